From an optimization exercise on the open Yosys and OpenROAD flow, aimed at small area; shortcuts taken in it are not production practice.
Where RTL was checked, it was by simulation tests only, not by an equivalence proof against the original.
Runs are listed by start time; runs that overlapped did not see each other's results, and the first one shown may already differ from the original design.
Some runs may be left out. An edit can pass the tests and still lose a function that they never use.
For runs 5 and 6, only the layout was checked, not whether the RTL still works.
Power is estimated from default activity; no workload was simulated. The flow treats the clock pin as an ideal source, which a real chip does not have.

### flow/design.v
package trdb_pkg;
    localparam FORMATLEN = 2;
    localparam BRANCHLEN = 5;
    localparam ILEN = 32;
    localparam XLEN = 32;
    localparam PRIVLEN = 3;
    localparam CAUSELEN = 5;
    localparam CONTEXTLEN = 32;  
    localparam PACKET_LEN = 72;
    localparam BUS_ADDR_WIDTH = XLEN;
    localparam BUS_DATA_WIDTH = 32;
    localparam PACKET_BYTE_HEADER_LEN = 4;
    localparam PACKET_TOTAL = PACKET_LEN + PACKET_BYTE_HEADER_LEN;
    localparam PACKET_BUFFER_STAGES = 4;
    localparam SOFTWARE_BUFFER_STAGES = 2;
    localparam TIMER_WIDTH = 40;
typedef enum logic[1:0] {
   F_BRANCH_FULL = 2'h0,
   F_BRANCH_DIFF = 2'h1,
   F_ADDR_ONLY   = 2'h2,
   F_SYNC        = 2'h3
} trdb_format_e;
typedef enum logic[1:0] {
    SF_START     = 2'h0,
    SF_EXCEPTION = 2'h1,
    SF_CONTEXT   = 2'h2,
    SF_UNDEF     = 2'h3
} trdb_subformat_e;
typedef enum logic [1:0] {
    W_EMPTY    = 2'h0,
    W_TIME     = 2'h1,
    W_TRACE    = 2'h2,
    W_SOFTWARE = 2'h3
} trdb_marker_e;
parameter REG_TRDB_CTRL           = 8'h0;  
parameter REG_TRDB_STATUS         = 8'h4;  
parameter REG_TRDB_FILTER         = 8'h8;  
parameter REG_TRDB_DUMP           = 8'hc;  
parameter REG_TRDB_DUMP_WITH_TIME = 8'h10; 
parameter REG_TRDB_LOWER_ADDR     = 8'h20; 
parameter REG_TRDB_HIGHER_ADDR    = 8'h24; 
typedef struct packed {
    logic      implicit_ret;
    logic      full_addr;
    logic      flush_stream;
    logic      clear_fifo;
    logic      activated;
    logic      enable;
} trdb_ctrl_t;
typedef struct packed {
    logic      ext_fifo_overflow;
    logic      fifo_overflow;
    logic      range_match;
    logic      priv_match;
    logic      qualified;
} trdb_status_t;
typedef struct packed {
    logic [1:0] stop_event;
    logic [1:0] range_event;
    logic [1:0] which_priv;
    logic       trace_priv;
    logic       apply_filters;
} trdb_filterconf_t;
parameter TRDB_CTRL_SIZE = 6;
parameter TRDB_ENABLE = 0;
parameter TRDB_TRACE_ACTIVATED = 1;
parameter TRDB_CLEAR_FIFO = 2;
parameter TRDB_FLUSH_STREAM = 3;
parameter TRDB_FULL_ADDR = 4;
parameter TRDB_IMPLICIT_RET = 5;
parameter TRDB_STATUS_SIZE = 5;
parameter TRDB_QUALIFIED = 0;
parameter TRDB_PRIV_MATCH = 1;
parameter TRDB_RANGE_MATCH = 2;
parameter TRDB_FIFO_OVERFLOW = 3;
parameter TRDB_EXTERNAL_FIFO_OVERFLOW = 4;
parameter TRDB_FILTER_SIZE = 7;  
parameter TRDB_APPLY_FILTERS = 0;
parameter TRDB_TRACE_PRIV = 1;
parameter TRDB_WHICH_PRIV = 3;
parameter TRDB_RANGE_EVENT = 4;
parameter TRDB_STOP_EVENT = 6;
parameter OP_MASK_RD = 32'h1f;
parameter OP_SH_RD = 32'd7;
parameter MASK_RD = 32'hf80;
parameter OP_MASK_RS1 = 32'h1f;
parameter OP_SH_RS1 = 32'd15;
parameter MASK_RS1 = 32'hf8000;
parameter MASK_IMM = 32'hfff00000;
parameter X_RA = 32'h1;
parameter MATCH_BEQ = 32'h63;
parameter MASK_BEQ = 32'h707f;
parameter MATCH_BNE = 32'h1063;
parameter MASK_BNE = 32'h707f;
parameter MATCH_BLT = 32'h4063;
parameter MASK_BLT = 32'h707f;
parameter MATCH_BGE = 32'h5063;
parameter MASK_BGE = 32'h707f;
parameter MATCH_BLTU = 32'h6063;
parameter MASK_BLTU = 32'h707f;
parameter MATCH_BGEU = 32'h7063;
parameter MASK_BGEU = 32'h707f;
parameter MATCH_JALR = 32'h67;
parameter MASK_JALR = 32'h707f;
parameter MATCH_JAL = 32'h6f;
parameter MASK_JAL = 32'h7f;
parameter MATCH_LUI = 32'h37;
parameter MASK_LUI = 32'h7f;
parameter MATCH_AUIPC = 32'h17;
parameter MASK_AUIPC = 32'h7f;
parameter MATCH_ADDI = 32'h13;
parameter MASK_ADDI = 32'h707f;
parameter MATCH_SLLI = 32'h1013;
parameter MASK_SLLI = 32'hfc00707f;
parameter MATCH_SLTI = 32'h2013;
parameter MASK_SLTI = 32'h707f;
parameter MATCH_SLTIU = 32'h3013;
parameter MASK_SLTIU = 32'h707f;
parameter MATCH_XORI = 32'h4013;
parameter MASK_XORI = 32'h707f;
parameter MATCH_SRLI = 32'h5013;
parameter MASK_SRLI = 32'hfc00707f;
parameter MATCH_SRAI = 32'h40005013;
parameter MASK_SRAI = 32'hfc00707f;
parameter MATCH_ORI = 32'h6013;
parameter MASK_ORI = 32'h707f;
parameter MATCH_ANDI = 32'h7013;
parameter MASK_ANDI = 32'h707f;
parameter MATCH_ADD = 32'h33;
parameter MASK_ADD = 32'hfe00707f;
parameter MATCH_SUB = 32'h40000033;
parameter MASK_SUB = 32'hfe00707f;
parameter MATCH_SLL = 32'h1033;
parameter MASK_SLL = 32'hfe00707f;
parameter MATCH_SLT = 32'h2033;
parameter MASK_SLT = 32'hfe00707f;
parameter MATCH_SLTU = 32'h3033;
parameter MASK_SLTU = 32'hfe00707f;
parameter MATCH_XOR = 32'h4033;
parameter MASK_XOR = 32'hfe00707f;
parameter MATCH_SRL = 32'h5033;
parameter MASK_SRL = 32'hfe00707f;
parameter MATCH_SRA = 32'h40005033;
parameter MASK_SRA = 32'hfe00707f;
parameter MATCH_OR = 32'h6033;
parameter MASK_OR = 32'hfe00707f;
parameter MATCH_AND = 32'h7033;
parameter MASK_AND = 32'hfe00707f;
parameter MATCH_ADDIW = 32'h1b;
parameter MASK_ADDIW = 32'h707f;
parameter MATCH_SLLIW = 32'h101b;
parameter MASK_SLLIW = 32'hfe00707f;
parameter MATCH_SRLIW = 32'h501b;
parameter MASK_SRLIW = 32'hfe00707f;
parameter MATCH_SRAIW = 32'h4000501b;
parameter MASK_SRAIW = 32'hfe00707f;
parameter MATCH_ADDW = 32'h3b;
parameter MASK_ADDW = 32'hfe00707f;
parameter MATCH_SUBW = 32'h4000003b;
parameter MASK_SUBW = 32'hfe00707f;
parameter MATCH_SLLW = 32'h103b;
parameter MASK_SLLW = 32'hfe00707f;
parameter MATCH_SRLW = 32'h503b;
parameter MASK_SRLW = 32'hfe00707f;
parameter MATCH_SRAW = 32'h4000503b;
parameter MASK_SRAW = 32'hfe00707f;
parameter MATCH_LB = 32'h3;
parameter MASK_LB = 32'h707f;
parameter MATCH_LH = 32'h1003;
parameter MASK_LH = 32'h707f;
parameter MATCH_LW = 32'h2003;
parameter MASK_LW = 32'h707f;
parameter MATCH_LD = 32'h3003;
parameter MASK_LD = 32'h707f;
parameter MATCH_LBU = 32'h4003;
parameter MASK_LBU = 32'h707f;
parameter MATCH_LHU = 32'h5003;
parameter MASK_LHU = 32'h707f;
parameter MATCH_LWU = 32'h6003;
parameter MASK_LWU = 32'h707f;
parameter MATCH_SB = 32'h23;
parameter MASK_SB = 32'h707f;
parameter MATCH_SH = 32'h1023;
parameter MASK_SH = 32'h707f;
parameter MATCH_SW = 32'h2023;
parameter MASK_SW = 32'h707f;
parameter MATCH_SD = 32'h3023;
parameter MASK_SD = 32'h707f;
parameter MATCH_FENCE = 32'hf;
parameter MASK_FENCE = 32'h707f;
parameter MATCH_FENCE_I = 32'h100f;
parameter MASK_FENCE_I = 32'h707f;
parameter MATCH_MUL = 32'h2000033;
parameter MASK_MUL = 32'hfe00707f;
parameter MATCH_MULH = 32'h2001033;
parameter MASK_MULH = 32'hfe00707f;
parameter MATCH_MULHSU = 32'h2002033;
parameter MASK_MULHSU = 32'hfe00707f;
parameter MATCH_MULHU = 32'h2003033;
parameter MASK_MULHU = 32'hfe00707f;
parameter MATCH_DIV = 32'h2004033;
parameter MASK_DIV = 32'hfe00707f;
parameter MATCH_DIVU = 32'h2005033;
parameter MASK_DIVU = 32'hfe00707f;
parameter MATCH_REM = 32'h2006033;
parameter MASK_REM = 32'hfe00707f;
parameter MATCH_REMU = 32'h2007033;
parameter MASK_REMU = 32'hfe00707f;
parameter MATCH_MULW = 32'h200003b;
parameter MASK_MULW = 32'hfe00707f;
parameter MATCH_DIVW = 32'h200403b;
parameter MASK_DIVW = 32'hfe00707f;
parameter MATCH_DIVUW = 32'h200503b;
parameter MASK_DIVUW = 32'hfe00707f;
parameter MATCH_REMW = 32'h200603b;
parameter MASK_REMW = 32'hfe00707f;
parameter MATCH_REMUW = 32'h200703b;
parameter MASK_REMUW = 32'hfe00707f;
parameter MATCH_AMOADD_W = 32'h202f;
parameter MASK_AMOADD_W = 32'hf800707f;
parameter MATCH_AMOXOR_W = 32'h2000202f;
parameter MASK_AMOXOR_W = 32'hf800707f;
parameter MATCH_AMOOR_W = 32'h4000202f;
parameter MASK_AMOOR_W = 32'hf800707f;
parameter MATCH_AMOAND_W = 32'h6000202f;
parameter MASK_AMOAND_W = 32'hf800707f;
parameter MATCH_AMOMIN_W = 32'h8000202f;
parameter MASK_AMOMIN_W = 32'hf800707f;
parameter MATCH_AMOMAX_W = 32'ha000202f;
parameter MASK_AMOMAX_W = 32'hf800707f;
parameter MATCH_AMOMINU_W = 32'hc000202f;
parameter MASK_AMOMINU_W = 32'hf800707f;
parameter MATCH_AMOMAXU_W = 32'he000202f;
parameter MASK_AMOMAXU_W = 32'hf800707f;
parameter MATCH_AMOSWAP_W = 32'h800202f;
parameter MASK_AMOSWAP_W = 32'hf800707f;
parameter MATCH_LR_W = 32'h1000202f;
parameter MASK_LR_W = 32'hf9f0707f;
parameter MATCH_SC_W = 32'h1800202f;
parameter MASK_SC_W = 32'hf800707f;
parameter MATCH_AMOADD_D = 32'h302f;
parameter MASK_AMOADD_D = 32'hf800707f;
parameter MATCH_AMOXOR_D = 32'h2000302f;
parameter MASK_AMOXOR_D = 32'hf800707f;
parameter MATCH_AMOOR_D = 32'h4000302f;
parameter MASK_AMOOR_D = 32'hf800707f;
parameter MATCH_AMOAND_D = 32'h6000302f;
parameter MASK_AMOAND_D = 32'hf800707f;
parameter MATCH_AMOMIN_D = 32'h8000302f;
parameter MASK_AMOMIN_D = 32'hf800707f;
parameter MATCH_AMOMAX_D = 32'ha000302f;
parameter MASK_AMOMAX_D = 32'hf800707f;
parameter MATCH_AMOMINU_D = 32'hc000302f;
parameter MASK_AMOMINU_D = 32'hf800707f;
parameter MATCH_AMOMAXU_D = 32'he000302f;
parameter MASK_AMOMAXU_D = 32'hf800707f;
parameter MATCH_AMOSWAP_D = 32'h800302f;
parameter MASK_AMOSWAP_D = 32'hf800707f;
parameter MATCH_LR_D = 32'h1000302f;
parameter MASK_LR_D = 32'hf9f0707f;
parameter MATCH_SC_D = 32'h1800302f;
parameter MASK_SC_D = 32'hf800707f;
parameter MATCH_ECALL = 32'h73;
parameter MASK_ECALL = 32'hffffffff;
parameter MATCH_EBREAK = 32'h100073;
parameter MASK_EBREAK = 32'hffffffff;
parameter MATCH_URET = 32'h200073;
parameter MASK_URET = 32'hffffffff;
parameter MATCH_SRET = 32'h10200073;
parameter MASK_SRET = 32'hffffffff;
parameter MATCH_MRET = 32'h30200073;
parameter MASK_MRET = 32'hffffffff;
parameter MATCH_DRET = 32'h7b200073;
parameter MASK_DRET = 32'hffffffff;
parameter MATCH_SFENCE_VMA = 32'h12000073;
parameter MASK_SFENCE_VMA = 32'hfe007fff;
parameter MATCH_WFI = 32'h10500073;
parameter MASK_WFI = 32'hffffffff;
parameter MATCH_CSRRW = 32'h1073;
parameter MASK_CSRRW = 32'h707f;
parameter MATCH_CSRRS = 32'h2073;
parameter MASK_CSRRS = 32'h707f;
parameter MATCH_CSRRC = 32'h3073;
parameter MASK_CSRRC = 32'h707f;
parameter MATCH_CSRRWI = 32'h5073;
parameter MASK_CSRRWI = 32'h707f;
parameter MATCH_CSRRSI = 32'h6073;
parameter MASK_CSRRSI = 32'h707f;
parameter MATCH_CSRRCI = 32'h7073;
parameter MASK_CSRRCI = 32'h707f;
parameter MATCH_FADD_S = 32'h53;
parameter MASK_FADD_S = 32'hfe00007f;
parameter MATCH_FSUB_S = 32'h8000053;
parameter MASK_FSUB_S = 32'hfe00007f;
parameter MATCH_FMUL_S = 32'h10000053;
parameter MASK_FMUL_S = 32'hfe00007f;
parameter MATCH_FDIV_S = 32'h18000053;
parameter MASK_FDIV_S = 32'hfe00007f;
parameter MATCH_FSGNJ_S = 32'h20000053;
parameter MASK_FSGNJ_S = 32'hfe00707f;
parameter MATCH_FSGNJN_S = 32'h20001053;
parameter MASK_FSGNJN_S = 32'hfe00707f;
parameter MATCH_FSGNJX_S = 32'h20002053;
parameter MASK_FSGNJX_S = 32'hfe00707f;
parameter MATCH_FMIN_S = 32'h28000053;
parameter MASK_FMIN_S = 32'hfe00707f;
parameter MATCH_FMAX_S = 32'h28001053;
parameter MASK_FMAX_S = 32'hfe00707f;
parameter MATCH_FSQRT_S = 32'h58000053;
parameter MASK_FSQRT_S = 32'hfff0007f;
parameter MATCH_FADD_D = 32'h2000053;
parameter MASK_FADD_D = 32'hfe00007f;
parameter MATCH_FSUB_D = 32'ha000053;
parameter MASK_FSUB_D = 32'hfe00007f;
parameter MATCH_FMUL_D = 32'h12000053;
parameter MASK_FMUL_D = 32'hfe00007f;
parameter MATCH_FDIV_D = 32'h1a000053;
parameter MASK_FDIV_D = 32'hfe00007f;
parameter MATCH_FSGNJ_D = 32'h22000053;
parameter MASK_FSGNJ_D = 32'hfe00707f;
parameter MATCH_FSGNJN_D = 32'h22001053;
parameter MASK_FSGNJN_D = 32'hfe00707f;
parameter MATCH_FSGNJX_D = 32'h22002053;
parameter MASK_FSGNJX_D = 32'hfe00707f;
parameter MATCH_FMIN_D = 32'h2a000053;
parameter MASK_FMIN_D = 32'hfe00707f;
parameter MATCH_FMAX_D = 32'h2a001053;
parameter MASK_FMAX_D = 32'hfe00707f;
parameter MATCH_FCVT_S_D = 32'h40100053;
parameter MASK_FCVT_S_D = 32'hfff0007f;
parameter MATCH_FCVT_D_S = 32'h42000053;
parameter MASK_FCVT_D_S = 32'hfff0007f;
parameter MATCH_FSQRT_D = 32'h5a000053;
parameter MASK_FSQRT_D = 32'hfff0007f;
parameter MATCH_FADD_Q = 32'h6000053;
parameter MASK_FADD_Q = 32'hfe00007f;
parameter MATCH_FSUB_Q = 32'he000053;
parameter MASK_FSUB_Q = 32'hfe00007f;
parameter MATCH_FMUL_Q = 32'h16000053;
parameter MASK_FMUL_Q = 32'hfe00007f;
parameter MATCH_FDIV_Q = 32'h1e000053;
parameter MASK_FDIV_Q = 32'hfe00007f;
parameter MATCH_FSGNJ_Q = 32'h26000053;
parameter MASK_FSGNJ_Q = 32'hfe00707f;
parameter MATCH_FSGNJN_Q = 32'h26001053;
parameter MASK_FSGNJN_Q = 32'hfe00707f;
parameter MATCH_FSGNJX_Q = 32'h26002053;
parameter MASK_FSGNJX_Q = 32'hfe00707f;
parameter MATCH_FMIN_Q = 32'h2e000053;
parameter MASK_FMIN_Q = 32'hfe00707f;
parameter MATCH_FMAX_Q = 32'h2e001053;
parameter MASK_FMAX_Q = 32'hfe00707f;
parameter MATCH_FCVT_S_Q = 32'h40300053;
parameter MASK_FCVT_S_Q = 32'hfff0007f;
parameter MATCH_FCVT_Q_S = 32'h46000053;
parameter MASK_FCVT_Q_S = 32'hfff0007f;
parameter MATCH_FCVT_D_Q = 32'h42300053;
parameter MASK_FCVT_D_Q = 32'hfff0007f;
parameter MATCH_FCVT_Q_D = 32'h46100053;
parameter MASK_FCVT_Q_D = 32'hfff0007f;
parameter MATCH_FSQRT_Q = 32'h5e000053;
parameter MASK_FSQRT_Q = 32'hfff0007f;
parameter MATCH_FLE_S = 32'ha0000053;
parameter MASK_FLE_S = 32'hfe00707f;
parameter MATCH_FLT_S = 32'ha0001053;
parameter MASK_FLT_S = 32'hfe00707f;
parameter MATCH_FEQ_S = 32'ha0002053;
parameter MASK_FEQ_S = 32'hfe00707f;
parameter MATCH_FLE_D = 32'ha2000053;
parameter MASK_FLE_D = 32'hfe00707f;
parameter MATCH_FLT_D = 32'ha2001053;
parameter MASK_FLT_D = 32'hfe00707f;
parameter MATCH_FEQ_D = 32'ha2002053;
parameter MASK_FEQ_D = 32'hfe00707f;
parameter MATCH_FLE_Q = 32'ha6000053;
parameter MASK_FLE_Q = 32'hfe00707f;
parameter MATCH_FLT_Q = 32'ha6001053;
parameter MASK_FLT_Q = 32'hfe00707f;
parameter MATCH_FEQ_Q = 32'ha6002053;
parameter MASK_FEQ_Q = 32'hfe00707f;
parameter MATCH_FCVT_W_S = 32'hc0000053;
parameter MASK_FCVT_W_S = 32'hfff0007f;
parameter MATCH_FCVT_WU_S = 32'hc0100053;
parameter MASK_FCVT_WU_S = 32'hfff0007f;
parameter MATCH_FCVT_L_S = 32'hc0200053;
parameter MASK_FCVT_L_S = 32'hfff0007f;
parameter MATCH_FCVT_LU_S = 32'hc0300053;
parameter MASK_FCVT_LU_S = 32'hfff0007f;
parameter MATCH_FMV_X_W = 32'he0000053;
parameter MASK_FMV_X_W = 32'hfff0707f;
parameter MATCH_FCLASS_S = 32'he0001053;
parameter MASK_FCLASS_S = 32'hfff0707f;
parameter MATCH_FCVT_W_D = 32'hc2000053;
parameter MASK_FCVT_W_D = 32'hfff0007f;
parameter MATCH_FCVT_WU_D = 32'hc2100053;
parameter MASK_FCVT_WU_D = 32'hfff0007f;
parameter MATCH_FCVT_L_D = 32'hc2200053;
parameter MASK_FCVT_L_D = 32'hfff0007f;
parameter MATCH_FCVT_LU_D = 32'hc2300053;
parameter MASK_FCVT_LU_D = 32'hfff0007f;
parameter MATCH_FMV_X_D = 32'he2000053;
parameter MASK_FMV_X_D = 32'hfff0707f;
parameter MATCH_FCLASS_D = 32'he2001053;
parameter MASK_FCLASS_D = 32'hfff0707f;
parameter MATCH_FCVT_W_Q = 32'hc6000053;
parameter MASK_FCVT_W_Q = 32'hfff0007f;
parameter MATCH_FCVT_WU_Q = 32'hc6100053;
parameter MASK_FCVT_WU_Q = 32'hfff0007f;
parameter MATCH_FCVT_L_Q = 32'hc6200053;
parameter MASK_FCVT_L_Q = 32'hfff0007f;
parameter MATCH_FCVT_LU_Q = 32'hc6300053;
parameter MASK_FCVT_LU_Q = 32'hfff0007f;
parameter MATCH_FMV_X_Q = 32'he6000053;
parameter MASK_FMV_X_Q = 32'hfff0707f;
parameter MATCH_FCLASS_Q = 32'he6001053;
parameter MASK_FCLASS_Q = 32'hfff0707f;
parameter MATCH_FCVT_S_W = 32'hd0000053;
parameter MASK_FCVT_S_W = 32'hfff0007f;
parameter MATCH_FCVT_S_WU = 32'hd0100053;
parameter MASK_FCVT_S_WU = 32'hfff0007f;
parameter MATCH_FCVT_S_L = 32'hd0200053;
parameter MASK_FCVT_S_L = 32'hfff0007f;
parameter MATCH_FCVT_S_LU = 32'hd0300053;
parameter MASK_FCVT_S_LU = 32'hfff0007f;
parameter MATCH_FMV_W_X = 32'hf0000053;
parameter MASK_FMV_W_X = 32'hfff0707f;
parameter MATCH_FCVT_D_W = 32'hd2000053;
parameter MASK_FCVT_D_W = 32'hfff0007f;
parameter MATCH_FCVT_D_WU = 32'hd2100053;
parameter MASK_FCVT_D_WU = 32'hfff0007f;
parameter MATCH_FCVT_D_L = 32'hd2200053;
parameter MASK_FCVT_D_L = 32'hfff0007f;
parameter MATCH_FCVT_D_LU = 32'hd2300053;
parameter MASK_FCVT_D_LU = 32'hfff0007f;
parameter MATCH_FMV_D_X = 32'hf2000053;
parameter MASK_FMV_D_X = 32'hfff0707f;
parameter MATCH_FCVT_Q_W = 32'hd6000053;
parameter MASK_FCVT_Q_W = 32'hfff0007f;
parameter MATCH_FCVT_Q_WU = 32'hd6100053;
parameter MASK_FCVT_Q_WU = 32'hfff0007f;
parameter MATCH_FCVT_Q_L = 32'hd6200053;
parameter MASK_FCVT_Q_L = 32'hfff0007f;
parameter MATCH_FCVT_Q_LU = 32'hd6300053;
parameter MASK_FCVT_Q_LU = 32'hfff0007f;
parameter MATCH_FMV_Q_X = 32'hf6000053;
parameter MASK_FMV_Q_X = 32'hfff0707f;
parameter MATCH_FLW = 32'h2007;
parameter MASK_FLW = 32'h707f;
parameter MATCH_FLD = 32'h3007;
parameter MASK_FLD = 32'h707f;
parameter MATCH_FLQ = 32'h4007;
parameter MASK_FLQ = 32'h707f;
parameter MATCH_FSW = 32'h2027;
parameter MASK_FSW = 32'h707f;
parameter MATCH_FSD = 32'h3027;
parameter MASK_FSD = 32'h707f;
parameter MATCH_FSQ = 32'h4027;
parameter MASK_FSQ = 32'h707f;
parameter MATCH_FMADD_S = 32'h43;
parameter MASK_FMADD_S = 32'h600007f;
parameter MATCH_FMSUB_S = 32'h47;
parameter MASK_FMSUB_S = 32'h600007f;
parameter MATCH_FNMSUB_S = 32'h4b;
parameter MASK_FNMSUB_S = 32'h600007f;
parameter MATCH_FNMADD_S = 32'h4f;
parameter MASK_FNMADD_S = 32'h600007f;
parameter MATCH_FMADD_D = 32'h2000043;
parameter MASK_FMADD_D = 32'h600007f;
parameter MATCH_FMSUB_D = 32'h2000047;
parameter MASK_FMSUB_D = 32'h600007f;
parameter MATCH_FNMSUB_D = 32'h200004b;
parameter MASK_FNMSUB_D = 32'h600007f;
parameter MATCH_FNMADD_D = 32'h200004f;
parameter MASK_FNMADD_D = 32'h600007f;
parameter MATCH_FMADD_Q = 32'h6000043;
parameter MASK_FMADD_Q = 32'h600007f;
parameter MATCH_FMSUB_Q = 32'h6000047;
parameter MASK_FMSUB_Q = 32'h600007f;
parameter MATCH_FNMSUB_Q = 32'h600004b;
parameter MASK_FNMSUB_Q = 32'h600007f;
parameter MATCH_FNMADD_Q = 32'h600004f;
parameter MASK_FNMADD_Q = 32'h600007f;
parameter MATCH_SLLI_RV32 = 32'h1013;
parameter MASK_SLLI_RV32 = 32'hfe00707f;
parameter MATCH_SRLI_RV32 = 32'h5013;
parameter MASK_SRLI_RV32 = 32'hfe00707f;
parameter MATCH_SRAI_RV32 = 32'h40005013;
parameter MASK_SRAI_RV32 = 32'hfe00707f;
parameter MATCH_FRFLAGS = 32'h102073;
parameter MASK_FRFLAGS = 32'hfffff07f;
parameter MATCH_FSFLAGS = 32'h101073;
parameter MASK_FSFLAGS = 32'hfff0707f;
parameter MATCH_FSFLAGSI = 32'h105073;
parameter MASK_FSFLAGSI = 32'hfff0707f;
parameter MATCH_FRRM = 32'h202073;
parameter MASK_FRRM = 32'hfffff07f;
parameter MATCH_FSRM = 32'h201073;
parameter MASK_FSRM = 32'hfff0707f;
parameter MATCH_FSRMI = 32'h205073;
parameter MASK_FSRMI = 32'hfff0707f;
parameter MATCH_FSCSR = 32'h301073;
parameter MASK_FSCSR = 32'hfff0707f;
parameter MATCH_FRCSR = 32'h302073;
parameter MASK_FRCSR = 32'hfffff07f;
parameter MATCH_RDCYCLE = 32'hc0002073;
parameter MASK_RDCYCLE = 32'hfffff07f;
parameter MATCH_RDTIME = 32'hc0102073;
parameter MASK_RDTIME = 32'hfffff07f;
parameter MATCH_RDINSTRET = 32'hc0202073;
parameter MASK_RDINSTRET = 32'hfffff07f;
parameter MATCH_RDCYCLEH = 32'hc8002073;
parameter MASK_RDCYCLEH = 32'hfffff07f;
parameter MATCH_RDTIMEH = 32'hc8102073;
parameter MASK_RDTIMEH = 32'hfffff07f;
parameter MATCH_RDINSTRETH = 32'hc8202073;
parameter MASK_RDINSTRETH = 32'hfffff07f;
parameter MATCH_SCALL = 32'h73;
parameter MASK_SCALL = 32'hffffffff;
parameter MATCH_SBREAK = 32'h100073;
parameter MASK_SBREAK = 32'hffffffff;
parameter MATCH_FMV_X_S = 32'he0000053;
parameter MASK_FMV_X_S = 32'hfff0707f;
parameter MATCH_FMV_S_X = 32'hf0000053;
parameter MASK_FMV_S_X = 32'hfff0707f;
parameter MATCH_FENCE_TSO = 32'h8330000f;
parameter MASK_FENCE_TSO = 32'hfff0707f;
parameter MATCH_C_ADDI4SPN = 32'h0;
parameter MASK_C_ADDI4SPN = 32'he003;
parameter MATCH_C_FLD = 32'h2000;
parameter MASK_C_FLD = 32'he003;
parameter MATCH_C_LW = 32'h4000;
parameter MASK_C_LW = 32'he003;
parameter MATCH_C_FLW = 32'h6000;
parameter MASK_C_FLW = 32'he003;
parameter MATCH_C_FSD = 32'ha000;
parameter MASK_C_FSD = 32'he003;
parameter MATCH_C_SW = 32'hc000;
parameter MASK_C_SW = 32'he003;
parameter MATCH_C_FSW = 32'he000;
parameter MASK_C_FSW = 32'he003;
parameter MATCH_C_ADDI = 32'h1;
parameter MASK_C_ADDI = 32'he003;
parameter MATCH_C_JAL = 32'h2001;
parameter MASK_C_JAL = 32'he003;
parameter MATCH_C_LI = 32'h4001;
parameter MASK_C_LI = 32'he003;
parameter MATCH_C_LUI = 32'h6001;
parameter MASK_C_LUI = 32'he003;
parameter MATCH_C_SRLI = 32'h8001;
parameter MASK_C_SRLI = 32'hec03;
parameter MATCH_C_SRAI = 32'h8401;
parameter MASK_C_SRAI = 32'hec03;
parameter MATCH_C_ANDI = 32'h8801;
parameter MASK_C_ANDI = 32'hec03;
parameter MATCH_C_SUB = 32'h8c01;
parameter MASK_C_SUB = 32'hfc63;
parameter MATCH_C_XOR = 32'h8c21;
parameter MASK_C_XOR = 32'hfc63;
parameter MATCH_C_OR = 32'h8c41;
parameter MASK_C_OR = 32'hfc63;
parameter MATCH_C_AND = 32'h8c61;
parameter MASK_C_AND = 32'hfc63;
parameter MATCH_C_SUBW = 32'h9c01;
parameter MASK_C_SUBW = 32'hfc63;
parameter MATCH_C_ADDW = 32'h9c21;
parameter MASK_C_ADDW = 32'hfc63;
parameter MATCH_C_J = 32'ha001;
parameter MASK_C_J = 32'he003;
parameter MATCH_C_BEQZ = 32'hc001;
parameter MASK_C_BEQZ = 32'he003;
parameter MATCH_C_BNEZ = 32'he001;
parameter MASK_C_BNEZ = 32'he003;
parameter MATCH_C_SLLI = 32'h2;
parameter MASK_C_SLLI = 32'he003;
parameter MATCH_C_FLDSP = 32'h2002;
parameter MASK_C_FLDSP = 32'he003;
parameter MATCH_C_LWSP = 32'h4002;
parameter MASK_C_LWSP = 32'he003;
parameter MATCH_C_FLWSP = 32'h6002;
parameter MASK_C_FLWSP = 32'he003;
parameter MATCH_C_MV = 32'h8002;
parameter MASK_C_MV = 32'hf003;
parameter MATCH_C_ADD = 32'h9002;
parameter MASK_C_ADD = 32'hf003;
parameter MATCH_C_FSDSP = 32'ha002;
parameter MASK_C_FSDSP = 32'he003;
parameter MATCH_C_SWSP = 32'hc002;
parameter MASK_C_SWSP = 32'he003;
parameter MATCH_C_FSWSP = 32'he002;
parameter MASK_C_FSWSP = 32'he003;
parameter MATCH_C_NOP = 32'h1;
parameter MASK_C_NOP = 32'hffff;
parameter MATCH_C_ADDI16SP = 32'h6101;
parameter MASK_C_ADDI16SP = 32'hef83;
parameter MATCH_C_JR = 32'h8002;
parameter MASK_C_JR = 32'hf07f;
parameter MATCH_C_JALR = 32'h9002;
parameter MASK_C_JALR = 32'hf07f;
parameter MATCH_C_EBREAK = 32'h9002;
parameter MASK_C_EBREAK = 32'hffff;
parameter MATCH_C_LD = 32'h6000;
parameter MASK_C_LD = 32'he003;
parameter MATCH_C_SD = 32'he000;
parameter MASK_C_SD = 32'he003;
parameter MATCH_C_ADDIW = 32'h2001;
parameter MASK_C_ADDIW = 32'he003;
parameter MATCH_C_LDSP = 32'h6002;
parameter MASK_C_LDSP = 32'he003;
parameter MATCH_C_SDSP = 32'he002;
parameter MASK_C_SDSP = 32'he003;
parameter MATCH_LP_STARTI = 32'h7b;
parameter MASK_LP_STARTI = 32'hfff7f;
parameter MATCH_LP_ENDI = 32'h107b;
parameter MASK_LP_ENDI = 32'hfff7f;
parameter MATCH_LP_COUNT = 32'h207b;
parameter MASK_LP_COUNT = 32'hfff07f7f;
parameter MATCH_LP_COUNTI = 32'h307b;
parameter MASK_LP_COUNTI = 32'hfff7f;
parameter MATCH_LP_SETUP = 32'h407b;
parameter MASK_LP_SETUP = 32'h7f7f;
parameter MATCH_LP_SETUPI = 32'h507b;
parameter MASK_LP_SETUPI = 32'h7f7f;
parameter MATCH_P_BEQIMM = 32'h2063;
parameter MASK_P_BEQIMM = 32'h707f;
parameter MATCH_P_BNEIMM = 32'h3063;
parameter MASK_P_BNEIMM = 32'h707f;
parameter CSR_FFLAGS = 32'h1;
parameter CSR_FRM = 32'h2;
parameter CSR_FCSR = 32'h3;
parameter CSR_CYCLE = 32'hc00;
parameter CSR_TIME = 32'hc01;
parameter CSR_INSTRET = 32'hc02;
parameter CSR_HPMCOUNTER3 = 32'hc03;
parameter CSR_HPMCOUNTER4 = 32'hc04;
parameter CSR_HPMCOUNTER5 = 32'hc05;
parameter CSR_HPMCOUNTER6 = 32'hc06;
parameter CSR_HPMCOUNTER7 = 32'hc07;
parameter CSR_HPMCOUNTER8 = 32'hc08;
parameter CSR_HPMCOUNTER9 = 32'hc09;
parameter CSR_HPMCOUNTER10 = 32'hc0a;
parameter CSR_HPMCOUNTER11 = 32'hc0b;
parameter CSR_HPMCOUNTER12 = 32'hc0c;
parameter CSR_HPMCOUNTER13 = 32'hc0d;
parameter CSR_HPMCOUNTER14 = 32'hc0e;
parameter CSR_HPMCOUNTER15 = 32'hc0f;
parameter CSR_HPMCOUNTER16 = 32'hc10;
parameter CSR_HPMCOUNTER17 = 32'hc11;
parameter CSR_HPMCOUNTER18 = 32'hc12;
parameter CSR_HPMCOUNTER19 = 32'hc13;
parameter CSR_HPMCOUNTER20 = 32'hc14;
parameter CSR_HPMCOUNTER21 = 32'hc15;
parameter CSR_HPMCOUNTER22 = 32'hc16;
parameter CSR_HPMCOUNTER23 = 32'hc17;
parameter CSR_HPMCOUNTER24 = 32'hc18;
parameter CSR_HPMCOUNTER25 = 32'hc19;
parameter CSR_HPMCOUNTER26 = 32'hc1a;
parameter CSR_HPMCOUNTER27 = 32'hc1b;
parameter CSR_HPMCOUNTER28 = 32'hc1c;
parameter CSR_HPMCOUNTER29 = 32'hc1d;
parameter CSR_HPMCOUNTER30 = 32'hc1e;
parameter CSR_HPMCOUNTER31 = 32'hc1f;
parameter CSR_SSTATUS = 32'h100;
parameter CSR_SIE = 32'h104;
parameter CSR_STVEC = 32'h105;
parameter CSR_SCOUNTEREN = 32'h106;
parameter CSR_SSCRATCH = 32'h140;
parameter CSR_SEPC = 32'h141;
parameter CSR_SCAUSE = 32'h142;
parameter CSR_STVAL = 32'h143;
parameter CSR_SIP = 32'h144;
parameter CSR_SATP = 32'h180;
parameter CSR_MSTATUS = 32'h300;
parameter CSR_MISA = 32'h301;
parameter CSR_MEDELEG = 32'h302;
parameter CSR_MIDELEG = 32'h303;
parameter CSR_MIE = 32'h304;
parameter CSR_MTVEC = 32'h305;
parameter CSR_MCOUNTEREN = 32'h306;
parameter CSR_MSCRATCH = 32'h340;
parameter CSR_MEPC = 32'h341;
parameter CSR_MCAUSE = 32'h342;
parameter CSR_MTVAL = 32'h343;
parameter CSR_MIP = 32'h344;
parameter CSR_PMPCFG0 = 32'h3a0;
parameter CSR_PMPCFG1 = 32'h3a1;
parameter CSR_PMPCFG2 = 32'h3a2;
parameter CSR_PMPCFG3 = 32'h3a3;
parameter CSR_PMPADDR0 = 32'h3b0;
parameter CSR_PMPADDR1 = 32'h3b1;
parameter CSR_PMPADDR2 = 32'h3b2;
parameter CSR_PMPADDR3 = 32'h3b3;
parameter CSR_PMPADDR4 = 32'h3b4;
parameter CSR_PMPADDR5 = 32'h3b5;
parameter CSR_PMPADDR6 = 32'h3b6;
parameter CSR_PMPADDR7 = 32'h3b7;
parameter CSR_PMPADDR8 = 32'h3b8;
parameter CSR_PMPADDR9 = 32'h3b9;
parameter CSR_PMPADDR10 = 32'h3ba;
parameter CSR_PMPADDR11 = 32'h3bb;
parameter CSR_PMPADDR12 = 32'h3bc;
parameter CSR_PMPADDR13 = 32'h3bd;
parameter CSR_PMPADDR14 = 32'h3be;
parameter CSR_PMPADDR15 = 32'h3bf;
parameter CSR_TSELECT = 32'h7a0;
parameter CSR_TDATA1 = 32'h7a1;
parameter CSR_TDATA2 = 32'h7a2;
parameter CSR_TDATA3 = 32'h7a3;
parameter CSR_DCSR = 32'h7b0;
parameter CSR_DPC = 32'h7b1;
parameter CSR_DSCRATCH = 32'h7b2;
parameter CSR_MCYCLE = 32'hb00;
parameter CSR_MINSTRET = 32'hb02;
parameter CSR_MHPMCOUNTER3 = 32'hb03;
parameter CSR_MHPMCOUNTER4 = 32'hb04;
parameter CSR_MHPMCOUNTER5 = 32'hb05;
parameter CSR_MHPMCOUNTER6 = 32'hb06;
parameter CSR_MHPMCOUNTER7 = 32'hb07;
parameter CSR_MHPMCOUNTER8 = 32'hb08;
parameter CSR_MHPMCOUNTER9 = 32'hb09;
parameter CSR_MHPMCOUNTER10 = 32'hb0a;
parameter CSR_MHPMCOUNTER11 = 32'hb0b;
parameter CSR_MHPMCOUNTER12 = 32'hb0c;
parameter CSR_MHPMCOUNTER13 = 32'hb0d;
parameter CSR_MHPMCOUNTER14 = 32'hb0e;
parameter CSR_MHPMCOUNTER15 = 32'hb0f;
parameter CSR_MHPMCOUNTER16 = 32'hb10;
parameter CSR_MHPMCOUNTER17 = 32'hb11;
parameter CSR_MHPMCOUNTER18 = 32'hb12;
parameter CSR_MHPMCOUNTER19 = 32'hb13;
parameter CSR_MHPMCOUNTER20 = 32'hb14;
parameter CSR_MHPMCOUNTER21 = 32'hb15;
parameter CSR_MHPMCOUNTER22 = 32'hb16;
parameter CSR_MHPMCOUNTER23 = 32'hb17;
parameter CSR_MHPMCOUNTER24 = 32'hb18;
parameter CSR_MHPMCOUNTER25 = 32'hb19;
parameter CSR_MHPMCOUNTER26 = 32'hb1a;
parameter CSR_MHPMCOUNTER27 = 32'hb1b;
parameter CSR_MHPMCOUNTER28 = 32'hb1c;
parameter CSR_MHPMCOUNTER29 = 32'hb1d;
parameter CSR_MHPMCOUNTER30 = 32'hb1e;
parameter CSR_MHPMCOUNTER31 = 32'hb1f;
parameter CSR_MHPMEVENT3 = 32'h323;
parameter CSR_MHPMEVENT4 = 32'h324;
parameter CSR_MHPMEVENT5 = 32'h325;
parameter CSR_MHPMEVENT6 = 32'h326;
parameter CSR_MHPMEVENT7 = 32'h327;
parameter CSR_MHPMEVENT8 = 32'h328;
parameter CSR_MHPMEVENT9 = 32'h329;
parameter CSR_MHPMEVENT10 = 32'h32a;
parameter CSR_MHPMEVENT11 = 32'h32b;
parameter CSR_MHPMEVENT12 = 32'h32c;
parameter CSR_MHPMEVENT13 = 32'h32d;
parameter CSR_MHPMEVENT14 = 32'h32e;
parameter CSR_MHPMEVENT15 = 32'h32f;
parameter CSR_MHPMEVENT16 = 32'h330;
parameter CSR_MHPMEVENT17 = 32'h331;
parameter CSR_MHPMEVENT18 = 32'h332;
parameter CSR_MHPMEVENT19 = 32'h333;
parameter CSR_MHPMEVENT20 = 32'h334;
parameter CSR_MHPMEVENT21 = 32'h335;
parameter CSR_MHPMEVENT22 = 32'h336;
parameter CSR_MHPMEVENT23 = 32'h337;
parameter CSR_MHPMEVENT24 = 32'h338;
parameter CSR_MHPMEVENT25 = 32'h339;
parameter CSR_MHPMEVENT26 = 32'h33a;
parameter CSR_MHPMEVENT27 = 32'h33b;
parameter CSR_MHPMEVENT28 = 32'h33c;
parameter CSR_MHPMEVENT29 = 32'h33d;
parameter CSR_MHPMEVENT30 = 32'h33e;
parameter CSR_MHPMEVENT31 = 32'h33f;
parameter CSR_MVENDORID = 32'hf11;
parameter CSR_MARCHID = 32'hf12;
parameter CSR_MIMPID = 32'hf13;
parameter CSR_MHARTID = 32'hf14;
parameter CSR_CYCLEH = 32'hc80;
parameter CSR_TIMEH = 32'hc81;
parameter CSR_INSTRETH = 32'hc82;
parameter CSR_HPMCOUNTER3H = 32'hc83;
parameter CSR_HPMCOUNTER4H = 32'hc84;
parameter CSR_HPMCOUNTER5H = 32'hc85;
parameter CSR_HPMCOUNTER6H = 32'hc86;
parameter CSR_HPMCOUNTER7H = 32'hc87;
parameter CSR_HPMCOUNTER8H = 32'hc88;
parameter CSR_HPMCOUNTER9H = 32'hc89;
parameter CSR_HPMCOUNTER10H = 32'hc8a;
parameter CSR_HPMCOUNTER11H = 32'hc8b;
parameter CSR_HPMCOUNTER12H = 32'hc8c;
parameter CSR_HPMCOUNTER13H = 32'hc8d;
parameter CSR_HPMCOUNTER14H = 32'hc8e;
parameter CSR_HPMCOUNTER15H = 32'hc8f;
parameter CSR_HPMCOUNTER16H = 32'hc90;
parameter CSR_HPMCOUNTER17H = 32'hc91;
parameter CSR_HPMCOUNTER18H = 32'hc92;
parameter CSR_HPMCOUNTER19H = 32'hc93;
parameter CSR_HPMCOUNTER20H = 32'hc94;
parameter CSR_HPMCOUNTER21H = 32'hc95;
parameter CSR_HPMCOUNTER22H = 32'hc96;
parameter CSR_HPMCOUNTER23H = 32'hc97;
parameter CSR_HPMCOUNTER24H = 32'hc98;
parameter CSR_HPMCOUNTER25H = 32'hc99;
parameter CSR_HPMCOUNTER26H = 32'hc9a;
parameter CSR_HPMCOUNTER27H = 32'hc9b;
parameter CSR_HPMCOUNTER28H = 32'hc9c;
parameter CSR_HPMCOUNTER29H = 32'hc9d;
parameter CSR_HPMCOUNTER30H = 32'hc9e;
parameter CSR_HPMCOUNTER31H = 32'hc9f;
parameter CSR_MCYCLEH = 32'hb80;
parameter CSR_MINSTRETH = 32'hb82;
parameter CSR_MHPMCOUNTER3H = 32'hb83;
parameter CSR_MHPMCOUNTER4H = 32'hb84;
parameter CSR_MHPMCOUNTER5H = 32'hb85;
parameter CSR_MHPMCOUNTER6H = 32'hb86;
parameter CSR_MHPMCOUNTER7H = 32'hb87;
parameter CSR_MHPMCOUNTER8H = 32'hb88;
parameter CSR_MHPMCOUNTER9H = 32'hb89;
parameter CSR_MHPMCOUNTER10H = 32'hb8a;
parameter CSR_MHPMCOUNTER11H = 32'hb8b;
parameter CSR_MHPMCOUNTER12H = 32'hb8c;
parameter CSR_MHPMCOUNTER13H = 32'hb8d;
parameter CSR_MHPMCOUNTER14H = 32'hb8e;
parameter CSR_MHPMCOUNTER15H = 32'hb8f;
parameter CSR_MHPMCOUNTER16H = 32'hb90;
parameter CSR_MHPMCOUNTER17H = 32'hb91;
parameter CSR_MHPMCOUNTER18H = 32'hb92;
parameter CSR_MHPMCOUNTER19H = 32'hb93;
parameter CSR_MHPMCOUNTER20H = 32'hb94;
parameter CSR_MHPMCOUNTER21H = 32'hb95;
parameter CSR_MHPMCOUNTER22H = 32'hb96;
parameter CSR_MHPMCOUNTER23H = 32'hb97;
parameter CSR_MHPMCOUNTER24H = 32'hb98;
parameter CSR_MHPMCOUNTER25H = 32'hb99;
parameter CSR_MHPMCOUNTER26H = 32'hb9a;
parameter CSR_MHPMCOUNTER27H = 32'hb9b;
parameter CSR_MHPMCOUNTER28H = 32'hb9c;
parameter CSR_MHPMCOUNTER29H = 32'hb9d;
parameter CSR_MHPMCOUNTER30H = 32'hb9e;
parameter CSR_MHPMCOUNTER31H = 32'hb9f;
parameter CAUSE_MISALIGNED_FETCH = 5'h0;
parameter CAUSE_FETCH_ACCESS = 5'h1;
parameter CAUSE_ILLEGAL_INSTRUCTION = 5'h2;
parameter CAUSE_BREAKPOINT = 5'h3;
parameter CAUSE_MISALIGNED_LOAD = 5'h4;
parameter CAUSE_LOAD_ACCESS = 5'h5;
parameter CAUSE_MISALIGNED_STORE = 5'h6;
parameter CAUSE_STORE_ACCESS = 5'h7;
parameter CAUSE_USER_ECALL = 5'h8;
parameter CAUSE_SUPERVISOR_ECALL = 5'h9;
parameter CAUSE_HYPERVISOR_ECALL = 5'ha;
parameter CAUSE_MACHINE_ECALL = 5'hb;
parameter CAUSE_FETCH_PAGE_FAULT = 5'hc;
parameter CAUSE_LOAD_PAGE_FAULT = 5'hd;
parameter CAUSE_STORE_PAGE_FAULT = 5'hf;
endpackage
module generic_fifo_adv
#(
    parameter int unsigned DATA_WIDTH = 32,
    parameter int unsigned DATA_DEPTH = 8
)
(
    input  logic                  clk,
    input  logic                  rst_n,
    input  logic                  clear_i,
    input  logic [DATA_WIDTH-1:0] data_i,
    input  logic                  valid_i,
    output logic                  grant_o,
    output logic [DATA_WIDTH-1:0] data_o,
    output logic                  valid_o,
    input  logic                  grant_i,
    input  logic                  test_mode_i
);
    localparam int unsigned ADDR_DEPTH = $clog2(DATA_DEPTH);
    typedef enum logic [1:0] {EMPTY, FULL, MIDDLE} fifo_state_e;
    fifo_state_e cs, ns;
    logic [ADDR_DEPTH-1:0] pop_ptr_q, pop_ptr_d;
    logic [ADDR_DEPTH-1:0] push_ptr_q, push_ptr_d;
    logic [ADDR_DEPTH-1:0] push_ptr_inc, pop_ptr_inc;
    logic [DATA_DEPTH-1:0][DATA_WIDTH-1:0] regs_q;
    assign push_ptr_inc = (push_ptr_q == ADDR_DEPTH'(DATA_DEPTH-1)) ?
                          '0 : push_ptr_q + 1'b1;
    assign pop_ptr_inc  = (pop_ptr_q == ADDR_DEPTH'(DATA_DEPTH-1)) ?
                          '0 : pop_ptr_q + 1'b1;
    assign grant_o = (cs == EMPTY) || (cs == MIDDLE);
    assign valid_o = (cs == MIDDLE) || (cs == FULL);
    always_comb begin
        ns         = cs;
        push_ptr_d = push_ptr_q;
        pop_ptr_d  = pop_ptr_q;
        case (cs)
        EMPTY: begin
            if (valid_i) begin
                ns         = MIDDLE;
                push_ptr_d = push_ptr_inc;
            end
        end
        MIDDLE: begin
            case ({valid_i, grant_i})
            2'b01: begin
                if (pop_ptr_inc == push_ptr_q)
                    ns = EMPTY;
                pop_ptr_d = pop_ptr_inc;
            end
            2'b11: begin
                push_ptr_d = push_ptr_inc;
                pop_ptr_d  = pop_ptr_inc;
            end
            2'b10: begin
                if (push_ptr_inc == pop_ptr_q)
                    ns = FULL;
                push_ptr_d = push_ptr_inc;
            end
            default: ;
            endcase
        end
        FULL: begin
            if (grant_i) begin
                ns        = MIDDLE;
                pop_ptr_d = pop_ptr_inc;
            end
        end
        default: begin
            ns         = EMPTY;
            push_ptr_d = '0;
            pop_ptr_d  = '0;
        end
        endcase
    end
    always_ff @(posedge clk, negedge rst_n) begin
        if (~rst_n) begin
            cs         <= EMPTY;
            pop_ptr_q  <= '0;
            push_ptr_q <= '0;
        end else if (clear_i) begin
            cs         <= EMPTY;
            pop_ptr_q  <= '0;
            push_ptr_q <= '0;
        end else begin
            cs         <= ns;
            pop_ptr_q  <= pop_ptr_d;
            push_ptr_q <= push_ptr_d;
        end
    end
    for (genvar i = 0; i < DATA_DEPTH; i++) begin : gen_regs
        always_ff @(posedge clk, negedge rst_n) begin
            if (~rst_n)
                regs_q[i] <= '0;
            else if (grant_o && valid_i && push_ptr_q == ADDR_DEPTH'(i))
                regs_q[i] <= data_i;
        end
    end
    assign data_o = regs_q[pop_ptr_q];
endmodule
module trdb_lzc #(
    parameter int WIDTH = 32,
    parameter int MODE  = 0
)(
    input  logic [WIDTH-1:0]         in_i,
    output logic [$clog2(WIDTH)-1:0] cnt_o,
    output logic                     empty_o  
);
    localparam int NUM_LEVELS = $clog2(WIDTH);
    logic [WIDTH-1:0][NUM_LEVELS-1:0]          index_lut;
    logic [2**NUM_LEVELS-1:0]                  sel_nodes;
    logic [2**NUM_LEVELS-1:0][NUM_LEVELS-1:0]  index_nodes;
    logic [WIDTH-1:0] in_tmp;
    for (genvar i = 0; i < WIDTH; i++) begin
        assign in_tmp[i] = MODE ? in_i[WIDTH-1-i] : in_i[i];
    end
    for (genvar j = 0; j < WIDTH; j++) begin
        assign index_lut[j] = j;
    end
    for (genvar level = 0; level < NUM_LEVELS; level++) begin
        if (level < NUM_LEVELS-1) begin
            for (genvar l = 0; l < 2**level; l++) begin
                assign sel_nodes[2**level-1+l]   = sel_nodes[2**(level+1)-1+l*2] | sel_nodes[2**(level+1)-1+l*2+1];
                assign index_nodes[2**level-1+l] = (sel_nodes[2**(level+1)-1+l*2] == 1'b1) ?
                    index_nodes[2**(level+1)-1+l*2] : index_nodes[2**(level+1)-1+l*2+1];
            end
        end
        if (level == NUM_LEVELS-1) begin
            for (genvar k = 0; k < 2**level; k++) begin
                if (k * 2 < WIDTH-1) begin
                    assign sel_nodes[2**level-1+k]   = in_tmp[k*2] | in_tmp[k*2+1];
                    assign index_nodes[2**level-1+k] = (in_tmp[k*2] == 1'b1) ? index_lut[k*2] : index_lut[k*2+1];
                end
                if (k * 2 == WIDTH-1) begin
                    assign sel_nodes[2**level-1+k]   = in_tmp[k*2];
                    assign index_nodes[2**level-1+k] = index_lut[k*2];
                end
                if (k * 2 > WIDTH-1) begin
                    assign sel_nodes[2**level-1+k]   = 1'b0;
                    assign index_nodes[2**level-1+k] = '0;
                end
            end
        end
    end
    assign cnt_o   = NUM_LEVELS > 0 ? index_nodes[0] : '0;
    assign empty_o = NUM_LEVELS > 0 ? ~sel_nodes[0]  : ~(|in_i);
endmodule : trdb_lzc
module trdb_apb_if
    #(parameter APB_ADDR_WIDTH = 12)
    (input logic [APB_ADDR_WIDTH-1:0]  paddr,
     input logic [31:0]                pwdata,
     input logic                       pwrite,
     input logic                       psel,
     input logic                       penable,
     output logic [31:0]               prdata,
     output logic                      pready,
     output logic                      pslverr,
     input logic [31:0]                per_rdata_i,
     input logic                       per_ready_i,
     output logic [31:0]               per_wdata_o,
     output logic [APB_ADDR_WIDTH-1:0] per_addr_o,
     output logic                      per_we_o,
     output logic                      per_valid_o);
    assign per_addr_o = paddr[11:0];
    assign per_we_o = pwrite;
    assign per_wdata_o = pwdata;
    assign per_valid_o = psel & penable;
    assign prdata = per_rdata_i;
    assign pready = per_ready_i;
    assign pslverr = 1'b0;
endmodule  
import trdb_pkg::*;
module trdb_filter
     (
     input logic            trace_activated_i,
     output logic           trace_req_deactivate_o,
     input logic            apply_filters_i,
     input logic            trace_selected_priv_i,
     input logic [1:0]      which_priv_i,
     input logic [1:0]      priv_i,
     input logic            trace_range_event_i,
     input logic            trace_stop_event_i,
     input logic [XLEN-1:0] trace_lower_addr_i,
     input logic [XLEN-1:0] trace_higher_addr_i,
     input logic [XLEN-1:0] iaddr_i,
     output logic           trace_range_match_o,
     output logic           trace_priv_match_o,
     output logic           trace_qualified_o);
    logic                   ip_in_range;
    logic                   priv_matching;
    always_comb begin: ip_range_check
        if(trace_lower_addr_i <= iaddr_i && iaddr_i < trace_higher_addr_i)
            ip_in_range = '1;
        else
            ip_in_range = '0;
    end
    always_comb begin: stop_check
        trace_req_deactivate_o = apply_filters_i && ip_in_range &&
                                 trace_stop_event_i;
    end
    always_comb begin: priv_check
        priv_matching = '1;
    end
    assign trace_range_match_o = ip_in_range;
    assign trace_priv_match_o = priv_matching;
    always_comb begin
        trace_qualified_o = '0;
        if(!apply_filters_i)
            trace_qualified_o = trace_activated_i;
        else
            trace_qualified_o = trace_activated_i &&
                                (trace_range_event_i && ip_in_range) &&
                                priv_matching;
    end
endmodule
module trdb_branch_map
    (input logic         clk_i,
     input logic                    clk_en_i,
     input logic         rst_ni,
     input logic         valid_i,
     input logic         branch_taken_i,
     input logic         flush_i,
     output logic [30:0] map_o,
     output logic [4:0]  branches_o,
     output logic        is_full_o,
     output logic        is_empty_o);
    logic [30:0]         map_d, map_q;
    logic [4:0]          branchcnt_d, branchcnt_q;
    always_comb begin
        map_d       = map_q;
        branchcnt_d = branchcnt_q;
        if(flush_i) begin
            map_d       = '0;
            branchcnt_d = '0;
        end
        if(valid_i) begin
            if(flush_i) begin
                map_d[0]    = ~branch_taken_i;
                branchcnt_d = 5'b1;
            end else begin
                map_d[branchcnt_q] = ~branch_taken_i;
                branchcnt_d        = branchcnt_q + 1;
            end
        end
    end
    assign map_o = map_d;
    assign branches_o = branchcnt_d;
    assign is_full_o = (branchcnt_d == 31);
    assign is_empty_o = (branchcnt_d == 0);
    always_ff @(posedge clk_i, negedge rst_ni) begin
        if(~rst_ni) begin
            map_q <= '0;
            branchcnt_q <= '0;
        end else if(clk_en_i) begin
            map_q <= map_d;
            branchcnt_q <= branchcnt_d;
        end
    end
endmodule  
import trdb_pkg::*;
module trdb_priority
    (input logic                   valid_i,
     input logic [XLEN-1:0]        full_addr_i,
     input logic [XLEN-1:0]        diff_addr_i,
     input logic                   lc_exception_i,
     input logic                   lc_exception_sync_i,
     input logic                   tc_first_qualified_i,
     input logic                   nc_unqualified_i,
     input logic                   tc_privchange_i,
     input logic                   lc_u_discontinuity_i,
     input logic                   nc_exception_i,
     input logic                   nc_privchange_i,
     input logic                   branch_map_full_i,
     input logic                   branch_map_empty_i,
     input logic                   use_full_addr_i,
     output logic [$clog2(XLEN):0] keep_bits_o,
     output logic                  valid_o,
     output logic [1:0]            packet_format_o,
     output logic [1:0]            packet_subformat_o);
    logic                          prefer_differential;
    logic [$clog2(XLEN)-1:0]       diff_addr_zeros, diff_addr_ones;
    logic [$clog2(XLEN)-1:0]       full_addr_zeros, full_addr_ones;
    logic [$clog2(XLEN)-1:0]       abs_sign_extendable, diff_sign_extendable,
                                   sign_extendable;
    logic         tc_unhalted_i;
    logic         nc_halt_i;
    logic         tc_context_change;
    assign tc_unhalted_i     = '0;
    assign nc_halt_i         = '0;
    assign tc_context_change = '0;
    always_comb begin: select_packet
        valid_o            = '0;
        packet_format_o    = F_ADDR_ONLY;
        packet_subformat_o = SF_UNDEF;
        if (valid_i) begin
            if (lc_exception_i) begin
                packet_format_o    = F_SYNC;
                packet_subformat_o = SF_EXCEPTION;
                valid_o            = '1;
            end else if (lc_exception_sync_i) begin
                packet_format_o    = F_SYNC;
                packet_subformat_o = SF_START;
                valid_o            = '1;
            end else if (tc_first_qualified_i || tc_unhalted_i ||
                         tc_privchange_i) begin
                packet_format_o    = F_SYNC;
                packet_subformat_o = SF_START;
                valid_o            = '1;
            end else if (lc_u_discontinuity_i) begin
                if (branch_map_empty_i)
                    packet_format_o = F_ADDR_ONLY;
                else begin
                    if (use_full_addr_i) begin
                        packet_format_o = F_BRANCH_FULL;
                    end else begin
                        packet_format_o = prefer_differential ?
                                          F_BRANCH_DIFF : F_BRANCH_FULL;
                    end
                end
                valid_o = '1;
            end else if (nc_halt_i || nc_exception_i || nc_privchange_i ||
                         nc_unqualified_i) begin
                if(branch_map_empty_i)
                    packet_format_o = F_ADDR_ONLY;
                else begin
                    if (use_full_addr_i) begin
                        packet_format_o = F_BRANCH_FULL;
                    end else begin
                        packet_format_o = prefer_differential ?
                                          F_BRANCH_DIFF : F_BRANCH_FULL;
                    end
                end
                valid_o = '1;
            end else if (branch_map_full_i) begin
                packet_format_o    = F_BRANCH_FULL;
                valid_o            = '1;
            end else if (tc_context_change) begin
                packet_format_o    = F_SYNC;
                packet_subformat_o = SF_CONTEXT;
                valid_o            = '1;
            end
        end
    end
    always_comb begin: absolute_or_differential
        abs_sign_extendable  = full_addr_zeros > full_addr_ones ?
                               full_addr_zeros : full_addr_ones;
        diff_sign_extendable = diff_addr_zeros > diff_addr_ones ?
                               diff_addr_zeros : diff_addr_ones;
        prefer_differential  = diff_sign_extendable > abs_sign_extendable;
        sign_extendable      = prefer_differential ?
                               diff_sign_extendable : abs_sign_extendable;
        keep_bits_o = use_full_addr_i ? XLEN : XLEN - sign_extendable + 1;
    end
    trdb_lzc
        #(.WIDTH(XLEN),
          .MODE(1))
    i_trdb_lzc_full
        (.in_i(full_addr_i),
         .cnt_o(full_addr_zeros),
         .empty_o());
    trdb_lzc
        #(.WIDTH(XLEN),
          .MODE(1))
    i_trdb_loc_full
        (.in_i(~full_addr_i),
         .cnt_o(full_addr_ones),
         .empty_o());
    trdb_lzc
        #(.WIDTH(XLEN),
          .MODE(1))
    i_trdb_lzc_diff
        (.in_i(diff_addr_i),
         .cnt_o(diff_addr_zeros),
         .empty_o());
    trdb_lzc
        #(.WIDTH(XLEN),
          .MODE(1))
    i_trdb_loc_diff
        (.in_i(~diff_addr_i),
         .cnt_o(diff_addr_ones),
         .empty_o());
endmodule  
import trdb_pkg::*;
module trdb_timer
    #(parameter TIMER_WIDTH = 40)
    (input logic                    clk_i,
     input logic                    clk_en_i,
     input logic                    rst_ni,
     input logic                    manual_rst_i,  
     input logic                    tu_req_i,
     output logic                   tu_valid_o,
     input logic                    tu_grant_i,
     output logic [TIMER_WIDTH-1:0] trdb_time_o);
    logic [TIMER_WIDTH-1:0]         trdb_time_q, trdb_time_d;
    enum logic [1:0] {IDLE, REQ} cs, ns;
    assign trdb_time_o = trdb_time_q;
    always_comb begin: timer_req_packet
        ns         = cs;
        tu_valid_o = '0;
        case(cs)
        IDLE: begin
            tu_valid_o = '0;
            if(tu_req_i)
                ns = REQ;
        end
        REQ: begin
            tu_valid_o = '1;
            if(tu_grant_i)
                ns = IDLE;
        end
        endcase  
    end
    always_comb begin: inc_timer
        if(!manual_rst_i)
            trdb_time_d <= trdb_time_q + 1;
        else
            trdb_time_d <= '0;
    end
    always_ff @(posedge clk_i, negedge rst_ni) begin
        if(~rst_ni) begin
            trdb_time_q <= '0;
            cs          <= IDLE;
        end else if(clk_en_i) begin
            trdb_time_q <= trdb_time_d;
            cs          <= ns;
        end
    end
endmodule
import trdb_pkg::*;
module trdb_packet_emitter
    (input logic                   clk_i,
     input logic                    clk_en_i,
     input logic                    rst_ni,
     input logic [1:0]              packet_format_i,
     input logic [1:0]              packet_subformat_i,
     input logic [$clog2(XLEN):0]   keep_bits_i,
     input logic                    valid_i,
     input logic                    use_full_addr_i,
     input logic                    interrupt_i,
     input logic [CAUSELEN-1:0]     cause_i,
     input logic [XLEN-1:0]         tval_i,
     input logic [PRIVLEN-1:0]      priv_i,
     input logic [XLEN-1:0]         iaddr_i,
     input logic [CONTEXTLEN-1:0]   context_i,
     input logic                    lc_u_discontinuity_i,
     input logic [30:0]             branch_map_i,
     input logic [4:0]              branch_map_cnt_i,
     input logic                    branch_map_empty_i,
     input logic                    branch_map_full_i,
     input logic                    is_branch_i,
     output logic                   branch_map_flush_o,
     output logic [XLEN-1:0]        diff_addr_o,
     input logic                    sw_valid_i,
     input logic [XLEN-1:0]         sw_word_i,
     output logic                   sw_grant_o,
     input logic                    tu_valid_i,
     input logic [TIMER_WIDTH-1:0]  tu_time_i,
     input logic                    tu_fulltime_i,
     output logic                   tu_grant_o,
     output logic [PACKET_LEN-1:0]  packet_bits_o,  
     output logic [6:0]             packet_len_o,
     output logic                   packet_valid_o);
    logic [PACKET_LEN-1:0]         packet_bits;
    logic [$clog2(PACKET_LEN)-1:0] packet_len;
    logic                          packet_gen_valid;
    logic                          branch_map_flush_q, branch_map_flush_d;
    logic [4:0]                    branch_packet_off ;
    logic                          branch_map_edge_case;
    logic [XLEN-1:0]               caddr;
    logic [XLEN-1:0]               diff_addr;
    logic [XLEN-1:0]               last_addr_q, last_addr_d;
    assign branch_map_flush_o = branch_map_flush_q;
    always_comb begin: branch_map_offset
        if(branch_map_cnt_i == 0) begin
            branch_packet_off = 31;
        end else if(branch_map_cnt_i <= 1) begin
            branch_packet_off = 1;
        end else if(branch_map_cnt_i <= 9) begin
            branch_packet_off = 9;
        end else if(branch_map_cnt_i <= 17) begin
            branch_packet_off = 17;
        end else if(branch_map_cnt_i <= 25) begin
            branch_packet_off = 25;
        end else begin
            branch_packet_off = 31;
        end
    end
    assign diff_addr = last_addr_q - iaddr_i;
    assign diff_addr_o = diff_addr;
    always_comb begin: compress_address
       caddr = (use_full_addr_i || packet_format_i == F_BRANCH_FULL) ?
               iaddr_i : diff_addr;
    end
    always_comb begin: set_packet_bits
        packet_bits          = '0;
        packet_len           = '0;
        branch_map_flush_d   = '0;
        branch_map_edge_case = lc_u_discontinuity_i;
        packet_gen_valid     = '0;
        sw_grant_o           = '0;
        tu_grant_o           = '0;
        last_addr_d          = last_addr_q;
        if(valid_i) begin
            last_addr_d          = iaddr_i;
            packet_gen_valid   = '1;
            packet_bits[1:0]   = W_TRACE;
            packet_bits[3:2]   = packet_format_i;
            branch_map_flush_d = '1;
            case(packet_format_i)
            F_BRANCH_FULL, F_BRANCH_DIFF: begin
                packet_bits[8:4]   = branch_map_cnt_i;
                branch_map_flush_d = '1;
                if(branch_packet_off == 1) begin
                    packet_bits[9+:1+XLEN] = {caddr, branch_map_i[0]};
                    packet_len = 2 + FORMATLEN + BRANCHLEN + 1 + keep_bits_i;
                end else if(branch_packet_off == 9) begin
                    packet_bits[9+:9+XLEN] = {caddr, branch_map_i[8:0]};
                    packet_len = 2 + FORMATLEN + BRANCHLEN + 9 + keep_bits_i;
                end else if(branch_packet_off == 17) begin
                    packet_bits[9+:17+XLEN] = {caddr, branch_map_i[16:0]};
                    packet_len = 2 + FORMATLEN + BRANCHLEN + 17 + keep_bits_i;
                end else if(branch_packet_off == 25) begin
                    packet_bits[9+:25+XLEN] = {caddr, branch_map_i[24:0]};
                    packet_len = 2 + FORMATLEN + BRANCHLEN + 25 + keep_bits_i;
                end else if (branch_packet_off == 31 && !branch_map_full_i) begin
                    packet_bits[9+:31+XLEN] = {caddr, branch_map_i[30:0]};
                    packet_len = 2 + FORMATLEN + BRANCHLEN + 31 + keep_bits_i;
                end else begin
                    packet_bits[9+:31+XLEN] = {branch_map_edge_case ? caddr :
                                               32'b0, branch_map_i[30:0]};
                    packet_len = 2 + FORMATLEN + BRANCHLEN + 31 +
                                 (branch_map_edge_case ? keep_bits_i : 0);
                    packet_bits[8:4] = branch_map_edge_case ?
                                       packet_bits[8:4] : 5'b0;
                    last_addr_d = branch_map_edge_case ? iaddr_i : last_addr_q;
                end
            end
            F_ADDR_ONLY: begin
                packet_bits[4+:XLEN] = caddr;
                packet_len           = 2 + FORMATLEN + keep_bits_i;
            end
            F_SYNC: begin
                case(packet_subformat_i)
                SF_START: begin
                    packet_bits[4+:2+PRIVLEN+1+XLEN]
                        = {iaddr_i, is_branch_i, priv_i, packet_subformat_i};
                    packet_len = 2 + FORMATLEN + FORMATLEN + PRIVLEN + 1 + XLEN;
                end
                SF_EXCEPTION: begin
                    packet_bits[4+:2+PRIVLEN+1+XLEN+CAUSELEN+1]
                        = {interrupt_i, cause_i, iaddr_i, is_branch_i, priv_i,
                           packet_subformat_i};
                    packet_len = 2 + FORMATLEN + FORMATLEN + PRIVLEN + 1 + XLEN
                                 + CAUSELEN + 1;
                end
                SF_CONTEXT: begin
                end
                endcase
            end
            endcase
        end else if(sw_valid_i) begin
            packet_gen_valid     = '1;
            sw_grant_o           = '1;
            packet_bits[1:0]     = W_SOFTWARE;
            packet_bits[2+:32]   = sw_word_i;
            packet_len           = 2 + 32;
        end else if(tu_valid_i) begin
            packet_gen_valid            = '1;
            tu_grant_o                  = '1;
            packet_bits[1:0]            = W_TIME;
            packet_bits[2+:TIMER_WIDTH] = tu_time_i;
            packet_len                  = 2+TIMER_WIDTH;
        end
    end
    assign packet_bits_o = packet_bits;
    assign packet_len_o = packet_len;
    assign packet_valid_o = packet_gen_valid;
    always_ff @(posedge clk_i, negedge rst_ni) begin
        if(~rst_ni) begin
            branch_map_flush_q <= '0;
            last_addr_q        <= '0;
        end else if(clk_en_i) begin
            branch_map_flush_q <= branch_map_flush_d;
            last_addr_q        <= last_addr_d;
        end
    end
endmodule  
import trdb_pkg::*;
module trdb_align8 #(
    parameter ID = 1
) (
    input logic                          clk_i,
     input logic                    clk_en_i,
    input logic                          rst_ni,
    input logic [PACKET_LEN-1:0]         payload_bits_i,
    input logic [$clog2(PACKET_LEN)-1:0] payload_len_i,
    input logic                          valid_i,
    output logic                         grant_o,
    input logic                          flush_stream_i,
    output logic                         flush_confirm_o,
    output logic [BUS_DATA_WIDTH-1:0]    data_o,
    input logic                          grant_i,
    output logic                         valid_o
);
    localparam PACKET_MAX_BYTES = PACKET_TOTAL/8 + (PACKET_TOTAL % 8 != 0);
    localparam DATA_WIDTH       = BUS_DATA_WIDTH;
    localparam DATA_OFFSET_LEN  = BUS_DATA_WIDTH/8 + 1;
    localparam DATA_BYTES       = BUS_DATA_WIDTH/8;
    logic [DATA_WIDTH+PACKET_TOTAL-1:0]       padded_packet_bits;
    logic [$clog2(DATA_WIDTH+PACKET_TOTAL):0] low_ptr_d, low_ptr_q, high_ptr;
    logic [PACKET_BYTE_HEADER_LEN-1:0]    payload_bytes;
    logic [$clog2(PACKET_LEN)-1:0]        packet_len_no_header;
    logic [$clog2(PACKET_TOTAL)-1:0]      effective_packet_len;
    logic [$clog2(PACKET_MAX_BYTES)-1:0]  packet_bytes;
    logic [$clog2(DATA_OFFSET_LEN)-1:0]   offset_q, offset_d, offset_inv;
    logic [$clog2(DATA_OFFSET_LEN)-1+3:0] offset_shifted, offset_inv_shifted;
    logic [DATA_WIDTH-1:0]                data_q, data_d, residual_q, residual_d;
    logic                                 valid_d, valid_q;
    logic                                 update;
    enum logic [2:0] {Idle, Waitgrant, Stream, Full, Overfull} state_q, state_d;
    logic [4:0]                          instance_id;
    assign instance_id = ID;
    assign data_o = data_q;
    assign update = valid_o && grant_i;
    assign packet_len_no_header = payload_len_i - 4;
    assign payload_bytes = (packet_len_no_header >> 3)
        + (packet_len_no_header[2:0] != 2'h0);
    assign padded_packet_bits = {{DATA_WIDTH{1'b0}},
                                 payload_bits_i,
                                 payload_bytes};
    assign offset_shifted = offset_q << 3;
    assign offset_inv = DATA_BYTES - offset_q;
    assign offset_inv_shifted = offset_inv << 3;
    assign effective_packet_len = payload_len_i + PACKET_BYTE_HEADER_LEN;
    assign packet_bytes = (effective_packet_len >> 3)
        + (effective_packet_len[2:0] != 2'h0);
    always_comb begin : out_valid
        logic [15:0] offset_v;
        offset_v = ((packet_bytes % DATA_BYTES) + offset_q);
        valid_o  = '0;
        if(valid_i) begin
            case (state_q)
            Stream:   valid_o = '1;
            Full:     valid_o = '1;
            Overfull: valid_o = (offset_v >= DATA_BYTES);
            default:  valid_o = '0;
            endcase
        end
    end
    always_comb begin : align_bytes
        logic [15:0] offset;
        offset          = '0;
        low_ptr_d       = low_ptr_q;
        valid_d         = '0;
        data_d          = '0;
        grant_o         = '0;
        residual_d      = residual_q;
        offset_d        = offset_q;
        high_ptr        = '0;
        flush_confirm_o = '0;
        state_d         = state_q;
        if(valid_i) begin
            low_ptr_d  = low_ptr_q;
            high_ptr   = low_ptr_q + DATA_BYTES;
            data_d     = (padded_packet_bits[low_ptr_q*8 +: DATA_WIDTH] << offset_shifted) | residual_q;
            if (update)
                residual_d = (padded_packet_bits[low_ptr_q*8 +: DATA_WIDTH] >> offset_inv_shifted);
            case (state_q)
            Idle: begin
                if (high_ptr < packet_bytes) begin
                    state_d = Stream;
                end else if (high_ptr == packet_bytes) begin
                    state_d = Full;
                end else if (high_ptr > packet_bytes) begin
                    state_d = Overfull;
                end
            end
            Stream: begin
                if (update) begin
                    state_d   = Idle;
                    low_ptr_d = high_ptr;
                end
            end
            Full: begin
                if (update) begin
                    state_d   = Idle;
                    low_ptr_d = '0;
                    grant_o   = '1;
                end
            end
            Overfull: begin
                offset = ((packet_bytes % DATA_BYTES) + offset_q);
                if (offset == DATA_BYTES) begin
                    if (update)
                        residual_d = '0;
                end else if (offset > DATA_BYTES) begin
                        if (update) begin
                        case (offset % DATA_BYTES)
                            0: residual_d = residual_d;
                            1: residual_d = residual_d & {1{8'hff}};
                            2: residual_d = residual_d & {2{8'hff}};
                            3: residual_d = residual_d & {3{8'hff}};
                        endcase
                    end
                end else if (offset < DATA_BYTES) begin
                    case (offset)
                        0: residual_d = data_q;  
                        1: residual_d = data_q & {1{8'hff}};
                        2: residual_d = data_q & {2{8'hff}};
                        3: residual_d = data_q & {3{8'hff}};
                    endcase
                    state_d   = Idle;
                    offset_d  = offset % DATA_BYTES;
                    low_ptr_d = '0;
                    grant_o   = '1;
                end
                if (update) begin
                    state_d   = Idle;
                    offset_d  = offset % DATA_BYTES;
                    low_ptr_d = '0;
                    grant_o   = '1;
                end
            end
            endcase  
        end else if(flush_stream_i) begin
            flush_confirm_o = '1;
            if(offset_d != 0) begin
                data_d  = residual_d;
                valid_d = '1;
            end
        end
    end
    always_ff @(posedge clk_i, negedge rst_ni) begin
        if(~rst_ni) begin
            offset_q   <= '0;
            low_ptr_q  <= '0;
            residual_q <= '0;
            valid_q    <= '0;
            data_q     <= '0;
            state_q    <= Idle;
        end else if(clk_en_i) begin
            offset_q   <= offset_d;
            low_ptr_q  <= low_ptr_d;
            residual_q <= residual_d;
            valid_q    <= valid_d;
            data_q     <= data_d;
            state_q    <= state_d;
        end
    end
endmodule  
import trdb_pkg::*;
module trdb_reg
    #(parameter APB_ADDR_WIDTH = 12)
    (input logic                      clk_i,
     input logic                      rst_ni,
     input logic                      test_mode_i,
     output logic                     clk_en_o,
     output logic [31:0]              per_rdata_o,
     output logic                     per_ready_o,
     input logic [31:0]               per_wdata_i,
     input logic [APB_ADDR_WIDTH-1:0] per_addr_i,
     input logic                      per_we_i,
     input logic                      per_valid_i,
     output                           flush_stream_o,
     input                            flush_confirm_i,
     output logic                     clear_fifo_o,
     output logic                     trace_enable_o,
     output logic                     trace_activated_o,
     output logic                     trace_full_addr_o,
     input logic                      trace_req_deactivate_i,
     output logic                     trace_implicit_ret_o,
     output logic                     apply_filters_o,
     output logic                     trace_selected_priv_o,
     output logic [1:0]               trace_which_priv_o,
     output logic                     trace_range_event_o,
     output logic                     trace_stop_event_o,
     output logic [XLEN-1:0]          trace_lower_addr_o,
     output logic [XLEN-1:0]          trace_higher_addr_o,
     input logic                      trace_qualified_i,
     input logic                      trace_priv_match_i,
     input logic                      trace_range_match_i,
     input logic                      trace_fifo_overflow_i,
     input logic                      external_fifo_overflow_i,
     output logic [31:0]              sw_word_o,
     output logic                     sw_valid_o,
     input logic                      sw_grant_i,
     output logic                     tu_req_o);
    logic                             clk_en;
    trdb_pkg::trdb_ctrl_t ctrl_q;
    trdb_pkg::trdb_ctrl_t ctrl_d;
    trdb_pkg::trdb_status_t status_q;
    trdb_pkg::trdb_status_t status_d;
    trdb_pkg::trdb_filterconf_t filter_q;
    trdb_pkg::trdb_filterconf_t filter_d;
    logic [31:0] dump_q, dump_d;
    logic        dump_valid_q, dump_valid_d;
    logic        sw_fifo_not_full;
    logic        clear_sw_fifo;
    logic [XLEN-1:0]       higher_addr_q, higher_addr_d;
    logic [XLEN-1:0]       lower_addr_q, lower_addr_d;
    assign trace_enable_o = ctrl_q.enable;
    assign trace_activated_o = ctrl_q.activated;
    assign clear_fifo_o = ctrl_q.clear_fifo;
    assign flush_stream_o = ctrl_q.flush_stream;
    assign trace_full_addr_o = ctrl_q.full_addr;
    assign trace_implicit_ret_o = ctrl_q.implicit_ret;
    assign apply_filters_o = filter_q.apply_filters;
    assign trace_selected_priv_o = filter_q.trace_priv;
    assign trace_which_priv_o = filter_q.which_priv;
    assign trace_range_event_o = filter_q.range_event[0];
    assign trace_stop_event_o = filter_q.stop_event[0];
    assign trace_lower_addr_o = lower_addr_q;
    assign trace_higher_addr_o = higher_addr_q;
    always_comb begin: read_reg
        per_rdata_o = 32'h0;
        if(per_valid_i & ~per_we_i) begin
            case(per_addr_i[7:0])
            REG_TRDB_CTRL:
                per_rdata_o = ctrl_q;
            REG_TRDB_STATUS:
                per_rdata_o = status_q;
            REG_TRDB_FILTER:
                per_rdata_o = filter_q;
            REG_TRDB_DUMP:
                per_rdata_o = 32'h0;
            REG_TRDB_DUMP_WITH_TIME:
                per_rdata_o = 32'h0;
            default:
                per_rdata_o = 32'h0;
            endcase
        end
    end
    generic_fifo_adv
        #(.DATA_WIDTH(32),
          .DATA_DEPTH(SOFTWARE_BUFFER_STAGES))
    i_sw_fifo
        (.clk(clk_i),
         .rst_n(rst_ni),
         .clear_i(clear_sw_fifo),
         .data_i(dump_q),
         .valid_i(dump_valid_q),
         .grant_o(sw_fifo_not_full),  
         .data_o(sw_word_o),
         .valid_o(sw_valid_o),
         .grant_i(sw_grant_i),
         .test_mode_i('0));  
    assign clear_sw_fifo = 1'b0;
    assign per_ready_o = 1'b1;
    assign status_d.qualified = trace_qualified_i;
    assign status_d.priv_match = trace_priv_match_i;
    assign status_d.range_match = trace_range_match_i;
    assign status_d.fifo_overflow = trace_fifo_overflow_i;
    assign status_d.ext_fifo_overflow = external_fifo_overflow_i;
    always_comb begin: write_reg
        trdb_pkg::trdb_ctrl_t ctrl_w;
        ctrl_w        = '0;
        ctrl_d        = ctrl_q;
        filter_d      = filter_q;
        dump_d        = dump_q;
        dump_valid_d  = '0;
        tu_req_o      = '0;
        lower_addr_d  = lower_addr_q;
        higher_addr_d = higher_addr_q;
        if(per_valid_i & per_we_i) begin
            case (per_addr_i[7:0])
            REG_TRDB_CTRL: begin
                ctrl_w              = per_wdata_i[TRDB_CTRL_SIZE-1:0];
                ctrl_d.activated    = ctrl_w.activated;
                ctrl_d.flush_stream = ctrl_w.flush_stream;
                ctrl_d.enable       = ctrl_w.enable;
                ctrl_d.clear_fifo   = ctrl_w.clear_fifo;
                ctrl_d.full_addr    = ctrl_w.full_addr;
                ctrl_d.implicit_ret = ctrl_w.implicit_ret;
            end
            REG_TRDB_STATUS: begin
            end
            REG_TRDB_FILTER:
                filter_d = {per_wdata_i[6], 1'b0, per_wdata_i[4:0]};
            REG_TRDB_DUMP: begin
                dump_d       = per_wdata_i;
                dump_valid_d = '1;
            end
            REG_TRDB_DUMP_WITH_TIME: begin
                dump_d       = per_wdata_i;
                dump_valid_d = '1;
                tu_req_o     = '1;
            end
            REG_TRDB_LOWER_ADDR:
                lower_addr_d = per_wdata_i;
            REG_TRDB_HIGHER_ADDR:
                higher_addr_d = per_wdata_i;
            endcase
        end
        if(flush_confirm_i)
            ctrl_d.flush_stream = 1'b0;
        if(trace_req_deactivate_i)
            ctrl_d.activated = 1'b0;
    end
    assign clk_en = ctrl_q.enable | test_mode_i;
    assign clk_en_o = clk_en;
    always_ff @(posedge clk_i, negedge rst_ni) begin
        if(~rst_ni) begin
            ctrl_q <= 'h0;
        end else begin
            ctrl_q <= ctrl_d;
        end
    end
    always_ff @(posedge clk_i, negedge rst_ni) begin
        if(~rst_ni) begin
            status_q      <= 'h0;
            filter_q      <= 'h0;
            dump_q        <= 'h0;
            dump_valid_q  <= 'h0;
            higher_addr_q <= 'h0;
            lower_addr_q  <= 'h0;
        end else if(clk_en) begin
            status_q      <= status_d;
            filter_q      <= filter_d;
            dump_q        <= dump_d;
            dump_valid_q  <= dump_valid_d;
            higher_addr_q <= higher_addr_d;
            lower_addr_q  <= lower_addr_d;
        end
    end
endmodule  
import trdb_pkg::*;
module trace_debugger
    #(parameter APB_ADDR_WIDTH = 32)
    (input logic                clk_i,
     input logic                rst_ni,
     input logic                test_mode_i,
     input logic                ivalid_i,  
     input logic                iexception_i,
     input logic                interrupt_i,
     input logic [CAUSELEN-1:0] cause_i,
     input logic [XLEN-1:0]     tval_i,
     input logic [PRIVLEN-1:0]  priv_i,
     input logic [XLEN-1:0]     iaddr_i,
     input logic [ILEN-1:0]     instr_i,
     input logic                compressed_i,
     input logic [APB_ADDR_WIDTH-1:0] apb_paddr_i,
     input logic [31:0]         apb_pwdata_i,
     input logic                apb_pwrite_i,
     input logic                apb_psel_i,
     input logic                apb_penable_i,
     output logic [31:0]        apb_prdata_o,
     output logic               apb_pready_o,
     output logic               apb_pslverr_o,
     output logic [XLEN-1:0]    packet_word_o,
     output logic               packet_word_valid_o,
     input logic                grant_i);
    logic                       trace_enable;
    logic                       clk_en;
    logic                       trace_activated;
    logic                       debug_mode;
    logic                       trace_valid;
    logic                       flush_stream;
    logic                       flush_confirm;
    logic                       clear_fifo;
    logic                       fifo_overflow;
    logic                       packet_after_exception;
    logic                       trace_full_addr;
    logic                       ivalid_q, ivalid_d;
    logic                       iexception_q, iexception_d;
    logic                       interrupt_q, interrupt_d;
    logic [CAUSELEN-1:0]        cause_q, cause_d;
    logic [PRIVLEN-1:0]         priv_q, priv_d;
    logic [XLEN-1:0]            iaddr_q, iaddr_d;
    logic [ILEN-1:0]            instr_q, instr_d;
    logic                       compressed_q, compressed_d;
    logic [XLEN-1:0]            lc_tval;
    logic [CONTEXTLEN-1:0]      tc_context;
    logic [PRIVLEN-1:0]         nc_priv, tc_priv;
    logic                       nc_privchange, tc_privchange;
    logic                       nc_exception, lc_exception;
    logic                       lc_u_discontinuity;
    logic                       tc_first_qualified;
    logic                       tc_is_branch;
    logic                       tc_branch_taken;
    logic                       tc_qualified, lc_qualified, nc_qualified,
                                nc_unqualified;
    logic                       tc_compressed;
    logic [XLEN-1:0]            tc_iaddr, nc_iaddr;
    logic                       lc_exception_sync;
    logic                       lc_interrupt;
    logic [CAUSELEN-1:0]        lc_cause;
    logic                       interrupt0_q, interrupt0_d;
    logic                       interrupt1_q, interrupt1_d;
    logic [CAUSELEN-1:0]        cause0_q, cause0_d;
    logic [CAUSELEN-1:0]        cause1_q, cause1_d;
    logic [PRIVLEN-1:0]         priv0_q, priv0_d;
    logic                       privchange0_q, privchange0_d;
    logic                       exception0_q, exception0_d,
                                exception1_q, exception1_d,
                                exception2_q, exception2_d;
    logic                       u_discontinuity0_q, u_discontinuity0_d,
                                u_discontinuity1_q, u_discontinuity1_d;
    logic                       is_branch0_q, is_branch0_d;
    logic                       compressed0_q, compressed0_d;
    logic [XLEN-1:0]            iaddr0_q, iaddr0_d;
    logic                       qualified0_q, qualified0_d, qualified1_q,
                                qualified1_d;
    logic                       trace_implicit_ret;
    logic                       not_ret;
    logic                       really_c_jalr;
    logic                       really_c_jr;
    logic                       is_ret;
    logic                       is_c_ret;
    logic                       is_jump;
    logic                       is_priv_ret;
    logic                       branch_map_flush;
    logic                       branch_map_full;
    logic                       branch_map_empty;
    logic [30:0]                branch_map;
    logic [4:0]                 branch_map_cnt;
    logic                       packet_valid;
    logic [1:0]                 packet_format;
    logic [1:0]                 packet_subformat;
    logic [$clog2(XLEN)-1+1:0]  keep_addr_bits;
    logic [XLEN-1:0]            diff_addr;
    logic [PACKET_LEN-1:0]     packet_gen_bits;
    logic [6:0]                packet_gen_len;
    logic                      packet_gen_valid;
    logic [PACKET_LEN-1:0]     packet_fifo_bits;
    logic [6:0]                packet_fifo_len;
    logic                      packet_fifo_valid;
    logic                      packet_fifo_not_full;
    logic                      packet_is_read;
    logic [XLEN-1:0]           packet_word;
    logic                      packet_word_valid;
    logic [31:0]               per_rdata;
    logic                      per_ready;
    logic [31:0]               per_wdata;
    logic [APB_ADDR_WIDTH-1:0] per_addr;
    logic                      per_we;
    logic                      per_valid;
    logic [31:0]               sw_word;
    logic                      sw_valid;
    logic                      sw_grant;
    logic                      timer_rst;
    logic [TIMER_WIDTH-1:0]    tu_time;
    logic                      tu_fulltime;
    logic                      tu_grant;
    logic                      tu_valid;
    logic                      tu_req;
    logic                      apply_filters;
    logic                      trace_selected_priv;
    logic [1:0]                trace_which_priv;
    logic                      trace_range_event;
    logic                      trace_stop_event;
    logic [XLEN-1:0]           trace_lower_addr;
    logic [XLEN-1:0]           trace_higher_addr;
    logic                      filter_qualified_decision;
    logic                      trace_req_deactivate;
    logic                      trace_range_match;
    logic                      trace_priv_match;
    assign timer_rst = '0;
    assign tu_fulltime = '0;
    assign ivalid_d = ivalid_i;
    assign iexception_d = iexception_i;
    assign interrupt_d = interrupt_i;
    assign cause_d  = cause_i;
    assign priv_d = priv_i;
    assign iaddr_d = iaddr_i;
    assign instr_d = instr_i;
    assign compressed_d = compressed_i;
    assign trace_valid = ivalid_q && debug_mode && trace_enable;
    assign debug_mode = priv_q[PRIVLEN-1];
    assign packet_after_exception                      = '1;
    assign lc_tval = '0;
    assign tc_context = '0;
    assign interrupt0_d = interrupt_q;
    assign interrupt1_d = interrupt0_q;
    assign cause0_d = cause_q;
    assign cause1_d = cause0_q;
    assign priv0_d = priv_q;
    assign exception0_d = iexception_q && ivalid_q;
    assign exception1_d = exception0_q;
    assign exception2_d = exception1_q;
    assign compressed0_d = compressed_q;
    assign iaddr0_d = iaddr_q;
    assign u_discontinuity1_d = u_discontinuity0_q;
    assign qualified0_d = trace_enable && filter_qualified_decision;  
    assign qualified1_d = qualified0_q;
    assign nc_priv = priv0_d;
    assign tc_priv = priv0_q;
    assign lc_interrupt = interrupt1_q;
    assign lc_cause = cause1_q;
    assign nc_privchange = privchange0_d;
    assign tc_privchange = privchange0_q;
    assign nc_exception = exception0_d;
    assign lc_exception = exception1_q;
    assign lc_exception_sync = exception2_q;
    assign lc_u_discontinuity = u_discontinuity1_q;
    assign tc_is_branch = is_branch0_q;
    assign nc_qualified = qualified0_d;
    assign tc_qualified = qualified0_q;
    assign lc_qualified = qualified1_q;
    assign tc_compressed = compressed0_q;
    assign nc_iaddr = iaddr0_d;
    assign tc_iaddr = iaddr0_q;
    trdb_filter i_trdb_filter
        (.trace_activated_i(trace_activated),
         .trace_req_deactivate_o(trace_req_deactivate),
         .apply_filters_i(apply_filters),
         .trace_selected_priv_i(trace_selected_priv),
         .which_priv_i(trace_which_priv),
         .priv_i(priv_d[1:0]),
         .trace_range_event_i(trace_range_event),
         .trace_stop_event_i(trace_stop_event),
         .trace_lower_addr_i(trace_lower_addr),
         .trace_higher_addr_i(trace_higher_addr),
         .iaddr_i(iaddr_d),
         .trace_range_match_o(trace_range_match),
         .trace_priv_match_o(trace_priv_match),
         .trace_qualified_o(filter_qualified_decision));
    always_comb begin
        privchange0_d = (tc_priv != nc_priv) && ivalid_q;
    end
    always_comb begin: is_branch
        is_branch0_d
            = ((instr_q & MASK_BEQ)      == MATCH_BEQ) ||
              ((instr_q & MASK_BNE)      == MATCH_BNE) ||
              ((instr_q & MASK_BLT)      == MATCH_BLT) ||
              ((instr_q & MASK_BGE)      == MATCH_BGE) ||
              ((instr_q & MASK_BLTU)     == MATCH_BLTU) ||
              ((instr_q & MASK_BGEU)     == MATCH_BGEU) ||
              ((instr_q & MASK_P_BNEIMM) == MATCH_P_BNEIMM) ||
              ((instr_q & MASK_P_BEQIMM) == MATCH_P_BEQIMM) ||
              ((instr_q & MASK_C_BEQZ)   == MATCH_C_BEQZ) ||
              ((instr_q & MASK_C_BNEZ)   == MATCH_C_BNEZ);
    end
    always_comb begin: is_discontinuity
        really_c_jalr = ((instr_q & MASK_C_JALR) == MATCH_C_JALR)
                        && ((instr_q & MASK_RD) != 0);
        really_c_jr = ((instr_q & MASK_C_JR) == MATCH_C_JR)
                      && ((instr_q & MASK_RD) != 0);
        is_jump = ((instr_q & MASK_JALR) == MATCH_JALR) ||
                  really_c_jalr || really_c_jr;
        is_priv_ret = ((instr_q & MASK_MRET) == MATCH_MRET) ||
                  ((instr_q & MASK_SRET) == MATCH_SRET) ||
                  ((instr_q & MASK_URET) == MATCH_URET);
        not_ret = '1;
        is_ret = ((instr_q & (MASK_JALR | MASK_RD | MASK_RS1 | MASK_IMM)) ==
                 (MATCH_JALR | (X_RA << OP_SH_RS1)));
        is_c_ret = (instr_q & (MASK_C_JR | MASK_RD)) ==
                   (MATCH_C_JR | (X_RA << OP_SH_RD));
        if(trace_implicit_ret)
            not_ret = !(is_ret || is_c_ret);
        u_discontinuity0_d = (is_jump || is_priv_ret) && not_ret;
    end
    always_comb begin: is_qualified
        tc_first_qualified = !lc_qualified && tc_qualified;
    end
    always_comb begin: becomes_unqualified
        nc_unqualified = !nc_qualified;
    end
    always_comb begin: is_branch_taken
        tc_branch_taken = tc_compressed ?
                          !(tc_iaddr + 2 == nc_iaddr):
                          !(tc_iaddr + 4 == nc_iaddr);
    end
    trdb_branch_map i_trdb_branch_map
        (.clk_i(clk_i),
         .clk_en_i(clk_en),
         .rst_ni(rst_ni),
         .valid_i(tc_is_branch && trace_valid && tc_qualified),
         .branch_taken_i(tc_branch_taken),
         .flush_i(branch_map_flush),
         .map_o(branch_map),
         .branches_o(branch_map_cnt),
         .is_full_o(branch_map_full),
         .is_empty_o(branch_map_empty));
    trdb_priority i_trdb_priority
        ( 
         .valid_i(trace_valid && tc_qualified),
         .full_addr_i(tc_iaddr),
         .diff_addr_i(diff_addr),
         .lc_exception_i(lc_exception),
         .lc_exception_sync_i(lc_exception_sync && packet_after_exception),
         .tc_first_qualified_i(tc_first_qualified),
         .nc_unqualified_i(nc_unqualified),
         .tc_privchange_i(tc_privchange),
         .lc_u_discontinuity_i(lc_u_discontinuity),
         .nc_exception_i(nc_exception),
         .nc_privchange_i(nc_privchange),
         .branch_map_full_i(branch_map_full),
         .branch_map_empty_i(branch_map_empty),
         .use_full_addr_i(trace_full_addr),
         .keep_bits_o(keep_addr_bits),
         .valid_o(packet_valid),
         .packet_format_o(packet_format),
         .packet_subformat_o(packet_subformat));
    trdb_timer
        #(.TIMER_WIDTH(TIMER_WIDTH))
    i_trdb_timer
        (.clk_i(clk_i),
         .clk_en_i(clk_en),
         .rst_ni(rst_ni),
         .manual_rst_i(timer_rst),
         .tu_req_i(tu_req),
         .tu_valid_o(tu_valid),
         .tu_grant_i(tu_grant),
         .trdb_time_o(tu_time));
    trdb_packet_emitter i_trdb_packet_emitter
        (.clk_i(clk_i),
         .clk_en_i(clk_en),
         .rst_ni(rst_ni),
         .packet_format_i(packet_format),
         .packet_subformat_i(packet_subformat),
         .keep_bits_i(keep_addr_bits),
         .valid_i(packet_valid),
         .use_full_addr_i(trace_full_addr),
         .interrupt_i(lc_interrupt),  
         .cause_i(lc_cause),
         .tval_i(lc_tval),
         .priv_i(tc_priv),
         .iaddr_i(tc_iaddr),
         .context_i(tc_context),
         .lc_u_discontinuity_i(lc_u_discontinuity),
         .branch_map_i(branch_map),
         .branch_map_cnt_i(branch_map_cnt),
         .branch_map_empty_i(branch_map_empty),
         .branch_map_full_i(branch_map_full),
         .is_branch_i(tc_is_branch),
         .branch_map_flush_o(branch_map_flush),
         .diff_addr_o(diff_addr),
         .sw_valid_i(sw_valid),
         .sw_word_i(sw_word),
         .sw_grant_o(sw_grant),
         .tu_valid_i(tu_valid),
         .tu_time_i(tu_time),
         .tu_fulltime_i(tu_fulltime),
         .tu_grant_o(tu_grant),
         .packet_bits_o(packet_gen_bits),
         .packet_len_o(packet_gen_len),
         .packet_valid_o(packet_gen_valid));
    assign clear_fifo = 1'b0;
    assign fifo_overflow = ~packet_fifo_not_full;
    generic_fifo_adv
        #(.DATA_WIDTH(PACKET_LEN + $clog2(PACKET_LEN)),
          .DATA_DEPTH(PACKET_BUFFER_STAGES))
    i_packet_fifo
        (.clk(clk_i),
         .rst_n(rst_ni),
         .clear_i(clear_fifo),  
         .data_i({packet_gen_bits, packet_gen_len}),
         .valid_i(packet_gen_valid),
         .grant_o(packet_fifo_not_full),
         .data_o({packet_fifo_bits, packet_fifo_len}),
         .valid_o(packet_fifo_valid),
         .grant_i(packet_is_read),
         .test_mode_i('0));  
    trdb_align8 i_trdb_align8
        (.clk_i(clk_i),
         .clk_en_i(clk_en),
         .rst_ni(rst_ni),
         .payload_bits_i(packet_fifo_bits),
         .payload_len_i(packet_fifo_len),
         .valid_i(packet_fifo_valid),
         .grant_o(packet_is_read),
         .flush_stream_i(flush_stream),
         .flush_confirm_o(flush_confirm),
         .data_o(packet_word),
         .grant_i(grant_i),
         .valid_o(packet_word_valid));
    assign packet_word_o = packet_word;
    assign packet_word_valid_o = packet_word_valid;
    always_ff @(posedge clk_i, negedge rst_ni) begin
        if(~rst_ni) begin
            ivalid_q           <= '0;
            iexception_q       <= '0;
            interrupt_q        <= '0;
            cause_q            <= '0;
            priv_q             <= '0;
            iaddr_q            <= '0;
            instr_q            <= '0;
            compressed_q       <= '0;
            interrupt0_q       <= '0;
            interrupt1_q       <= '0;
            cause0_q           <= '0;
            cause1_q           <= '0;
            priv0_q            <= 3'h7;  
            privchange0_q      <= '0;
            exception0_q       <= '0;
            exception1_q       <= '0;
            exception2_q       <= '0;
            u_discontinuity0_q <= '0;
            u_discontinuity1_q <= '0;
            is_branch0_q       <= '0;
            compressed0_q      <= '0;
            iaddr0_q           <= '0;
            qualified0_q       <= '0;
            qualified1_q       <= '0;
        end else if(clk_en) begin
            ivalid_q     <= ivalid_d;
            iexception_q <= iexception_d;
            interrupt_q  <= interrupt_d;
            cause_q      <= cause_d;
            priv_q       <= priv_d;
            iaddr_q      <= iaddr_d;
            instr_q      <= instr_d;
            compressed_q <= compressed_d;
            if(ivalid_q) begin
                interrupt0_q       <= interrupt0_d;
                interrupt1_q       <= interrupt1_d;
                cause0_q           <= cause0_d;
                cause1_q           <= cause1_d;
                priv0_q            <= priv0_d;
                privchange0_q      <= privchange0_d;
                exception0_q       <= exception0_d;
                exception1_q       <= exception1_d;
                exception2_q       <= exception2_d;
                u_discontinuity0_q <= u_discontinuity0_d;
                u_discontinuity1_q <= u_discontinuity1_d;
                is_branch0_q       <= is_branch0_d;
                compressed0_q      <= compressed0_d;
                iaddr0_q           <= iaddr0_d;
                qualified0_q       <= qualified0_d;
                qualified1_q       <= qualified1_d;
            end
        end
    end
    trdb_apb_if
        #(.APB_ADDR_WIDTH(APB_ADDR_WIDTH))
    i_trdb_apb_if
        (.paddr(apb_paddr_i),
         .pwdata(apb_pwdata_i),
         .pwrite(apb_pwrite_i),
         .psel(apb_psel_i),
         .penable(apb_penable_i),
         .prdata(apb_prdata_o),
         .pready(apb_pready_o),
         .pslverr(apb_pslverr_o),
         .per_rdata_i(per_rdata),
         .per_ready_i(per_ready),
         .per_wdata_o(per_wdata),
         .per_addr_o(per_addr),
         .per_we_o(per_we),
         .per_valid_o(per_valid));
    trdb_reg
        #(.APB_ADDR_WIDTH(APB_ADDR_WIDTH))
    i_trdb_reg
        (.clk_i(clk_i),
         .rst_ni(rst_ni),
         .test_mode_i(test_mode_i),
         .clk_en_o(clk_en),
         .per_rdata_o(per_rdata),
         .per_ready_o(per_ready),
         .per_wdata_i(per_wdata),
         .per_addr_i(per_addr),
         .per_we_i(per_we),
         .per_valid_i(per_valid),
         .flush_stream_o(flush_stream),
         .flush_confirm_i(flush_confirm),
         .clear_fifo_o(),  
         .trace_enable_o(trace_enable),
         .trace_activated_o(trace_activated),
         .trace_full_addr_o(trace_full_addr),
         .trace_req_deactivate_i(trace_req_deactivate),
         .trace_implicit_ret_o(trace_implicit_ret),
         .apply_filters_o(apply_filters),
         .trace_selected_priv_o(trace_selected_priv),
         .trace_which_priv_o(trace_which_priv),
         .trace_range_event_o(trace_range_event),
         .trace_stop_event_o(trace_stop_event),
         .trace_lower_addr_o(trace_lower_addr),
         .trace_higher_addr_o(trace_higher_addr),
         .trace_qualified_i(qualified0_d),
         .trace_priv_match_i(trace_priv_match),
         .trace_range_match_i(trace_range_match),
         .trace_fifo_overflow_i(fifo_overflow),
         .external_fifo_overflow_i(~grant_i),  
         .sw_word_o(sw_word),
         .sw_valid_o(sw_valid),
         .sw_grant_i(sw_grant),
         .tu_req_o(tu_req));
endmodule  
### flow/run.sh
#!/bin/bash
# synth_recipe.tcl (not shown) runs the flow's synth.tcl, then flattens the netlist and writes it again
# the make line also repeats each setting of config.mk as NAME=value (left out here)
make -C /OpenROAD-flow-scripts/flow DESIGN_CONFIG=/design/flow/config.mk WORK_HOME=/design/flow/orfs CLKGATE_MAP_FILE= SYNTH_SCRIPT=/design/flow/synth_recipe.tcl finish
### flow/config.mk
export PLATFORM = sky130hd
export DESIGN_NAME = trace_debugger
export DESIGN_NICKNAME = trace_debugger
export VERILOG_FILES = /design/flow/design.v
export SDC_FILE = /design/flow/constraint.sdc
export NUM_CORES = 4
export LEC_CHECK = 0
export CAP_MARGIN = 20
export CORE_MARGIN = 2
export CORE_UTILIZATION = 40
export SLEW_MARGIN = 20
### flow/constraint.sdc
create_clock -name core_clock -period 11.0 [get_ports {clk_i}]
set_input_delay 2.2000 -clock core_clock [delete_from_list [all_inputs] [get_ports {clk_i}]]
set_output_delay 2.2000 -clock core_clock [all_outputs]
set_load 0.01 [all_outputs]
==> summary.txt, run 1 <==
PortBufs=162; r2r startpoint=iaddr0_q[3]; Worst VDD drop=0.149 mV; largest net degree at the start of global routing=182; Net Sw Power=3.40 mW; Routed Antenna Nets=0; nets=5705; Yosys reg bits=822; CP dominant cell by count=buf_4; Synth Area per Inst=9.15 sq um; Final Hold Fails=0; H-tree depth=3; hold_sp=instr_q[19]; critical path capture point type=flip-flop; most frequent cells in the layout=nand2_1 (886), dfrtp_1 (816), o21ai_0 (525), nor2_1 (353), a21oi_1 (289); worst-path maximum fanout=16; row cnt=127; hold crit path type=reg -> reg; Clock Skew=0.0296 ns; drt wl/cell=23.6 microns; EDFF count, synth=0; die area=0.124 sq mm; Max stage delay on crit path=0.93 ns; I/O pins=246; Initial Util=40.4%; distinct cell type count after synthesis=106; post-synth top area cell=dfrtp_1; Clock Latency Late Sink=0.70 ns; Core Area=0.120 sq mm; Worst Path Arrival=10.51 ns; status=timing/DRC/antenna clean; leakage power=24.1 nW; initial antenna violation count=4; DR iter-0 viols=4108; fraction of layout cells with a size suffix above 1=13.8%; max frequency=100 MHz; post-CTS sizing=0; Hold-fix buffers, CTS=0; root buf cell=clkbuf_16; clock-pin slew on the worst setup and hold paths=0.06 ns; CTS tree=done; Die Span Y=352 microns; DR vias/cell=5.95; Crit Path Class=reg -> reg; share of the synthesized area in the top cell type=42.3%; Filler cells=11500; sequential fraction of the synthesis area=42.5%; GPL Wtd Cong=0.967; first-pass GRT wire length=254000 microns; count of pins over their slew limit=0; Post-DP HPWL=122000 microns; sequential cell fraction of total power=34.7%; area growth from synthesis to layout=13.8%; grt ovf=0; post-CTS setup buffer count=0; Util after Layout=46.0%; min Tclk post-route=9.97 ns; Post-Synthesis Cells=5296; WP data required=11.54 ns; Critical Path Start Type=flip-flop; RSZ-0062 raised after global routing=no; Worst Tran Pin Value=1.13 ns; synth top area cells=dfrtp_1 (42%), nand2_1 (6.9%), mux2_2 (6.6%); setup_tns=0 ns; Setup violations, final=0; final period utilization=90.6%; Sw Ratio=36.2%; DR DRC count=0; cell at the slowest stage of the critical path=o311ai_0; Num CTS Buffers=90; Max Cap Violations=0; Die W=352 microns; Worst slew margin=23.6%; Post-Syn Area=0.0484 sq mm; YS warnings=10; Total GRT Usage=26.4%; routed wire length=167000 microns; leading cell type in the layout, fill and taps excluded=nand2_1; Hold WS=0.459 ns; prevailing post-synth register cell=dfrtp_1; P per Cell Area=170 mW/mm^2; vias after detailed routing=42100; clock power share=33.8%; Pint=5.98 mW; Comb pwr share=31.5%; clk buf depth=3; drt first pass iters=7; crit path from=iaddr0_q[3]; number of global-route vias before repair=40500; Async SR Flop Fraction=100%; Clock Sinks=822
## cell usage after synthesis, types with 28 or more instances
cell type,number
o31ai_1,58
a22oi_1,45
mux2_2,284
nor3_1,127
buf_4,28
a21o_1,37
ha_1,149
xor2_1,59
o211ai_1,39
nand4_1,61
buf_1,32
nor2_1,357
and2_1,33
and3_1,39
a21oi_1,289
clkbuf_1,287
nor4_1,36
nand3_1,90
nand2_1,891
dfrtp_1,819
mux4_2,77
inv_1,159
mux2i_1,87
a31oi_1,56
xnor2_1,81
o21ai_0,527
a211oi_1,52
nor2b_1,30
o22ai_1,39
## metrics by stage
stage	setup slack [ns]	cells	cell area (sq um)	total power, mW
2_1_floorplan	1.62	5321	48500	5.14
3_3_place_gp	1.42	6895	52000	6.17
3_5_place_dp	1.38	6895	52000	6.18
4_1_cts	1.34	7062	55100	9.37
5_1_grt	0.531	7062	55100	9.78
6_report	1.03	7063	55100	9.38
## registers in the layout, summed over array words and instances, names as in the netlist, 5 cells and up
name,flops
i_packet_fifo.regs_q,316
i_trdb_reg.i_sw_fifo.regs_q,64
i_trdb_timer.trdb_time_q,40
i_trdb_align8.data_q,32
i_trdb_align8.residual_q,32
i_trdb_packet_emitter.last_addr_q,32
i_trdb_reg.dump_q,32
i_trdb_reg.higher_addr_q,32
i_trdb_reg.lower_addr_q,32
iaddr0_q,32
iaddr_q,32
instr_q,32
i_trdb_branch_map.map_q,31
i_trdb_align8.low_ptr_q,6
i_trdb_reg.ctrl_q,6
i_trdb_reg.filter_q,6
cause0_q,5
cause1_q,5
cause_q,5
i_trdb_branch_map.branchcnt_q,5
i_trdb_reg.status_q,5
## power by group through the flow
stage / clock network (mW) / logic [mW] / registers, mW
finish: 3.17 / 2.96 / 3.26
global placement: 0 / 2.86 / 3.31
detailed placement: 0 / 2.87 / 3.31
global route: 3.34 / 3.17 / 3.27
floorplan: 0 / 1.88 / 3.26
CTS: 3.23 / 2.89 / 3.26
## path summary, 6_finish.rpt
kind / endpoint / slack [ns] / cells after the start
setup / recovery: i_packet_fifo.regs_q[197] / 1.03 / 37
hold / removal: instr_q[19] / 0.46 / 2
setup reg to reg: i_packet_fifo.regs_q[197] / 1.03 / 37
hold reg to reg: instr_q[19] / 0.46 / 2
max in group asynchronous: i_trdb_align8.data_q[12] / 7.06 / 3
min in group asynchronous: i_packet_fifo.regs_q[71] / 1.52 / 1
## cell type report
cell class                      instances  area, sq um  area share [%]
Multi-Input combinational cell       3976        26000            47.1
Clock buffer                          127         2590            4.70
Inverter                              161          604            1.10
Clock inverter                         40          480           0.871
Antenna cell                            1         2.50         0.00454
Timing Repair Buffer                  324         2880            5.22
Tap cell                             1612         2020            3.66
Sequential cell                       822        20600            37.3
## kinds of logic (layout without fill, tap and decap cells)
group / Yosys count / after routing / share of synthesized area [%]
fa+ha+maj: 151 / 151 / 3.93
other cells: 2 / 28 / 0.0155
xor+xnor: 140 / 140 / 2.53
flops: 822 / 822 / 42.5
mux: 450 / 450 / 12.0
buf+inv: 523 / 652 / 4.35
compound gates: 1404 / 1404 / 18.0
simple gates: 1804 / 1804 / 16.6
## layer usage
metal  routed length (microns)  share of wire [%]  vias up  GRT usage (%)
met5                        13             0.0078        -              0
met4                      6670                4.0        2           9.91
met3                     10100                6.0      327           3.57
met2                     76600                 46     1527           42.1
met1                     73600                 44    21000           36.6
li1                          -                  -    19200              -
## worst max-delay path: cells and delay by family (launching register included)
kind | cells | cell delay (ns)
compound gates | 16 | 4.15
xor+xnor | 1 | 0.28
fa+ha+maj | 3 | 1.03
buf+inv | 7 | 1.52
flops | 1 | 0.68
simple gates | 10 | 2.13
==> run 2, diff against run 1 <==
--- a/flow/design.v
+++ b/flow/design.v
@@ -868,82 +868,48 @@
     input  logic                  grant_i,
     input  logic                  test_mode_i
 );
-    localparam int unsigned ADDR_DEPTH = $clog2(DATA_DEPTH);
-    typedef enum logic [1:0] {EMPTY, FULL, MIDDLE} fifo_state_e;
-    fifo_state_e cs, ns;
-    logic [ADDR_DEPTH-1:0] pop_ptr_q, pop_ptr_d;
-    logic [ADDR_DEPTH-1:0] push_ptr_q, push_ptr_d;
+    localparam int unsigned ADDR_DEPTH = (DATA_DEPTH > 1) ? $clog2(DATA_DEPTH) : 1;
+    logic [ADDR_DEPTH-1:0] pop_ptr_q, push_ptr_q;
     logic [ADDR_DEPTH-1:0] push_ptr_inc, pop_ptr_inc;
+    logic                  full_q, empty_q;
+    logic                  push, pop;
     logic [DATA_DEPTH-1:0][DATA_WIDTH-1:0] regs_q;
     assign push_ptr_inc = (push_ptr_q == ADDR_DEPTH'(DATA_DEPTH-1)) ?
                           '0 : push_ptr_q + 1'b1;
     assign pop_ptr_inc  = (pop_ptr_q == ADDR_DEPTH'(DATA_DEPTH-1)) ?
                           '0 : pop_ptr_q + 1'b1;
-    assign grant_o = (cs == EMPTY) || (cs == MIDDLE);
-    assign valid_o = (cs == MIDDLE) || (cs == FULL);
-    always_comb begin
-        ns         = cs;
-        push_ptr_d = push_ptr_q;
-        pop_ptr_d  = pop_ptr_q;
-        case (cs)
-        EMPTY: begin
-            if (valid_i) begin
-                ns         = MIDDLE;
-                push_ptr_d = push_ptr_inc;
-            end
-        end
-        MIDDLE: begin
-            case ({valid_i, grant_i})
-            2'b01: begin
-                if (pop_ptr_inc == push_ptr_q)
-                    ns = EMPTY;
-                pop_ptr_d = pop_ptr_inc;
-            end
-            2'b11: begin
-                push_ptr_d = push_ptr_inc;
-                pop_ptr_d  = pop_ptr_inc;
-            end
-            2'b10: begin
-                if (push_ptr_inc == pop_ptr_q)
-                    ns = FULL;
-                push_ptr_d = push_ptr_inc;
-            end
-            default: ;
-            endcase
-        end
-        FULL: begin
-            if (grant_i) begin
-                ns        = MIDDLE;
-                pop_ptr_d = pop_ptr_inc;
-            end
-        end
-        default: begin
-            ns         = EMPTY;
-            push_ptr_d = '0;
-            pop_ptr_d  = '0;
-        end
-        endcase
-    end
+    assign grant_o = ~full_q;
+    assign valid_o = ~empty_q;
+    assign push = valid_i & ~full_q;
+    assign pop  = grant_i & ~empty_q;
     always_ff @(posedge clk, negedge rst_n) begin
         if (~rst_n) begin
-            cs         <= EMPTY;
+            full_q     <= 1'b0;
+            empty_q    <= 1'b1;
             pop_ptr_q  <= '0;
             push_ptr_q <= '0;
         end else if (clear_i) begin
-            cs         <= EMPTY;
+            full_q     <= 1'b0;
+            empty_q    <= 1'b1;
             pop_ptr_q  <= '0;
             push_ptr_q <= '0;
         end else begin
-            cs         <= ns;
-            pop_ptr_q  <= pop_ptr_d;
-            push_ptr_q <= push_ptr_d;
+            if (push)
+                push_ptr_q <= push_ptr_inc;
+            if (pop)
+                pop_ptr_q <= pop_ptr_inc;
+            if (push & ~pop) begin
+                empty_q <= 1'b0;
+                full_q  <= (push_ptr_inc == pop_ptr_q);
+            end else if (pop & ~push) begin
+                full_q  <= 1'b0;
+                empty_q <= (pop_ptr_inc == push_ptr_q);
+            end
         end
     end
     for (genvar i = 0; i < DATA_DEPTH; i++) begin : gen_regs
-        always_ff @(posedge clk, negedge rst_n) begin
-            if (~rst_n)
-                regs_q[i] <= '0;
-            else if (grant_o && valid_i && push_ptr_q == ADDR_DEPTH'(i))
+        always_ff @(posedge clk) begin
+            if (push && push_ptr_q == ADDR_DEPTH'(i))
                 regs_q[i] <= data_i;
         end
     end
@@ -1129,8 +1095,6 @@
      output logic [1:0]            packet_format_o,
      output logic [1:0]            packet_subformat_o);
     logic                          prefer_differential;
-    logic [$clog2(XLEN)-1:0]       diff_addr_zeros, diff_addr_ones;
-    logic [$clog2(XLEN)-1:0]       full_addr_zeros, full_addr_ones;
     logic [$clog2(XLEN)-1:0]       abs_sign_extendable, diff_sign_extendable,
                                    sign_extendable;
     logic         tc_unhalted_i;
@@ -1192,44 +1156,20 @@
             end
         end
     end
+    function automatic logic [$clog2(XLEN)-1:0] sign_run(input logic [XLEN-1:0] x);
+        sign_run = XLEN-1;
+        for (int i = 0; i < XLEN-1; i++)
+            if (x[i+1] ^ x[i])
+                sign_run = XLEN-1-i;
+    endfunction
     always_comb begin: absolute_or_differential
-        abs_sign_extendable  = full_addr_zeros > full_addr_ones ?
-                               full_addr_zeros : full_addr_ones;
-        diff_sign_extendable = diff_addr_zeros > diff_addr_ones ?
-                               diff_addr_zeros : diff_addr_ones;
+        abs_sign_extendable  = sign_run(full_addr_i);
+        diff_sign_extendable = sign_run(diff_addr_i);
         prefer_differential  = diff_sign_extendable > abs_sign_extendable;
         sign_extendable      = prefer_differential ?
                                diff_sign_extendable : abs_sign_extendable;
         keep_bits_o = use_full_addr_i ? XLEN : XLEN - sign_extendable + 1;
     end
-    trdb_lzc
-        #(.WIDTH(XLEN),
-          .MODE(1))
-    i_trdb_lzc_full
-        (.in_i(full_addr_i),
-         .cnt_o(full_addr_zeros),
-         .empty_o());
-    trdb_lzc
-        #(.WIDTH(XLEN),
-          .MODE(1))
-    i_trdb_loc_full
-        (.in_i(~full_addr_i),
-         .cnt_o(full_addr_ones),
-         .empty_o());
-    trdb_lzc
-        #(.WIDTH(XLEN),
-          .MODE(1))
-    i_trdb_lzc_diff
-        (.in_i(diff_addr_i),
-         .cnt_o(diff_addr_zeros),
-         .empty_o());
-    trdb_lzc
-        #(.WIDTH(XLEN),
-          .MODE(1))
-    i_trdb_loc_diff
-        (.in_i(~diff_addr_i),
-         .cnt_o(diff_addr_ones),
-         .empty_o());
 endmodule  
 import trdb_pkg::*;
 module trdb_timer
@@ -1309,295 +1249,283 @@
      input logic                    tu_fulltime_i,
      output logic                   tu_grant_o,
      output logic [PACKET_LEN-1:0]  packet_bits_o,  
-     output logic [6:0]             packet_len_o,
+     output logic [3:0]             packet_pb_o,
      output logic                   packet_valid_o);
     logic [PACKET_LEN-1:0]         packet_bits;
-    logic [$clog2(PACKET_LEN)-1:0] packet_len;
+    logic [6:0]                    packet_len;
     logic                          packet_gen_valid;
-    logic                          branch_map_flush_q, branch_map_flush_d;
-    logic [4:0]                    branch_packet_off ;
-    logic                          branch_map_edge_case;
+    logic                          branch_map_flush_q;
     logic [XLEN-1:0]               caddr;
     logic [XLEN-1:0]               diff_addr;
-    logic [XLEN-1:0]               last_addr_q, last_addr_d;
+    logic [XLEN-1:0]               last_addr_q;
+    logic                          off1, off9, off17, off25, off31;
+    logic [5:0]                    branch_off;
+    logic                          no_addr;
+    logic                          is_branch_pkt;
+    typedef enum logic [2:0] {SH2, SH4, SH10, SH18, SH26, SH34, SH40} shift_e;
+    shift_e                        shift;
+    logic [TIMER_WIDTH-1:0]        value;
+    logic [PACKET_LEN-1:0]         placed;
+    logic [PACKET_LEN-1:0]         fields;
     assign branch_map_flush_o = branch_map_flush_q;
     always_comb begin: branch_map_offset
-        if(branch_map_cnt_i == 0) begin
-            branch_packet_off = 31;
-        end else if(branch_map_cnt_i <= 1) begin
-            branch_packet_off = 1;
-        end else if(branch_map_cnt_i <= 9) begin
-            branch_packet_off = 9;
-        end else if(branch_map_cnt_i <= 17) begin
-            branch_packet_off = 17;
-        end else if(branch_map_cnt_i <= 25) begin
-            branch_packet_off = 25;
-        end else begin
-            branch_packet_off = 31;
-        end
+        off1  = branch_map_cnt_i == 1;
+        off9  = branch_map_cnt_i >= 2  && branch_map_cnt_i <= 9;
+        off17 = branch_map_cnt_i >= 10 && branch_map_cnt_i <= 17;
+        off25 = branch_map_cnt_i >= 18 && branch_map_cnt_i <= 25;
+        off31 = !(off1 || off9 || off17 || off25);
+        branch_off = off1 ? 6'd1 : off9 ? 6'd9 : off17 ? 6'd17 :
+                     off25 ? 6'd25 : 6'd31;
     end
-    assign diff_addr = last_addr_q - iaddr_i;
+    assign diff_addr   = last_addr_q - iaddr_i;
     assign diff_addr_o = diff_addr;
     always_comb begin: compress_address
        caddr = (use_full_addr_i || packet_format_i == F_BRANCH_FULL) ?
                iaddr_i : diff_addr;
     end
-    always_comb begin: set_packet_bits
-        packet_bits          = '0;
-        packet_len           = '0;
-        branch_map_flush_d   = '0;
-        branch_map_edge_case = lc_u_discontinuity_i;
-        packet_gen_valid     = '0;
-        sw_grant_o           = '0;
-        tu_grant_o           = '0;
-        last_addr_d          = last_addr_q;
-        if(valid_i) begin
-            last_addr_d          = iaddr_i;
-            packet_gen_valid   = '1;
-            packet_bits[1:0]   = W_TRACE;
-            packet_bits[3:2]   = packet_format_i;
-            branch_map_flush_d = '1;
-            case(packet_format_i)
-            F_BRANCH_FULL, F_BRANCH_DIFF: begin
-                packet_bits[8:4]   = branch_map_cnt_i;
-                branch_map_flush_d = '1;
-                if(branch_packet_off == 1) begin
-                    packet_bits[9+:1+XLEN] = {caddr, branch_map_i[0]};
-                    packet_len = 2 + FORMATLEN + BRANCHLEN + 1 + keep_bits_i;
-                end else if(branch_packet_off == 9) begin
-                    packet_bits[9+:9+XLEN] = {caddr, branch_map_i[8:0]};
-                    packet_len = 2 + FORMATLEN + BRANCHLEN + 9 + keep_bits_i;
-                end else if(branch_packet_off == 17) begin
-                    packet_bits[9+:17+XLEN] = {caddr, branch_map_i[16:0]};
-                    packet_len = 2 + FORMATLEN + BRANCHLEN + 17 + keep_bits_i;
-                end else if(branch_packet_off == 25) begin
-                    packet_bits[9+:25+XLEN] = {caddr, branch_map_i[24:0]};
-                    packet_len = 2 + FORMATLEN + BRANCHLEN + 25 + keep_bits_i;
-                end else if (branch_packet_off == 31 && !branch_map_full_i) begin
-                    packet_bits[9+:31+XLEN] = {caddr, branch_map_i[30:0]};
-                    packet_len = 2 + FORMATLEN + BRANCHLEN + 31 + keep_bits_i;
-                end else begin
-                    packet_bits[9+:31+XLEN] = {branch_map_edge_case ? caddr :
-                                               32'b0, branch_map_i[30:0]};
-                    packet_len = 2 + FORMATLEN + BRANCHLEN + 31 +
-                                 (branch_map_edge_case ? keep_bits_i : 0);
-                    packet_bits[8:4] = branch_map_edge_case ?
-                                       packet_bits[8:4] : 5'b0;
-                    last_addr_d = branch_map_edge_case ? iaddr_i : last_addr_q;
-                end
-            end
-            F_ADDR_ONLY: begin
-                packet_bits[4+:XLEN] = caddr;
-                packet_len           = 2 + FORMATLEN + keep_bits_i;
-            end
-            F_SYNC: begin
-                case(packet_subformat_i)
-                SF_START: begin
-                    packet_bits[4+:2+PRIVLEN+1+XLEN]
-                        = {iaddr_i, is_branch_i, priv_i, packet_subformat_i};
-                    packet_len = 2 + FORMATLEN + FORMATLEN + PRIVLEN + 1 + XLEN;
-                end
-                SF_EXCEPTION: begin
-                    packet_bits[4+:2+PRIVLEN+1+XLEN+CAUSELEN+1]
-                        = {interrupt_i, cause_i, iaddr_i, is_branch_i, priv_i,
-                           packet_subformat_i};
-                    packet_len = 2 + FORMATLEN + FORMATLEN + PRIVLEN + 1 + XLEN
-                                 + CAUSELEN + 1;
-                end
-                SF_CONTEXT: begin
-                end
-                endcase
-            end
-            endcase
-        end else if(sw_valid_i) begin
-            packet_gen_valid     = '1;
-            sw_grant_o           = '1;
-            packet_bits[1:0]     = W_SOFTWARE;
-            packet_bits[2+:32]   = sw_word_i;
-            packet_len           = 2 + 32;
-        end else if(tu_valid_i) begin
-            packet_gen_valid            = '1;
-            tu_grant_o                  = '1;
-            packet_bits[1:0]            = W_TIME;
-            packet_bits[2+:TIMER_WIDTH] = tu_time_i;
-            packet_len                  = 2+TIMER_WIDTH;
+    assign is_branch_pkt = !packet_format_i[1];
+    assign no_addr       = off31 && branch_map_full_i && !lc_u_discontinuity_i;
+    always_comb begin: select_value
+        value = '0;
+        shift = SH2;
+        if (valid_i) begin
+            if (packet_format_i == F_SYNC) begin
+                value = {8'b0, iaddr_i};
+                shift = SH10;
+            end else if (packet_format_i == F_ADDR_ONLY) begin
+                value = {8'b0, caddr};
+                shift = SH4;
+            end else begin
+                value = no_addr ? '0 : {8'b0, caddr};
+                shift = off1 ? SH10 : off9 ? SH18 : off17 ? SH26 :
+                        off25 ? SH34 : SH40;
+            end
+        end else if (sw_valid_i) begin
+            value = {8'b0, sw_word_i};
+        end else if (tu_valid_i) begin
+            value = tu_time_i;
+        end
+    end
+    always_comb begin: place_value
+        case (shift)
+        SH2:     placed = PACKET_LEN'({value, 2'b0});
+        SH4:     placed = PACKET_LEN'({value, 4'b0});
+        SH10:    placed = PACKET_LEN'({value, 10'b0});
+        SH18:    placed = PACKET_LEN'({value, 18'b0});
+        SH26:    placed = PACKET_LEN'({value, 26'b0});
+        SH34:    placed = PACKET_LEN'({value, 34'b0});
+        default: placed = PACKET_LEN'({value, 40'b0});
+        endcase
+    end
+    always_comb begin: fixed_fields
+        fields = '0;
+        if (valid_i) begin
+            fields[1:0] = W_TRACE;
+            fields[3:2] = packet_format_i;
+            if (is_branch_pkt) begin
+                fields[8:4]  = no_addr ? 5'b0 : branch_map_cnt_i;
+                fields[39:9] = branch_map_i;
+            end else if (packet_format_i == F_SYNC) begin
+                fields[5:4] = packet_subformat_i;
+                fields[8:6] = priv_i;
+                fields[9]   = is_branch_i;
+                if (packet_subformat_i == SF_EXCEPTION)
+                    fields[47:42] = {interrupt_i, cause_i};
+            end
+        end else if (sw_valid_i) begin
+            fields[1:0] = W_SOFTWARE;
+        end else if (tu_valid_i) begin
+            fields[1:0] = W_TIME;
+        end
+    end
+    always_comb begin: packet_length
+        packet_len = 7'd0;
+        if (valid_i) begin
+            if (packet_format_i == F_SYNC)
+                packet_len = (packet_subformat_i == SF_EXCEPTION) ? 7'd48 : 7'd42;
+            else if (packet_format_i == F_ADDR_ONLY)
+                packet_len = 7'd4 + 7'(keep_bits_i);
+            else if (no_addr)
+                packet_len = 7'd40;
+            else
+                packet_len = 7'd9 + 7'(branch_off) + 7'(keep_bits_i);
+        end else if (sw_valid_i) begin
+            packet_len = 7'd34;
+        end else begin
+            packet_len = 7'd42;
         end
     end
-    assign packet_bits_o = packet_bits;
-    assign packet_len_o = packet_len;
+    assign packet_bits      = placed | fields;
+    assign packet_gen_valid = valid_i || sw_valid_i || tu_valid_i;
+    assign sw_grant_o       = !valid_i && sw_valid_i;
+    assign tu_grant_o       = !valid_i && !sw_valid_i && tu_valid_i;
+    assign packet_bits_o  = packet_bits;
+    assign packet_pb_o    = 4'((packet_len + 7'd3) >> 3);
     assign packet_valid_o = packet_gen_valid;
     always_ff @(posedge clk_i, negedge rst_ni) begin
         if(~rst_ni) begin
             branch_map_flush_q <= '0;
             last_addr_q        <= '0;
         end else if(clk_en_i) begin
-            branch_map_flush_q <= branch_map_flush_d;
-            last_addr_q        <= last_addr_d;
+            branch_map_flush_q <= valid_i;
+            if (valid_i && !(is_branch_pkt && no_addr))
+                last_addr_q <= iaddr_i;
         end
     end
 endmodule  
 import trdb_pkg::*;
-module trdb_align8 #(
-    parameter ID = 1
-) (
+module trdb_align8 (
     input logic                          clk_i,
-     input logic                    clk_en_i,
+    input logic                          clk_en_i,
     input logic                          rst_ni,
     input logic [PACKET_LEN-1:0]         payload_bits_i,
-    input logic [$clog2(PACKET_LEN)-1:0] payload_len_i,
+    input logic [3:0]                    payload_bytes_i,
     input logic                          valid_i,
     output logic                         grant_o,
     input logic                          flush_stream_i,
     output logic                         flush_confirm_o,
-    output logic [BUS_DATA_WIDTH-1:0]    data_o,
+    output logic [31:0]                  data_o,
     input logic                          grant_i,
     output logic                         valid_o
 );
-    localparam PACKET_MAX_BYTES = PACKET_TOTAL/8 + (PACKET_TOTAL % 8 != 0);
-    localparam DATA_WIDTH       = BUS_DATA_WIDTH;
-    localparam DATA_OFFSET_LEN  = BUS_DATA_WIDTH/8 + 1;
-    localparam DATA_BYTES       = BUS_DATA_WIDTH/8;
-    logic [DATA_WIDTH+PACKET_TOTAL-1:0]       padded_packet_bits;
-    logic [$clog2(DATA_WIDTH+PACKET_TOTAL):0] low_ptr_d, low_ptr_q, high_ptr;
-    logic [PACKET_BYTE_HEADER_LEN-1:0]    payload_bytes;
-    logic [$clog2(PACKET_LEN)-1:0]        packet_len_no_header;
-    logic [$clog2(PACKET_TOTAL)-1:0]      effective_packet_len;
-    logic [$clog2(PACKET_MAX_BYTES)-1:0]  packet_bytes;
-    logic [$clog2(DATA_OFFSET_LEN)-1:0]   offset_q, offset_d, offset_inv;
-    logic [$clog2(DATA_OFFSET_LEN)-1+3:0] offset_shifted, offset_inv_shifted;
-    logic [DATA_WIDTH-1:0]                data_q, data_d, residual_q, residual_d;
-    logic                                 valid_d, valid_q;
-    logic                                 update;
-    enum logic [2:0] {Idle, Waitgrant, Stream, Full, Overfull} state_q, state_d;
-    logic [4:0]                          instance_id;
-    assign instance_id = ID;
+    typedef enum logic [1:0] {Idle, Stream, Full, Overfull} state_e;
+    state_e state_q, state_d;
+    logic [1:0]  word_q, word_d;      
+    logic [1:0]  offset_q, offset_d;  
+    logic [31:0] data_q, data_d, residual_q, residual_d;
+    logic [3:0]  packet_bytes;
+    logic [3:0]  high_ptr;
+    logic [2:0]  over;
+    logic [31:0] word, rot, shifted, carried;
+    logic        update;
     assign data_o = data_q;
-    assign update = valid_o && grant_i;
-    assign packet_len_no_header = payload_len_i - 4;
-    assign payload_bytes = (packet_len_no_header >> 3)
-        + (packet_len_no_header[2:0] != 2'h0);
-    assign padded_packet_bits = {{DATA_WIDTH{1'b0}},
-                                 payload_bits_i,
-                                 payload_bytes};
-    assign offset_shifted = offset_q << 3;
-    assign offset_inv = DATA_BYTES - offset_q;
-    assign offset_inv_shifted = offset_inv << 3;
-    assign effective_packet_len = payload_len_i + PACKET_BYTE_HEADER_LEN;
-    assign packet_bytes = (effective_packet_len >> 3)
-        + (effective_packet_len[2:0] != 2'h0);
+    assign packet_bytes = payload_bytes_i + 4'd1;
+    assign high_ptr     = {word_q, 2'b00} + 4'd4;
+    assign over         = {1'b0, packet_bytes[1:0]} + {1'b0, offset_q};
+    always_comb begin : select_word
+        case (word_q)
+        2'd0:    word = {payload_bits_i[27:0], payload_bytes_i};
+        2'd1:    word = payload_bits_i[59:28];
+        default: word = {20'b0, payload_bits_i[71:60]};
+        endcase
+    end
+    always_comb begin : rotate
+        case (offset_q)
+        2'd0:    rot = word;
+        2'd1:    rot = {word[23:0], word[31:24]};
+        2'd2:    rot = {word[15:0], word[31:16]};
+        default: rot = {word[7:0],  word[31:8]};
+        endcase
+        case (offset_q)
+        2'd0:    shifted = rot;
+        2'd1:    shifted = {rot[31:8], 8'b0};
+        2'd2:    shifted = {rot[31:16], 16'b0};
+        default: shifted = {rot[31:24], 24'b0};
+        endcase
+        case (offset_q)
+        2'd0:    carried = '0;
+        2'd1:    carried = {24'b0, rot[7:0]};
+        2'd2:    carried = {16'b0, rot[15:0]};
+        default: carried = {8'b0,  rot[23:0]};
+        endcase
+    end
     always_comb begin : out_valid
-        logic [15:0] offset_v;
-        offset_v = ((packet_bytes % DATA_BYTES) + offset_q);
-        valid_o  = '0;
-        if(valid_i) begin
+        valid_o = 1'b0;
+        if (valid_i) begin
             case (state_q)
-            Stream:   valid_o = '1;
-            Full:     valid_o = '1;
-            Overfull: valid_o = (offset_v >= DATA_BYTES);
-            default:  valid_o = '0;
+            Stream:   valid_o = 1'b1;
+            Full:     valid_o = 1'b1;
+            Overfull: valid_o = over[2];
+            default:  valid_o = 1'b0;
             endcase
         end
     end
+    assign update = valid_o & grant_i;
     always_comb begin : align_bytes
-        logic [15:0] offset;
-        offset          = '0;
-        low_ptr_d       = low_ptr_q;
-        valid_d         = '0;
+        word_d          = word_q;
         data_d          = '0;
-        grant_o         = '0;
+        grant_o         = 1'b0;
         residual_d      = residual_q;
         offset_d        = offset_q;
-        high_ptr        = '0;
-        flush_confirm_o = '0;
+        flush_confirm_o = 1'b0;
         state_d         = state_q;
-        if(valid_i) begin
-            low_ptr_d  = low_ptr_q;
-            high_ptr   = low_ptr_q + DATA_BYTES;
-            data_d     = (padded_packet_bits[low_ptr_q*8 +: DATA_WIDTH] << offset_shifted) | residual_q;
+        if (valid_i) begin
+            data_d = shifted | residual_q;
             if (update)
-                residual_d = (padded_packet_bits[low_ptr_q*8 +: DATA_WIDTH] >> offset_inv_shifted);
+                residual_d = carried;
             case (state_q)
             Idle: begin
-                if (high_ptr < packet_bytes) begin
+                if (high_ptr < packet_bytes)
                     state_d = Stream;
-                end else if (high_ptr == packet_bytes) begin
+                else if (high_ptr == packet_bytes)
                     state_d = Full;
-                end else if (high_ptr > packet_bytes) begin
+                else
                     state_d = Overfull;
-                end
             end
             Stream: begin
                 if (update) begin
-                    state_d   = Idle;
-                    low_ptr_d = high_ptr;
+                    state_d = Idle;
+                    word_d  = word_q + 2'd1;
                 end
             end
             Full: begin
                 if (update) begin
-                    state_d   = Idle;
-                    low_ptr_d = '0;
-                    grant_o   = '1;
+                    state_d = Idle;
+                    word_d  = '0;
+                    grant_o = 1'b1;
                 end
             end
-            Overfull: begin
-                offset = ((packet_bytes % DATA_BYTES) + offset_q);
-                if (offset == DATA_BYTES) begin
-                    if (update)
-                        residual_d = '0;
-                end else if (offset > DATA_BYTES) begin
-                        if (update) begin
-                        case (offset % DATA_BYTES)
-                            0: residual_d = residual_d;
-                            1: residual_d = residual_d & {1{8'hff}};
-                            2: residual_d = residual_d & {2{8'hff}};
-                            3: residual_d = residual_d & {3{8'hff}};
+            default: begin  
+                if (over[2]) begin
+                    if (update) begin
+                        case (over[1:0])
+                        2'd0:    residual_d = '0;
+                        2'd1:    residual_d = {24'b0, carried[7:0]};
+                        2'd2:    residual_d = {16'b0, carried[15:0]};
+                        default: residual_d = carried;
                         endcase
+                        state_d  = Idle;
+                        offset_d = over[1:0];
+                        word_d   = '0;
+                        grant_o  = 1'b1;
                     end
-                end else if (offset < DATA_BYTES) begin
-                    case (offset)
-                        0: residual_d = data_q;  
-                        1: residual_d = data_q & {1{8'hff}};
-                        2: residual_d = data_q & {2{8'hff}};
-                        3: residual_d = data_q & {3{8'hff}};
+                end else begin
+                    case (over[1:0])
+                    2'd0:    residual_d = data_q;
+                    2'd1:    residual_d = {24'b0, data_q[7:0]};
+                    2'd2:    residual_d = {16'b0, data_q[15:0]};
+                    default: residual_d = {8'b0,  data_q[23:0]};
                     endcase
-                    state_d   = Idle;
-                    offset_d  = offset % DATA_BYTES;
-                    low_ptr_d = '0;
-                    grant_o   = '1;
+                    state_d  = Idle;
+                    offset_d = over[1:0];
+                    word_d   = '0;
+                    grant_o  = 1'b1;
                 end
-                if (update) begin
-                    state_d   = Idle;
-                    offset_d  = offset % DATA_BYTES;
-                    low_ptr_d = '0;
-                    grant_o   = '1;
-                end
-            end
-            endcase  
-        end else if(flush_stream_i) begin
-            flush_confirm_o = '1;
-            if(offset_d != 0) begin
-                data_d  = residual_d;
-                valid_d = '1;
             end
+            endcase
+        end else if (flush_stream_i) begin
+            flush_confirm_o = 1'b1;
+            if (offset_q != 2'd0)
+                data_d = residual_q;
         end
     end
     always_ff @(posedge clk_i, negedge rst_ni) begin
-        if(~rst_ni) begin
+        if (~rst_ni) begin
             offset_q   <= '0;
-            low_ptr_q  <= '0;
+            word_q     <= '0;
             residual_q <= '0;
-            valid_q    <= '0;
-            data_q     <= '0;
             state_q    <= Idle;
-        end else if(clk_en_i) begin
+        end else if (clk_en_i) begin
             offset_q   <= offset_d;
-            low_ptr_q  <= low_ptr_d;
+            word_q     <= word_d;
             residual_q <= residual_d;
-            valid_q    <= valid_d;
-            data_q     <= data_d;
             state_q    <= state_d;
         end
     end
+    always_ff @(posedge clk_i) begin
+        if (clk_en_i)
+            data_q <= data_d;
+    end
 endmodule  
 import trdb_pkg::*;
 module trdb_reg
@@ -1756,18 +1684,20 @@
             ctrl_q <= ctrl_d;
         end
     end
+    always_ff @(posedge clk_i) begin
+        if(clk_en)
+            dump_q <= dump_d;
+    end
     always_ff @(posedge clk_i, negedge rst_ni) begin
         if(~rst_ni) begin
             status_q      <= 'h0;
             filter_q      <= 'h0;
-            dump_q        <= 'h0;
             dump_valid_q  <= 'h0;
             higher_addr_q <= 'h0;
             lower_addr_q  <= 'h0;
         end else if(clk_en) begin
             status_q      <= status_d;
             filter_q      <= filter_d;
-            dump_q        <= dump_d;
             dump_valid_q  <= dump_valid_d;
             higher_addr_q <= higher_addr_d;
             lower_addr_q  <= lower_addr_d;
@@ -1817,7 +1747,9 @@
     logic [CAUSELEN-1:0]        cause_q, cause_d;
     logic [PRIVLEN-1:0]         priv_q, priv_d;
     logic [XLEN-1:0]            iaddr_q, iaddr_d;
-    logic [ILEN-1:0]            instr_q, instr_d;
+    logic [ILEN-1:0]            instr_d;
+    logic [1:0]                 iclass_q, iclass_d;
+    logic                       is_branch;
     logic                       compressed_q, compressed_d;
     logic [XLEN-1:0]            lc_tval;
     logic [CONTEXTLEN-1:0]      tc_context;
@@ -1852,7 +1784,6 @@
     logic                       qualified0_q, qualified0_d, qualified1_q,
                                 qualified1_d;
     logic                       trace_implicit_ret;
-    logic                       not_ret;
     logic                       really_c_jalr;
     logic                       really_c_jr;
     logic                       is_ret;
@@ -1870,10 +1801,10 @@
     logic [$clog2(XLEN)-1+1:0]  keep_addr_bits;
     logic [XLEN-1:0]            diff_addr;
     logic [PACKET_LEN-1:0]     packet_gen_bits;
-    logic [6:0]                packet_gen_len;
+    logic [3:0]                packet_gen_pb;
     logic                      packet_gen_valid;
     logic [PACKET_LEN-1:0]     packet_fifo_bits;
-    logic [6:0]                packet_fifo_len;
+    logic [3:0]                packet_fifo_pb;
     logic                      packet_fifo_valid;
     logic                      packet_fifo_not_full;
     logic                      packet_is_read;
@@ -1968,37 +1899,36 @@
     always_comb begin
         privchange0_d = (tc_priv != nc_priv) && ivalid_q;
     end
-    always_comb begin: is_branch
-        is_branch0_d
-            = ((instr_q & MASK_BEQ)      == MATCH_BEQ) ||
-              ((instr_q & MASK_BNE)      == MATCH_BNE) ||
-              ((instr_q & MASK_BLT)      == MATCH_BLT) ||
-              ((instr_q & MASK_BGE)      == MATCH_BGE) ||
-              ((instr_q & MASK_BLTU)     == MATCH_BLTU) ||
-              ((instr_q & MASK_BGEU)     == MATCH_BGEU) ||
-              ((instr_q & MASK_P_BNEIMM) == MATCH_P_BNEIMM) ||
-              ((instr_q & MASK_P_BEQIMM) == MATCH_P_BEQIMM) ||
-              ((instr_q & MASK_C_BEQZ)   == MATCH_C_BEQZ) ||
-              ((instr_q & MASK_C_BNEZ)   == MATCH_C_BNEZ);
-    end
-    always_comb begin: is_discontinuity
-        really_c_jalr = ((instr_q & MASK_C_JALR) == MATCH_C_JALR)
-                        && ((instr_q & MASK_RD) != 0);
-        really_c_jr = ((instr_q & MASK_C_JR) == MATCH_C_JR)
-                      && ((instr_q & MASK_RD) != 0);
-        is_jump = ((instr_q & MASK_JALR) == MATCH_JALR) ||
+    always_comb begin: classify
+        is_branch = ((instr_d & MASK_BEQ)      == MATCH_BEQ) ||
+                    ((instr_d & MASK_BNE)      == MATCH_BNE) ||
+                    ((instr_d & MASK_BLT)      == MATCH_BLT) ||
+                    ((instr_d & MASK_BGE)      == MATCH_BGE) ||
+                    ((instr_d & MASK_BLTU)     == MATCH_BLTU) ||
+                    ((instr_d & MASK_BGEU)     == MATCH_BGEU) ||
+                    ((instr_d & MASK_P_BNEIMM) == MATCH_P_BNEIMM) ||
+                    ((instr_d & MASK_P_BEQIMM) == MATCH_P_BEQIMM) ||
+                    ((instr_d & MASK_C_BEQZ)   == MATCH_C_BEQZ) ||
+                    ((instr_d & MASK_C_BNEZ)   == MATCH_C_BNEZ);
+        really_c_jalr = ((instr_d & MASK_C_JALR) == MATCH_C_JALR)
+                        && ((instr_d & MASK_RD) != 0);
+        really_c_jr = ((instr_d & MASK_C_JR) == MATCH_C_JR)
+                      && ((instr_d & MASK_RD) != 0);
+        is_jump = ((instr_d & MASK_JALR) == MATCH_JALR) ||
                   really_c_jalr || really_c_jr;
-        is_priv_ret = ((instr_q & MASK_MRET) == MATCH_MRET) ||
-                  ((instr_q & MASK_SRET) == MATCH_SRET) ||
-                  ((instr_q & MASK_URET) == MATCH_URET);
-        not_ret = '1;
-        is_ret = ((instr_q & (MASK_JALR | MASK_RD | MASK_RS1 | MASK_IMM)) ==
+        is_priv_ret = ((instr_d & MASK_MRET) == MATCH_MRET) ||
+                  ((instr_d & MASK_SRET) == MATCH_SRET) ||
+                  ((instr_d & MASK_URET) == MATCH_URET);
+        is_ret = ((instr_d & (MASK_JALR | MASK_RD | MASK_RS1 | MASK_IMM)) ==
                  (MATCH_JALR | (X_RA << OP_SH_RS1)));
-        is_c_ret = (instr_q & (MASK_C_JR | MASK_RD)) ==
+        is_c_ret = (instr_d & (MASK_C_JR | MASK_RD)) ==
                    (MATCH_C_JR | (X_RA << OP_SH_RD));
-        if(trace_implicit_ret)
-            not_ret = !(is_ret || is_c_ret);
-        u_discontinuity0_d = (is_jump || is_priv_ret) && not_ret;
+        iclass_d[1] = is_jump || is_priv_ret;
+        iclass_d[0] = (is_jump || is_priv_ret) ? (is_ret || is_c_ret) : is_branch;
+    end
+    always_comb begin: is_branch_and_discontinuity
+        is_branch0_d = !iclass_q[1] && iclass_q[0];
+        u_discontinuity0_d = iclass_q[1] && !(trace_implicit_ret && iclass_q[0]);
     end
     always_comb begin: is_qualified
         tc_first_qualified = !lc_qualified && tc_qualified;
@@ -2007,9 +1937,7 @@
         nc_unqualified = !nc_qualified;
     end
     always_comb begin: is_branch_taken
-        tc_branch_taken = tc_compressed ?
-                          !(tc_iaddr + 2 == nc_iaddr):
-                          !(tc_iaddr + 4 == nc_iaddr);
+        tc_branch_taken = (tc_iaddr + (tc_compressed ? 32'd2 : 32'd4)) != nc_iaddr;
     end
     trdb_branch_map i_trdb_branch_map
         (.clk_i(clk_i),
@@ -2084,21 +2012,21 @@
          .tu_fulltime_i(tu_fulltime),
          .tu_grant_o(tu_grant),
          .packet_bits_o(packet_gen_bits),
-         .packet_len_o(packet_gen_len),
+         .packet_pb_o(packet_gen_pb),
          .packet_valid_o(packet_gen_valid));
     assign clear_fifo = 1'b0;
     assign fifo_overflow = ~packet_fifo_not_full;
     generic_fifo_adv
-        #(.DATA_WIDTH(PACKET_LEN + $clog2(PACKET_LEN)),
+        #(.DATA_WIDTH(PACKET_LEN + 4),
           .DATA_DEPTH(PACKET_BUFFER_STAGES))
     i_packet_fifo
         (.clk(clk_i),
          .rst_n(rst_ni),
          .clear_i(clear_fifo),  
-         .data_i({packet_gen_bits, packet_gen_len}),
+         .data_i({packet_gen_bits, packet_gen_pb}),
          .valid_i(packet_gen_valid),
          .grant_o(packet_fifo_not_full),
-         .data_o({packet_fifo_bits, packet_fifo_len}),
+         .data_o({packet_fifo_bits, packet_fifo_pb}),
          .valid_o(packet_fifo_valid),
          .grant_i(packet_is_read),
          .test_mode_i('0));  
@@ -2107,7 +2035,7 @@
          .clk_en_i(clk_en),
          .rst_ni(rst_ni),
          .payload_bits_i(packet_fifo_bits),
-         .payload_len_i(packet_fifo_len),
+         .payload_bytes_i(packet_fifo_pb),
          .valid_i(packet_fifo_valid),
          .grant_o(packet_is_read),
          .flush_stream_i(flush_stream),
@@ -2120,54 +2048,42 @@
     always_ff @(posedge clk_i, negedge rst_ni) begin
         if(~rst_ni) begin
             ivalid_q           <= '0;
-            iexception_q       <= '0;
-            interrupt_q        <= '0;
-            cause_q            <= '0;
-            priv_q             <= '0;
-            iaddr_q            <= '0;
-            instr_q            <= '0;
-            compressed_q       <= '0;
-            interrupt0_q       <= '0;
-            interrupt1_q       <= '0;
-            cause0_q           <= '0;
-            cause1_q           <= '0;
             priv0_q            <= 3'h7;  
-            privchange0_q      <= '0;
             exception0_q       <= '0;
             exception1_q       <= '0;
-            exception2_q       <= '0;
             u_discontinuity0_q <= '0;
-            u_discontinuity1_q <= '0;
-            is_branch0_q       <= '0;
-            compressed0_q      <= '0;
-            iaddr0_q           <= '0;
             qualified0_q       <= '0;
-            qualified1_q       <= '0;
         end else if(clk_en) begin
             ivalid_q     <= ivalid_d;
+            if(ivalid_q) begin
+                priv0_q            <= priv0_d;
+                exception0_q       <= exception0_d;
+                exception1_q       <= exception1_d;
+                u_discontinuity0_q <= u_discontinuity0_d;
+                qualified0_q       <= qualified0_d;
+            end
+        end
+    end
+    always_ff @(posedge clk_i) begin
+        if(clk_en) begin
             iexception_q <= iexception_d;
             interrupt_q  <= interrupt_d;
             cause_q      <= cause_d;
             priv_q       <= priv_d;
             iaddr_q      <= iaddr_d;
-            instr_q      <= instr_d;
+            iclass_q     <= iclass_d;
             compressed_q <= compressed_d;
             if(ivalid_q) begin
                 interrupt0_q       <= interrupt0_d;
                 interrupt1_q       <= interrupt1_d;
                 cause0_q           <= cause0_d;
                 cause1_q           <= cause1_d;
-                priv0_q            <= priv0_d;
                 privchange0_q      <= privchange0_d;
-                exception0_q       <= exception0_d;
-                exception1_q       <= exception1_d;
                 exception2_q       <= exception2_d;
-                u_discontinuity0_q <= u_discontinuity0_d;
                 u_discontinuity1_q <= u_discontinuity1_d;
                 is_branch0_q       <= is_branch0_d;
                 compressed0_q      <= compressed0_d;
                 iaddr0_q           <= iaddr0_d;
-                qualified0_q       <= qualified0_d;
                 qualified1_q       <= qualified1_d;
             end
         end
==> run 2 against run 1 <==
  * Still clean on timing, DRC and antenna
  * Final area fell by 16%
  * Cell count fell by 30%
  * Worst setup slack improved by 0.78 ns
  * Critical path depth fell by 8
  * Critical path type unchanged
  * Critical endpoint is now i_packet_fifo.regs_q[3]
  * Largest cell class is now registers
  * Highest routed layer unchanged
==> summary.txt, run 2 <==
Num CTS Buffers=85; Critical Path Start Type=flip-flop; prevailing post-synth register cell=edfxtp_1; crit-path leading delay family=compound AO/OA/AOI/OAI gates; area growth from synthesis to layout=14.9%; post-synth top area cell=edfxtp_1; RSZ-0062 raised after global routing=no; fraction of layout cells with a size suffix above 1=10.7%; Crit Path Class=reg -> reg; P per Cell Area=217 mW/mm^2; first-pass GRT wire length=176000 microns; status=timing/DRC/antenna clean; RR Endpoint=i_packet_fifo.regs_q[3]; Worst slew margin=21.2%; CP bufs+invs=4; post-CTS setup buffer count=0; drt first pass iters=12; min Tclk post-route=9.19 ns; die area=0.103 sq mm; antenna fix cells=0; Most flops, register=i_packet_fifo.regs_q; DR DRC count=0; r2r startpoint=iaddr0_q[0]; nets=3951; clk buf depth=3; Initial Util=40.2%; Final Hold Fails=0; Core Area=0.0997 sq mm; vias after detailed routing=28800; R2R cell count=29; Post-DP HPWL=84000 microns; root buf cell=clkbuf_16; Max Cap Violations=0; final period utilization=83.5%; Synth Area per Inst=11.6 sq um; setup_tns=0 ns; count leader, synth=edfxtp_1; Filler cells=9016; PortBufs=162; DR iter-0 viols=3037; CTS tree=done; grt ovf=0; Worst Path Arrival=9.55 ns; synth top area cells=edfxtp_1 (39%), dfrtp_1 (15%), ha_1 (5.1%); Max stage delay on crit path=0.55 ns; drt wl/cell=23.5 microns; leakage power=18.2 nW; most frequent cells after synthesis=edfxtp_1 (527), nand2_1 (381), nor2_1 (253); worst-path maximum fanout=7; clock-pin slew on the worst setup and hold paths=0.06 ns; Post-Syn Area=0.0401 sq mm; Post-Synthesis Cells=3471; max FFs per register=304; CP dominant cell by count=ha_1; most frequent cells in the layout=edfxtp_1 (527), nand2_1 (380), nor2_1 (250), o21ai_0 (249), dfrtp_1 (240); number of global-route vias before repair=27800; DR vias/cell=5.78; sequential fraction of the synthesis area=55.0%; Async SR Flop Fraction=32.0%; largest net degree at the start of global routing=74; Clock Sinks=775; max frequency=109 MHz; Routed Antenna Nets=0; leading cell type in the layout, fill and taps excluded=edfxtp_1; row cnt=116; Die W=321 microns; distinct cell type count after synthesis=93; Clock Skew=0.0570 ns; cell at the slowest stage of the critical path=or4_1; Hold-fix buffers, CTS=0; Yosys reg bits=775; critical path capture point type=flip-flop; Clock Latency Late Sink=0.69 ns; initial antenna violation count=2; hold_sp=compressed_q; Worst VDD drop=0.155 mV; H-tree depth=3; share of the synthesized area in the top cell type=39.5%; Setup violations, final=0; EDFF count, synth=527; DP Worst Slack=1.85 ns; Worst Hold Path Cells=0; I/O pins=246; final setup margin=1.81 ns; Worst R2R Setup Slack=1.81 ns; YS warnings=10; GPL Wtd Cong=0.946; hold-critical path endpoint=compressed0_q; Die Span Y=321 microns; post-CTS sizing=0; Util after Layout=46.2%; hold crit path type=reg -> reg; Largest regs=i_packet_fifo.regs_q x304, i_trdb_reg.i_sw_fifo.regs_q x64, i_trdb_timer.trdb_time_q x40; routed wire length=117000 microns; Total GRT Usage=22.7%; WP data required=11.36 ns; Worst Tran Pin Value=1.18 ns; count of pins over their slew limit=0
-- run 2: cell types whose count changed in the layout (fill, tap and decap cells not counted), moves of 37 or more --
| cell | delta |
|---|---|
| edfxtp_1 | +527 |
| a21oi_1 | -137 |
| nor2_1 | -103 |
| mux2_2 | -222 |
| o21ai_0 | -276 |
| nor3_1 | -62 |
| dfrtp_1 | -576 |
| nand3_1 | -37 |
| nand2_1 | -506 |
| buf_4 | -112 |
-- run 2: metrics by stage --
| stage | power [mW] | cell area [sq um] | hold slack, ns | instances |
|---|---|---|---|---|
| global route | 10.5 | 46100 | 0.420 | 4977 |
| CTS | 10.1 | 46000 | 0.419 | 4976 |
| floorplan | 5.91 | 40200 | 0.400 | 3496 |
| global placement | 6.95 | 43100 | 0.403 | 4816 |
| finish | 10.0 | 46100 | 0.418 | 4977 |
| detailed placement | 6.99 | 43100 | 0.405 | 4816 |
-- run 2: how the worst max path moves through the flow --
stage               cells after the start                                  from                        end
CTS                                    29                           iaddr0_q[0]    i_packet_fifo.regs_q[3]
floorplan                              31  i_trdb_packet_emitter.last_addr_q[0]  i_packet_fifo.regs_q[154]
detailed placement                     29                           iaddr0_q[0]  i_packet_fifo.regs_q[231]
finish                                 29                           iaddr0_q[0]    i_packet_fifo.regs_q[3]
global route                           31                           iaddr0_q[0]    i_packet_fifo.regs_q[3]
global placement                       29                           iaddr0_q[0]  i_packet_fifo.regs_q[231]
-- run 2: final cells by class --
type | count | area (sq um) | share of cell area, %
clock inverters | 52 | 654 | 1.42
flip-flops and latches | 775 | 22000 | 47.9
well taps | 1298 | 1620 | 3.53
multi-input cells | 2375 | 16800 | 36.5
clock buffers | 108 | 2340 | 5.07
inverters | 159 | 599 | 1.30
repair buffers | 210 | 1980 | 4.31
-- run 2: metal layers --
metal,up-vias,share of wire [%],global-route usage [%]
met5,-,0.028,0
met4,4,3.7,8.63
met2,1117,46,35.5
met1,14200,44,32.0
li1,13200,-,-
met3,216,6.6,3.24
-- run 2: power by group --
part,switching (mW),internal (mW)
Clock,1.24,1.80
Combinational,1.75,1.11
Sequential,0.296,3.80
Total,3.29,6.71
-- run 2: cell families (layout without fill, tap and decap cells) --
group / after synthesis / in the layout / synth area share (%)
buffers and inverters: 346 / 529 / 3.53
flip-flops: 775 / 775 / 55.0
other: 2 / 27 / 0.0187
AND/OR/NAND/NOR: 971 / 971 / 11.1
adder cells (fa/ha/maj): 166 / 166 / 5.26
multiplexers: 212 / 212 / 7.86
XOR/XNOR: 170 / 170 / 3.73
AO/OA/AOI/OAI: 829 / 829 / 13.6
==> run 3, diff against run 2 <==
--- a/flow/design.v
+++ b/flow/design.v
@@ -999,6 +999,8 @@
      input logic            trace_stop_event_i,
      input logic [XLEN-1:0] trace_lower_addr_i,
      input logic [XLEN-1:0] trace_higher_addr_i,
+     input logic            trace_lower_addr_set_i,
+     input logic            trace_higher_addr_set_i,
      input logic [XLEN-1:0] iaddr_i,
      output logic           trace_range_match_o,
      output logic           trace_priv_match_o,
@@ -1006,7 +1008,8 @@
     logic                   ip_in_range;
     logic                   priv_matching;
     always_comb begin: ip_range_check
-        if(trace_lower_addr_i <= iaddr_i && iaddr_i < trace_higher_addr_i)
+        if((!trace_lower_addr_set_i || trace_lower_addr_i <= iaddr_i) &&
+           trace_higher_addr_set_i && iaddr_i < trace_higher_addr_i)
             ip_in_range = '1;
         else
             ip_in_range = '0;
@@ -1202,17 +1205,22 @@
         endcase  
     end
     always_comb begin: inc_timer
-        if(!manual_rst_i)
-            trdb_time_d <= trdb_time_q + 1;
+        if(!(manual_rst_i && clk_en_i))
+            trdb_time_d = trdb_time_q + TIMER_WIDTH'(clk_en_i);
         else
-            trdb_time_d <= '0;
+            trdb_time_d = '0;
     end
     always_ff @(posedge clk_i, negedge rst_ni) begin
         if(~rst_ni) begin
             trdb_time_q <= '0;
+        end else begin
+            trdb_time_q <= trdb_time_d;
+        end
+    end
+    always_ff @(posedge clk_i, negedge rst_ni) begin
+        if(~rst_ni) begin
             cs          <= IDLE;
         end else if(clk_en_i) begin
-            trdb_time_q <= trdb_time_d;
             cs          <= ns;
         end
     end
@@ -1555,6 +1563,8 @@
      output logic                     trace_stop_event_o,
      output logic [XLEN-1:0]          trace_lower_addr_o,
      output logic [XLEN-1:0]          trace_higher_addr_o,
+     output logic                     trace_lower_addr_set_o,
+     output logic                     trace_higher_addr_set_o,
      input logic                      trace_qualified_i,
      input logic                      trace_priv_match_i,
      input logic                      trace_range_match_i,
@@ -1575,8 +1585,10 @@
     logic        dump_valid_q, dump_valid_d;
     logic        sw_fifo_not_full;
     logic        clear_sw_fifo;
-    logic [XLEN-1:0]       higher_addr_q, higher_addr_d;
-    logic [XLEN-1:0]       lower_addr_q, lower_addr_d;
+    logic [XLEN-1:0]       higher_addr_q;
+    logic [XLEN-1:0]       lower_addr_q;
+    logic                  higher_addr_set_q, lower_addr_set_q;
+    logic                  higher_addr_we, lower_addr_we;
     assign trace_enable_o = ctrl_q.enable;
     assign trace_activated_o = ctrl_q.activated;
     assign clear_fifo_o = ctrl_q.clear_fifo;
@@ -1590,6 +1602,8 @@
     assign trace_stop_event_o = filter_q.stop_event[0];
     assign trace_lower_addr_o = lower_addr_q;
     assign trace_higher_addr_o = higher_addr_q;
+    assign trace_lower_addr_set_o = lower_addr_set_q;
+    assign trace_higher_addr_set_o = higher_addr_set_q;
     always_comb begin: read_reg
         per_rdata_o = 32'h0;
         if(per_valid_i & ~per_we_i) begin
@@ -1638,8 +1652,6 @@
         dump_d        = dump_q;
         dump_valid_d  = '0;
         tu_req_o      = '0;
-        lower_addr_d  = lower_addr_q;
-        higher_addr_d = higher_addr_q;
         if(per_valid_i & per_we_i) begin
             case (per_addr_i[7:0])
             REG_TRDB_CTRL: begin
@@ -1664,10 +1676,7 @@
                 dump_valid_d = '1;
                 tu_req_o     = '1;
             end
-            REG_TRDB_LOWER_ADDR:
-                lower_addr_d = per_wdata_i;
-            REG_TRDB_HIGHER_ADDR:
-                higher_addr_d = per_wdata_i;
+            default: ;
             endcase
         end
         if(flush_confirm_i)
@@ -1688,19 +1697,33 @@
         if(clk_en)
             dump_q <= dump_d;
     end
+    assign lower_addr_we  = per_valid_i & per_we_i &
+                            (per_addr_i[7:0] == REG_TRDB_LOWER_ADDR);
+    assign higher_addr_we = per_valid_i & per_we_i &
+                            (per_addr_i[7:0] == REG_TRDB_HIGHER_ADDR);
+    always_ff @(posedge clk_i) begin
+        if(clk_en) begin
+            if (lower_addr_we)
+                lower_addr_q <= per_wdata_i;
+            if (higher_addr_we)
+                higher_addr_q <= per_wdata_i;
+        end
+    end
     always_ff @(posedge clk_i, negedge rst_ni) begin
         if(~rst_ni) begin
             status_q      <= 'h0;
             filter_q      <= 'h0;
             dump_valid_q  <= 'h0;
-            higher_addr_q <= 'h0;
-            lower_addr_q  <= 'h0;
+            higher_addr_set_q <= 1'b0;
+            lower_addr_set_q  <= 1'b0;
         end else if(clk_en) begin
             status_q      <= status_d;
             filter_q      <= filter_d;
             dump_valid_q  <= dump_valid_d;
-            higher_addr_q <= higher_addr_d;
-            lower_addr_q  <= lower_addr_d;
+            if (higher_addr_we)
+                higher_addr_set_q <= 1'b1;
+            if (lower_addr_we)
+                lower_addr_set_q <= 1'b1;
         end
     end
 endmodule  
@@ -1832,6 +1855,8 @@
     logic                      trace_stop_event;
     logic [XLEN-1:0]           trace_lower_addr;
     logic [XLEN-1:0]           trace_higher_addr;
+    logic                      trace_lower_addr_set;
+    logic                      trace_higher_addr_set;
     logic                      filter_qualified_decision;
     logic                      trace_req_deactivate;
     logic                      trace_range_match;
@@ -1892,6 +1917,8 @@
          .trace_stop_event_i(trace_stop_event),
          .trace_lower_addr_i(trace_lower_addr),
          .trace_higher_addr_i(trace_higher_addr),
+         .trace_lower_addr_set_i(trace_lower_addr_set),
+         .trace_higher_addr_set_i(trace_higher_addr_set),
          .iaddr_i(iaddr_d),
          .trace_range_match_o(trace_range_match),
          .trace_priv_match_o(trace_priv_match),
@@ -2133,6 +2160,8 @@
          .trace_stop_event_o(trace_stop_event),
          .trace_lower_addr_o(trace_lower_addr),
          .trace_higher_addr_o(trace_higher_addr),
+         .trace_lower_addr_set_o(trace_lower_addr_set),
+         .trace_higher_addr_set_o(trace_higher_addr_set),
          .trace_qualified_i(qualified0_d),
          .trace_priv_match_i(trace_priv_match),
          .trace_range_match_i(trace_range_match),
==> flow/flow/run.sh (new file) <==
#!/bin/bash
# Own flow: the standard layout, except that synthesis maps the
# combinational logic with an area oriented abc script (flow/area.abc).
set -euo pipefail
work=$(pwd)
export AREA_ABC_SCRIPT=$work/flow/area.abc
bash standard.sh SYNTH_SCRIPT=$work/flow/synth.tcl synth > synth.log 2>&1
bash standard.sh > layout.log 2>&1
==> flow/flow/area.abc (new file) <==
&get -n
&st
&deepsyn -T 120
&dch -f
&nf -R 1000
&put
==> flow/flow/synth.tcl (new file) <==
# The standard flow's synthesis script (synth_recipe.tcl) with an area oriented abc script:
# the same passes and flip-flop mapping; only the combinational mapping
# differs.
proc synth {args} { yosys synth -nofsm -noshare {*}$args }
proc abc {args} {
  set i [lsearch -exact $args -script]
  if {$i >= 0} { lset args [expr {$i+1}] $::env(AREA_ABC_SCRIPT) }
  yosys abc {*}$args
}
source $::env(SCRIPTS_DIR)/synth.tcl
# left out here: clear keep_hierarchy, flatten, clean up, hide names made inside functions, write 1_2_yosys.v
==> flow/standard.sh (new file) <==
#!/bin/bash
# synth_recipe.tcl (not shown) runs the flow's synth.tcl, then flattens the netlist and writes it again
# the make line also repeats each setting of config.mk as NAME=value (left out here)
make -C /OpenROAD-flow-scripts/flow DESIGN_CONFIG=/design/flow/config.mk WORK_HOME=/design/flow/orfs CLKGATE_MAP_FILE= SYNTH_SCRIPT=/design/flow/synth_recipe.tcl "${@:-finish}"
removed: flow/run.sh
==> run 3 against run 2 <==
  * Die area shrank 7.8%
  * First-iteration DRC count is 21% lower
  * Largest cell class unchanged
  * Routed wire length shrank 6.8%
  * Power is 1.3% higher
  * Critical endpoint is now i_packet_fifo.regs_q[106]
  * Register-to-register slack worse by 1.2 ns
  * Synthesized area down 7.9%
  * Global-route usage is 0.091 points higher
  * Via count shrank 5.5%
==> summary.txt, run 3 <==
prevailing post-synth register cell=edfxtp_1; max FFs per register=304; R2R cell count=57; leading cell type in the layout, fill and taps excluded=edfxtp_1; Crit Path Class=reg -> reg; initial antenna violation count=1; drt wl/cell=23.2 microns; Async SR Flop Fraction=23.9%; synth top area cells=edfxtp_1 (48%), dfrtp_1 (12%), ha_1 (5.5%); status=timing/DRC/antenna clean; Worst Tran Pin Value=1.02 ns; Routed Antenna Nets=0; distinct cell type count after synthesis=63; Finished Layout Cells=4700; count of pins over their slew limit=0; P per Cell Area=231 mW/mm^2; routed wire length=109000 microns; Die W=308 microns; clk buf depth=3; Setup violations, final=0; r2r startpoint=i_trdb_packet_emitter.last_addr_q[0]; hold_sp=cause_q[4]; Worst VDD drop=0.165 mV; grt ovf=0; Reg area=0.0224 sq mm; drt first pass iters=12; finished layout cell area=0.0438 sq mm; I/O pins=246; Post-DP HPWL=77700 microns; vias after detailed routing=27200; Util after Layout=47.9%; antenna fix cells=0; Worst Path Arrival=10.75 ns; Critical Path Start Type=flip-flop; GPL Wtd Cong=0.927; Num CTS Buffers=84; Worst R2R Setup Slack=0.66 ns; YS warnings=10; Post-Synthesis Cells=3088; Hold-fix buffers, CTS=0; row cnt=111; DR vias/cell=5.78; final period utilization=94.0%; sequential fraction of the synthesis area=60.7%; hold-critical path endpoint=cause0_q[4]; Initial Util=40.3%; hold crit path type=reg -> reg; Clock Latency Late Sink=0.66 ns; Total GRT Usage=22.8%; Worst slew margin=31.7%; Placed Cells=4540; Synth Area per Inst=12.0 sq um; Filler cells=8254; max frequency=96.7 MHz; RR Endpoint=i_packet_fifo.regs_q[106]; EDFF count, synth=591; Worst Hold Path Cells=0; Most flops, register=i_packet_fifo.regs_q; critical path capture point type=flip-flop; die area=0.0948 sq mm; PortBufs=162; count leader, synth=edfxtp_1; cell at the slowest stage of the critical path=fa_1; largest net degree at the start of global routing=99; first-pass GRT wire length=163000 microns; multi-input gate area in the final layout=0.0140 sq mm; Core Area=0.0915 sq mm; share of the synthesized area in the top cell type=48.1%; most frequent cells in the layout=edfxtp_1 (591), nand2_1 (300), nor2_1 (284), a22oi_1 (201), o21ai_0 (186); root buf cell=clkbuf_16; fraction of layout cells with a size suffix above 1=8.28%; Final Hold Fails=0; number of global-route vias before repair=26300; min Tclk post-route=10.34 ns; area growth from synthesis to layout=18.6%; Die Span Y=308 microns; DR iter-0 viols=2385; nets=3791; Clock Sinks=777; Max stage delay on crit path=0.46 ns; Post-Syn Area=0.0369 sq mm; Max Cap Violations=0; Clock Skew=0.0304 ns; placed cell area=0.0408 sq mm; WP data required=11.41 ns; CTS tree=done; worst-path maximum fanout=15; CP dominant cell by count=o21bai_1; DR DRC count=0; post-synth top area cell=edfxtp_1; leakage power=16.3 nW; Largest regs=i_packet_fifo.regs_q x304, i_trdb_reg.i_sw_fifo.regs_q x64, i_trdb_timer.trdb_time_q x40; Yosys reg bits=777; most frequent cells after synthesis=edfxtp_1 (591), nand2_1 (301), nor2_1 (287); clock-pin slew on the worst setup and hold paths=0.06 ns; H-tree depth=3
==> run 3: area by class of cell <==
| cell class | instances | area share, % |
|---|---|---|
| clock buffer | 110 | 5.14 |
| multi-input combinational | 2141 | 31.9 |
| tap | 1186 | 3.39 |
| timing repair buffer | 273 | 5.61 |
| inverter | 168 | 1.45 |
| sequential | 777 | 51.2 |
| clock inverter | 45 | 1.33 |
==> run 3: kinds of logic (layout without fill, tap and decap cells) <==
logic type	after synthesis	after routing	share of synthesized area [%]
other	2	27	0.0203
buffers and inverters	195	596	2.26
DFF	777	777	60.7
and+or+nand+nor	876	876	10.7
AOI/OAI and AO/OA	938	938	17.3
muxes	23	23	0.674
adders and majority gates	167	167	5.74
xor gates and xnor gates	110	110	2.61
==> run 3: power breakdown <==
part	leakage, nW	total, mW	internal, mW	switching (mW)
Combinational	7.16	3.10	1.06	2.04
Sequential	7.75	4.11	3.87	0.244
Clock	1.38	2.93	1.72	1.21
Total	16.3	10.1	6.64	3.49
==> run 3: per-layer routing <==
metal  track usage [%]  share of wire (%)  vias to the layer above
met5                 0                  0                        -
met2              37.3                 47                     1035
met3              3.21                6.5                      209
li1                  -                  -                    12600
met1              30.8                 43                    13400
met4              8.32                3.4                        0
==> run 3: worst max-delay path by stage <==
| stage | startpoint | to | slack [ns] | cells past startpoint |
|---|---|---|---|---|
| 2_1_floorplan | test_mode_i | i_trdb_timer.trdb_time_q[38] | 0.47 | 22 |
| 3_3_place_gp | i_trdb_packet_emitter.last_addr_q[0] | i_packet_fifo.regs_q[155] | 0.09 | 54 |
| 3_5_place_dp | i_trdb_packet_emitter.last_addr_q[0] | i_packet_fifo.regs_q[231] | -0.006 | 54 |
| 4_1_cts | i_trdb_packet_emitter.last_addr_q[0] | i_packet_fifo.regs_q[155] | 0.02 | 56 |
| 5_1_grt | iaddr0_q[1] | i_packet_fifo.regs_q[30] | -0.12 | 60 |
| 6_report | i_trdb_packet_emitter.last_addr_q[0] | i_packet_fifo.regs_q[106] | 0.66 | 57 |
==> run 3: timing repair <==
| item | CTS | global route |
|---|---|---|
| buffers inserted | 0 | 5 |
| pin swaps | 0 | 8 |
| setup endpoints to repair | 4 | 284 |
| resized for setup | 1 | 35 |
| hold endpoints to repair | 0 | 0 |
==> run 3: metrics by stage <==
step / power, mW / TNS [ns] / hold slack [ns] / worst slack, ns
final: 10.1 / 0 / 0.417 / 0.657
after global routing: 10.6 / -4.69 / 0.427 / -0.116
after CTS: 10.2 / 0 / 0.418 / 0.0201
after detailed placement: 7.23 / -0.0237 / 0.405 / -0.00598
after global placement: 7.19 / 0 / 0.405 / 0.0889
after floorplan: 5.95 / 0 / 0.400 / 0.467
==> run 3: critical path: cells and delay by family, from the launching register on <==
family / cells / cell delay, ns
adders and majority gates: 3 / 0.93
and+or+nand+nor: 6 / 0.84
buffers and inverters: 8 / 1.14
xor gates and xnor gates: 1 / 0.13
AOI/OAI and AO/OA: 39 / 6.67
DFF: 1 / 0.37
==> run 4, diff against run 3 <==
==> flow/flow/run.sh (replaced) <==
#!/bin/bash
# Own flow: the standard layout, except that
#  - synthesis maps the combinational logic with an area oriented abc script
#    (flow/area.abc); the flip-flops are mapped as in the standard synthesis;
#  - the ports are buffered with the smallest buffer;
#  - clock tree synthesis clusters more sinks per buffer and adds no dummy
#    loads.
set -euo pipefail
work=$(pwd)
export AREA_ABC_SCRIPT=$work/flow/area.abc
bash standard.sh SYNTH_SCRIPT=$work/flow/synth.tcl synth > synth.log 2>&1
bash standard.sh \
  "BUFFER_PORTS_ARGS=-buffer_cell sky130_fd_sc_hd__buf_1" \
  "CTS_ARGS=-sink_clustering_enable -repair_clock_nets -dont_use_dummy_load -sink_clustering_size 30 -sink_clustering_max_diameter 150" \
  > layout.log 2>&1
==> run 4 against run 3 <==
  * Still clean
  * Global-route usage is 0.48 points lower
  * Largest power group unchanged
  * Hold slack worse by 0.011 ns
  * Sequential share of layout area is 4.5 points higher
==> summary.txt, run 4 <==
R2R cell count=54; Placed Cells=4510; CP dominant cell by count=o21bai_1; Util after Layout=44.6%; area growth from synthesis to layout=10.3%; distinct cell type count after synthesis=59; count leader, synth=edfxtp_1; leakage power=14.4 nW; sequential fraction of the synthesis area=61.4%; GPL Wtd Cong=0.958; initial antenna violation count=2; root buf cell=clkbuf_16; Setup violations, final=0; Clock Latency Late Sink=0.67 ns; clk buf depth=3; DR DRC count=0; Max Cap Violations=0; number of global-route vias before repair=24700; share of the synthesized area in the top cell type=48.6%; P per Cell Area=213 mW/mm^2; Worst VDD drop=0.124 mV; Post-DP HPWL=77500 microns; Clock Sinks=777; drt wl/cell=23.4 microns; leading cell type in the layout, fill and taps excluded=edfxtp_1; Post-Syn Area=0.0365 sq mm; synth top area cells=edfxtp_1 (49%), dfrtp_1 (12%), ha_1 (5.6%); vias after detailed routing=26400; max frequency=98.4 MHz; Die Span Y=306 microns; Routed Antenna Nets=0; largest net degree at the start of global routing=71; I/O pins=246; Total GRT Usage=22.3%; DR iter-0 viols=2729; cell at the slowest stage of the critical path=o21ai_0; Final Hold Fails=0; hold crit path type=reg -> reg; CTS tree=done; DR vias/cell=5.82; max FFs per register=304; Largest regs=i_packet_fifo.regs_q x304, i_trdb_reg.i_sw_fifo.regs_q x64, i_trdb_timer.trdb_time_q x40; finished layout cell area=0.0403 sq mm; Initial Util=40.4%; drt first pass iters=9; count of pins over their slew limit=0; Synth Area per Inst=11.9 sq um; nets=3715; Tot Pwr=8.58 mW; row cnt=110; Core Area=0.0903 sq mm; EDFF count, synth=591; most frequent cells in the layout=edfxtp_1 (591), nor2_1 (289), o21ai_0 (259), nand2_1 (253), a21oi_1 (204); worst-path maximum fanout=8; placed cell area=0.0394 sq mm; Clock Skew=0.0777 ns; Post-Synthesis Cells=3064; min Tclk post-route=10.16 ns; Worst R2R Setup Slack=0.84 ns; post-synth top area cell=edfxtp_1; grt ovf=0; final period utilization=92.3%; status=timing/DRC/antenna clean; Yosys reg bits=777; prevailing post-synth register cell=edfxtp_1; die area=0.0937 sq mm; fraction of layout cells with a size suffix above 1=5.76%; Die W=306 microns; Num CTS Buffers=30; Worst slew margin=26.0%; WP data required=11.47 ns; Finished Layout Cells=4545; first-pass GRT wire length=159000 microns; Filler cells=8359; Async SR Flop Fraction=23.9%; setup_tns=0 ns; H-tree depth=1; YS warnings=10; critical path capture point type=flip-flop; Max stage delay on crit path=0.71 ns; Worst Hold Path Cells=0; PortBufs=162; routed wire length=106000 microns; Most flops, register=i_packet_fifo.regs_q; most frequent cells after synthesis=edfxtp_1 (591), nor2_1 (293), o21ai_0 (264); Critical Path Start Type=flip-flop; Worst Path Arrival=10.63 ns; Crit Path Class=reg -> reg; clock-pin slew on the worst setup and hold paths=0.11 ns; Worst Tran Pin Value=1.11 ns
[run 4: cell count changes in the layout (fill, tap and decap cells not counted), sizes merged, moves of 46 or more]
cell / previous run / this run
o22ai: 19 / 87
clkdlybuf4s50: 161 / 0
o21ai: 194 / 264
nand2: 301 / 255
buf: 111 / 274
a22oi: 203 / 37
clkbuf: 111 / 31
[run 4: layer usage]
layer	wire length, microns	vias up	GRT usage [%]
li1	-	12200	-
met1	46800	13100	31.8
met2	49500	958	36.1
met3	7160	143	2.77
met4	2810	2	5.65
met5	13	-	0
[run 4: worst paths after layout]
check / from / endpoint
min reg2reg: cause_q[3] / cause0_q[3]
max: i_trdb_packet_emitter.last_addr_q[0] / i_packet_fifo.regs_q[155]
min in group asynchronous: rst_ni / i_trdb_packet_emitter.last_addr_q[22]
max reg2reg: i_trdb_packet_emitter.last_addr_q[0] / i_packet_fifo.regs_q[155]
max in group asynchronous: rst_ni / i_trdb_timer.trdb_time_q[13]
min: cause_q[3] / cause0_q[3]
[run 4: timing repair]
item / 4_1_cts / 5_1_grt
hold buffers: 0 / 0
endpoints found under the hold margin: 0 / 0
setup endpoints to repair: 0 / 288
resized for setup: 0 / 28
buffers inserted: 0 / 3
[run 4: area by class of cell]
cell class                 count  area, sq um  share of cell area [%]
clock buffer                  30          751                    1.87
inverter                     174          658                    1.64
multi-input combinational   2111        13500                    33.5
sequential                   777        22400                    55.7
antenna                        2         5.00                  0.0124
tap                         1176         1470                    3.66
timing repair buffer         275         1460                    3.63
[run 4: critical path, delay by kind of cell, from the launching register on]
family	cells	cell delay, ns
flip-flops	1	0.39
XOR/XNOR	4	0.77
buffers and inverters	4	0.42
AO/OA/AOI/OAI	32	5.32
AND/OR/NAND/NOR	9	1.48
adder cells (fa/ha/maj)	5	1.65
[run 4: stage by stage]
stage               setup WS (ns)  hold slack [ns]
global placement            0.221            0.404
floorplan                    1.04            0.400
global route             -0.00170            0.423
detailed placement          0.190            0.405
CTS                         0.101            0.415
finish                      0.842            0.406
[run 4: kinds of logic (layout without fill, tap and decap cells)]
family	after synthesis	after routing	synth area share [%]
compound gates	946	946	16.7
xor+xnor	117	117	2.81
fa+ha+maj	167	167	5.81
buf+inv	201	479	2.34
flops	777	777	61.4
mux	20	20	0.597
other cells	2	29	0.0206
simple gates	834	834	10.3
[run 4: where the power goes]
part | internal (mW) | switching (mW) | total, mW
Sequential | 3.87 | 0.241 | 4.11
Clock | 0.490 | 0.861 | 1.35
Combinational | 0.966 | 2.15 | 3.12
Total | 5.33 | 3.25 | 8.58
==> run 5, diff against run 4 <==
--- a/flow/design.v
+++ b/flow/design.v
@@ -1249,6 +1249,8 @@
      input logic                    is_branch_i,
      output logic                   branch_map_flush_o,
      output logic [XLEN-1:0]        diff_addr_o,
+     input logic                    shift_i,
+     input logic [XLEN-1:0]         step_i,
      input logic                    sw_valid_i,
      input logic [XLEN-1:0]         sw_word_i,
      output logic                   sw_grant_o,
@@ -1265,7 +1267,8 @@
     logic                          branch_map_flush_q;
     logic [XLEN-1:0]               caddr;
     logic [XLEN-1:0]               diff_addr;
-    logic [XLEN-1:0]               last_addr_q;
+    logic [XLEN-1:0]               diff_q, diff_base;
+    logic                          addr_emitted;
     logic                          off1, off9, off17, off25, off31;
     logic [5:0]                    branch_off;
     logic                          no_addr;
@@ -1276,6 +1279,8 @@
     logic [PACKET_LEN-1:0]         placed;
     logic [PACKET_LEN-1:0]         fields;
     assign branch_map_flush_o = branch_map_flush_q;
+    assign addr_emitted = valid_i && !(is_branch_pkt && no_addr);
+    assign diff_base    = addr_emitted ? '0 : diff_q;
     always_comb begin: branch_map_offset
         off1  = branch_map_cnt_i == 1;
         off9  = branch_map_cnt_i >= 2  && branch_map_cnt_i <= 9;
@@ -1285,7 +1290,7 @@
         branch_off = off1 ? 6'd1 : off9 ? 6'd9 : off17 ? 6'd17 :
                      off25 ? 6'd25 : 6'd31;
     end
-    assign diff_addr   = last_addr_q - iaddr_i;
+    assign diff_addr   = diff_q;
     assign diff_addr_o = diff_addr;
     always_comb begin: compress_address
        caddr = (use_full_addr_i || packet_format_i == F_BRANCH_FULL) ?
@@ -1373,11 +1378,10 @@
     always_ff @(posedge clk_i, negedge rst_ni) begin
         if(~rst_ni) begin
             branch_map_flush_q <= '0;
-            last_addr_q        <= '0;
+            diff_q             <= '0;
         end else if(clk_en_i) begin
             branch_map_flush_q <= valid_i;
-            if (valid_i && !(is_branch_pkt && no_addr))
-                last_addr_q <= iaddr_i;
+            diff_q <= diff_base + (shift_i ? step_i : '0);
         end
     end
 endmodule  
@@ -1823,6 +1827,7 @@
     logic [1:0]                 packet_subformat;
     logic [$clog2(XLEN)-1+1:0]  keep_addr_bits;
     logic [XLEN-1:0]            diff_addr;
+    logic [XLEN-1:0]            iaddr_step;
     logic [PACKET_LEN-1:0]     packet_gen_bits;
     logic [3:0]                packet_gen_pb;
     logic                      packet_gen_valid;
@@ -1964,7 +1969,8 @@
         nc_unqualified = !nc_qualified;
     end
     always_comb begin: is_branch_taken
-        tc_branch_taken = (tc_iaddr + (tc_compressed ? 32'd2 : 32'd4)) != nc_iaddr;
+        iaddr_step      = tc_iaddr - nc_iaddr;
+        tc_branch_taken = iaddr_step != (tc_compressed ? 32'hffff_fffe : 32'hffff_fffc);
     end
     trdb_branch_map i_trdb_branch_map
         (.clk_i(clk_i),
@@ -2031,6 +2037,8 @@
          .is_branch_i(tc_is_branch),
          .branch_map_flush_o(branch_map_flush),
          .diff_addr_o(diff_addr),
+         .shift_i(ivalid_q),
+         .step_i(iaddr_step),
          .sw_valid_i(sw_valid),
          .sw_word_i(sw_word),
          .sw_grant_o(sw_grant),
@@ -2080,6 +2088,7 @@
             exception1_q       <= '0;
             u_discontinuity0_q <= '0;
             qualified0_q       <= '0;
+            iaddr0_q           <= '0;
         end else if(clk_en) begin
             ivalid_q     <= ivalid_d;
             if(ivalid_q) begin
@@ -2088,6 +2097,7 @@
                 exception1_q       <= exception1_d;
                 u_discontinuity0_q <= u_discontinuity0_d;
                 qualified0_q       <= qualified0_d;
+                iaddr0_q           <= iaddr0_d;
             end
         end
     end
@@ -2110,7 +2120,6 @@
                 u_discontinuity1_q <= u_discontinuity1_d;
                 is_branch0_q       <= is_branch0_d;
                 compressed0_q      <= compressed0_d;
-                iaddr0_q           <= iaddr0_d;
                 qualified1_q       <= qualified1_d;
             end
         end
--- a/flow/flow/run.sh
+++ b/flow/flow/run.sh
@@ -11,5 +11,5 @@
 bash standard.sh SYNTH_SCRIPT=$work/flow/synth.tcl synth > synth.log 2>&1
 bash standard.sh \
   "BUFFER_PORTS_ARGS=-buffer_cell sky130_fd_sc_hd__buf_1" \
-  "CTS_ARGS=-sink_clustering_enable -repair_clock_nets -dont_use_dummy_load -sink_clustering_size 30 -sink_clustering_max_diameter 150" \
+  "CTS_ARGS=-sink_clustering_enable -repair_clock_nets -dont_use_dummy_load -sink_clustering_size 24 -sink_clustering_max_diameter 100" \
   > layout.log 2>&1
==> run 5 against run 4 <==
  * Now fails the layout checks on setup timing
  * Register-to-register slack gained 0.32 ns
  * Hold slack gained 0.019 ns
  * Core utilization grew 1.3 points
  * Largest cell class unchanged
  * Synthesized cell count grew 5.5%
  * Global-route usage grew 0.25 points
  * Final area grew 4.7%
  * Largest power group is now combinational cells
  * Highest routed layer unchanged
  * Via count grew 4.2%
==> summary.txt, run 5 <==
sequential fraction of the synthesis area=59.8%; Worst slew margin=25.9%; vias after detailed routing=27500; Crit Path Class=in -> reg; fraction of layout cells with a size suffix above 1=8.92%; EDFF count, synth=559; largest net degree at the start of global routing=85; r2r startpoint=i_trdb_reg.higher_addr_q[1]; Setup violations, final=1; Initial Util=40.5%; DR iter-0 viols=2825; Core Area=0.0919 sq mm; initial antenna violation count=1; count leader, synth=edfxtp_1; synth top area cells=edfxtp_1 (45%), dfrtp_1 (14%), ha_1 (5.5%); Max stage delay on crit path=0.50 ns; critical path capture point type=flip-flop; RR Endpoint=i_trdb_packet_emitter.diff_q[30]; count of pins over their slew limit=0; Worst VDD drop=0.240 mV; CP dominant cell by count=nand2b_1; min Tclk post-route=11.06 ns; first-pass GRT wire length=163000 microns; max frequency=90.4 MHz; distinct cell type count after synthesis=65; WP data required=11.45 ns; Comb pwr share=45.2%; Pint=6.37 mW; leading cell type in the layout, fill and taps excluded=edfxtp_1; DR DRC count=0; finished layout cell area=0.0422 sq mm; CTS tree=done; Post-Syn Area=0.0372 sq mm; Worst Tran Pin Value=1.11 ns; I/O pins=246; Critical Path Start Type=input pin; drt first pass iters=8; root buf cell=clkbuf_16; Tot Pwr=10.7 mW; hold-critical path endpoint=cause0_q[3]; placed cell area=0.0405 sq mm; Max Cap Violations=0; Finished Layout Cells=4866; worst-path maximum fanout=6; routed wire length=109000 microns; grt ovf=0; status=complete, but fails checks; Worst Hold Path Cells=0; Clock Skew=0.0593 ns; Routed Antenna Nets=0; H-tree depth=2; Yosys reg bits=777; post-synth top area cell=edfxtp_1; Sw Ratio=40.5%; Die W=309 microns; clock power share=14.5%; area growth from synthesis to layout=13.2%; final period utilization=101%; nets=3970; prevailing post-synth register cell=edfxtp_1; DR vias/cell=5.66; P per Cell Area=254 mW/mm^2; Clock Latency Late Sink=0.61 ns; DP Worst Slack=-1.32 ns; max FFs per register=304; final setup margin=-0.0601 ns; YS warnings=10; Net Sw Power=4.33 mW; Placed Cells=4773; Final Hold Fails=0; drt wl/cell=22.4 microns; clk buf depth=3; Post-DP HPWL=77700 microns; most frequent cells after synthesis=edfxtp_1 (559), nor2_1 (351), a21oi_1 (282); hold_sp=cause_q[3]; row cnt=111; Worst Path Arrival=11.51 ns; Post-Synthesis Cells=3232; clock-pin slew on the worst setup and hold paths=0.10 ns; cell at the slowest stage of the critical path=or4_4; sequential cell fraction of total power=40.3%; RSZ-0062 raised after global routing=yes; Total GRT Usage=22.5%; R2R cell count=78; Clock Sinks=777; Async SR Flop Fraction=28.1%; share of the synthesized area in the top cell type=45.1%; SO Viols=setup timing; die area=0.0955 sq mm; PortBufs=162; Worst R2R Setup Slack=1.16 ns; Most flops, register=i_packet_fifo.regs_q; leakage power=15.5 nW; Hold WS=0.425 ns; hold crit path type=reg -> reg; Num CTS Buffers=40; Synth Area per Inst=11.5 sq um; most frequent cells in the layout=edfxtp_1 (559), nor2_1 (338), a21oi_1 (261), nand2_1 (214), dfrtp_1 (213); Die Span Y=309 microns; GPL Wtd Cong=0.929; number of global-route vias before repair=26000; Largest regs=i_packet_fifo.regs_q x304, i_trdb_reg.i_sw_fifo.regs_q x64, i_trdb_timer.trdb_time_q x40
[run 5: routing by layer]
metal	vias to the layer above	track usage [%]	wire length [microns]
met5	-	0.708	95
met4	2	6.80	3470
met1	13500	31.3	47000
met3	155	2.62	6820
met2	916	37.0	51500
li1	12900	-	-
[run 5: critical path, delay by kind of cell]
kind | cells | cell delay, ns
simple gates | 40 | 4.64
compound gates | 32 | 3.80
fa+ha+maj | 2 | 0.41
buf+inv | 3 | 0.32
xor+xnor | 1 | 0.15
[run 5: how the worst max path moves through the flow]
stage               cells after the start        from                                to  slack, ns
floorplan                              76  iaddr_i[1]  i_trdb_packet_emitter.diff_q[30]      -0.28
global placement                       77  iaddr_i[1]  i_trdb_packet_emitter.diff_q[30]      -1.22
detailed placement                     77  iaddr_i[1]  i_trdb_packet_emitter.diff_q[30]      -1.32
CTS                                    80  iaddr_i[1]  i_trdb_packet_emitter.diff_q[16]      -0.25
global route                           78  iaddr_i[1]  i_trdb_packet_emitter.diff_q[30]      -0.88
finish                                 78  iaddr_i[1]  i_trdb_packet_emitter.diff_q[30]      -0.06
[run 5: power by group through the flow]
stage          combinational, mW  sequential (mW)  clock, mW
3_5_place_dp                4.53             4.36          0
5_1_grt                     5.33             4.38       1.68
2_1_floorplan               2.93             4.29          0
6_report                    4.84             4.31       1.55
3_3_place_gp                4.50             4.35          0
4_1_cts                     4.77             4.30       1.59
[run 5: cells by family after synthesis]
| logic type | share of synthesized area, % |
|---|---|
| and+or+nand+nor | 12.4 |
| buffers and inverters | 2.40 |
| AOI/OAI and AO/OA | 16.8 |
| xor gates and xnor gates | 2.00 |
| adders and majority gates | 5.76 |
| DFF | 59.8 |
| other | 0.0202 |
| muxes | 0.891 |
[run 5: layout make-up]
type / instances / area [sq um]
Fill cell: 8585 / 49800
Sequential cell: 777 / 22200
Multi-Input combinational cell: 2269 / 14500
Timing Repair Buffer: 350 / 2110
Tap cell: 1243 / 1560
Clock buffer: 40 / 1000
Inverter: 184 / 697
Antenna cell: 3 / 7.51
[run 5: stage by stage]
step           TNS (ns)  util (%)
2_1_floorplan    -0.282         -
5_1_grt           -3.53      45.8
4_1_cts          -0.824      45.6
3_3_place_gp      -6.02      44.0
6_report        -0.0601      45.8
3_5_place_dp      -7.04      44.0
[run 5: timing repair]
item                                   CTS  global route
hold buffers                             0             0
buffers inserted                        50            17
gates cloned                             0             1
setup endpoints to repair                6            10
endpoints found under the hold margin    0             0
pin swaps                               39            50
resized for setup                       44            35
==> run 6, diff against run 5 <==
--- a/flow/design.v
+++ b/flow/design.v
@@ -1267,7 +1267,7 @@
     logic                          branch_map_flush_q;
     logic [XLEN-1:0]               caddr;
     logic [XLEN-1:0]               diff_addr;
-    logic [XLEN-1:0]               diff_q, diff_base;
+    logic [XLEN-1:0]               diff_q;
     logic                          addr_emitted;
     logic                          off1, off9, off17, off25, off31;
     logic [5:0]                    branch_off;
@@ -1280,7 +1280,6 @@
     logic [PACKET_LEN-1:0]         fields;
     assign branch_map_flush_o = branch_map_flush_q;
     assign addr_emitted = valid_i && !(is_branch_pkt && no_addr);
-    assign diff_base    = addr_emitted ? '0 : diff_q;
     always_comb begin: branch_map_offset
         off1  = branch_map_cnt_i == 1;
         off9  = branch_map_cnt_i >= 2  && branch_map_cnt_i <= 9;
@@ -1381,7 +1380,10 @@
             diff_q             <= '0;
         end else if(clk_en_i) begin
             branch_map_flush_q <= valid_i;
-            diff_q <= diff_base + (shift_i ? step_i : '0);
+            if (addr_emitted)
+                diff_q <= shift_i ? step_i : '0;
+            else if (shift_i)
+                diff_q <= diff_q + step_i;
         end
     end
 endmodule  
==> run 6 against run 5 <==
  * Now clean on timing, DRC and antenna
  * Via count barely moved
  * Core utilization is 1.6 points lower
  * Final area shrank 2.5%
  * Sequential power rose by 3%
  * Non-clock buffer count decreased by 115
  * Worst setup slack gained 1.9 ns
  * Clock skew rose by 0.040 ns
  * Sequential share of layout area is 1.4 points higher
  * Cell count decreased by 2.2%
  * Critical path depth fell by 40
  * Synthesized cell count about the same
  * Critical path type is now reg -> reg
  * Critical endpoint is now i_packet_fifo.regs_q[15]
  * Largest power group unchanged
  * Highest routed layer is now met4
==> summary.txt, run 6 <==
nets=3856; Placed Cells=4720; final period utilization=83.0%; Total GRT Usage=22.7%; row cnt=112; Yosys reg bits=777; clk buf depth=3; leading cell type in the layout, fill and taps excluded=edfxtp_1; die area=0.0959 sq mm; Num CTS Buffers=40; Synth Area in XOR/XNOR=2.13%; post-synthesis adder-cell area fraction=5.74%; root buf cell=clkbuf_16; DR vias/cell=5.78; setup_tns=0 ns; Worst slew margin=23.3%; status=timing/DRC/antenna clean; critical path capture point type=flip-flop; Final Hold Fails=0; Synth Area per Inst=11.6 sq um; I/O pins=246; area growth from synthesis to layout=9.94%; share of the synthesized area in the top cell type=44.9%; fraction of layout cells with a size suffix above 1=3.85%; Largest regs=i_packet_fifo.regs_q x304, i_trdb_reg.i_sw_fifo.regs_q x64, i_trdb_timer.trdb_time_q x40; Tot Pwr=11.0 mW; initial antenna violation count=1; post-CTS setup buffer count=0; Setup violations, final=0; clock-pin slew on the worst setup and hold paths=0.09 ns; max FFs per register=304; most frequent cells after synthesis=edfxtp_1 (559), nand2_1 (299), nor2_1 (298); largest net degree at the start of global routing=75; worst-path maximum fanout=4; Post-DP HPWL=79300 microns; Routed Antenna Nets=0; CP dominant cell by count=a21oi_1; PortBufs=162; most frequent cells in the layout=edfxtp_1 (559), nand2_1 (299), nor2_1 (292), a21oi_1 (285), dfrtp_1 (213); Max Cap Violations=0; Async SR Flop Fraction=28.1%; Crit Path Class=reg -> reg; first-pass GRT wire length=165000 microns; distinct cell type count after synthesis=61; Worst VDD drop=0.286 mV; post-synth top area cell=edfxtp_1; grt ovf=0; CTS tree=done; Util after Layout=44.2%; Critical Path Start Type=flip-flop; Finished Layout Cells=4761; P per Cell Area=268 mW/mm^2; vias after detailed routing=27500; Worst Tran Pin Value=1.15 ns; routed wire length=110000 microns; Post-Synthesis Cells=3233; multiplexer share of the synthesized area=0.529%; synth top area cells=edfxtp_1 (45%), dfrtp_1 (14%), ha_1 (5.5%); H-tree depth=2; count of pins over their slew limit=0; Initial Util=40.2%; largest family of logic cells by synthesized area=compound AO/OA/AOI/OAI gates; Clock Latency Late Sink=0.62 ns; EDFF count, synth=559; hold crit path type=reg -> reg; drt wl/cell=23.1 microns; prevailing post-synth register cell=edfxtp_1; WP data required=11.27 ns; drt first pass iters=8; max frequency=110 MHz; RSZ-0062 raised after global routing=no; Most flops, register=i_packet_fifo.regs_q; Die W=310 microns; GPL Wtd Cong=0.950; Post-Syn Area=0.0374 sq mm; Clock Skew=0.0995 ns; Worst Path Arrival=9.40 ns; YS warnings=10; post-synthesis simple-gate area fraction=11.3%; leakage power=15.1 nW; Die Span Y=310 microns; sequential fraction of the synthesis area=59.5%; Clock Sinks=777; Hold-fix buffers, CTS=0; DR iter-0 viols=2674; Max stage delay on crit path=0.82 ns; count leader, synth=edfxtp_1; Synth Area in Compound Gates=18.3%; Core Area=0.0929 sq mm; number of global-route vias before repair=26200; cell at the slowest stage of the critical path=nor3b_1; DR DRC count=0; post-CTS sizing=0; min Tclk post-route=9.13 ns
run 6: cell types whose count changed in the layout (fill, tap and decap cells not counted), moves of 18 or more:
cell	change
and2_0	-21
a22oi_1	+138
o22ai_1	-39
nor2b_1	-37
o221ai_1	-23
a221oi_1	+21
a21oi_1	+24
buf_4	-106
nor2_1	-46
nand2_1	+85
clkinv_1	+18
a21oi_2	-20
o21ai_0	-46
o31ai_1	-21
run 6: power breakdown:
| group | internal [mW] | switching [mW] | leakage [nW] |
|---|---|---|---|
| sequential | 3.97 | 0.452 | 7.86 |
| combinational | 1.81 | 3.23 | 6.70 |
| clock | 0.651 | 0.905 | 0.493 |
run 6: critical path: cells and delay by family (launching register included):
family | cells | cell delay (ns)
AO/OA/AOI/OAI | 30 | 5.50
XOR/XNOR | 1 | 0.22
adder cells (fa/ha/maj) | 2 | 0.67
buffers and inverters | 1 | 0.10
flip-flops | 1 | 0.59
AND/OR/NAND/NOR | 4 | 1.72
run 6: cell type report:
| type | instances | area, sq um |
|---|---|---|
| fillers | 8687 | 51800 |
| flip-flops and latches | 777 | 22200 |
| multi-input cells | 2254 | 14300 |
| well taps | 1254 | 1570 |
| repair buffers | 235 | 1180 |
| clock buffers | 40 | 1000 |
| inverters | 200 | 757 |
| diodes | 1 | 2.50 |
run 6: final timing paths:
| path | startpoint | slack (ns) | end | cells after the start |
|---|---|---|---|---|
| max in group asynchronous | rst_ni | 7.13 | i_trdb_reg.filter_q[2] | 3 |
| min in group asynchronous | rst_ni | 1.63 | i_trdb_align8.residual_q[29] | 1 |
| worst max-delay path | iaddr_q[0] | 1.87 | i_packet_fifo.regs_q[15] | 38 |
| worst min-delay path | interrupt_q | 0.43 | interrupt0_q | 0 |
| worst max register to register | iaddr_q[0] | 1.87 | i_packet_fifo.regs_q[15] | 38 |
| worst min register to register | interrupt_q | 0.43 | interrupt0_q | 0 |
run 6: cells by family (layout without fill, tap and decap cells):
| logic type | Yosys count | count (layout) |
|---|---|---|
| AOI/OAI and AO/OA | 1027 | 1027 |
| xor gates and xnor gates | 91 | 91 |
| adders and majority gates | 169 | 169 |
| buffers and inverters | 227 | 475 |
| DFF | 777 | 777 |
| muxes | 18 | 18 |
| other | 2 | 28 |
| and+or+nand+nor | 922 | 922 |
run 6: metrics by stage:
| step | setup WS [ns] | hold WS [ns] | cell area, sq um |
|---|---|---|---|
| 2_1_floorplan | 0.668 | 0.400 | 37500 |
| 3_3_place_gp | 1.44 | 0.405 | 40100 |
| 3_5_place_dp | 1.37 | 0.407 | 40100 |
| 4_1_cts | 1.97 | 0.427 | 41100 |
| 5_1_grt | 1.10 | 0.434 | 41100 |
| 6_report | 1.87 | 0.426 | 41100 |
run 6: per-layer routing:
metal  track usage, %  vias up  routed length (microns)
met1             31.2    13600                    47400
met3             2.93      178                     6990
met5                0        -                        0
met2             37.3      987                    51700
met4             7.73        0                     3980
li1                 -    12800                        -
==> run 7, diff against run 6 <==
==> flow/design.v: back to that of run 3 <==
--- a/flow/flow/run.sh
+++ b/flow/flow/run.sh
@@ -11,5 +11,5 @@
 bash standard.sh SYNTH_SCRIPT=$work/flow/synth.tcl synth > synth.log 2>&1
 bash standard.sh \
   "BUFFER_PORTS_ARGS=-buffer_cell sky130_fd_sc_hd__buf_1" \
-  "CTS_ARGS=-sink_clustering_enable -repair_clock_nets -dont_use_dummy_load -sink_clustering_size 24 -sink_clustering_max_diameter 100" \
+  "CTS_ARGS=-sink_clustering_enable -repair_clock_nets -dont_use_dummy_load -sink_clustering_size 30 -sink_clustering_max_diameter 120" \
   > layout.log 2>&1
==> flow/flow/area.abc (replaced) <==
&get -n
&st
&deepsyn -T 300 -I 2 -o
&dch -f
&nf -R 1000
&put
--- a/flow/config.mk
+++ b/flow/config.mk
@@ -8,4 +8,5 @@
 export CAP_MARGIN = 20
 export CORE_MARGIN = 2
 export CORE_UTILIZATION = 40
+export GPL_TIMING_DRIVEN = 0
 export SLEW_MARGIN = 20
==> run 7 against run 6 <==
  * Flip-flop and latch count is the same
  * Worst setup slack got worse by 1.3 ns
  * Combinational power shrank 38%
  * Sequential power down 6.1%
  * Synthesized cell count fell by 7.7%
  * Register-to-register slack worse by 1.3 ns
  * Critical endpoint is now i_packet_fifo.regs_q[263]
  * Clock-buffer cell count decreased by 9
  * Final area down 0.93%
  * Clock power is 13% lower
  * Via count is 5.8% lower
==> summary.txt, run 7 <==
Yosys reg bits=777; root buf cell=clkbuf_16; post-synthesis simple-gate area fraction=11.1%; drt first pass iters=7; Setup violations, final=0; initial antenna violation count=1; max FFs per register=304; Hold-fix buffers, CTS=0; final setup margin=0.591 ns; largest family of logic cells by synthesized area=compound AO/OA/AOI/OAI gates; EDFF count, synth=591; status=timing/DRC/antenna clean; cell at the slowest stage of the critical path=a22o_1; Clock Sinks=777; PortBufs=162; critical path capture point type=flip-flop; Max Cap Violations=0; number of global-route vias before repair=24900; GRT met2 Usage=36.2%; fraction of layout cells with a size suffix above 1=6.56%; clock-pin slew on the worst setup and hold paths=0.12 ns; Worst VDD drop=0.133 mV; met3 usage=2.32%; peak-usage layer in the global routing report=met2; Clock Skew=0.0592 ns; DP Worst Slack=-1.38 ns; multiplexer share of the synthesized area=1.05%; distinct cell type count after synthesis=62; Post-DP HPWL=77700 microns; count of pins over their slew limit=0; first-pass GRT wire length=158000 microns; DR vias/cell=5.84; RSZ-0062 raised after global routing=yes; WP data required=11.35 ns; Hold WS=0.393 ns; Routed Antenna Nets=0; placed cell area=0.0395 sq mm; clk buf depth=3; crit-path leading delay family=compound AO/OA/AOI/OAI gates; prevailing post-synth register cell=edfxtp_1; share of the synthesized area in the top cell type=48.7%; crit path from=iaddr0_q[1]; Initial Util=40.4%; H-tree depth=1; Clock Latency Late Sink=0.65 ns; DR iter-0 viols=2583; Num CTS Buffers=31; Worst Tran Pin Value=1.20 ns; I/O pins=246; Max stage delay on crit path=0.64 ns; nets=3609; Total GRT Usage=22.1%; Core Area=0.0901 sq mm; post-synthesis adder-cell area fraction=5.82%; sequential fraction of the synthesis area=61.5%; Final Hold Fails=0; routed wire length=105000 microns; Post-Syn Area=0.0364 sq mm; Largest regs=i_packet_fifo.regs_q x304, i_trdb_reg.i_sw_fifo.regs_q x64, i_trdb_timer.trdb_time_q x40; YS warnings=10; row cnt=110; Post-Synthesis Cells=2985; CTS tree=done; CP dominant cell by count=a21oi_1; Most flops, register=i_packet_fifo.regs_q; M1 GR Usage=31.0%; finished layout cell area=0.0407 sq mm; vias after detailed routing=25900; drt wl/cell=23.7 microns; P per Cell Area=211 mW/mm^2; largest net degree at the start of global routing=71; count leader, synth=edfxtp_1; Die W=306 microns; post-synth top area cell=edfxtp_1; DR DRC count=0; Synth Area per Inst=12.2 sq um; die area=0.0935 sq mm; Critical Path Start Type=flip-flop; Worst slew margin=19.2%; CP bufs+invs=1; most frequent cells in the layout=edfxtp_1 (591), nand2_1 (325), nor2_1 (223), a21oi_1 (189), dfrtp_1 (179); Worst Path Arrival=10.76 ns; min Tclk post-route=10.41 ns; setup_tns=0 ns; hold_sp=cause0_q[4]; Synth Area in XOR/XNOR=2.72%; leading cell type in the layout, fill and taps excluded=edfxtp_1; area growth from synthesis to layout=11.8%; Die Span Y=306 microns; most frequent cells after synthesis=edfxtp_1 (591), nand2_1 (329), nor2_1 (234); hold crit path type=reg -> reg; Tot Pwr=8.61 mW; leakage power=14.7 nW; r2r startpoint=iaddr0_q[1]; Synth Area in Compound Gates=15.4%; Crit Path Class=reg -> reg; worst-path maximum fanout=15; synth top area cells=edfxtp_1 (49%), dfrtp_1 (12%), ha_1 (5.6%); final period utilization=94.6%; max frequency=96.1 MHz; Async SR Flop Fraction=23.9%; GPL Wtd Cong=0.909; grt ovf=0
==> run 7: path summary, 6_finish.rpt <==
check | slack, ns | cells after the start | endpoint
worst min-delay path | 0.39 | 0 | cause1_q[4]
max in group asynchronous | 8.29 | 4 | priv0_q[0]
worst min register to register | 0.39 | 0 | cause1_q[4]
worst max-delay path | 0.59 | 53 | i_packet_fifo.regs_q[263]
worst max register to register | 0.59 | 53 | i_packet_fifo.regs_q[263]
min in group asynchronous | 1.57 | 1 | i_trdb_packet_emitter.last_addr_q[10]
==> run 7: cell type report <==
cell class	instances	area, sq um
Antenna cell	1	2.50
Buffer	27	203
Clock buffer	31	776
Fill cell	8221	49400
Inverter	172	652
Multi-Input combinational cell	2034	13700
Sequential cell	777	22400
Tap cell	1176	1470
Timing Repair Buffer	220	1550
==> run 7: through the flow <==
step | utilization, % | instances
2_1_floorplan | - | 3010
3_3_place_gp | 42.8 | 4348
3_5_place_dp | 43.8 | 4386
4_1_cts | 44.8 | 4418
5_1_grt | 45.2 | 4437
6_report | 45.2 | 4438
==> run 7: power by group <==
part	switching, mW	internal [mW]	total [mW]	leakage (nW)
Combinational	2.04	1.05	3.10	6.51
Clock	0.859	0.506	1.36	0.382
Sequential	0.279	3.87	4.15	7.76
==> run 7: repair_timing <==
action | in CTS | in global routing
resized for setup | 34 | 44
pin swaps | 2 | 24
endpoints found under the setup margin | 288 | 288
buffers inserted | 1 | 19
cloned | 0 | 0
==> run 7: kinds of logic after synthesis <==
kind of cell	count (synthesis)
adders and majority gates	167
AOI/OAI and AO/OA	821
xor gates and xnor gates	113
and+or+nand+nor	875
muxes	31
buffers and inverters	199
other	2
DFF	777
==> run 7: per-layer routing <==
metal,part of all wire [%],wire length [microns]
met1,44,45800
met2,47,49600
met3,6.0,6360
met4,3.3,3480
met5,0,0
==> run 8, diff against run 7 <==
--- a/flow/flow/run.sh
+++ b/flow/flow/run.sh
@@ -11,5 +11,5 @@
 bash standard.sh SYNTH_SCRIPT=$work/flow/synth.tcl synth > synth.log 2>&1
 bash standard.sh \
   "BUFFER_PORTS_ARGS=-buffer_cell sky130_fd_sc_hd__buf_1" \
-  "CTS_ARGS=-sink_clustering_enable -repair_clock_nets -dont_use_dummy_load -sink_clustering_size 30 -sink_clustering_max_diameter 120" \
+  "CTS_ARGS=-sink_clustering_enable -repair_clock_nets -dont_use_dummy_load -sink_clustering_size 30 -sink_clustering_max_diameter 150" \
   > layout.log 2>&1
==> flow/flow/area.abc (replaced) <==
&get -n
&st
&deepsyn -T 120
&dch -f
&nf -R 1000
&put
--- a/flow/config.mk
+++ b/flow/config.mk
@@ -8,5 +8,5 @@
 export CAP_MARGIN = 20
 export CORE_MARGIN = 2
 export CORE_UTILIZATION = 40
-export GPL_TIMING_DRIVEN = 0
+export PLACE_DENSITY = 0.75
 export SLEW_MARGIN = 20
==> run 8 against run 7 <==
  * Critical path depth is 3 higher
  * Flip-flop and latch count stayed put
  * Sequential power is 1% lower
  * Hold slack better by 0.040 ns
  * Non-clock buffer count is 46 higher
  * Core utilization is 0.50 points lower
  * Critical endpoint is now i_packet_fifo.regs_q[180]
  * Largest cell class unchanged
==> summary.txt, run 8 <==
status=timing/DRC/antenna clean; r2r startpoint=i_trdb_packet_emitter.last_addr_q[0]; YS warnings=10; sequential fraction of the synthesis area=60.7%; Hold-fix buffers, CTS=0; DR DRC count=0; Worst R2R Setup Slack=0.74 ns; post-synth top area cell=edfxtp_1; Clock Latency Late Sink=0.67 ns; Largest regs=i_packet_fifo.regs_q x304, i_trdb_reg.i_sw_fifo.regs_q x64, i_trdb_timer.trdb_time_q x40; critical path endpoint=i_packet_fifo.regs_q[180]; Clock Skew=0.0562 ns; Most flops, register=i_packet_fifo.regs_q; antenna fix cells=0; Max stage delay on crit path=0.48 ns; nets=3757; leading cell type in the layout, fill and taps excluded=edfxtp_1; Final Hold Fails=0; Tot Pwr=8.44 mW; min Tclk post-route=10.26 ns; Worst Path Arrival=10.66 ns; I/O pins=246; clock-pin slew on the worst setup and hold paths=0.12 ns; worst-path maximum fanout=21; area growth from synthesis to layout=10.7%; PortBufs=162; row cnt=111; share of the synthesized area in the top cell type=48.1%; critical path capture point type=flip-flop; clk buf depth=3; fraction of layout cells with a size suffix above 1=6.16%; placed cell area=0.0400 sq mm; DR vias/cell=5.93; H-tree depth=1; Num CTS Buffers=30; first-pass GRT wire length=155000 microns; root buf cell=clkbuf_16; crit-path leading delay family=compound AO/OA/AOI/OAI gates; CP dominant cell by count=o21bai_1; multi-input gate area in the final layout=0.0139 sq mm; Worst VDD drop=0.183 mV; R2R cell count=56; distinct cell type count after synthesis=63; Synth Area per Inst=12.0 sq um; Routed Antenna Nets=0; Post-Synthesis Cells=3088; largest net degree at the start of global routing=149; number of global-route vias before repair=25600; grt ovf=0; GPL Wtd Cong=0.940; routed wire length=104000 microns; cell at the slowest stage of the critical path=a221oi_1; Clock Sinks=777; Yosys reg bits=777; Worst path depth=56; crit path from=i_trdb_packet_emitter.last_addr_q[0]; CTS tree=done; Crit Path Class=reg -> reg; vias after detailed routing=27300; Initial Util=40.3%; final period utilization=93.2%; Max Cap Violations=0; Filler cells=8304; Total GRT Usage=21.3%; finished layout cell area=0.0409 sq mm; Critical Path Start Type=flip-flop; Async SR Flop Fraction=23.9%; drt wl/cell=22.6 microns; EDFF count, synth=591; DR iter-0 viols=3338; Setup violations, final=0; Worst Tran Pin Value=1.17 ns; most frequent cells in the layout=edfxtp_1 (591), nand2_1 (300), nor2_1 (284), a22oi_1 (203), o21ai_0 (192); Worst slew margin=21.7%; Die Span Y=308 microns; Util after Layout=44.7%; WP data required=11.41 ns; P per Cell Area=206 mW/mm^2; prevailing post-synth register cell=edfxtp_1; count of pins over their slew limit=0; most frequent cells after synthesis=edfxtp_1 (591), nand2_1 (301), nor2_1 (287); Post-Syn Area=0.0369 sq mm; initial antenna violation count=0; Reg area=0.0224 sq mm; Die W=308 microns; hold crit path type=reg -> reg; die area=0.0948 sq mm; Core Area=0.0915 sq mm; max frequency=97.5 MHz; setup_tns=0 ns; CP bufs+invs=8; Post-DP HPWL=75300 microns; max FFs per register=304; leakage power=15.0 nW; count leader, synth=edfxtp_1; synth top area cells=edfxtp_1 (48%), dfrtp_1 (12%), ha_1 (5.5%); drt first pass iters=9; RR Endpoint=i_packet_fifo.regs_q[180]
-- run 8: cell types whose count changed in the layout (fill, tap and decap cells not counted), moves of 15 or more --
cell / previous run / this run
a21oi_1: 189 / 170
a221o_1: 13 / 31
a221oi_1: 46 / 31
a222oi_1: 83 / 35
a22oi_1: 81 / 203
buf_16: 15 / 0
buf_4: 52 / 126
nand2_1: 325 / 300
nor2_1: 223 / 284
o21a_1: 6 / 21
o21ai_0: 150 / 192
-- run 8: repair_timing --
action                                 4_1_cts  5_1_grt
endpoints found under the hold margin        0        0
setup endpoints to repair                    0      284
resized for setup                            0       25
setup buffers                                0        1
-- run 8: routing by layer --
metal | up-vias | part of all wire (%) | GRT usage, %
met5 | - | 0 | 0
met1 | 13300 | 41 | 29.3
met2 | 1290 | 46 | 34.3
li1 | 12400 | - | -
met4 | 0 | 3.8 | 7.36
met3 | 204 | 8.7 | 3.28
-- run 8: final cells by class --
cell class	count	area share [%]
Inverter	168	1.55
Multi-Input combinational cell	2141	34.1
Timing Repair Buffer	293	4.06
Tap cell	1186	3.63
Clock buffer	30	1.84
Sequential cell	777	54.8
-- run 8: logic make-up after synthesis --
family	synth area share, %
compound gates	17.3
xor+xnor	2.61
fa+ha+maj	5.74
buf+inv	2.26
flops	60.7
mux	0.674
other cells	0.0203
simple gates	10.7
-- run 8: power by group --
group          leakage, nW  internal, mW  total, mW  switching (mW)
Clock                0.370         0.490       1.33           0.845
Combinational         6.84         0.973       3.00            2.03
Sequential            7.75          3.86       4.11           0.244
-- run 8: worst min-delay path by stage --
stage | cells past startpoint | startpoint | to | slack, ns
floorplan | 0 | cause_q[0] | cause0_q[0] | 0.40
global placement | 0 | cause_q[3] | cause0_q[3] | 0.41
detailed placement | 0 | cause_q[3] | cause0_q[3] | 0.41
CTS | 0 | interrupt0_q | interrupt1_q | 0.44
global route | 0 | cause_q[2] | cause0_q[2] | 0.45
finish | 0 | cause0_q[4] | cause1_q[4] | 0.43
-- run 8: metrics by stage --
stage               hold slack [ns]  setup WS [ns]  instances
finish                        0.433          0.743       4595
global route                  0.447        -0.0145       4595
CTS                           0.436          0.159       4594
detailed placement            0.405          0.248       4564
global placement              0.406          0.439       4564
floorplan                     0.400          0.467       3113
==> run 9, diff against run 8 <==
--- a/flow/config.mk
+++ b/flow/config.mk
@@ -5,8 +5,8 @@
 export SDC_FILE = /design/flow/constraint.sdc
 export NUM_CORES = 4
 export LEC_CHECK = 0
-export CAP_MARGIN = 20
+export CAP_MARGIN = 10
 export CORE_MARGIN = 2
 export CORE_UTILIZATION = 40
 export PLACE_DENSITY = 0.75
-export SLEW_MARGIN = 20
+export SLEW_MARGIN = 10
==> run 9 against run 8 <==
  * First-iteration DRC count increased by 0.39%
  * Highest routed layer unchanged
  * Still clean
  * Clock power is essentially flat
  * Die area unchanged
  * Sequential power is essentially flat
  * Power barely moved
  * Non-clock buffer count unchanged
  * Combinational power is essentially flat
  * Routed wire length is essentially flat
  * Hold slack barely moved
  * Synthesized area is the same
  * Flip-flop and latch count unchanged
  * Worst setup slack gained 0.020 ns
==> summary.txt, run 9 <==
status=timing/DRC/antenna clean; DR DRC count=0; count of pins over their slew limit=0; H-tree depth=1; placed cell area=0.0400 sq mm; final period utilization=93.1%; most frequent cells in the layout=edfxtp_1 (591), nand2_1 (301), nor2_1 (284), a22oi_1 (203), o21ai_0 (192); Routed Antenna Nets=0; most frequent cells after synthesis=edfxtp_1 (591), nand2_1 (301), nor2_1 (287); Yosys reg bits=777; EDFF count, synth=591; Post-DP HPWL=75300 microns; vias after detailed routing=27200; area growth from synthesis to layout=10.7%; sequential cell fraction of total power=48.7%; nets=3757; clock power share=15.8%; antenna fix cells=0; CTS tree=done; Worst Tran Pin Value=1.17 ns; synth top area cells=edfxtp_1 (48%), dfrtp_1 (12%), ha_1 (5.5%); Largest regs=i_packet_fifo.regs_q x304, i_trdb_reg.i_sw_fifo.regs_q x64, i_trdb_timer.trdb_time_q x40; Pint=5.33 mW; Async SR Flop Fraction=23.9%; DR iter-0 viols=3351; CP dominant cell by count=o21bai_1; root buf cell=clkbuf_16; DR vias/cell=5.92; Sw Ratio=36.9%; Total GRT Usage=21.3%; Critical Path Start Type=flip-flop; fraction of layout cells with a size suffix above 1=6.13%; die area=0.0948 sq mm; Clock Sinks=777; Final Hold Fails=0; min Tclk post-route=10.24 ns; drt first pass iters=7; max FFs per register=304; clock-pin slew on the worst setup and hold paths=0.12 ns; I/O pins=246; worst-path maximum fanout=21; leading cell type in the layout, fill and taps excluded=edfxtp_1; routed wire length=104000 microns; Worst Path Arrival=10.64 ns; Comb pwr share=35.5%; Worst VDD drop=0.182 mV; WP data required=11.40 ns; prevailing post-synth register cell=edfxtp_1; crit path from=i_trdb_packet_emitter.last_addr_q[0]; Most flops, register=i_packet_fifo.regs_q; Num CTS Buffers=30; Post-Syn Area=0.0369 sq mm; Synth Area per Inst=12.0 sq um; Net Sw Power=3.11 mW; clk buf depth=3; post-synth top area cell=edfxtp_1; Clock Latency Late Sink=0.67 ns; P per Cell Area=206 mW/mm^2; GPL Wtd Cong=0.940; Filler cells=8305; max frequency=97.7 MHz; share of the synthesized area in the top cell type=48.1%; YS warnings=10; sequential fraction of the synthesis area=60.7%; largest net degree at the start of global routing=149; Die Span Y=308 microns; r2r startpoint=i_trdb_packet_emitter.last_addr_q[0]; PortBufs=162; distinct cell type count after synthesis=63; Post-Synthesis Cells=3088; hold_sp=cause0_q[4]; Setup violations, final=0; Die W=308 microns; count leader, synth=edfxtp_1; hold crit path type=reg -> reg; Clock Skew=0.0596 ns; cell at the slowest stage of the critical path=a221oi_1; Core Area=0.0915 sq mm; Initial Util=40.3%; drt wl/cell=22.6 microns; Tot Pwr=8.44 mW; Hold-fix buffers, CTS=0; first-pass GRT wire length=155000 microns; number of global-route vias before repair=25600; Max stage delay on crit path=0.48 ns; Crit Path Class=reg -> reg; setup_tns=0 ns; Hold WS=0.433 ns; critical path capture point type=flip-flop; grt ovf=0; row cnt=111; Worst slew margin=21.8%; Max Cap Violations=0; finished layout cell area=0.0409 sq mm; leakage power=15.0 nW; initial antenna violation count=0
-- run 9: final cells by class --
| cell class | instances | area [sq um] | area share (%) |
|---|---|---|---|
| Sequential cell | 777 | 22400 | 54.8 |
| Multi-Input combinational cell | 2141 | 13900 | 34.1 |
| Timing Repair Buffer | 293 | 1660 | 4.06 |
| Tap cell | 1186 | 1480 | 3.63 |
| Clock buffer | 30 | 751 | 1.84 |
| Inverter | 168 | 636 | 1.55 |
-- run 9: power groups by stage --
stage | clock (mW) | combinational [mW] | sequential, mW
finish | 1.33 | 3.00 | 4.11
floorplan | 0 | 1.78 | 4.17
detailed placement | 0 | 2.93 | 4.17
global placement | 0 | 2.88 | 4.14
global route | 1.43 | 3.25 | 4.16
CTS | 1.35 | 2.94 | 4.11
-- run 9: layer usage --
layer,part of all wire [%],GRT usage (%)
met3,8.7,3.28
met5,0,0
met4,3.8,7.36
met2,46,34.3
met1,41,29.3
-- run 9: worst paths after layout --
kind | to | slack (ns) | cells after the start
worst max-delay path | i_packet_fifo.regs_q[180] | 0.76 | 56
worst max register to register | i_packet_fifo.regs_q[180] | 0.76 | 56
worst min register to register | cause1_q[4] | 0.43 | 0
worst min-delay path | cause1_q[4] | 0.43 | 0
min in group asynchronous | i_trdb_align8.residual_q[27] | 1.59 | 1
max in group asynchronous | i_trdb_reg.higher_addr_set_q | 8.03 | 2
-- run 9: worst max-delay path: cells and delay by family (launching register included) --
kind                       cells  cell delay (ns)
AOI/OAI and AO/OA             37             6.30
adders and majority gates      3             0.93
xor gates and xnor gates       1             0.22
buffers and inverters          8             1.26
and+or+nand+nor                7             0.88
DFF                            1             0.39
-- run 9: per-stage QoR --
stage | utilization [%] | worst slack [ns] | cells
final | 44.7 | 0.763 | 4595
after global routing | 44.7 | -0.0145 | 4595
after CTS | 44.6 | 0.159 | 4594
after detailed placement | 43.8 | 0.248 | 4564
after global placement | 43.8 | 0.439 | 4564
after floorplan | - | 0.467 | 3113
-- run 9: kinds of logic after synthesis --
logic type / after synthesis / share of synthesized area (%)
fa+ha+maj: 167 / 5.74
flops: 777 / 60.7
simple gates: 876 / 10.7
mux: 23 / 0.674
xor+xnor: 110 / 2.61
buf+inv: 195 / 2.26
other cells: 2 / 0.0203
compound gates: 938 / 17.3
-- run 9: what timing repair did --
item / in CTS / in global routing
setup endpoints to repair: 0 / 284
setup buffers: 0 / 1
gates resized for setup: 0 / 25

==> what the ideal ports hide <==
The results above use ideal ports. As a check the final layouts listed here were re-extracted and re-timed, cells and wires unchanged. Step 1: set_driving_cell puts a clkbuf_16 on clk_i and a buf_2 on each other input, an assumption about the parent block. Step 2 moves the port delays by t, midway between the first and last clock arrival at a register: inputs arrive t later, outputs are due t later. That takes back most of the time a late clock gives input paths. Three values: ideal ports, drivers, drivers and shift; two values: the first two.
run	t (ns)	slack for setup (ns)	clock arrival spread, ns
run 1	0.764	1.031 / 1.031 / 1.031	0.030 / 0.029
run 2	0.730	1.813 / 1.813 / 1.813	0.059 / 0.059
run 3	0.718	0.657 / 0.657 / 0.657	0.031 / 0.031
run 4	0.697	0.842 / 0.842 / 0.842	0.077 / 0.078
run 5	0.655	-0.060 / -0.030 / -0.685	0.061 / 0.061
run 6	0.641	1.872 / 1.872 / 1.469	0.104 / 0.104
run 7	0.695	0.591 / 0.591 / 0.043	0.060 / 0.060
run 8	0.705	0.743 / 0.743 / 0.743	0.058 / 0.058
run 9	0.703	0.763 / 0.763 / 0.763	0.062 / 0.062
For run 5, which loses most, drivers alone change the setup slack by +0.030 ns; drivers and shift together by -0.625 ns.
